From an optimization exercise on the open Yosys and OpenROAD flow, aimed at small area; shortcuts taken in it are not production practice. Where RTL was checked, it was by simulation tests only, not by an equivalence proof against the original. The runs stand in the order in which they began. Some may have run side by side, so a run need not build on the results above it, and the first need not be the original design. Not every run is shown, and edits may drop behaviour that the tests do not exercise. Only the layout flow was run in run 7; the RTL was not checked for function there. The flow treats the clock pin as an ideal source, which a real chip does not have.

File: flow/config.mk
export PLATFORM = sky130hd
export DESIGN_NAME = TOP_FIR
export DESIGN_NICKNAME = TOP_FIR
export VERILOG_FILES = /design/flow/design.v
export SDC_FILE = /design/flow/constraint.sdc
export NUM_CORES = 4
export LEC_CHECK = 0
export CAP_MARGIN = 20
export CORE_MARGIN = 2
export CORE_UTILIZATION = 40
export SLEW_MARGIN = 20
File: flow/constraint.sdc
create_clock -name core_clock -period 5.0 [get_ports {clk}]
set_input_delay 1.0000 -clock core_clock [delete_from_list [all_inputs] [get_ports {clk}]]
set_output_delay 1.0000 -clock core_clock [all_outputs]
set_load 0.01 [all_outputs]
File: flow/design.v
`timescale 1ns / 1ps
module TOP_FIR(clk, rst, data_in, data_out);
input clk, rst;
input [15:0] data_in;
output [15:0] data_out;
reg [15:0] data_out;
parameter FIR_tap = 16;
reg [15:0] xn [(2*FIR_tap-1):0];  
wire [15:0] yn;
reg [30:0] prod [(FIR_tap-1):0];
reg [30:0] mac [(FIR_tap-1):0];
reg [15:0] b[(FIR_tap-1):0];
reg [15:0] coef_count;
reg [15:0] coefficient_addr_in;                                                                                                                                      
wire [15:0] coefficient_out;
always @ (posedge clk)
begin
	if(rst == 1)
		begin
		for(i=0; i<=(FIR_tap-1); i=i+1)
			b[i] <= 0;
		end
	else
		begin
			b[0] <= 16'd0001;
			b[1] <= 16'd0002;
			b[2] <= 16'd0003;
			b[3] <= 16'd0004;
			b[4] <= 16'd0005;
			b[5] <= 16'd0006;
			b[6] <= 16'd0007;
			b[7] <= 16'd0008;
			b[8] <= 16'd0009;
			b[9] <= 16'd0010;
			b[10] <= 16'd0011;
			b[11] <= 16'd0012;
			b[12] <= 16'd0013;
			b[13] <= 16'd0014;
			b[14] <= 16'd0015;
			b[15] <= 16'd0016;
		end
end
integer i;
always @ (posedge clk)
begin
	if(rst == 1)
		begin
			for(i=0; i<=(2*FIR_tap-1); i=i+1)
				xn[i] <= 0;
		end
	else
		begin
			xn[0] <= data_in;
			for(i=0; i<=(2*FIR_tap-2); i= i+1)
				begin
					xn[i+1] <= xn[i];
				end
		end
end
always @ (posedge clk)
begin
	if(rst == 1)
		begin
			for(i=0; i<=(FIR_tap-1); i=i+1)
				prod[i] <= 0;
		end
	else
		begin
			prod[0] <= xn[1] * b[15];
			prod[1] <= xn[3] * b[14];
			prod[2] <= xn[5] * b[13];
			prod[3] <= xn[7] * b[12];
			prod[4] <= xn[9] * b[11];
			prod[5] <= xn[11] * b[10];
			prod[6] <= xn[13] * b[9];
			prod[7] <= xn[15] * b[8];
			prod[8] <= xn[17] * b[7];
			prod[9] <= xn[19] * b[6];
			prod[10] <= xn[21] * b[5];
			prod[11] <= xn[23] * b[4];
			prod[12] <= xn[25] * b[3];
			prod[13] <= xn[27] * b[2];
			prod[14] <= xn[29] * b[1];
			prod[15] <= xn[31] * b[0];
		end
end
always @ (posedge clk)
begin
	if(rst==1)
		begin
			for(i=0; i<=(FIR_tap-1); i=i+1)
				mac[i] <= 0;
		end
	else
		begin
			mac[0] <= prod[0];
			for(i=1; i<=(FIR_tap-1); i=i+1)
				mac[i] <= mac[i-1] + prod[i];
		end
end
assign yn = mac[15];
always @ (posedge clk)
begin
	if(rst == 1)
		begin
			data_out[15:0] <= 0;
		end
	else
		begin
			data_out <= yn[15:0];
		end
end
endmodule
File: flow/run.sh
#!/bin/bash
# synth_recipe.tcl (not shown) runs the flow's synth.tcl, then flattens the netlist and writes it again
# the make line also repeats each setting of config.mk as NAME=value (left out here)
make -C /OpenROAD-flow-scripts/flow DESIGN_CONFIG=/design/flow/config.mk WORK_HOME=/design/flow/orfs CLKGATE_MAP_FILE= SYNTH_SCRIPT=/design/flow/synth_recipe.tcl finish
==> reports/qor.yml, run 1 <==
layout:
  syn_to_final_growth_pct: 12.5
  fin_area_um2: 52800
  regArea_um2: 20500
  layout-drive-gt1-share_pct: 5.51
  insertedDiodeCount: 0
  num-nets-final: 5428
  fill_cells: 11000
  multi_input_area_um2: 24900
yosys:
  yosys_warnings: 5
  syn_area_um2: 46900
  syn_nets: 5411
  yosysTopAreaCell: "dfxtp_1"
  synth-edff-count: 0
  synth.avg_cell_area_um2: 9.71
  synthCells: 4833
  synth_top_area_share_pct: 43.6
  synth_flop_cell: "dfxtp_1"
  synth_area_leaders: "dfxtp_1 44%, ha_1 13%, nor2b_1 9.2%, fa_1 3.8%, and2_1 2.9%"
  ys_types: 71
  async_reset_ff_share_pct: 0
  ys_seq_elements: 1022
  seq_area_frac_synth_pct: 43.6
detailed_routing:
  dr.pass1.iters: 7
  routed_wl_mm: 89.2
  vias: 31000
  route.detailed.drc: 0
  ant_nets: 0
  wl_per_cell_um: 13.8
  drt_iter0_markers: 1291
  vias_per_cell: 4.80
setup_path:
  critical_path_peak_fanout: 57
  start_kind: "flop"
  critical_path_buf_inv_count: 2
  worst_ep_arrival_time_ns: 4.76
  cp_slowest_cell: "dfxtp_4"
  crit_chain: "buf_4, and2_1, ha_1, inv_1, fa_1, fa_1, nor2b_1, o21ai_0, a21boi_0, o21ai_0, a31oi_1, mux2i_1"
  max_stage_delay_ns: 0.72
  critical_path_class: "reg2reg"
  cp_top_family: "compound AO/OA/AOI/OAI gates"
  cp-end-kind: "flop"
  worstPathRequired_ns: 5.61
timing:
  finClkSkew_ns: 0.0244
  drv_slew: 0
  fin_crit_sh_pct: 82.9
  setup_viol: 0
  max_freq_mhz: 241
  period_needed_ns: 4.15
  slew_headroom_pct: 33.0
  rsz0062_at_grt: "no"
  hold_viol: 0
  finalSetupTns_ns: 0
  tightest_slew_ns: 1.00
worst_hold_path:
  hold_class: "reg2reg"
global_route:
  grt_overflow: 0
  antenna_found_initial: 1
  grt_pass1_wl_mm: 150
  grt_max_degree: 184
  grt_usage_pct: 14.8
  grt_pass1_vias: 29800
placed_design:
  globalplace.congestion: 0.819
  placed_area_um2: 48900
  port_buffers: 33
  hpwl_mm: 64.1
cts:
  cts-htree-levels: 3
  cts_resized: 0
  cts_buffer_depth: 3
  cts.clk_slew.worst_paths_ns: 0.06
  clkLatencyLatePin_ns: 0.69
  cts_setup_buffers: 0
  cts.sinks: 1022
  root_buffer: "clkbuf_16"
  cts_buffers: 106
  cts_tree: "done"
  ctsHoldBuffers: 0
floorplanning:
  start_util_pct: 40.4
  boundaryPins: 34
  row_count: 125
  die_w_um: 347
  die-area_um2: 120000
  core_um2: 116000
  die_height_um: 347
status:
  outcome: "complete, no violations"
flow_run:
  maxCapViolations: 0
[placed cells by master (no fill, tap or decap), types with 22 or more instances in the layout]
cell,n
a211oi_1,63
o21ai_0,162
nand2_1,178
mux2_2,35
xnor2_1,121
and3_1,31
nor2_1,362
clkbuf_16,106
nor3_1,145
dfxtp_1,1021
xor2_1,83
bufinv_16,22
nand2b_1,34
ha_1,471
clkdlybuf4s50_1,32
o21a_1,80
a21o_1,103
inv_1,278
o21bai_1,38
a31oi_1,32
nand3_1,52
and2_1,219
fa_1,89
a21oi_1,173
nor2b_1,686
[cell families (layout without fill, tap and decap cells)]
| family | after synthesis | after routing | share of synthesized area (%) |
|---|---|---|---|
| compound gates | 799 | 799 | 11.4 |
| buf+inv | 425 | 530 | 3.40 |
| simple gates | 1777 | 1777 | 20.4 |
| fa+ha+maj | 564 | 564 | 16.4 |
| xor+xnor | 204 | 204 | 3.81 |
| flops | 1022 | 1022 | 43.6 |
| mux | 42 | 42 | 1.00 |
[metrics by stage]
step | hold slack (ns) | cells | utilization, % | setup WS [ns]
after floorplan | 0.406 | 4833 | - | 1.16
after global placement | 0.411 | 6266 | 42.1 | 1.03
after detailed placement | 0.411 | 6266 | 42.1 | 0.852
after CTS | 0.413 | 6462 | 45.4 | 0.845
after global routing | 0.432 | 6462 | 45.4 | 0.514
final | 0.419 | 6462 | 45.4 | 0.854
[final cells by class]
type	instances	share of cell area, %
clock buffers	135	5.55
clock inverters	61	1.88
inverters	279	1.98
multi-input cells	3386	47.1
flip-flops and latches	1022	38.8
well taps	1524	3.61
repair buffers	55	1.11
[registers in the layout (all words and copies together) (netlist names)]
signal / cells
b: 1
data_out: 16
prod: 241
xn: 512
mac: 252
[routing by layer]
metal	part of all wire, %	up-vias	global-route usage [%]	routed length, µm
li1	-	16300	-	-
met1	50	14300	20.3	44800
met2	45	282	24.3	40100
met3	2.6	137	2.25	2340
met4	2.2	0	3.87	1980
met5	0	-	0	0
[Yosys cell counts (all sizes together) (31+ instances only)]
| library cell | n |
|---|---|
| nand2 | 178 |
| o21a | 80 |
| a21oi | 173 |
| dfxtp | 1022 |
| and2 | 219 |
| xor2 | 83 |
| o21ai | 163 |
| inv | 278 |
| nor2 | 362 |
| nor2b | 687 |
| nor3 | 145 |
| and3 | 31 |
| mux2 | 39 |
| a21o | 103 |
| o21bai | 38 |
| nand3 | 52 |
| a31oi | 32 |
| fa | 89 |
| clkbuf | 134 |
| a211oi | 63 |
| xnor2 | 121 |
| ha | 471 |
| nand2b | 34 |
[worst reg2reg max path: stages (launching register included)]
cell and delay [ns]:
dfxtp_4 0.72, buf_4 0.44, and2_1 0.26, ha_1 0.25, inv_1 0.08, fa_1 0.45
fa_1 0.40, nor2b_1 0.18, o21ai_0 0.13, a21boi_0 0.51, o21ai_0 0.23, a31oi_1 0.24
mux2i_1 0.20
[path summary, 6_finish.rpt]
path | from | to | slack [ns] | depth (start not counted)
worst max-delay path | b[14][2]$_DFF_P_ | prod[3][13]$_SDFF_PP0_ | 0.85 | 12
worst min-delay path | xn[2][2]$_SDFF_PP0_ | xn[3][2]$_SDFF_PP0_ | 0.42 | 1
worst max register to register | b[14][2]$_DFF_P_ | prod[3][13]$_SDFF_PP0_ | 0.85 | 12
worst min register to register | xn[2][2]$_SDFF_PP0_ | xn[3][2]$_SDFF_PP0_ | 0.42 | 1
Power of run 1 is not shown: the default activity estimate is doubtful for this run.
==> run 2, diff against run 1 <==
==> flow/design.v (replaced) <==
`timescale 1ns / 1ps
module TOP_FIR(clk, rst, data_in, data_out);
input clk, rst;
input [15:0] data_in;
output [15:0] data_out;
reg [15:0] data_out;    
reg [15:0] d [0:34];
reg [5:0] cnt;          
reg [15:0] N;           
integer i;
always @(posedge clk) begin
	d[0] <= data_in;
	for (i = 1; i < 35; i = i + 1)
		d[i] <= d[i-1];
end
always @(posedge clk) begin
	if (rst)
		cnt <= 6'd0;
	else if (cnt != 6'd35)
		cnt <= cnt + 6'd1;
end
wire va = (cnt >= 6'd19);
wire vb = (cnt == 6'd35);
wire [15:0] a  = d[18] & {16{va}};       
wire [15:0] na = ~(d[18] & {16{va}});    
wire [15:0] b  = d[34] & {16{vb}};       
wire [15:0] ns_s = N ^ b ^ na;
wire [15:0] ns_c = (N & b) | (N & na) | (b & na);
wire [15:0] n_p = ns_s;
wire [15:0] n_q = {ns_c[14:0], 1'b1};
wire [16:0] n_k;
wire [15:0] n_sum;
assign n_k[0] = 1'b0;
genvar g;
generate for (g = 0; g < 16; g = g + 1) begin : n_add
	assign n_sum[g] = n_p[g] ^ n_q[g] ^ n_k[g];
	assign n_k[g+1] = (n_p[g] & n_q[g]) | (n_p[g] & n_k[g]) | (n_q[g] & n_k[g]);
end endgenerate
wire [15:0] a16 = {a[11:0], 4'b0000};
wire [15:0] ys_s = data_out ^ a16 ^ N;
wire [15:0] ys_c = (data_out & a16) | (data_out & N) | (a16 & N);
wire [15:0] y_p = ys_s;
wire [15:0] y_q = {ys_c[14:0], 1'b0};
wire [16:0] y_k;
wire [15:0] y_sum;
assign y_k[0] = 1'b0;
generate for (g = 0; g < 16; g = g + 1) begin : y_add
	assign y_sum[g] = y_p[g] ^ y_q[g] ^ y_k[g];
	assign y_k[g+1] = (y_p[g] & y_q[g]) | (y_p[g] & y_k[g]) | (y_q[g] & y_k[g]);
end endgenerate
always @(posedge clk) begin
	if (rst) begin
		N <= 16'd0;
		data_out <= 16'd0;
	end else begin
		N <= n_sum;
		data_out <= y_sum;
	end
end
endmodule
==> run 2 against run 1 <==
  * Die area decreased by 70%
  * Global-route usage down 5.9 points
  * Synthesized area fell by 70%
  * Setup slack got worse by 2.9 ns
  * Design area decreased by 68%
  * Utilization increased by 4.2 points
  * Hold slack lost 0.097 ns
  * Register-to-register slack got worse by 2.9 ns
  * Count of clock-buffer cells in the layout down 59
  * Synthesized cell count fell by 83%
  * Clock skew fell by 0.0082 ns
  * Final cell count shrank 78%
  * The layout now fails its checks (setup timing)
==> reports/qor.yml, run 2 <==
cts:
  root_buffer: "clkbuf_16"
  cts_tree: "done"
  cts-htree-levels: 2
  cts.sinks: 598
  ctsHoldBuffers: 0
  cts.clk_slew.worst_paths_ns: 0.06
  cts_buffers: 54
  clkLatencyLatePin_ns: 0.57
  cts_buffer_depth: 3
detailed_routing:
  route.detailed.drc: 0
  ant_nets: 0
  wl_per_cell_um: 10.6
  vias_per_cell: 3.74
  drt_iter0_markers: 166
  vias: 5329
  dr.pass1.iters: 4
  routed_wl_mm: 15.0
yosys:
  synth_area_leaders: "dfxtp_1 86%, fa_1 7.6%, nor2b_1 1.7%, inv_1 1.4%, ha_1 0.54%"
  synth.avg_cell_area_um2: 17.2
  synth_flop_cell: "dfxtp_1"
  async_reset_ff_share_pct: 0
  synth_most_common_cell: "dfxtp_1"
  syn_nets: 885
  syn_area_um2: 13900
  synth_top_area_share_pct: 86.0
  ys_types: 25
  ys_seq_elements: 598
  yosysTopAreaCell: "dfxtp_1"
  synthCells: 808
  seq_area_frac_synth_pct: 86.0
  synth-edff-count: 0
  synth_common_cells: "598 x dfxtp_1, 53 x fa_1, 52 x inv_1"
  yosys_warnings: 2
layout:
  reg_top3: "d x560, N x16, data_out x16"
  multi_input_area_um2: 1870
  regMostFlops: "d"
  syn_to_final_growth_pct: 22.5
  num-nets-final: 1002
  largest_reg_flops: 560
  regArea_um2: 12000
  insertedDiodeCount: 0
  final_cell_mix: "593 x dfxtp_1, 54 x clkbuf_16, 47 x inv_1, 35 x buf_4, 33 x clkdlybuf4s50_1"
  fin_cells: 1424
  layout-drive-gt1-share_pct: 18.2
  final_common_cell: "dfxtp_1"
  fill_cells: 2897
floorplanning:
  core_um2: 34400
  die_w_um: 191
  start_util_pct: 40.5
  boundaryPins: 34
  row_count: 68
  die_height_um: 191
  die-area_um2: 36300
global_route:
  grt_overflow: 0
  grt_pass1_wl_mm: 25.9
  antenna_found_initial: 0
  grt_pass1_vias: 5492
  grt_usage_pct: 8.90
  grt_max_degree: 40
placed_design:
  port_buffers: 33
  hpwl_mm: 8.97
  globalplace.congestion: 0.737
  dp.cells: 1323
worst_hold_path:
  hold_class: "reg2reg"
timing:
  finalSetupTns_ns: -8.38
  max_freq_mhz: 142
  final.setup.worst_slack_ns: -2.04
  fin_crit_sh_pct: 141
  hold_viol: 0
  period_needed_ns: 7.04
  finClkSkew_ns: 0.0162
  rsz0062_at_grt: "yes"
  slew_headroom_pct: 66.5
  drv_slew: 0
  tightest_slew_ns: 0.502
  setup_viol: 9
status:
  so_faults: "setup timing"
  outcome: "complete, but fails checks"
setup_path:
  critical_path_peak_fanout: 3
  cp-end-kind: "flop"
  worst_ep_arrival_time_ns: 7.54
  critical_path_class: "reg2reg"
  worstPathRequired_ns: 5.50
  start_kind: "flop"
flow_run:
  maxCapViolations: 0
-- run 2: what timing repair did --
action                     CTS  global route
buffers inserted             2             1
resized for setup           16            12
hold endpoints to repair     0             0
pin swaps                    5             7
setup endpoints to repair   11            11
-- run 2: critical path, cell delays in order (launching register included) --
cell	delay (ns)
dfxtp_2	0.33
ha_4	0.16
o31a_4	0.31
nor2_4	0.12
nor2b_4	0.05
fa_1	0.51
fa_2	0.21
inv_2	0.04
fa_2	0.38
fa_2	0.35
fa_2	0.34
fa_2	0.35
fa_2	0.34
fa_2	0.35
fa_2	0.35
fa_2	0.34
fa_2	0.34
fa_2	0.34
fa_2	0.36
fa_2	0.35
fa_2	0.34
xor2_1	0.16
xnor2_1	0.19
xnor2_1	0.15
mux2i_1	0.20
-- run 2: kinds of logic after synthesis --
group / synth area share [%]
and+or+nand+nor: 3.03
xor gates and xnor gates: 0.755
AOI/OAI and AO/OA: 0.225
buffers and inverters: 1.73
DFF: 86.0
adders and majority gates: 8.16
muxes: 0.144
-- run 2: per-layer routing --
metal  part of all wire, %  up-vias  track usage [%]  wire length, µm
met5                     0        -                0                0
met2                    45       89             13.8             6700
li1                      -     2679                -                -
met1                    47     2513             11.4             7090
met4                   2.9        0             4.11              432
met3                   5.4       48             2.83              810
-- run 2: final timing paths --
kind,start,endpoint,slack [ns],cells after the start
max reg2reg,cnt[0]$_SDFFE_PP0P_,N[15]$_SDFF_PP0_,-2.04,24
max,cnt[0]$_SDFFE_PP0P_,N[15]$_SDFF_PP0_,-2.04,24
min,d[32][4]$_DFF_P_,d[33][4]$_DFF_P_,0.32,0
min reg2reg,d[32][4]$_DFF_P_,d[33][4]$_DFF_P_,0.32,0
-- run 2: per-stage QoR --
stage / hold WS (ns) / cell area [µm²] / setup WS (ns) / utilization, %
floorplan: 0.310 / 14000 / -2.03 / -
finish: 0.321 / 17100 / -2.04 / 49.6
CTS: 0.325 / 17000 / -2.07 / 49.5
global placement: 0.310 / 15100 / -2.03 / 43.9
detailed placement: 0.312 / 15100 / -2.16 / 43.9
global route: 0.328 / 17100 / -2.30 / 49.6
-- run 2: final cells by class --
| class | instances | share of cell area, % |
|---|---|---|
| Tap cell | 455 | 3.34 |
| Timing Repair Buffer | 68 | 3.48 |
| Clock inverter | 24 | 1.77 |
| Sequential cell | 598 | 70.2 |
| Clock buffer | 76 | 9.11 |
| Multi-Input combinational cell | 151 | 10.9 |
| Inverter | 52 | 1.14 |
Power of run 2 is not shown: the default activity estimate is doubtful for this run.
==> run 3, diff against run 2 <==
==> flow/design.v (replaced) <==
`timescale 1ns / 1ps
module TOP_FIR(clk, rst, data_in, data_out);
input clk, rst;
input [15:0] data_in;
output [15:0] data_out;
reg [15:0] data_out;
reg [15:0] d [0:34];
reg [5:0] cnt;                 
reg f18, f19, f34, f35;        
reg [7:0] nlo;                 
reg [7:0] nhi;                 
reg [7:0] ylo;                 
reg cn7, kn8, cy7, ky8;        
integer i;
always @(posedge clk) begin
	d[0] <= data_in;
	for (i = 1; i < 35; i = i + 1)
		d[i] <= d[i-1];
end
always @(posedge clk) begin
	if (rst) begin
		cnt <= 6'd0;
		f18 <= 1'b0;
		f19 <= 1'b0;
		f34 <= 1'b0;
		f35 <= 1'b0;
	end else begin
		if (cnt != 6'd33)
			cnt <= cnt + 6'd1;
		f18 <= (cnt >= 6'd17);
		f19 <= f18;
		f34 <= (cnt == 6'd33);
		f35 <= f34;
	end
end
wire [15:0] a_h = d[18] & {16{f19}};    
wire [15:0] b_h = d[34] & {16{f35}};    
wire [15:0] a_l = d[17] & {16{f18}};    
wire [15:0] b_l = d[33] & {16{f34}};    
genvar g;
wire [7:0] nl_p = nlo ^ b_l[7:0] ^ ~a_l[7:0];
wire [7:0] nl_c = (nlo & b_l[7:0]) | (nlo & ~a_l[7:0]) | (b_l[7:0] & ~a_l[7:0]);
wire [7:0] nl_q = {nl_c[6:0], 1'b1};
wire [8:0] nl_k;
wire [7:0] nl_s;
assign nl_k[0] = 1'b0;
generate for (g = 0; g < 8; g = g + 1) begin : nl_add
	assign nl_s[g] = nl_p[g] ^ nl_q[g] ^ nl_k[g];
	assign nl_k[g+1] = (nl_p[g] & nl_q[g]) | (nl_p[g] & nl_k[g]) | (nl_q[g] & nl_k[g]);
end endgenerate
wire [7:0] nh_p = nhi ^ b_h[15:8] ^ ~a_h[15:8];
wire [7:0] nh_c = (nhi & b_h[15:8]) | (nhi & ~a_h[15:8]) | (b_h[15:8] & ~a_h[15:8]);
wire [7:0] nh_q = {nh_c[6:0], cn7};
wire [8:0] nh_k;
wire [7:0] nh_s;
assign nh_k[0] = kn8;
generate for (g = 0; g < 8; g = g + 1) begin : nh_add
	assign nh_s[g] = nh_p[g] ^ nh_q[g] ^ nh_k[g];
	assign nh_k[g+1] = (nh_p[g] & nh_q[g]) | (nh_p[g] & nh_k[g]) | (nh_q[g] & nh_k[g]);
end endgenerate
wire [7:0] al16 = {a_l[3:0], 4'b0000};
wire [7:0] yl_p = ylo ^ al16 ^ nlo;
wire [7:0] yl_c = (ylo & al16) | (ylo & nlo) | (al16 & nlo);
wire [7:0] yl_q = {yl_c[6:0], 1'b0};
wire [8:0] yl_k;
wire [7:0] yl_s;
assign yl_k[0] = 1'b0;
generate for (g = 0; g < 8; g = g + 1) begin : yl_add
	assign yl_s[g] = yl_p[g] ^ yl_q[g] ^ yl_k[g];
	assign yl_k[g+1] = (yl_p[g] & yl_q[g]) | (yl_p[g] & yl_k[g]) | (yl_q[g] & yl_k[g]);
end endgenerate
wire [7:0] ah16 = a_h[11:4];
wire [7:0] yh_p = data_out[15:8] ^ ah16 ^ nhi;
wire [7:0] yh_c = (data_out[15:8] & ah16) | (data_out[15:8] & nhi) | (ah16 & nhi);
wire [7:0] yh_q = {yh_c[6:0], cy7};
wire [8:0] yh_k;
wire [7:0] yh_s;
assign yh_k[0] = ky8;
generate for (g = 0; g < 8; g = g + 1) begin : yh_add
	assign yh_s[g] = yh_p[g] ^ yh_q[g] ^ yh_k[g];
	assign yh_k[g+1] = (yh_p[g] & yh_q[g]) | (yh_p[g] & yh_k[g]) | (yh_q[g] & yh_k[g]);
end endgenerate
always @(posedge clk) begin
	if (rst) begin
		nlo <= 8'd0;
		nhi <= 8'd0;
		ylo <= 8'd0;
		data_out <= 16'd0;
		cn7 <= 1'b0;
		kn8 <= 1'b1;
		cy7 <= 1'b0;
		ky8 <= 1'b0;
	end else begin
		nlo <= nl_s;
		nhi <= nh_s;
		ylo <= yl_s;
		data_out <= {yh_s, ylo};
		cn7 <= nl_c[7];
		kn8 <= nl_k[8];
		cy7 <= yl_c[7];
		ky8 <= yl_k[8];
	end
end
endmodule
==> run 3 against run 2 <==
  * The run now finishes clean
  * Global-route usage decreased by 0.71 points
  * Critical path depth decreased by 9
  * Synthesized cell count increased by 4.8%
  * Clock skew increased by 0.0040 ns
  * Count of clock-buffer cells in the layout decreased by 3
  * Maximum frequency increased by 56%
  * Register-to-register slack improved by 2.5 ns
  * Utilization decreased by 1.4 points
  * Via count increased by 0.69%
==> reports/qor.yml, run 3 <==
cts:
  cts.clk_slew.worst_paths_ns: 0.06
  cts.sinks: 606
  cts_tree: "done"
  cts_buffer_depth: 3
  clkLatencyLatePin_ns: 0.56
  cts_buffers: 56
  ctsHoldBuffers: 0
  cts_setup_buffers: 0
  root_buffer: "clkbuf_16"
  cts-htree-levels: 2
  cts_resized: 0
setup_path:
  endpoint: "nhi[7]$_SDFF_PP0_"
  worstPathRequired_ns: 5.44
  rrSetupSlack_ns: 0.50
  crit_top_cell: "fa_1"
  r2r_end: "nhi[7]$_SDFF_PP0_"
  worst_ep_arrival_time_ns: 4.94
  max_stage_delay_ns: 0.49
  critical_path_buf_inv_count: 3
  rr_worst_depth: 15
  critical_path_peak_fanout: 13
  start_kind: "flop"
  crit_chain: "and2_1, fa_1, inv_1, fa_1, inv_1, fa_1, inv_1, fa_1, fa_1, fa_1, fa_1, fa_1, nand3b_1, and3_1, mux2_1"
  cp_top_family: "adder cells"
  crit_start: "f19$_SDFF_PP0_"
  cp_slowest_cell: "fa_1"
  critical_path_class: "reg2reg"
  cp.depth: 15
  cp-end-kind: "flop"
  r2r-start: "f19$_SDFF_PP0_"
layout:
  regArea_um2: 12100
  insertedDiodeCount: 0
  syn_to_final_growth_pct: 19.6
  regMostFlops: "d"
  num-nets-final: 1011
  final_common_cell: "dfxtp_1"
  fill_cells: 2985
  layout-drive-gt1-share_pct: 9.79
  reg_top3: "d x552, data_out x16"
  largest_reg_flops: 552
  multi_input_area_um2: 1850
  final_cell_mix: "606 x dfxtp_1, 59 x inv_1, 56 x clkbuf_16, 53 x fa_1, 35 x nor2b_1"
yosys:
  synth_top_area_share_pct: 85.2
  synth-edff-count: 0
  synthCells: 847
  yosys_warnings: 2
  syn_nets: 926
  async_reset_ff_share_pct: 0
  ys_seq_elements: 606
  synth_flop_cell: "dfxtp_1"
  seq_area_frac_synth_pct: 85.2
  synth_area_leaders: "dfxtp_1 85%, fa_1 7.5%, inv_1 1.6%, nor2b_1 1.5%, and2_1 0.79%"
  syn_area_um2: 14200
  synth_common_cells: "606 x dfxtp_1, 59 x inv_1, 53 x fa_1"
  synth.avg_cell_area_um2: 16.8
  ys_types: 28
  synth_most_common_cell: "dfxtp_1"
  yosysTopAreaCell: "dfxtp_1"
detailed_routing:
  wl_per_cell_um: 10.0
  top_layer_used: "met4"
  routed_wl_mm: 14.3
  dr.pass1.iters: 4
  routedLengthMet1_mm: 6.90
  vias_per_cell: 3.75
  drt_iter0_markers: 123
  ant_nets: 0
  wl_met2_mm: 6.03
  vias: 5366
  wl_met3_um: 888
  route.detailed.drc: 0
flow_run:
  maxCapViolations: 0
global_route:
  grt_overflow: 0
  grt_max_degree: 55
  antenna_found_initial: 0
  grt_pass1_wl_mm: 24.1
  grt_usage_pct: 8.19
  grt_pass1_vias: 5172
placed_design:
  globalplace.congestion: 0.764
  hpwl_mm: 8.21
  dp_slack_ns: 0.506
  port_buffers: 33
timing:
  setup_viol: 0
  drv_slew: 0
  period_needed_ns: 4.50
  max_freq_mhz: 222
  finClkSkew_ns: 0.0202
  rsz0062_at_grt: "no"
  tightest_slew_ns: 0.565
  finalSetupTns_ns: 0
  final.setup.worst_slack_ns: 0.500
  hold_viol: 0
  fin_crit_sh_pct: 90.0
  slew_headroom_pct: 62.3
floorplanning:
  boundaryPins: 34
  row_count: 69
  die_w_um: 193
  die_height_um: 193
  die-area_um2: 37100
  core_um2: 35300
  start_util_pct: 40.3
worst_hold_path:
  hold_class: "reg2reg"
status:
  outcome: "complete, no violations"
==> run 3: cell count changes after synthesis, sizes merged, moves of 3 or more <==
cell	before	now
and2	1	18
dfxtp	598	606
inv	52	59
a21oi	0	5
nand2	14	19
xnor2	7	4
==> run 3: how the worst min path moves through the flow <==
| stage | from | end | slack [ns] | depth (start not counted) |
|---|---|---|---|---|
| final | d[26][5]$_DFF_P_ | d[27][5]$_DFF_P_ | 0.31 | 0 |
| after global routing | d[12][1]$_DFF_P_ | d[13][1]$_DFF_P_ | 0.32 | 0 |
| after CTS | d[12][0]$_DFF_P_ | d[13][0]$_DFF_P_ | 0.31 | 0 |
| after detailed placement | d[31][0]$_DFF_P_ | d[32][0]$_DFF_P_ | 0.31 | 0 |
| after global placement | d[12][9]$_DFF_P_ | d[13][9]$_DFF_P_ | 0.31 | 0 |
| after floorplan | d[9][0]$_DFF_P_ | d[10][0]$_DFF_P_ | 0.31 | 0 |
==> run 3: stage by stage <==
stage | hold slack [ns] | instance area (µm²) | instances | utilization [%]
3_5_place_dp | 0.312 | 15100 | 1335 | 42.8
6_report | 0.306 | 17000 | 1431 | 48.2
2_1_floorplan | 0.310 | 14200 | 847 | -
5_1_grt | 0.322 | 17000 | 1431 | 48.2
4_1_cts | 0.308 | 17000 | 1431 | 48.2
3_3_place_gp | 0.310 | 15100 | 1335 | 42.8
==> run 3: routing by layer <==
| metal | global-route usage [%] | vias up |
|---|---|---|
| met1 | 10.6 | 2498 |
| met3 | 2.86 | 48 |
| met4 | 4.46 | 0 |
| li1 | - | 2732 |
| met2 | 12.0 | 88 |
| met5 | 0 | - |
==> run 3: cell families (layout without fill, tap and decap cells) <==
group / after synthesis / count (layout) / share of synthesized area (%)
fa+ha+maj: 61 / 61 / 8.16
mux: 1 / 1 / 0.0791
simple gates: 97 / 97 / 3.85
compound gates: 8 / 8 / 0.352
flops: 606 / 606 / 85.2
buf+inv: 66 / 189 / 1.75
xor+xnor: 8 / 8 / 0.589
==> run 3: area by class of cell <==
| cell class | count | share of cell area, % |
|---|---|---|
| flip-flops and latches | 606 | 71.2 |
| multi-input cells | 175 | 10.9 |
| clock buffers | 73 | 9.19 |
| well taps | 461 | 3.39 |
| clock inverters | 23 | 2.03 |
| repair buffers | 34 | 1.95 |
| inverters | 59 | 1.30 |
==> run 3: worst reg2reg max path, delay by kind of cell, from the launching register on <==
family / cells / cell delay, ns
fa+ha+maj: 8 / 2.90
buf+inv: 3 / 0.17
flops: 1 / 0.42
mux: 1 / 0.28
simple gates: 3 / 0.62
Power of run 3 is not shown: the default activity estimate is doubtful for this run.
==> run 4, diff against run 3 <==
==> flow/flow/run.sh (new file) <==
#!/bin/bash
export CTS_ARGS="-sink_clustering_enable -repair_clock_nets -dont_use_dummy_load -buf_list sky130_fd_sc_hd__clkbuf_4 -sink_clustering_size 20"
export BUFFER_PORTS_ARGS="-buffer_cell sky130_fd_sc_hd__buf_1"
bash standard.sh > standard.log 2>&1
==> flow/standard.sh (new file) <==
#!/bin/bash
# synth_recipe.tcl (not shown) runs the flow's synth.tcl, then flattens the netlist and writes it again
# the make line also repeats each setting of config.mk as NAME=value (left out here)
make -C /OpenROAD-flow-scripts/flow DESIGN_CONFIG=/design/flow/config.mk WORK_HOME=/design/flow/orfs CLKGATE_MAP_FILE= SYNTH_SCRIPT=/design/flow/synth_recipe.tcl "${@:-finish}"
removed: flow/run.sh
==> run 4 against run 3 <==
  * Die area stayed put
  * Still clean on timing, DRC and antenna
  * Wire length is 2.3% higher
  * Sequential cell count stayed put
  * Global-route usage is 0.54 points higher
  * Sequential share of layout area is 4.5 points higher
  * Count of clock-buffer cells in the layout is 72 higher
  * Maximum frequency is 0.18% lower
  * Synthesized cell count stayed put
  * Final cell count is 3.5% higher
  * Design area is 6.0% lower
  * Synthesized area stayed put
  * Clock skew is 0.025 ns higher
==> reports/qor.yml, run 4 <==
detailed_routing:
  vias_per_cell: 3.85
  route.detailed.drc: 0
  vias: 5706
  drt_iter0_markers: 111
  dr.pass1.iters: 4
  ant_nets: 0
  wl_per_cell_um: 9.91
  routed_wl_mm: 14.7
worst_hold_path:
  hold_end: "d[8][11]$_DFF_P_"
  hold_depth: 0
  hold_start: "d[7][11]$_DFF_P_"
  hold_class: "reg2reg"
placed_design:
  hpwl_mm: 8.32
  dp_slack_ns: 0.496
  globalplace.congestion: 0.748
  dp.cells: 1335
  port_buffers: 33
yosys:
  yosys_warnings: 2
  synthXorXnorAreaFrac_pct: 0.589
  async_reset_ff_share_pct: 0
  synthSimpleGateAreaFrac_pct: 3.85
  synth_top_family_by_area: "adder cells"
  synthCells: 847
  synth-compound-area-share_pct: 0.352
  synth_top_area_share_pct: 85.2
  synth_most_common_cell: "dfxtp_1"
  syn_nets: 926
  synth.area.mux_share_pct: 0.0791
  synth_common_cells: "606 x dfxtp_1, 59 x inv_1, 53 x fa_1"
  synthAdderAreaFrac_pct: 8.16
  ys_types: 28
  synth.avg_cell_area_um2: 16.8
  syn_area_um2: 14200
  synth-edff-count: 0
  synth_area_leaders: "dfxtp_1 85%, fa_1 7.5%, inv_1 1.6%, nor2b_1 1.5%, and2_1 0.79%"
  yosysTopAreaCell: "dfxtp_1"
  synth_flop_cell: "dfxtp_1"
  seq_area_frac_synth_pct: 85.2
  ys_seq_elements: 606
global_route:
  grt_overflow: 0
  grt_use_met3_pct: 5.02
  grtUsageMet1_pct: 9.59
  antenna_found_initial: 2
  grt_max_degree: 55
  grt_pass1_vias: 5872
  grt_usage_pct: 8.73
  grt_pass1_wl_mm: 25.0
  grtUsageMet2_pct: 12.3
  top_usage_layer: "met2"
setup_path:
  critical_path_buf_inv_count: 3
  crit_top_cell: "fa_1"
  worst_ep_arrival_time_ns: 5.09
  cp.depth: 15
  cp_top_family: "adder cells"
  critical_path_peak_fanout: 13
  r2r-start: "f19$_SDFF_PP0_"
  critical_path_class: "reg2reg"
  cp-end-kind: "flop"
  rr_worst_depth: 15
  rrSetupSlack_ns: 0.49
  crit_chain: "and2_1, fa_1, inv_1, fa_1, inv_1, fa_1, inv_1, fa_1, fa_1, fa_1, fa_1, fa_1, nand3b_1, and3_1, mux2_1"
  r2r_end: "nhi[7]$_SDFF_PP0_"
  max_stage_delay_ns: 0.48
  start_kind: "flop"
  worstPathRequired_ns: 5.58
  cp_slowest_cell: "fa_1"
layout:
  syn_to_final_growth_pct: 12.5
  num-nets-final: 1100
  multi_input_area_um2: 1850
  largest_reg_flops: 552
  final_cell_mix: "606 x dfxtp_1, 145 x clkbuf_4, 59 x inv_1, 53 x fa_1, 35 x nor2b_1"
  layout-drive-gt1-share_pct: 14.8
  reg_top3: "d x552, data_out x16"
  final_common_cell: "dfxtp_1"
  fin_cells: 1481
  regMostFlops: "d"
  regArea_um2: 12100
  fill_cells: 3127
cts:
  clkLatencyLatePin_ns: 0.74
  cts_resized: 0
  root_buffer: "clkbuf_4"
  ctsHoldBuffers: 0
  cts_buffers: 145
  cts.clk_slew.worst_paths_ns: 0.06
  cts_buffer_depth: 3
  cts_setup_buffers: 0
  cts-htree-levels: 4
  cts.sinks: 606
  cts_tree: "done"
timing:
  finalSetupTns_ns: 0
  fin_crit_sh_pct: 90.2
  tightest_slew_ns: 0.566
  drv_slew: 0
  finClkSkew_ns: 0.0456
  hold_viol: 0
  slew_headroom_pct: 62.3
  setup_viol: 0
  final.setup.worst_slack_ns: 0.492
  period_needed_ns: 4.51
  max_freq_mhz: 222
  rsz0062_at_grt: "no"
floorplanning:
  die-area_um2: 37100
  die_w_um: 193
  row_count: 69
  start_util_pct: 40.3
  die_height_um: 193
  boundaryPins: 34
  core_um2: 35300
status:
  outcome: "complete, no violations"
flow_run:
  maxCapViolations: 0
==> run 4: changes by cell type in the layout (fill, tap and decap cells not counted), sizes merged <==
cell           before  now
clkbuf             73  146
clkdlybuf4s50      32    0
buf                 2   33
bufinv              8    0
clkinv              8    0
clkinvlp            6    0
diode               0    1
inv                60   59
==> run 4: metrics by stage <==
stage / instance area (µm²) / util (%) / hold WS [ns]
2_1_floorplan: 14200 / - / 0.310
3_3_place_gp: 14900 / 42.2 / 0.310
3_5_place_dp: 14900 / 42.2 / 0.312
4_1_cts: 16000 / 45.3 / 0.243
5_1_grt: 16000 / 45.3 / 0.241
6_report: 16000 / 45.3 / 0.283
==> run 4: worst register-to-register path, cell delays in order (launching register included) <==
cell and delay (ns):
dfxtp_1 0.41, and2_1 0.22, fa_1 0.48, inv_1 0.05, fa_1 0.35, inv_1 0.08, fa_1 0.16, inv_1 0.05
fa_1 0.37, fa_1 0.38, fa_1 0.39, fa_1 0.39, fa_1 0.38, nand3b_1 0.18, and3_1 0.20, mux2_1 0.28
==> run 4: worst max-delay path by stage <==
stage                         from                end
floorplan           f19$_SDFF_PP0_  nhi[7]$_SDFF_PP0_
global placement    f19$_SDFF_PP0_  nhi[7]$_SDFF_PP0_
detailed placement  f19$_SDFF_PP0_  nhi[7]$_SDFF_PP0_
CTS                 f19$_SDFF_PP0_  nhi[7]$_SDFF_PP0_
global route        f19$_SDFF_PP0_  nhi[7]$_SDFF_PP0_
finish              f19$_SDFF_PP0_  nhi[7]$_SDFF_PP0_
==> run 4: cell type report <==
cell class	instances	share of cell area, %
Timing Repair Buffer	34	0.829
Tap cell	461	3.60
Sequential cell	606	75.8
Multi-Input combinational cell	175	11.6
Inverter	59	1.38
Antenna cell	1	0.0156
Clock buffer	145	6.80
==> run 4: kinds of logic after synthesis <==
logic type | Yosys count
AOI/OAI and AO/OA | 8
xor gates and xnor gates | 8
adders and majority gates | 61
buffers and inverters | 66
DFF | 606
muxes | 1
and+or+nand+nor | 97
==> run 4: routing by layer <==
metal | vias to the layer above | part of all wire, %
met5 | - | 0
met4 | 0 | 3.2
met3 | 43 | 7.4
met2 | 143 | 44
met1 | 2601 | 46
li1 | 2919 | -
Power of run 4 is not shown: the default activity estimate is doubtful for this run.
==> run 5, diff against run 4 <==
==> flow/flow/run.sh (replaced) <==
#!/bin/bash
export CTS_ARGS="-sink_clustering_enable -repair_clock_nets -dont_use_dummy_load -buf_list sky130_fd_sc_hd__clkbuf_16 -sink_clustering_size 35 -sink_clustering_max_diameter 100"
export BUFFER_PORTS_ARGS="-buffer_cell sky130_fd_sc_hd__buf_1"
bash standard.sh > standard.log 2>&1
==> run 5 against run 4 <==
  * Still clean
  * Critical path depth unchanged
  * First-iteration DRC count up 5.4%
  * Register-to-register slack better by 0.03 ns
  * Synthesized cell count unchanged
  * Design area down 3.5%
  * Final cell count shrank 8.4%
  * Clock skew shrank 0.020 ns
==> reports/qor.yml, run 5 <==
floorplanning:
  die_w_um: 193
  start_util_pct: 40.3
  core_um2: 35300
  boundaryPins: 34
  die-area_um2: 37100
  die_height_um: 193
  row_count: 69
detailed_routing:
  ant_nets: 0
  vias_per_cell: 3.72
  vias: 5048
  routed_wl_mm: 13.6
  dr.pass1.iters: 4
  wl_per_cell_um: 10.0
  route.detailed.drc: 0
  drt_iter0_markers: 117
timing:
  final.setup.worst_slack_ns: 0.520
  finalSetupTns_ns: 0
  setup_viol: 0
  period_needed_ns: 4.48
  hold_viol: 0
  tightest_slew_ns: 0.566
  finClkSkew_ns: 0.0257
  rsz0062_at_grt: "no"
  drv_slew: 0
  max_freq_mhz: 223
  fin_crit_sh_pct: 89.6
  slew_headroom_pct: 62.3
yosys:
  ys_types: 28
  synth-edff-count: 0
  synth_most_common_cell: "dfxtp_1"
  synth_flop_cell: "dfxtp_1"
  ys_seq_elements: 606
  syn_nets: 926
  synth.avg_cell_area_um2: 16.8
  yosys_warnings: 2
  synthCells: 847
  synth_top_area_share_pct: 85.2
  syn_area_um2: 14200
  seq_area_frac_synth_pct: 85.2
  async_reset_ff_share_pct: 0
  yosysTopAreaCell: "dfxtp_1"
  synth_area_leaders: "dfxtp_1 85%, fa_1 7.5%, inv_1 1.6%, nor2b_1 1.5%, and2_1 0.79%"
  synth_common_cells: "606 x dfxtp_1, 59 x inv_1, 53 x fa_1"
cts:
  cts_setup_buffers: 0
  cts_tree: "done"
  cts-htree-levels: 1
  cts.sinks: 606
  cts_buffers: 21
  ctsHoldBuffers: 0
  cts_resized: 0
  root_buffer: "clkbuf_16"
  cts.clk_slew.worst_paths_ns: 0.12
  cts_buffer_depth: 3
  clkLatencyLatePin_ns: 0.53
flow_run:
  maxCapViolations: 0
layout:
  num-nets-final: 976
  regMostFlops: "d"
  postLayoutCoreUtil_pct: 43.7
  syn_to_final_growth_pct: 8.48
  final_common_cell: "dfxtp_1"
  reg_top3: "d x552, data_out x16"
  largest_reg_flops: 552
  insertedDiodeCount: 0
  layout-drive-gt1-share_pct: 3.02
  final_cell_mix: "606 x dfxtp_1, 59 x inv_1, 53 x fa_1, 35 x nor2b_1, 32 x buf_1"
global_route:
  grt_overflow: 0
  grt_pass1_wl_mm: 22.3
  grt_pass1_vias: 4698
  grt_max_degree: 55
  antenna_found_initial: 1
  grt_usage_pct: 7.45
setup_path:
  critical_path_peak_fanout: 13
  cp_slowest_cell: "fa_1"
  crit_chain: "and2_1, fa_1, inv_1, fa_1, inv_1, fa_1, inv_1, fa_1, fa_1, fa_1, fa_1, fa_1, nand3b_1, and3_1, mux2_1"
  cp-end-kind: "flop"
  max_stage_delay_ns: 0.48
  start_kind: "flop"
  critical_path_class: "reg2reg"
  rrSetupSlack_ns: 0.52
  r2r_end: "nhi[7]$_SDFF_PP0_"
  worstPathRequired_ns: 5.44
  crit_top_cell: "fa_1"
  r2r-start: "f19$_SDFF_PP0_"
  rr_worst_depth: 15
  worst_ep_arrival_time_ns: 4.92
placed_design:
  globalplace.congestion: 0.748
  port_buffers: 33
  hpwl_mm: 8.32
  dp_slack_ns: 0.496
status:
  outcome: "complete, no violations"
worst_hold_path:
  hold_end: "d[1][5]$_DFF_P_"
  hold_depth: 0
  hold_start: "d[0][5]$_DFF_P_"
  hold_class: "reg2reg"
run 5: worst max-delay path by stage:
| stage | startpoint | endpoint | cells after the start |
|---|---|---|---|
| final | f19$_SDFF_PP0_ | nhi[7]$_SDFF_PP0_ | 15 |
| after global routing | f19$_SDFF_PP0_ | nhi[7]$_SDFF_PP0_ | 15 |
| after CTS | f19$_SDFF_PP0_ | nhi[7]$_SDFF_PP0_ | 15 |
| after detailed placement | f19$_SDFF_PP0_ | nhi[7]$_SDFF_PP0_ | 15 |
| after global placement | f19$_SDFF_PP0_ | nhi[7]$_SDFF_PP0_ | 15 |
| after floorplan | f19$_SDFF_PP0_ | nhi[7]$_SDFF_PP0_ | 16 |
run 5: critical path, delay by kind of cell, from the launching register on:
kind                       cells  cell delay, ns
and+or+nand+nor                3            0.60
muxes                          1            0.28
DFF                            1            0.43
buffers and inverters          3            0.18
adders and majority gates      8            2.91
run 5: cell type report:
type	count	area, µm²
inverters	59	221
well taps	461	577
multi-input cells	175	1850
fillers	3109	19900
clock buffers	21	526
flip-flops and latches	606	12100
repair buffers	34	133
run 5: kinds of logic after synthesis:
| logic type | Yosys count | synth area share, % |
|---|---|---|
| AND/OR/NAND/NOR | 97 | 3.85 |
| flip-flops | 606 | 85.2 |
| adder cells (fa/ha/maj) | 61 | 8.16 |
| AO/OA/AOI/OAI | 8 | 0.352 |
| XOR/XNOR | 8 | 0.589 |
| buffers and inverters | 66 | 1.75 |
| multiplexers | 1 | 0.0791 |
run 5: through the flow:
step / cells / instance area, µm² / hold WS (ns)
floorplan: 847 / 14200 / 0.310
CTS: 1356 / 15400 / 0.304
global placement: 1335 / 14900 / 0.310
detailed placement: 1335 / 14900 / 0.312
finish: 1356 / 15400 / 0.303
global route: 1356 / 15400 / 0.308
run 5: layer usage:
metal | vias to the layer above | routed length (µm) | track usage (%)
li1 | 2626 | - | -
met1 | 2336 | 6910 | 10.2
met2 | 59 | 5620 | 11.5
met3 | 27 | 532 | 1.75
met4 | 0 | 497 | 2.85
met5 | - | 0 | 0
Power of run 5 is not shown: the default activity estimate is doubtful for this run.
==> run 6, diff against run 5 <==
==> flow/flow/run.sh (replaced) <==
#!/bin/bash
export CTS_ARGS="-sink_clustering_enable -repair_clock_nets -dont_use_dummy_load -buf_list sky130_fd_sc_hd__clkbuf_16 -sink_clustering_size 40 -sink_clustering_max_diameter 60"
export BUFFER_PORTS_ARGS="-buffer_cell sky130_fd_sc_hd__buf_1"
bash standard.sh > standard.log 2>&1
==> run 6 against run 5 <==
  * Synthesized area did not move
  * Die area did not move
  * Hold slack got worse by 0.027 ns
  * Sequential share of layout area fell by 1.7 points
  * Sequential cell count did not move
  * Global-route usage rose by 0.27 points
  * Still clean on timing, DRC and antenna
==> reports/qor.yml, run 6 <==
status:
  outcome: "complete, no violations"
yosys:
  synth_flop_cell: "dfxtp_1"
  synth-compound-area-share_pct: 0.352
  syn_area_um2: 14200
  yosys_warnings: 2
  synthAdderAreaFrac_pct: 8.16
  ys_seq_elements: 606
  async_reset_ff_share_pct: 0
  seq_area_frac_synth_pct: 85.2
  synthXorXnorAreaFrac_pct: 0.589
  synth_top_area_share_pct: 85.2
  synth.area.mux_share_pct: 0.0791
  synthSimpleGateAreaFrac_pct: 3.85
  synth-edff-count: 0
  synth_area_leaders: "dfxtp_1 85%, fa_1 7.5%, inv_1 1.6%, nor2b_1 1.5%, and2_1 0.79%"
  synth.avg_cell_area_um2: 16.8
  synth_most_common_cell: "dfxtp_1"
  synth_common_cells: "606 x dfxtp_1, 59 x inv_1, 53 x fa_1"
  ys_types: 28
  synthCells: 847
  yosysTopAreaCell: "dfxtp_1"
  syn_nets: 926
  synth_top_family_by_area: "adder cells"
floorplanning:
  die-area_um2: 37100
  boundaryPins: 34
  die_w_um: 193
  start_util_pct: 40.3
  row_count: 69
  core_um2: 35300
  die_height_um: 193
layout:
  largest_reg_flops: 552
  insertedDiodeCount: 0
  multi_input_area_um2: 1850
  final_common_cell: "dfxtp_1"
  layout-drive-gt1-share_pct: 4.51
  fill_cells: 3087
  regMostFlops: "d"
  syn_to_final_growth_pct: 10.9
  reg_top3: "d x552, data_out x16"
  fin_area_um2: 15800
  final_cell_mix: "606 x dfxtp_1, 59 x inv_1, 53 x fa_1, 35 x nor2b_1, 35 x clkbuf_16"
  regArea_um2: 12100
  num-nets-final: 990
cts:
  cts.clk_slew.worst_paths_ns: 0.11
  cts_buffer_depth: 3
  cts_tree: "done"
  cts_setup_buffers: 0
  ctsHoldBuffers: 0
  clkLatencyLatePin_ns: 0.53
  cts.sinks: 606
  cts_resized: 0
  root_buffer: "clkbuf_16"
  cts_buffers: 35
  cts-htree-levels: 2
placed_design:
  hpwl_mm: 8.32
  globalplace.congestion: 0.748
  port_buffers: 33
  placed_area_um2: 14900
detailed_routing:
  dr.pass1.iters: 4
  ant_nets: 0
  route.detailed.drc: 0
  vias_per_cell: 3.75
  drt_iter0_markers: 130
  vias: 5144
  routed_wl_mm: 13.8
  wl_per_cell_um: 10.1
flow_run:
  maxCapViolations: 0
timing:
  rsz0062_at_grt: "no"
  tightest_slew_ns: 0.561
  drv_slew: 0
  slew_headroom_pct: 62.6
  setup_viol: 0
  fin_crit_sh_pct: 90.1
  finClkSkew_ns: 0.0558
  finalSetupTns_ns: 0
  period_needed_ns: 4.50
  max_freq_mhz: 222
  hold_viol: 0
setup_path:
  crit_chain: "and2_1, fa_1, inv_1, fa_1, inv_1, fa_1, inv_1, fa_1, fa_1, fa_1, fa_1, fa_1, nand3b_1, and3_1, mux2_1"
  critical_path_class: "reg2reg"
  start_kind: "flop"
  cp_top_family: "adder cells"
  cp_slowest_cell: "fa_1"
  max_stage_delay_ns: 0.48
  critical_path_peak_fanout: 13
  worst_ep_arrival_time_ns: 4.91
  critical_path_buf_inv_count: 3
  worstPathRequired_ns: 5.41
  cp-end-kind: "flop"
  rrSetupSlack_ns: 0.50
  crit_top_cell: "fa_1"
global_route:
  grt_usage_pct: 7.72
  grt_max_degree: 55
  grt_pass1_wl_mm: 22.7
  grt_pass1_vias: 4870
  antenna_found_initial: 1
  grt_overflow: 0
worst_hold_path:
  hold_class: "reg2reg"
[run 6: cell counts after synthesis]
No cell type changed its count.
[run 6: per-layer routing]
metal | GRT usage (%) | vias to the layer above | part of all wire, %
met2 | 11.6 | 81 | 41
met3 | 2.33 | 41 | 5.2
li1 | - | 2656 | -
met4 | 3.76 | 0 | 3.8
met1 | 10.1 | 2366 | 50
met5 | 0 | - | 0
[run 6: logic make-up (layout without fill, tap and decap cells)]
| group | count (synthesis) | in the layout |
|---|---|---|
| multiplexers | 1 | 1 |
| XOR/XNOR | 8 | 8 |
| buffers and inverters | 66 | 128 |
| adder cells (fa/ha/maj) | 61 | 61 |
| AO/OA/AOI/OAI | 8 | 8 |
| flip-flops | 606 | 606 |
| AND/OR/NAND/NOR | 97 | 97 |
[run 6: worst register-to-register path: stages, from the launching register on]
cell and delay [ns]:
dfxtp_1 0.43, and2_1 0.22, fa_1 0.48, inv_1 0.05
fa_1 0.35, inv_1 0.08, fa_1 0.16, inv_1 0.05
fa_1 0.37, fa_1 0.38, fa_1 0.39, fa_1 0.40
fa_1 0.38, nand3b_1 0.18, and3_1 0.20, mux2_1 0.28
[run 6: final timing paths]
| check | from | end | cells past startpoint |
|---|---|---|---|
| hold / removal | d[23][2]$_DFF_P_ | d[24][2]$_DFF_P_ | 0 |
| setup / recovery | f19$_SDFF_PP0_ | nhi[7]$_SDFF_PP0_ | 15 |
| setup reg to reg | f19$_SDFF_PP0_ | nhi[7]$_SDFF_PP0_ | 15 |
| hold reg to reg | d[23][2]$_DFF_P_ | d[24][2]$_DFF_P_ | 0 |
[run 6: final cells by class]
| type | instances | area share [%] |
|---|---|---|
| repair buffers | 34 | 0.840 |
| clock buffers | 35 | 5.55 |
| multi-input cells | 175 | 11.7 |
| inverters | 59 | 1.40 |
| well taps | 461 | 3.65 |
| flip-flops and latches | 606 | 76.8 |
[run 6: stage by stage]
stage / setup slack (ns) / instances / hold WS [ns] / util, %
floorplan: 0.646 / 847 / 0.310 / -
global placement: 0.550 / 1335 / 0.310 / 42.2
detailed placement: 0.496 / 1335 / 0.312 / 42.2
CTS: 0.444 / 1370 / 0.277 / 44.7
global route: 0.240 / 1370 / 0.281 / 44.7
finish: 0.496 / 1370 / 0.276 / 44.7
Power of run 6 is not shown: the default activity estimate is doubtful for this run.
==> run 7, diff against run 6 <==
--- a/flow/design.v
+++ b/flow/design.v
@@ -8,3 +8,2 @@
 reg [5:0] cnt;                 
-reg f18, f19, f34, f35;        
 reg [7:0] nlo;                 
@@ -20,17 +19,11 @@
 always @(posedge clk) begin
-	if (rst) begin
+	if (rst)
 		cnt <= 6'd0;
-		f18 <= 1'b0;
-		f19 <= 1'b0;
-		f34 <= 1'b0;
-		f35 <= 1'b0;
-	end else begin
-		if (cnt != 6'd33)
-			cnt <= cnt + 6'd1;
-		f18 <= (cnt >= 6'd17);
-		f19 <= f18;
-		f34 <= (cnt == 6'd33);
-		f35 <= f34;
-	end
+	else if (cnt != 6'd35)
+		cnt <= cnt + 6'd1;
 end
+wire f18 = (cnt >= 6'd18);
+wire f19 = (cnt >= 6'd19);
+wire f34 = (cnt >= 6'd34);
+wire f35 = (cnt == 6'd35);
 wire [15:0] a_h = d[18] & {16{f19}};    
==> flow/flow/run.sh (replaced) <==
#!/bin/bash
export CTS_ARGS="-sink_clustering_enable -repair_clock_nets -dont_use_dummy_load -buf_list sky130_fd_sc_hd__clkbuf_16 -sink_clustering_size 35 -sink_clustering_max_diameter 100"
export BUFFER_PORTS_ARGS="-buffer_cell sky130_fd_sc_hd__buf_1"
bash standard.sh > standard.log 2>&1
==> run 7 against run 6 <==
  * Clock skew is 0.0074 ns higher
  * Global-route usage hardly changed
  * Die area is 0.55% lower
  * Via count is 1.5% lower
  * Count of clock-buffer cells in the layout is 14 lower
  * Design area is 1.8% lower
  * Synthesized cell count is 0.71% lower
  * Utilization is 0.067 points lower
  * Register-to-register slack worse by 0.33 ns
  * Final cell count is 1.2% lower
  * Critical path depth is 3 higher
  * Wire length is 1.1% lower
  * Critical path type unchanged
  * Largest cell class unchanged
==> reports/qor.yml, run 7 <==
worst_hold_path:
  hold_end: "d[3][1]$_DFF_P_"
  hold_start: "d[2][1]$_DFF_P_"
  hold_class: "reg2reg"
  hold_depth: 0
cts:
  clkLatencyLatePin_ns: 0.54
  cts.sinks: 602
  cts-htree-levels: 1
  cts.clk_slew.worst_paths_ns: 0.11
  cts_buffers: 21
  cts_buffer_depth: 3
  root_buffer: "clkbuf_16"
  cts_tree: "done"
yosys:
  synth_top_area_share_pct: 85.1
  ys_seq_elements: 602
  synth_flop_cell: "dfxtp_1"
  ys_types: 30
  synth-edff-count: 0
  synth_most_common_cell: "dfxtp_1"
  synth_common_cells: "602 x dfxtp_1, 54 x inv_1, 53 x fa_1"
  synth_area_leaders: "dfxtp_1 85%, fa_1 7.5%, nor2b_1 1.7%, inv_1 1.4%, ha_1 0.62%"
  seq_area_frac_synth_pct: 85.1
  yosysTopAreaCell: "dfxtp_1"
  async_reset_ff_share_pct: 0
  syn_area_um2: 14200
  syn_nets: 919
  synthCells: 841
  yosys_warnings: 2
  synth.avg_cell_area_um2: 16.8
detailed_routing:
  vias_per_cell: 3.74
  dr.pass1.iters: 4
  drt_iter0_markers: 189
  ant_nets: 0
  vias: 5068
  route.detailed.drc: 0
  routed_wl_mm: 13.7
  wl_per_cell_um: 10.1
timing:
  fin_hold_ws_ns: 0.250
  rsz0062_at_grt: "yes"
  hold_viol: 0
  slew_headroom_pct: 61.6
  tightest_slew_ns: 0.576
  setup_viol: 0
  max_freq_mhz: 207
  drv_slew: 0
  period_needed_ns: 4.83
  final.setup.worst_slack_ns: 0.169
  finClkSkew_ns: 0.0632
  fin_crit_sh_pct: 96.6
setup_path:
  r2r-start: "cnt[3]$_SDFFE_PP0P_"
  worstPathRequired_ns: 5.45
  critical_path_peak_fanout: 4
  critical_path_class: "reg2reg"
  rrSetupSlack_ns: 0.17
  rr_worst_depth: 18
  worst_ep_arrival_time_ns: 5.28
  r2r_end: "nhi[7]$_SDFF_PP0_"
  start_kind: "flop"
  cp-end-kind: "flop"
layout:
  fin_area_um2: 15500
  final_cell_mix: "597 x dfxtp_1, 54 x inv_1, 47 x fa_1, 38 x nor2b_1, 32 x buf_1"
  regMostFlops: "d"
  fill_cells: 3043
  num-nets-final: 979
  fin_cells: 1354
  final_common_cell: "dfxtp_1"
  largest_reg_flops: 552
  insertedDiodeCount: 0
  layout-drive-gt1-share_pct: 6.67
  reg_top3: "d x552, data_out x16"
  multi_input_area_um2: 1900
  syn_to_final_growth_pct: 9.52
  regArea_um2: 12100
placed_design:
  dp_slack_ns: -0.0451
  globalplace.congestion: 0.766
  port_buffers: 33
  hpwl_mm: 8.26
  dp.cells: 1329
  placed_area_um2: 14900
global_route:
  grt_overflow: 0
  grt_pass1_wl_mm: 23.0
  grt_pass1_vias: 4885
  antenna_found_initial: 0
  grt_max_degree: 36
  grt_usage_pct: 7.72
flow_run:
  maxCapViolations: 0
floorplanning:
  start_util_pct: 40.8
  core_um2: 34700
  row_count: 68
  die-area_um2: 36900
  die_w_um: 192
  die_height_um: 192
  boundaryPins: 34
status:
  outcome: "complete, no violations"
## run 7: worst max-delay path by stage
stage / from / to / slack [ns] / cells after the start
finish: cnt[3]$_SDFFE_PP0P_ / nhi[7]$_SDFF_PP0_ / 0.17 / 18
global route: cnt[3]$_SDFFE_PP0P_ / nhi[7]$_SDFF_PP0_ / -0.04 / 18
CTS: cnt[3]$_SDFFE_PP0P_ / nhi[7]$_SDFF_PP0_ / 0.004 / 18
detailed placement: cnt[2]$_SDFFE_PP0P_ / nhi[7]$_SDFF_PP0_ / -0.05 / 18
global placement: cnt[0]$_SDFFE_PP0P_ / nhi[7]$_SDFF_PP0_ / 0.11 / 19
floorplan: cnt[1]$_SDFFE_PP0P_ / nhi[7]$_SDFF_PP0_ / 0.002 / 20
## run 7: kinds of logic after synthesis
family | after synthesis | share of synthesized area (%)
AO/OA/AOI/OAI | 7 | 0.389
flip-flops | 602 | 85.1
AND/OR/NAND/NOR | 94 | 3.76
multiplexers | 1 | 0.0795
adder cells (fa/ha/maj) | 60 | 8.11
XOR/XNOR | 11 | 0.681
buffers and inverters | 66 | 1.84
## run 7: repair_timing
action,CTS,global route
gates cloned,0,0
gates resized for setup,8,8
pin swaps,3,3
hold buffers,0,0
setup buffers,1,3
endpoints found under the setup margin,1,4
endpoints found under the hold margin,0,0
## run 7: metal layers
| metal | vias to the layer above | wire [µm] | track usage, % |
|---|---|---|---|
| li1 | 2624 | - | - |
| met1 | 2353 | 7000 | 10.6 |
| met2 | 61 | 5640 | 11.7 |
| met3 | 30 | 616 | 2.17 |
| met4 | 0 | 434 | 2.67 |
| met5 | - | 0 | 0 |
## run 7: layout make-up
cell class | instances | area share, %
clock buffers | 21 | 3.39
inverters | 57 | 1.38
flip-flops and latches | 602 | 77.8
repair buffers | 46 | 1.46
well taps | 455 | 3.67
multi-input cells | 173 | 12.3
## run 7: through the flow
step	setup TNS [ns]	utilization, %
final	0	44.7
after global routing	-0.0386	44.7
after CTS	0	44.5
after detailed placement	-0.0451	42.9
after global placement	0	42.9
after floorplan	0	-
## run 7: critical path, cell delays in order, from the launching register on
cell     delay (ns)
dfxtp_4        0.38
nor4b_4        0.32
and2_4         0.20
nand2_1        0.08
fa_1           0.52
inv_1          0.05
fa_1           0.35
inv_1          0.08
fa_1           0.17
inv_1          0.05
fa_2           0.34
fa_2           0.34
fa_2           0.34
fa_2           0.34
fa_2           0.35
xor2_2         0.17
xnor2_2        0.14
xnor2_1        0.16
mux2_2         0.34
Power of run 7 is not shown: the default activity estimate is doubtful for this run.
==> run 8, diff against run 7 <==
--- a/flow/design.v
+++ b/flow/design.v
@@ -8,2 +8,3 @@
 reg [5:0] cnt;                 
+reg f18, f19, f34, f35;        
 reg [7:0] nlo;                 
@@ -19,11 +20,17 @@
 always @(posedge clk) begin
-	if (rst)
+	if (rst) begin
 		cnt <= 6'd0;
-	else if (cnt != 6'd35)
-		cnt <= cnt + 6'd1;
+		f18 <= 1'b0;
+		f19 <= 1'b0;
+		f34 <= 1'b0;
+		f35 <= 1'b0;
+	end else begin
+		if (cnt != 6'd33)
+			cnt <= cnt + 6'd1;
+		f18 <= (cnt >= 6'd17);
+		f19 <= f18;
+		f34 <= (cnt == 6'd33);
+		f35 <= f34;
+	end
 end
-wire f18 = (cnt >= 6'd18);
-wire f19 = (cnt >= 6'd19);
-wire f34 = (cnt >= 6'd34);
-wire f35 = (cnt == 6'd35);
 wire [15:0] a_h = d[18] & {16{f19}};    
==> flow/flow/run.sh (replaced) <==
#!/bin/bash
# The standard layout with three changes:
#  - after synthesis, flow/polopt.py re-chooses the polarity of the full-adder
#    cells to drop inverters (the netlist stays logically the same, registers untouched);
#  - clock tree synthesis adds no dummy loads and clusters up to 35 sinks per buffer;
#  - port buffers are buf_1.
set -e
W=$PWD
R=$W/orfs/results/sky130hd/TOP_FIR/base
export CTS_ARGS="-sink_clustering_enable -repair_clock_nets -dont_use_dummy_load -buf_list sky130_fd_sc_hd__clkbuf_16 -sink_clustering_size 35 -sink_clustering_max_diameter 100"
export BUFFER_PORTS_ARGS="-buffer_cell sky130_fd_sc_hd__buf_1"
bash standard.sh $R/1_2_yosys.v > standard_synth.log 2>&1
cp $R/1_2_yosys.v $W/1_2_yosys_orig.v
python3 $W/flow/polopt.py $W/1_2_yosys_orig.v $R/1_2_yosys.v > polopt.log 2>&1
bash standard.sh > standard.log 2>&1
==> flow/flow/polopt.py (new file) <==
#!/usr/bin/env python3
"""Re-choose the polarity of full-adder cells in a mapped sky130hd netlist.

A full adder is self-dual: FA(~a, ~b, ~c) = (~sum, ~cout). For every fa cell this
script chooses whether it computes on true or complemented signals so that as few
inverters as possible are needed between cells. nor2b cells whose B_N input is
available complemented become nor2 cells. All inverters (inv_*) of the input
netlist are removed and the inverters still needed are re-inserted. Registers and
ports are untouched.

usage: polopt.py in.v out.v
"""
import re
import random
import sys

INV_RE = re.compile(r'^sky130_fd_sc_hd__(inv|clkinv)_\d+$')
INST_RE = re.compile(r'^(\s*)(sky130_fd_sc_hd__\w+)\s+(\S+)\s*\((.*?)\);', re.S | re.M)
PIN_RE = re.compile(r'\.(\w+)\(\s*([^()]*?)\s*\)')
OUT_PINS = {'X', 'Y', 'Q', 'Q_N', 'SUM', 'COUT', 'HI', 'LO'}

A_INV = 3.7536
A_NOR2B = 6.256
A_NOR2 = 3.7536


def main(src, dst):
    text = open(src).read()
    insts = []
    for m in INST_RE.finditer(text):
        pins = PIN_RE.findall(m.group(4))
        insts.append(dict(span=m.span(), indent=m.group(1), typ=m.group(2), name=m.group(3),
                          pins=[(p, n) for p, n in pins]))
    driver = {}
    for i, c in enumerate(insts):
        for p, n in c['pins']:
            if p in OUT_PINS:
                driver[n] = (i, p)

    rm_inv_set = set()
    invs = {i for i, c in enumerate(insts) if INV_RE.match(c['typ'])}

    def base(n):
        pol = 0
        while n in driver and driver[n][0] in rm_inv_set:
            c = insts[driver[n][0]]
            n = dict(c['pins'])['A']
            pol ^= 1
        return n, pol

    # ports: nets named like the module ports; inverters driving a port are kept
    hdr = re.search(r'module\s+\w+\s*\((.*?)\);', text, re.S).group(1)
    ports = {p.strip() for p in hdr.split(',')}

    def is_port(n):
        return n.split('[')[0].strip() in ports

    keep_inv = set()
    for i in invs:
        y = dict(insts[i]['pins'])['Y']
        if is_port(y):
            keep_inv.add(i)
    rm_inv = invs - keep_inv
    rm_inv_set.update(rm_inv)

    fas = [i for i, c in enumerate(insts) if c['typ'].startswith('sky130_fd_sc_hd__fa_')]
    fa_index = {i: k for k, i in enumerate(fas)}

    # sinks: (cell, pin, base net, pol)
    sinks = []
    for i, c in enumerate(insts):
        if i in rm_inv:
            continue
        for p, n in c['pins']:
            if p in OUT_PINS:
                continue
            b, pol = base(n)
            sinks.append((i, p, b, pol))
    # loads of removed inverters that are kept inverters' inputs are covered above

    by_base = {}
    for s in sinks:
        by_base.setdefault(s[2], []).append(s)

    def src_pol(b, f):
        if b in driver and driver[b][0] in fa_index:
            return f[fa_index[driver[b][0]]]
        return 0

    nor2b = {i for i, c in enumerate(insts) if c['typ'] == 'sky130_fd_sc_hd__nor2b_1'}

    def cost_base(b, f):
        sp = src_pol(b, f)
        need_inv = False
        extra = 0.0
        for (i, p, _, pol) in by_base[b]:
            req = pol ^ (f[fa_index[i]] if i in fa_index else 0)
            if i in nor2b and p == 'B_N':
                # nor2b(A, v) == nor2(A, ~v)
                extra += A_NOR2B if req == sp else A_NOR2
                continue
            if req != sp:
                need_inv = True
        return (A_INV if need_inv else 0.0) + extra

    # bases touched by each fa (its outputs and its inputs)
    touch = {}
    for i in fas:
        bs = set()
        for p, n in insts[i]['pins']:
            if p in OUT_PINS:
                if n in by_base:
                    bs.add(n)
            else:
                bs.add(base(n)[0])
        touch[i] = bs

    def total(f):
        return sum(cost_base(b, f) for b in by_base)

    def delta(f, k):
        bs = touch[fas[k]]
        before = sum(cost_base(b, f) for b in bs)
        f[k] ^= 1
        after = sum(cost_base(b, f) for b in bs)
        f[k] ^= 1
        return after - before

    rng = random.Random(1)
    best_f = [0] * len(fas)
    best = total(best_f)
    start = best
    for restart in range(60):
        f = [0] * len(fas) if restart == 0 else [rng.randint(0, 1) for _ in fas]
        improved = True
        while improved:
            improved = False
            order = list(range(len(fas)))
            rng.shuffle(order)
            for k in order:
                if delta(f, k) < -1e-9:
                    f[k] ^= 1
                    improved = True
            if not improved:
                # try pair flips of connected adders
                for k in order:
                    for k2 in range(len(fas)):
                        if k2 == k or not (touch[fas[k]] & touch[fas[k2]]):
                            continue
                        c0 = total_local(f, k, k2, touch, fas, cost_base)
                        f[k] ^= 1
                        f[k2] ^= 1
                        c1 = total_local(f, k, k2, touch, fas, cost_base)
                        if c1 < c0 - 1e-9:
                            improved = True
                            break
                        f[k] ^= 1
                        f[k2] ^= 1
                    if improved:
                        break
        t = total(f)
        if t < best - 1e-9:
            best, best_f = t, f[:]
    f = best_f
    sys.stderr.write('polopt: %d fa, %d inverters removed, cost %.1f -> %.1f\n'
                     % (len(fas), len(rm_inv), start, best))

    # ---- rebuild ----
    new_conn = {}      # (inst, pin) -> net
    new_type = {}      # inst -> type
    new_invs = []      # (name, in, out)
    inv_net = {}
    wires = []

    def inverted(b):
        if b not in inv_net:
            k = len(inv_net)
            nn = '_polopt_n%d_' % k
            inv_net[b] = nn
            new_invs.append(('_polopt_inv%d_' % k, b, nn))
            wires.append(nn)
        return inv_net[b]

    for b, ss in by_base.items():
        sp = src_pol(b, f)
        for (i, p, _, pol) in ss:
            req = pol ^ (f[fa_index[i]] if i in fa_index else 0)
            if i in nor2b and p == 'B_N':
                if req == sp:
                    new_conn[(i, p)] = b
                else:
                    new_type[i] = 'sky130_fd_sc_hd__nor2_1'
                    new_conn[(i, 'B')] = b
                    new_conn[(i, p)] = None
                continue
            new_conn[(i, p)] = b if req == sp else inverted(b)

    out = []
    pos = 0
    for i, c in enumerate(insts):
        s, e = c['span']
        out.append(text[pos:s])
        pos = e
        if i in rm_inv:
            continue
        typ = new_type.get(i, c['typ'])
        pins = []
        for p, n in c['pins']:
            if p in OUT_PINS:
                pins.append((p, n))
            elif (i, p) in new_conn:
                if new_conn[(i, p)] is None:
                    pins.append(('B', new_conn[(i, 'B')]))
                else:
                    pins.append((p, new_conn[(i, p)]))
            else:
                pins.append((p, n))
        body = ',\n'.join('    .%s(%s)' % (p, n if not n.startswith('\\') else n + ' ')
                          for p, n in pins)
        out.append('%s%s %s (\n%s\n  );' % (c['indent'], typ, c['name'], body))
    out.append(text[pos:])
    res = ''.join(out)
    add = ''.join('  wire %s;\n' % w for w in wires)
    add += ''.join('  sky130_fd_sc_hd__inv_1 %s (\n    .A(%s),\n    .Y(%s)\n  );\n'
                   % (nm, a if not a.startswith('\\') else a + ' ', y) for nm, a, y in new_invs)
    k = res.rindex('endmodule')
    res = res[:k] + add + res[k:]
    open(dst, 'w').write(res)


def total_local(f, k, k2, touch, fas, cost_base):
    bs = touch[fas[k]] | touch[fas[k2]]
    return sum(cost_base(b, f) for b in bs)


if __name__ == '__main__':
    main(sys.argv[1], sys.argv[2])
==> run 8 against run 7 <==
  * Critical path depth is 5 lower
  * First-iteration DRC count up 14%
  * Design area down 1.2%
  * Non-clock buffer count shrank 11
  * Synthesized area is 0.34% lower
  * Largest cell class unchanged
==> reports/qor.yml, run 8 <==
timing:
  fin_crit_sh_pct: 91.3
  finClkSkew_ns: 0.0527
  drv_slew: 0
  fin_hold_ws_ns: 0.262
  max_freq_mhz: 219
  finalSetupTns_ns: 0
  period_needed_ns: 4.57
  rsz0062_at_grt: "no"
  tightest_slew_ns: 0.579
  slew_headroom_pct: 61.3
  setup_viol: 0
  hold_viol: 0
yosys:
  synth.avg_cell_area_um2: 17.1
  syn_area_um2: 14100
  yosys_warnings: 2
  synthCells: 823
  syn_nets: 902
global_route:
  grt_overflow: 0
  antenna_found_initial: 0
  grt_pass1_vias: 4841
  grt_pass1_wl_mm: 23.2
  grt_usage_pct: 7.85
  grt_max_degree: 55
setup_path:
  worst_ep_arrival_time_ns: 5.00
  worstPathRequired_ns: 5.44
  r2r-start: "f35$_SDFF_PP0_"
  endpoint: "nhi[7]$_SDFF_PP0_"
  cp-end-kind: "flop"
  r2r_end: "nhi[7]$_SDFF_PP0_"
  start_kind: "flop"
  critical_path_peak_fanout: 8
  critical_path_class: "reg2reg"
  crit_start: "f35$_SDFF_PP0_"
  rr_worst_depth: 13
  rrSetupSlack_ns: 0.43
floorplanning:
  start_util_pct: 40.7
  die_w_um: 192
  die-area_um2: 36800
  die_height_um: 192
  row_count: 68
  boundaryPins: 34
  core_um2: 34600
placed_design:
  globalplace.congestion: 0.732
  hpwl_mm: 8.38
  port_buffers: 33
cts:
  root_buffer: "clkbuf_16"
  cts_buffers: 21
  cts-htree-levels: 1
  ctsHoldBuffers: 0
  cts.clk_slew.worst_paths_ns: 0.11
  cts.sinks: 606
  cts_buffer_depth: 3
  clkLatencyLatePin_ns: 0.53
  cts_resized: 0
  cts_tree: "done"
  cts_setup_buffers: 0
layout:
  multi_input_area_um2: 1820
  syn_to_final_growth_pct: 8.56
  largest_reg_flops: 552
  regMostFlops: "d"
  postLayoutCoreUtil_pct: 44.2
  reg_top3: "d x552, data_out x16"
  final_common_cell: "dfxtp_1"
  final_cell_mix: "606 x dfxtp_1, 53 x fa_1, 35 x inv_1, 32 x buf_1, 26 x nor2_1"
  fill_cells: 3018
  regArea_um2: 12100
  layout-drive-gt1-share_pct: 3.21
  num-nets-final: 953
  insertedDiodeCount: 0
status:
  outcome: "complete, no violations"
flow_run:
  maxCapViolations: 0
detailed_routing:
  ant_nets: 0
  vias: 5082
  route.detailed.drc: 0
  wl_per_cell_um: 10.2
  dr.pass1.iters: 4
  drt_iter0_markers: 216
  vias_per_cell: 3.83
  routed_wl_mm: 13.5
worst_hold_path:
  hold_class: "reg2reg"
==> run 8: through the flow <==
stage | area, µm² | instances | setup slack [ns]
after floorplan | 14100 | 823 | 0.383
after global placement | 14800 | 1306 | 0.490
after detailed placement | 14800 | 1306 | 0.414
after CTS | 15300 | 1327 | 0.397
after global routing | 15300 | 1327 | 0.286
final | 15300 | 1327 | 0.434
==> run 8: how the worst min path moves through the flow <==
| stage | start | to | cells after the start |
|---|---|---|---|
| after floorplan | d[9][0]$_DFF_P_ | d[10][0]$_DFF_P_ | 0 |
| after global placement | d[12][12]$_DFF_P_ | d[13][12]$_DFF_P_ | 0 |
| after detailed placement | d[32][4]$_DFF_P_ | d[33][4]$_DFF_P_ | 0 |
| after CTS | d[7][3]$_DFF_P_ | d[8][3]$_DFF_P_ | 0 |
| after global routing | d[6][2]$_DFF_P_ | d[7][2]$_DFF_P_ | 0 |
| final | d[7][3]$_DFF_P_ | d[8][3]$_DFF_P_ | 0 |
==> run 8: layer usage <==
metal | global-route usage, % | vias to the layer above | routed length (µm)
met1 | 11.0 | 2406 | 6990
met5 | 0 | - | 0
met4 | 2.87 | 0 | 452
li1 | - | 2583 | -
met2 | 11.8 | 60 | 5520
met3 | 1.83 | 33 | 544
==> run 8: critical path, stage by stage (launching register included) <==
cell and delay [ns]:
dfxtp_1 0.45, nand2_1 0.12, fa_1 0.49, fa_1 0.39, fa_1 0.39, fa_1 0.39, fa_1 0.38, fa_1 0.38
fa_1 0.38, fa_1 0.37, inv_1 0.06, a21bo_2 0.22, and3_1 0.15, mux2_1 0.28
==> run 8: layout make-up <==
class | count | area share [%]
Tap cell | 455 | 3.72
Timing Repair Buffer | 35 | 0.915
Sequential cell | 606 | 79.2
Inverter | 35 | 0.858
Clock buffer | 21 | 3.43
Multi-Input combinational cell | 175 | 11.9
Power of run 8 is not shown: the default activity estimate is doubtful for this run.
==> run 9, diff against run 8 <==
--- a/flow/flow/run.sh
+++ b/flow/flow/run.sh
@@ -9,3 +9,3 @@
 R=$W/orfs/results/sky130hd/TOP_FIR/base
-export CTS_ARGS="-sink_clustering_enable -repair_clock_nets -dont_use_dummy_load -buf_list sky130_fd_sc_hd__clkbuf_16 -sink_clustering_size 35 -sink_clustering_max_diameter 100"
+export CTS_ARGS="-sink_clustering_enable -repair_clock_nets -dont_use_dummy_load -buf_list sky130_fd_sc_hd__clkbuf_8 -sink_clustering_size 20 -sink_clustering_max_diameter 60"
 export BUFFER_PORTS_ARGS="-buffer_cell sky130_fd_sc_hd__buf_1"
==> run 9 against run 8 <==
  * Critical endpoint unchanged
  * Sequential cell count stayed put
  * Sequential share of layout area is 0.058 points lower
  * Utilization hardly changed
  * Count of clock-buffer cells in the layout is 18 higher
  * Clock skew is 0.0094 ns lower
  * Wire length is 1.8% higher
  * Global-route usage is 0.34 points higher
  * Hold slack better by 0.022 ns
  * First-iteration DRC count is 6.0% lower
  * Synthesized area stayed put
  * Synthesized cell count stayed put
==> reports/qor.yml, run 9 <==
setup_path:
  cp-end-kind: "flop"
  worst_ep_arrival_time_ns: 4.98
  critical_path_peak_fanout: 8
  critical_path_class: "reg2reg"
  rr_worst_depth: 13
  start_kind: "flop"
  worstPathRequired_ns: 5.46
cts:
  cts_resized: 0
  cts_buffers: 39
  cts-htree-levels: 2
  cts_buffer_depth: 3
  cts.sinks: 606
  cts_setup_buffers: 0
  cts.clk_slew.worst_paths_ns: 0.10
  ctsHoldBuffers: 0
  cts_tree: "done"
  clkLatencyLatePin_ns: 0.57
  root_buffer: "clkbuf_8"
yosys:
  yosys_warnings: 2
  syn_area_um2: 14100
  synthCells: 823
  synth.avg_cell_area_um2: 17.1
  syn_nets: 902
timing:
  finClkSkew_ns: 0.0433
  rsz0062_at_grt: "no"
  drv_slew: 0
  finalSetupTns_ns: 0
  tightest_slew_ns: 0.577
  fin_crit_sh_pct: 90.3
  hold_viol: 0
  slew_headroom_pct: 61.4
  period_needed_ns: 4.51
  setup_viol: 0
  fin_hold_ws_ns: 0.284
  max_freq_mhz: 222
floorplanning:
  start_util_pct: 40.7
  die_w_um: 192
  core_um2: 34600
  row_count: 68
  die-area_um2: 36800
  boundaryPins: 34
  die_height_um: 192
global_route:
  antenna_found_initial: 0
  grt_pass1_wl_mm: 23.9
  grt_usage_pct: 8.19
  grt_overflow: 0
  grt_max_degree: 55
  grt_pass1_vias: 5057
placed_design:
  port_buffers: 33
  hpwl_mm: 8.38
  globalplace.congestion: 0.732
layout:
  regArea_um2: 12100
  layout-drive-gt1-share_pct: 5.17
  largest_reg_flops: 552
  num-nets-final: 971
  multi_input_area_um2: 1820
  fill_cells: 3021
  final_common_cell: "dfxtp_1"
  regMostFlops: "d"
  syn_to_final_growth_pct: 8.64
  insertedDiodeCount: 0
  final_cell_mix: "606 x dfxtp_1, 53 x fa_1, 39 x clkbuf_8, 35 x inv_1, 32 x buf_1"
  reg_top3: "d x552, data_out x16"
worst_hold_path:
  hold_depth: 0
  hold_class: "reg2reg"
detailed_routing:
  wl_per_cell_um: 10.2
  dr.pass1.iters: 4
  routed_wl_mm: 13.8
  route.detailed.drc: 0
  drt_iter0_markers: 203
  vias: 5148
  vias_per_cell: 3.83
  ant_nets: 0
status:
  outcome: "complete, no violations"
flow_run:
  maxCapViolations: 0
## run 9: area by class of cell
| cell class | instances | area share (%) |
|---|---|---|
| Tap cell | 455 | 3.71 |
| Clock buffer | 39 | 3.50 |
| Timing Repair Buffer | 35 | 0.914 |
| Sequential cell | 606 | 79.2 |
| Inverter | 35 | 0.857 |
| Multi-Input combinational cell | 175 | 11.9 |
## run 9: critical path: stages, from the launching register on
cell and delay, ns:
dfxtp_1 0.43, nand2_1 0.12, fa_1 0.49, fa_1 0.39, fa_1 0.39, fa_1 0.39, fa_1 0.38, fa_1 0.38
fa_1 0.38, fa_1 0.36, inv_1 0.06, a21bo_2 0.22, and3_1 0.15, mux2_1 0.28
## run 9: metal layers
layer	share of wire, %	GRT usage [%]	up-vias	wire length, µm
met2	40	11.9	89	5560
met5	0	0	-	0
met1	50	11.0	2406	6870
met3	5.8	2.56	41	797
met4	3.8	4.11	0	529
li1	-	-	2612	-
## run 9: metrics by stage
stage                     instance area, µm²  utilization [%]  setup WS (ns)  cells
after floorplan                        14100                -          0.383    823
after global routing                   15300             44.3          0.287   1345
after global placement                 14800             42.7          0.490   1306
after detailed placement               14800             42.7          0.414   1306
final                                  15300             44.3          0.486   1345
after CTS                              15300             44.3          0.454   1345
## run 9: final timing paths
check | to | slack, ns | startpoint
max | nhi[7]$_SDFF_PP0_ | 0.49 | f35$_SDFF_PP0_
min | d[28][12]$_DFF_P_ | 0.28 | d[27][12]$_DFF_P_
max reg2reg | nhi[7]$_SDFF_PP0_ | 0.49 | f35$_SDFF_PP0_
min reg2reg | d[28][12]$_DFF_P_ | 0.28 | d[27][12]$_DFF_P_
Power of run 9 is not shown: the default activity estimate is doubtful for this run.
==> run 10, diff against run 9 <==
--- a/flow/flow/run.sh
+++ b/flow/flow/run.sh
@@ -9,3 +9,3 @@
 R=$W/orfs/results/sky130hd/TOP_FIR/base
-export CTS_ARGS="-sink_clustering_enable -repair_clock_nets -dont_use_dummy_load -buf_list sky130_fd_sc_hd__clkbuf_8 -sink_clustering_size 20 -sink_clustering_max_diameter 60"
+export CTS_ARGS="-sink_clustering_enable -repair_clock_nets -dont_use_dummy_load -buf_list sky130_fd_sc_hd__clkbuf_16 -sink_clustering_size 40 -sink_clustering_max_diameter 60"
 export BUFFER_PORTS_ARGS="-buffer_cell sky130_fd_sc_hd__buf_1"
==> run 10 against run 9 <==
  * Hold slack worse by 0.018 ns
  * Wire length grew 0.81%
  * Design area up 2.4%
  * Die area did not move
==> reports/qor.yml, run 10 <==
global_route:
  grt_pass1_vias: 5077
  grt_overflow: 0
  grt_usage_pct: 8.18
  antenna_found_initial: 0
  grt_pass1_wl_mm: 24.0
  grt_max_degree: 55
timing:
  rsz0062_at_grt: "no"
  hold_viol: 0
  max_freq_mhz: 219
  drv_slew: 0
  finClkSkew_ns: 0.0610
  period_needed_ns: 4.56
  final.setup.worst_slack_ns: 0.441
  tightest_slew_ns: 0.580
  finalSetupTns_ns: 0
  slew_headroom_pct: 61.2
  setup_viol: 0
  fin_crit_sh_pct: 91.2
yosys:
  synthCells: 823
  synth.avg_cell_area_um2: 17.1
  yosys_warnings: 2
  syn_nets: 902
  syn_area_um2: 14100
layout:
  layout-drive-gt1-share_pct: 4.85
  reg_top3: "d x552, data_out x16"
  syn_to_final_growth_pct: 11.2
  regMostFlops: "d"
  final_cell_mix: "606 x dfxtp_1, 53 x fa_1, 36 x clkbuf_16, 35 x inv_1, 32 x buf_1"
  largest_reg_flops: 552
  final_common_cell: "dfxtp_1"
  num-nets-final: 968
  insertedDiodeCount: 0
setup_path:
  critical_path_peak_fanout: 8
  rr_worst_depth: 13
  worstPathRequired_ns: 5.38
  critical_path_class: "reg2reg"
  start_kind: "flop"
  cp-end-kind: "flop"
  worst_ep_arrival_time_ns: 4.93
cts:
  clkLatencyLatePin_ns: 0.53
  cts.clk_slew.worst_paths_ns: 0.11
  cts_setup_buffers: 0
  cts-htree-levels: 2
  cts_buffers: 36
  cts_buffer_depth: 3
  cts.sinks: 606
  ctsHoldBuffers: 0
  cts_tree: "done"
  root_buffer: "clkbuf_16"
  cts_resized: 0
worst_hold_path:
  hold_depth: 0
  hold_class: "reg2reg"
detailed_routing:
  dr.pass1.iters: 4
  ant_nets: 0
  wl_per_cell_um: 10.3
  vias: 5148
  routed_wl_mm: 13.9
  vias_per_cell: 3.84
  route.detailed.drc: 0
  drt_iter0_markers: 153
floorplanning:
  die-area_um2: 36800
  row_count: 68
  core_um2: 34600
  start_util_pct: 40.7
  die_w_um: 192
  die_height_um: 192
  boundaryPins: 34
placed_design:
  hpwl_mm: 8.38
  globalplace.congestion: 0.732
  dp_slack_ns: 0.414
  port_buffers: 33
flow_run:
  maxCapViolations: 0
status:
  outcome: "complete, no violations"
[run 10: layer usage]
layer  vias up  part of all wire, %  track usage (%)
met5         -                    0                0
met4         0                  3.7             3.82
met3        39                  4.9             2.38
met2        75                   41             12.2
met1      2423                   51             11.0
li1       2611                    -                -
[run 10: worst paths after layout]
kind	from	to	slack [ns]
setup / recovery	f35$_SDFF_PP0_	nhi[7]$_SDFF_PP0_	0.44
hold / removal	d[6][14]$_DFF_P_	d[7][14]$_DFF_P_	0.27
setup reg to reg	f35$_SDFF_PP0_	nhi[7]$_SDFF_PP0_	0.44
hold reg to reg	d[6][14]$_DFF_P_	d[7][14]$_DFF_P_	0.27
[run 10: area by class of cell]
cell class / count / area [µm²]
Clock buffer: 36 / 901
Fill cell: 2986 / 18900
Inverter: 35 / 131
Multi-Input combinational cell: 175 / 1820
Sequential cell: 606 / 12100
Tap cell: 455 / 569
Timing Repair Buffer: 35 / 140
[run 10: through the flow]
stage / cells / util, % / cell area [µm²] / hold WS, ns
floorplan: 823 / - / 14100 / 0.310
global placement: 1306 / 42.7 / 14800 / 0.310
detailed placement: 1306 / 42.7 / 14800 / 0.312
CTS: 1342 / 45.3 / 15700 / 0.264
global route: 1342 / 45.3 / 15700 / 0.257
finish: 1342 / 45.3 / 15700 / 0.266
[run 10: worst max-delay path, cell delays in order (launching register included)]
cell and delay, ns:
dfxtp_1 0.43, nand2_1 0.12, fa_1 0.49, fa_1 0.39, fa_1 0.39, fa_1 0.39
fa_1 0.38, fa_1 0.38, fa_1 0.38, fa_1 0.36, inv_1 0.06, a21bo_2 0.22
and3_1 0.15, mux2_1 0.28
Power of run 10 is not shown: the default activity estimate is doubtful for this run.
==> run 11, diff against run 10 <==
--- a/flow/flow/run.sh
+++ b/flow/flow/run.sh
@@ -9,3 +9,3 @@
 R=$W/orfs/results/sky130hd/TOP_FIR/base
-export CTS_ARGS="-sink_clustering_enable -repair_clock_nets -dont_use_dummy_load -buf_list sky130_fd_sc_hd__clkbuf_16 -sink_clustering_size 40 -sink_clustering_max_diameter 60"
+export CTS_ARGS="-sink_clustering_enable -repair_clock_nets -dont_use_dummy_load -buf_list sky130_fd_sc_hd__clkbuf_16 -sink_clustering_size 35 -sink_clustering_max_diameter 200"
 export BUFFER_PORTS_ARGS="-buffer_cell sky130_fd_sc_hd__buf_1"
==> run 11 against run 10 <==
  * Global-route usage is 0.33 points lower
  * Register-to-register slack hardly changed
  * First-iteration DRC count increased by 41%
  * Count of clock-buffer cells in the layout shrank 15
  * Critical path depth unchanged
==> reports/qor.yml, run 11 <==
global_route:
  grt_overflow: 0
  antenna_found_initial: 0
  grt_pass1_vias: 4841
  grt_usage_pct: 7.85
  grt_pass1_wl_mm: 23.2
  grt_max_degree: 55
cts:
  cts.sinks: 606
  cts_tree: "done"
  root_buffer: "clkbuf_16"
  clkLatencyLatePin_ns: 0.53
  cts_buffer_depth: 3
  cts_buffers: 21
  cts_setup_buffers: 0
  cts.clk_slew.worst_paths_ns: 0.11
  ctsHoldBuffers: 0
  cts-htree-levels: 1
  cts_resized: 0
layout:
  final_cell_mix: "606 x dfxtp_1, 53 x fa_1, 35 x inv_1, 32 x buf_1, 26 x nor2_1"
  largest_reg_flops: 552
  fin_area_um2: 15300
  regMostFlops: "d"
  insertedDiodeCount: 0
  reg_top3: "d x552, data_out x16"
  final_common_cell: "dfxtp_1"
  layout-drive-gt1-share_pct: 3.21
  fill_cells: 3018
  syn_to_final_growth_pct: 8.56
  num-nets-final: 953
  postLayoutCoreUtil_pct: 44.2
detailed_routing:
  vias_per_cell: 3.83
  vias: 5082
  dr.pass1.iters: 4
  routed_wl_mm: 13.5
  wl_per_cell_um: 10.2
  ant_nets: 0
  drt_iter0_markers: 216
  route.detailed.drc: 0
timing:
  max_freq_mhz: 219
  period_needed_ns: 4.57
  drv_slew: 0
  rsz0062_at_grt: "no"
  finalSetupTns_ns: 0
  finClkSkew_ns: 0.0527
  slew_headroom_pct: 61.3
  fin_crit_sh_pct: 91.3
  final.setup.worst_slack_ns: 0.434
  tightest_slew_ns: 0.579
  hold_viol: 0
  setup_viol: 0
setup_path:
  cp-end-kind: "flop"
  critical_path_peak_fanout: 8
  worstPathRequired_ns: 5.44
  critical_path_class: "reg2reg"
  worst_ep_arrival_time_ns: 5.00
  start_kind: "flop"
yosys:
  synthCells: 823
  syn_nets: 902
  syn_area_um2: 14100
  synth.avg_cell_area_um2: 17.1
  yosys_warnings: 2
placed_design:
  dp_slack_ns: 0.414
  globalplace.congestion: 0.732
  placed_area_um2: 14800
  port_buffers: 33
  hpwl_mm: 8.38
floorplanning:
  start_util_pct: 40.7
  core_um2: 34600
  boundaryPins: 34
  die_height_um: 192
  die_w_um: 192
  die-area_um2: 36800
  row_count: 68
worst_hold_path:
  hold_class: "reg2reg"
flow_run:
  maxCapViolations: 0
status:
  outcome: "complete, no violations"
-- run 11: through the flow --
step | hold WS, ns | cells
3_3_place_gp | 0.310 | 1306
2_1_floorplan | 0.310 | 823
4_1_cts | 0.258 | 1327
6_report | 0.262 | 1327
5_1_grt | 0.262 | 1327
3_5_place_dp | 0.312 | 1306
-- run 11: worst max-delay path, cell delays in order, from the launching register on --
cell and delay (ns):
dfxtp_1 0.45, nand2_1 0.12, fa_1 0.49, fa_1 0.39, fa_1 0.39, fa_1 0.39
fa_1 0.38, fa_1 0.38, fa_1 0.38, fa_1 0.37, inv_1 0.06, a21bo_2 0.22
and3_1 0.15, mux2_1 0.28
-- run 11: path summary, 6_finish.rpt --
kind	startpoint	endpoint	slack, ns	cells after the start
worst max-delay path	f35$_SDFF_PP0_	nhi[7]$_SDFF_PP0_	0.43	13
worst max register to register	f35$_SDFF_PP0_	nhi[7]$_SDFF_PP0_	0.43	13
worst min-delay path	d[7][3]$_DFF_P_	d[8][3]$_DFF_P_	0.26	0
worst min register to register	d[7][3]$_DFF_P_	d[8][3]$_DFF_P_	0.26	0
-- run 11: layer usage --
metal	wire, µm	vias up	GRT usage, %
met5	0	-	0
met4	452	0	2.87
met3	544	33	1.83
met2	5520	60	11.8
met1	6990	2406	11.0
li1	-	2583	-
-- run 11: area by class of cell --
cell class | instances | area, µm² | share of cell area, %
inverters | 35 | 131 | 0.858
repair buffers | 35 | 140 | 0.915
multi-input cells | 175 | 1820 | 11.9
flip-flops and latches | 606 | 12100 | 79.2
clock buffers | 21 | 526 | 3.43
well taps | 455 | 569 | 3.72
Power of run 11 is not shown: the default activity estimate is doubtful for this run.
==> run 12, diff against run 11 <==
--- a/flow/design.v
+++ b/flow/design.v
@@ -60,11 +60,18 @@
 end endgenerate
-wire [7:0] al16 = {a_l[3:0], 4'b0000};
-wire [7:0] yl_p = ylo ^ al16 ^ nlo;
-wire [7:0] yl_c = (ylo & al16) | (ylo & nlo) | (al16 & nlo);
-wire [7:0] yl_q = {yl_c[6:0], 1'b0};
-wire [8:0] yl_k;
+wire [3:0] yl0_s;
+wire [4:0] yl0_k;
+assign yl0_k[0] = 1'b0;
+generate for (g = 0; g < 4; g = g + 1) begin : yl0_add
+	assign yl0_s[g] = ylo[g] ^ nlo[g] ^ yl0_k[g];
+	assign yl0_k[g+1] = (ylo[g] & nlo[g]) | (ylo[g] & yl0_k[g]) | (nlo[g] & yl0_k[g]);
+end endgenerate
+wire [3:0] yl_p = ylo[7:4] ^ a_l[3:0] ^ nlo[7:4];
+wire [3:0] yl_c = (ylo[7:4] & a_l[3:0]) | (ylo[7:4] & nlo[7:4]) | (a_l[3:0] & nlo[7:4]);
+wire [3:0] yl_q = {yl_c[2:0], 1'b0};
+wire [4:0] yl_k;
 wire [7:0] yl_s;
-assign yl_k[0] = 1'b0;
-generate for (g = 0; g < 8; g = g + 1) begin : yl_add
-	assign yl_s[g] = yl_p[g] ^ yl_q[g] ^ yl_k[g];
+assign yl_k[0] = yl0_k[4];
+assign yl_s[3:0] = yl0_s;
+generate for (g = 0; g < 4; g = g + 1) begin : yl_add
+	assign yl_s[g+4] = yl_p[g] ^ yl_q[g] ^ yl_k[g];
 	assign yl_k[g+1] = (yl_p[g] & yl_q[g]) | (yl_p[g] & yl_k[g]) | (yl_q[g] & yl_k[g]);
@@ -99,4 +106,4 @@
 		kn8 <= nl_k[8];
-		cy7 <= yl_c[7];
-		ky8 <= yl_k[8];
+		cy7 <= yl_c[3];
+		ky8 <= yl_k[4];
 	end
==> flow/flow/run.sh (replaced) <==
#!/bin/bash
# The standard layout with three changes:
#  - after synthesis, flow/polopt2.py re-chooses the polarity of the full-adder
#    cells (and the cell type of two-input gates) to drop inverters (the netlist stays logically the same, registers untouched);
#  - clock tree synthesis adds no dummy loads and clusters up to 35 sinks per buffer;
#  - port buffers are buf_1.
set -e
W=$PWD
R=$W/orfs/results/sky130hd/TOP_FIR/base
export CTS_ARGS="-sink_clustering_enable -repair_clock_nets -dont_use_dummy_load -buf_list sky130_fd_sc_hd__clkbuf_16 -sink_clustering_size 35 -sink_clustering_max_diameter 100"
export BUFFER_PORTS_ARGS="-buffer_cell sky130_fd_sc_hd__buf_1"
bash standard.sh $R/1_2_yosys.v > standard_synth.log 2>&1
cp $R/1_2_yosys.v $W/1_2_yosys_orig.v
python3 $W/flow/polopt2.py $W/1_2_yosys_orig.v $R/1_2_yosys.v > polopt.log 2>&1
bash standard.sh > standard.log 2>&1
==> flow/flow/polopt2.py (new file) <==
#!/usr/bin/env python3
"""Re-choose signal polarities in a mapped sky130hd netlist to save inverters.

 - A full adder is self-dual: FA(~a, ~b, ~c) = (~sum, ~cout), so every fa cell may
   compute on complemented signals instead.
 - A two-input gate (and2, nand2, nor2, or2 and their inverted-input forms, xor2,
   xnor2) may be replaced by the cheapest such cell that computes the same output
   from whatever polarity of its inputs is available.
All inverters of the input netlist are removed, a polarity is chosen for every
full adder, and the inverters still needed are re-inserted. Registers, their names
and ports are untouched; the netlist computes the same function.

usage: polopt2.py in.v out.v
"""
import re
import random
import sys

INV_RE = re.compile(r'^sky130_fd_sc_hd__(inv|clkinv)_\d+$')
INST_RE = re.compile(r'^(\s*)(sky130_fd_sc_hd__\w+)\s+(\S+)\s*\((.*?)\);', re.S | re.M)
PIN_RE = re.compile(r'\.(\w+)\(\s*([^()]*?)\s*\)')
OUT_PINS = {'X', 'Y', 'Q', 'Q_N', 'SUM', 'COUT', 'HI', 'LO'}
P = 'sky130_fd_sc_hd__'
A_INV = 3.7536

# two-input cells: name -> (area, input pins, output pin, function of the two pins)
G2 = {
    'and2_1': (6.256, ('A', 'B'), 'X', lambda a, b: a & b),
    'and2b_1': (7.5072, ('A_N', 'B'), 'X', lambda a, b: (1 - a) & b),
    'nand2_1': (3.7536, ('A', 'B'), 'Y', lambda a, b: 1 - (a & b)),
    'nand2b_1': (6.256, ('A_N', 'B'), 'Y', lambda a, b: 1 - ((1 - a) & b)),
    'nor2_1': (3.7536, ('A', 'B'), 'Y', lambda a, b: 1 - (a | b)),
    'nor2b_1': (6.256, ('A', 'B_N'), 'Y', lambda a, b: (1 - a) & b),
    'or2_1': (6.256, ('A', 'B'), 'X', lambda a, b: a | b),
    'or2b_1': (7.5072, ('A', 'B_N'), 'X', lambda a, b: a | (1 - b)),
    'xor2_1': (8.7584, ('A', 'B'), 'X', lambda a, b: a ^ b),
    'xnor2_1': (8.7584, ('A', 'B'), 'Y', lambda a, b: 1 - (a ^ b)),
}


def tt(fn):
    return tuple(fn(a, b) for a in (0, 1) for b in (0, 1))


BEST = {}
for cell, (area, pins, outp, fn) in G2.items():
    for swap in (0, 1):
        t = tuple(fn(b, a) if swap else fn(a, b) for a in (0, 1) for b in (0, 1))
        if t not in BEST or area < BEST[t][0]:
            BEST[t] = (area, cell, swap)


def main(src, dst, seed=1, restarts=200):
    text = open(src).read()
    insts = []
    for m in INST_RE.finditer(text):
        insts.append(dict(span=m.span(), indent=m.group(1), typ=m.group(2), name=m.group(3),
                          pins=PIN_RE.findall(m.group(4))))
    driver = {}
    for i, c in enumerate(insts):
        for p, n in c['pins']:
            if p in OUT_PINS:
                driver[n] = (i, p)

    hdr = re.search(r'module\s+\w+\s*\((.*?)\);', text, re.S).group(1)
    ports = {p.strip() for p in hdr.split(',')}

    def is_port(n):
        return n.split('[')[0].strip() in ports

    invs = {i for i, c in enumerate(insts) if INV_RE.match(c['typ'])}
    rm_inv = {i for i in invs if not is_port(dict(insts[i]['pins'])['Y'])}

    def base(n):
        pol = 0
        while n in driver and driver[n][0] in rm_inv:
            n = dict(insts[driver[n][0]]['pins'])['A']
            pol ^= 1
        return n, pol

    fas = [i for i, c in enumerate(insts) if c['typ'] == P + 'fa_1']
    fa_index = {i: k for k, i in enumerate(fas)}
    gates = {}
    for i, c in enumerate(insts):
        short = c['typ'][len(P):]
        if short in G2:
            area, pins, outp, fn = G2[short]
            pm = dict(c['pins'])
            # logical function over (pin0 net, pin1 net) as given
            gates[i] = (tt(fn), [pm[pins[0]], pm[pins[1]]], outp, pm[outp])

    # rigid sinks: (inst, pin, base, pol)
    rigid = {}
    gate_in = {}   # gate inst -> [(base, pol), (base, pol)]
    for i, c in enumerate(insts):
        if i in rm_inv:
            continue
        if i in gates:
            gate_in[i] = [base(n) for n in gates[i][1]]
            continue
        for p, n in c['pins']:
            if p in OUT_PINS:
                continue
            b, pol = base(n)
            rigid.setdefault(b, []).append((i, p, pol))
    bases = set(rigid)
    for i, ins in gate_in.items():
        for b, _ in ins:
            bases.add(b)
    bases = sorted(bases)

    def src_pol(b, f):
        if b in driver and driver[b][0] in fa_index:
            return f[fa_index[driver[b][0]]]
        return 0

    def evaluate(f, detail=False):
        sp = {b: src_pol(b, f) for b in bases}
        has_inv = {}
        for b in bases:
            need = False
            for (i, p, pol) in rigid.get(b, ()):
                req = pol ^ (f[fa_index[i]] if i in fa_index else 0)
                if req != sp[b]:
                    need = True
                    break
            has_inv[b] = need
        cost = A_INV * sum(has_inv.values())
        choice = {}
        for i, (t, _, _, _) in gates.items():
            (b0, p0), (b1, p1) = gate_in[i]
            best = None
            opts0 = [sp[b0]] + ([1 - sp[b0]] if has_inv[b0] else [])
            opts1 = [sp[b1]] + ([1 - sp[b1]] if has_inv[b1] else [])
            for q0 in opts0:
                for q1 in opts1:
                    # physical value x0 = logical_base0 ^ q0; gate wants logical input
                    # v0 = base0 ^ p0 = x0 ^ q0 ^ p0
                    d0, d1 = q0 ^ p0, q1 ^ p1
                    tt2 = tuple(t[(a ^ d0) * 2 + (b ^ d1)] for a in (0, 1) for b in (0, 1))
                    area, cell, swap = BEST[tt2]
                    if best is None or area < best[0]:
                        best = (area, cell, swap, q0, q1)
            cost += best[0]
            choice[i] = best
        if detail:
            return cost, sp, has_inv, choice
        return cost

    rng = random.Random(seed)
    nfa = len(fas)
    best_f = [0] * nfa
    best = evaluate(best_f)
    start = best
    for restart in range(restarts):
        f = [0] * nfa if restart == 0 else [rng.randint(0, 1) for _ in fas]
        cur = evaluate(f)
        improved = True
        while improved:
            improved = False
            order = list(range(nfa))
            rng.shuffle(order)
            for k in order:
                f[k] ^= 1
                c = evaluate(f)
                if c < cur - 1e-9:
                    cur = c
                    improved = True
                else:
                    f[k] ^= 1
        if cur < best - 1e-9:
            best, best_f = cur, f[:]
    f = best_f
    cost, sp, has_inv, choice = evaluate(f, True)
    sys.stderr.write('polopt2: %d fa, %d gates, %d inverters removed, cost %.1f -> %.1f\n'
                     % (nfa, len(gates), len(rm_inv), start, cost))

    # ---- rebuild ----
    inv_net = {}
    new_invs = []

    def net(b, q):
        """physical net carrying base b complemented q times relative to its source"""
        if q == sp[b]:
            return b
        if b not in inv_net:
            k = len(inv_net)
            inv_net[b] = '_polopt_n%d_' % k
            new_invs.append(('_polopt_inv%d_' % k, b, inv_net[b]))
        return inv_net[b]

    new_pins = {}
    for b, ss in rigid.items():
        for (i, p, pol) in ss:
            req = pol ^ (f[fa_index[i]] if i in fa_index else 0)
            new_pins[(i, p)] = net(b, req)
    for i, (area, cell, swap, q0, q1) in choice.items():
        (b0, _), (b1, _) = gate_in[i]
        n0, n1 = net(b0, q0), net(b1, q1)
        cpins = G2[cell][1]
        outp = G2[cell][2]
        ins = (n1, n0) if swap else (n0, n1)
        new_pins[i] = (P + cell, [(cpins[0], ins[0]), (cpins[1], ins[1]), (outp, gates[i][3])])

    def fmt(n):
        return n + ' ' if n.startswith('\\') else n

    out = []
    pos = 0
    for i, c in enumerate(insts):
        s, e = c['span']
        out.append(text[pos:s])
        pos = e
        if i in rm_inv:
            continue
        if i in gates:
            typ, pins = new_pins[i]
        else:
            typ = c['typ']
            pins = [(p, new_pins.get((i, p), n)) if p not in OUT_PINS else (p, n)
                    for p, n in c['pins']]
        body = ',\n'.join('    .%s(%s)' % (p, fmt(n)) for p, n in pins)
        out.append('%s%s %s (\n%s\n  );' % (c['indent'], typ, c['name'], body))
    out.append(text[pos:])
    res = ''.join(out)
    add = ''.join('  wire %s;\n' % nn for _, _, nn in new_invs)
    add += ''.join('  %sinv_1 %s (\n    .A(%s),\n    .Y(%s)\n  );\n' % (P, nm, fmt(a), y)
                   for nm, a, y in new_invs)
    k = res.rindex('endmodule')
    open(dst, 'w').write(res[:k] + add + res[k:])


if __name__ == '__main__':
    main(sys.argv[1], sys.argv[2])
removed: flow/flow/polopt.py
==> run 12 against run 11 <==
  * Non-clock buffer count stayed put
  * Final cell count is 0.53% lower
  * Largest cell class unchanged
  * Synthesized cell count decreased by 0.85%
  * Sequential cell count is the same
  * First-iteration DRC count is 13% lower
  * Via count fell by 0.77%
  * Utilization about the same
  * Maximum frequency fell by 0.62%
  * Synthesized area is 0.37% lower
  * Die area fell by 0.36%
==> reports/qor.yml, run 12 <==
global_route:
  grt_pass1_wl_mm: 23.8
  grt_max_degree: 54
  grt_usage_pct: 8.06
  grt_overflow: 0
  antenna_found_initial: 0
  grt_pass1_vias: 4915
layout:
  num-nets-final: 943
  insertedDiodeCount: 0
  regArea_um2: 12100
  fill_cells: 3085
  regMostFlops: "d"
  fin_area_um2: 15300
  multi_input_area_um2: 1780
  largest_reg_flops: 552
  layout-drive-gt1-share_pct: 3.24
  final_cell_mix: "606 x dfxtp_1, 53 x fa_1, 32 x buf_1, 31 x inv_1, 26 x nor2_1"
  final_common_cell: "dfxtp_1"
  reg_top3: "d x552, data_out x16"
  syn_to_final_growth_pct: 8.59
setup_path:
  rrSetupSlack_ns: 0.41
  crit_top_cell: "fa_1"
  max_stage_delay_ns: 0.48
  critical_path_class: "reg2reg"
  cp_slowest_cell: "fa_1"
  cp-end-kind: "flop"
  start_kind: "flop"
  cp_top_family: "adder cells"
  critical_path_peak_fanout: 8
  worst_ep_arrival_time_ns: 5.02
  critical_path_buf_inv_count: 1
  worstPathRequired_ns: 5.43
  crit_chain: "nand2_1, fa_1, fa_1, fa_1, fa_1, fa_1, fa_1, fa_1, fa_1, inv_1, a21bo_2, and3_1, mux2_1"
yosys:
  synth.avg_cell_area_um2: 17.2
  syn_area_um2: 14100
  synthCells: 816
  yosys_warnings: 2
  syn_nets: 892
cts:
  cts.clk_slew.worst_paths_ns: 0.12
  cts_setup_buffers: 0
  root_buffer: "clkbuf_16"
  cts_resized: 0
  cts-htree-levels: 1
  cts_tree: "done"
  cts.sinks: 606
  ctsHoldBuffers: 0
  cts_buffers: 21
  cts_buffer_depth: 3
  clkLatencyLatePin_ns: 0.54
timing:
  hold_viol: 0
  max_freq_mhz: 218
  tightest_slew_ns: 0.557
  fin_crit_sh_pct: 91.9
  rsz0062_at_grt: "no"
  period_needed_ns: 4.59
  slew_headroom_pct: 62.9
  finClkSkew_ns: 0.0523
  finalSetupTns_ns: 0
  setup_viol: 0
  drv_slew: 0
floorplanning:
  core_um2: 34500
  row_count: 68
  start_util_pct: 40.7
  die_w_um: 191
  die_height_um: 191
  boundaryPins: 34
  die-area_um2: 36700
placed_design:
  hpwl_mm: 8.49
  port_buffers: 33
  placed_area_um2: 14700
  globalplace.congestion: 0.743
detailed_routing:
  vias: 5043
  vias_per_cell: 3.82
  route.detailed.drc: 0
  drt_iter0_markers: 187
  ant_nets: 0
  dr.pass1.iters: 4
  wl_per_cell_um: 10.5
  routed_wl_mm: 13.8
flow_run:
  maxCapViolations: 0
status:
  outcome: "complete, no violations"
worst_hold_path:
  hold_class: "reg2reg"
## run 12: metal layers
| layer | global-route usage [%] | vias to the layer above | wire length, µm |
|---|---|---|---|
| li1 | - | 2557 | - |
| met1 | 11.3 | 2405 | 7150 |
| met2 | 12.2 | 56 | 5700 |
| met3 | 2.11 | 25 | 625 |
| met4 | 2.51 | 0 | 362 |
| met5 | 0 | - | 0 |
## run 12: path summary, 6_finish.rpt
check / startpoint / end / cells past startpoint
setup / recovery: f35$_SDFF_PP0_ / nhi[7]$_SDFF_PP0_ / 13
hold / removal: d[11][2]$_DFF_P_ / d[12][2]$_DFF_P_ / 0
setup reg to reg: f35$_SDFF_PP0_ / nhi[7]$_SDFF_PP0_ / 13
hold reg to reg: d[11][2]$_DFF_P_ / d[12][2]$_DFF_P_ / 0
## run 12: worst register-to-register path, cell delays in order, from the launching register on
cell     delay, ns
dfxtp_1       0.45
nand2_1       0.12
fa_1          0.48
fa_1          0.41
fa_1          0.40
fa_1          0.39
fa_1          0.38
fa_1          0.38
fa_1          0.38
fa_1          0.37
inv_1         0.07
a21bo_2       0.22
and3_1        0.16
mux2_1        0.29
## run 12: per-stage QoR
stage	hold WS [ns]	instances	utilization [%]	setup WS (ns)
3_3_place_gp	0.310	1299	42.7	0.469
5_1_grt	0.260	1320	44.2	0.172
4_1_cts	0.263	1320	44.2	0.360
2_1_floorplan	0.310	816	-	0.383
3_5_place_dp	0.312	1299	42.7	0.383
6_report	0.267	1320	44.2	0.406
## run 12: final cells by class
| class | count | area share (%) |
|---|---|---|
| flip-flops and latches | 606 | 79.5 |
| multi-input cells | 172 | 11.7 |
| well taps | 455 | 3.73 |
| clock buffers | 21 | 3.44 |
| repair buffers | 35 | 0.918 |
| inverters | 31 | 0.762 |
Power of run 12 is not shown: the default activity estimate is doubtful for this run.
==> run 13, diff against run 12 <==
--- a/flow/design.v
+++ b/flow/design.v
@@ -7,3 +7,3 @@
 reg [15:0] d [0:34];
-reg [5:0] cnt;                 
+reg [4:0] lf;                  
 reg f18, f19, f34, f35;        
@@ -21,3 +21,3 @@
 	if (rst) begin
-		cnt <= 6'd0;
+		lf <= 5'd0;
 		f18 <= 1'b0;
@@ -27,7 +27,6 @@
 	end else begin
-		if (cnt != 6'd33)
-			cnt <= cnt + 6'd1;
-		f18 <= (cnt >= 6'd17);
+		lf <= {lf[3:0], ~(lf[4] ^ lf[0])};
+		f18 <= f18 | (lf[4] & lf[3] & ~lf[0]);
 		f19 <= f18;
-		f34 <= (cnt == 6'd33);
+		f34 <= f34 | (f18 & lf[3] & lf[2] & lf[1]);
 		f35 <= f34;
==> flow/flow/run.sh (replaced) <==
#!/bin/bash
# The standard layout (standard.sh) with these changes:
#  - after the standard synthesis, flow/handmap.py rebuilds the logic in front of
#    the accumulator registers as the carry-save / ripple-carry adders the RTL
#    describes, and flow/polopt2.py re-chooses the polarity of the full-adder cells
#    and the type of two-input gates to drop inverters. Both keep the netlist
#    logically the same and leave every register, its name and cell type alone;
#  - clock tree synthesis adds no dummy loads and clusters up to 35 sinks per buffer;
#  - port buffers are buf_1.
set -e
W=$PWD
R=$W/orfs/results/sky130hd/TOP_FIR/base
export CTS_ARGS="-sink_clustering_enable -repair_clock_nets -dont_use_dummy_load -buf_list sky130_fd_sc_hd__clkbuf_16 -sink_clustering_size 35 -sink_clustering_max_diameter 100"
export BUFFER_PORTS_ARGS="-buffer_cell sky130_fd_sc_hd__buf_1"
bash standard.sh $R/1_2_yosys.v > standard_synth.log 2>&1
cp $R/1_2_yosys.v $W/1_2_yosys_std.v
python3 $W/flow/handmap.py $W/1_2_yosys_std.v $W/1_2_yosys_hm.v > handmap.log 2>&1
python3 $W/flow/polopt2.py $W/1_2_yosys_hm.v $R/1_2_yosys.v > polopt.log 2>&1
bash standard.sh > standard.log 2>&1
==> flow/flow/handmap.py (new file) <==
#!/usr/bin/env python3
"""Map the filter's arithmetic by hand.

Reads bench's standard synthesis of rtl/TOP_FIR.v and replaces the logic in front
of the accumulator registers (nlo, nhi, ylo, data_out and the four carry
registers) with the carry-save / ripple-carry structure that rtl/TOP_FIR.v
describes, built from sky130hd fa_1, ha_1 and two-input gates. Logic that no
longer drives anything is removed. All registers, their names and cell types, and
the rest of the logic (sample delay line, reset counter and flags) stay as
synthesized. The result computes the same function as the RTL.

usage: handmap.py in.v out.v
"""
import re
import sys

INST_RE = re.compile(r'^(\s*)(sky130_fd_sc_hd__\w+)\s+(\S+)\s*\((.*?)\);', re.S | re.M)
PIN_RE = re.compile(r'\.(\w+)\(\s*([^()]*?)\s*\)')
OUT_PINS = {'X', 'Y', 'Q', 'Q_N', 'SUM', 'COUT', 'HI', 'LO'}
P = 'sky130_fd_sc_hd__'


def main(src, dst):
    text = open(src).read()
    insts = []
    for m in INST_RE.finditer(text):
        insts.append(dict(span=m.span(), typ=m.group(2), name=m.group(3),
                          pins=[list(x) for x in PIN_RE.findall(m.group(4))]))
    hdr = re.search(r'module\s+\w+\s*\((.*?)\);', text, re.S).group(1)
    ports = {p.strip() for p in hdr.split(',')}

    # register name (before the $) -> instance
    flops = {}
    for i, c in enumerate(insts):
        if c['typ'].startswith(P + 'df'):
            flops[c['name'].lstrip('\\').split('$')[0]] = i

    def q(reg):
        return dict(insts[flops[reg]]['pins'])['Q']

    new = []
    cnt = [0]

    def net():
        cnt[0] += 1
        return '_hm_n%d_' % cnt[0]

    def cell(typ, **pins):
        cnt[0] += 1
        new.append((P + typ, '_hm_c%d_' % cnt[0], list(pins.items())))

    def g2(typ, a, b, apin='A', bpin='B', opin=None):
        o = net()
        if opin is None:
            opin = 'X' if typ.startswith(('and', 'or', 'xor')) else 'Y'
        cell(typ, **{apin: a, bpin: b, opin: o})
        return o

    def fa(a, b, c, need_cout=True):
        s, co = net(), net()
        pins = dict(A=a, B=b, CIN=c, SUM=s)
        if need_cout:
            pins['COUT'] = co
        cell('fa_1', **pins)
        return s, (co if need_cout else None)

    def ha(a, b):
        s, co = net(), net()
        cell('ha_1', A=a, B=b, SUM=s, COUT=co)
        return s, co

    def xor5(a, b, c_, d_, e):
        return g2('xor2_1', g2('xor2_1', g2('xor2_1', a, b), c_), g2('xor2_1', d_, e))

    rst = 'rst'
    d = lambda k, i: q('d[%d][%d]' % (k, i))
    f18, f19, f34, f35 = q('f18'), q('f19'), q('f34'), q('f35')
    nlo = [q('nlo[%d]' % i) for i in range(8)]
    nhi = [q('nhi[%d]' % i) for i in range(8)]
    ylo = [q('ylo[%d]' % i) for i in range(8)]
    dout = [q('data_out[%d]' % i) for i in range(16)]

    D = {}   # register -> net for its D pin

    def keep0(reg, s):
        D[reg] = g2('nor2b_1', rst, s, 'A', 'B_N', 'Y')      # ~rst & s

    # masked samples
    na_l = {i: g2('nand2_1', d(17, i), f18) for i in range(8)}
    al = {i: g2('and2_1', d(17, i), f18) for i in range(4)}
    na_h = {i: g2('nand2_1', d(18, i), f19) for i in range(8, 16)}
    ah = {i: g2('and2_1', d(18, i), f19) for i in range(4, 12)}
    bl = {i: g2('and2_1', d(33, i), f34) for i in range(8)}
    bh = {i: g2('and2_1', d(34, i), f35) for i in range(8, 16)}

    # N low byte: nlo + b + ~a + 1
    p, c = {}, {}
    for i in range(8):
        p[i], c[i] = fa(nlo[i], bl[i], na_l[i])
    D['nlo[0]'] = g2('nor2_1', rst, p[0])                  # ~rst & ~p0
    k = p[0]
    for i in range(1, 8):
        s, k = fa(p[i], c[i - 1], k)
        keep0('nlo[%d]' % i, s)
    keep0('cn7', c[7])
    D['kn8'] = g2('or2_1', rst, k)                         # reset value 1

    # N high byte: nhi + b + ~a + carries
    p, c = {}, {}
    for j in range(7):
        p[j], c[j] = fa(nhi[j], bh[8 + j], na_h[8 + j])
    k = q('kn8')
    cin = q('cn7')
    for j in range(7):
        s, k = fa(p[j], cin if j == 0 else c[j - 1], k)
        keep0('nhi[%d]' % j, s)
    # top bit: sum only
    keep0('nhi[7]', xor5(nhi[7], bh[15], na_h[15], c[6], k))

    # y low byte: ylo + 16*a + N
    s, k = ha(ylo[0], nlo[0])
    keep0('ylo[0]', s)
    for i in range(1, 4):
        s, k = fa(ylo[i], nlo[i], k)
        keep0('ylo[%d]' % i, s)
    p, c = {}, {}
    for i in range(4, 8):
        p[i], c[i] = fa(ylo[i], al[i - 4], nlo[i])
    s, k = ha(p[4], k)
    keep0('ylo[4]', s)
    for i in range(5, 8):
        s, k = fa(p[i], c[i - 1], k)
        keep0('ylo[%d]' % i, s)
    keep0('cy7', c[7])
    keep0('ky8', k)
    for i in range(8):
        keep0('data_out[%d]' % i, ylo[i])

    # y high byte: y + 16*a + N + carries
    p, c = {}, {}
    for j in range(7):
        p[j], c[j] = fa(dout[8 + j], ah[4 + j], nhi[j])
    k = q('ky8')
    for j in range(7):
        s, k = fa(p[j], q('cy7') if j == 0 else c[j - 1], k)
        keep0('data_out[%d]' % (8 + j), s)
    keep0('data_out[15]', xor5(dout[15], ah[11], nhi[7], c[6], k))

    # rewire the D pins
    for reg, n in D.items():
        for pin in insts[flops[reg]]['pins']:
            if pin[0] == 'D':
                pin[1] = n

    # remove logic that drives nothing
    def is_port(n):
        return n.split('[')[0].strip() in ports
    alive = [True] * len(insts)
    while True:
        used = set()
        for i, c in enumerate(insts):
            if alive[i]:
                for p_, n in c['pins']:
                    if p_ not in OUT_PINS:
                        used.add(n)
        for _, _, pins in new:
            for p_, n in pins:
                if p_ not in OUT_PINS:
                    used.add(n)
        changed = False
        for i, c in enumerate(insts):
            if not alive[i] or c['typ'].startswith(P + 'df'):
                continue
            outs = [n for p_, n in c['pins'] if p_ in OUT_PINS]
            if not any(n in used or is_port(n) for n in outs):
                alive[i] = False
                changed = True
        if not changed:
            break

    def fmt(n):
        return n + ' ' if n.startswith('\\') else n

    out = []
    pos = 0
    for i, c in enumerate(insts):
        s_, e_ = c['span']
        out.append(text[pos:s_])
        pos = e_
        if not alive[i]:
            continue
        body = ',\n'.join('    .%s(%s)' % (p_, fmt(n)) for p_, n in c['pins'])
        out.append('  %s %s (\n%s\n  );' % (c['typ'], c['name'], body))
    out.append(text[pos:])
    res = ''.join(out)
    nets = sorted({n for _, _, pins in new for _, n in pins if n.startswith('_hm_n')})
    add = ''.join('  wire %s;\n' % n for n in nets)
    for typ, name, pins in new:
        body = ',\n'.join('    .%s(%s)' % (p_, fmt(n)) for p_, n in pins)
        add += '  %s %s (\n%s\n  );\n' % (typ, name, body)
    kk = res.rindex('endmodule')
    open(dst, 'w').write(res[:kk] + add + res[kk:])
    sys.stderr.write('handmap: %d cells added, %d removed\n'
                     % (len(new), alive.count(False)))


if __name__ == '__main__':
    main(sys.argv[1], sys.argv[2])
==> run 13 against run 12 <==
  * Setup slack improved by 0.19 ns
  * Design area decreased by 1.1%
  * Non-clock buffer count up 1
  * Register-to-register slack better by 0.19 ns
  * Synthesized cell count fell by 5.6%
  * Sequential share of layout area is 0.78 points higher
  * Wire length down 4.2%
==> reports/qor.yml, run 13 <==
setup_path:
  cp-end-kind: "flop"
  critical_path_peak_fanout: 15
  critical_path_class: "reg2reg"
  r2r-start: "f19$_SDFF_PP0_"
  max_stage_delay_ns: 0.46
  worstPathRequired_ns: 5.42
  crit_chain: "buf_4, nand2_1, fa_1, fa_1, fa_1, fa_1, fa_1, fa_1, fa_1, fa_1, xor2_1, xor2_1, nor2b_1"
  crit_top_cell: "fa_1"
  cp_slowest_cell: "fa_1"
  crit_start: "f19$_SDFF_PP0_"
  worst_ep_arrival_time_ns: 4.83
  start_kind: "flop"
floorplanning:
  core_um2: 34400
  start_util_pct: 40.3
  row_count: 68
  boundaryPins: 34
  die-area_um2: 36200
  die_height_um: 190
  die_w_um: 190
detailed_routing:
  route.detailed.drc: 0
  vias: 4782
  routed_wl_mm: 13.3
  dr.pass1.iters: 3
  drt_iter0_markers: 140
  ant_nets: 0
  wl_per_cell_um: 10.4
  vias_per_cell: 3.74
yosys:
  synth.avg_cell_area_um2: 18.0
  synthCells: 770
  syn_nets: 843
  yosys_warnings: 2
  syn_area_um2: 13900
global_route:
  grt_max_degree: 36
  grt_overflow: 0
  grt_usage_pct: 7.92
  grt_pass1_wl_mm: 23.1
  grt_pass1_vias: 4812
  antenna_found_initial: 0
placed_design:
  hpwl_mm: 8.06
  port_buffers: 33
  dp.cells: 1258
  dp_slack_ns: 0.570
  globalplace.congestion: 0.733
cts:
  cts_tree: "done"
  ctsHoldBuffers: 0
  cts_setup_buffers: 0
  clkLatencyLatePin_ns: 0.54
  root_buffer: "clkbuf_16"
  cts.sinks: 605
  cts_buffers: 21
  cts_buffer_depth: 3
  cts_resized: 0
  cts.clk_slew.worst_paths_ns: 0.12
  cts-htree-levels: 1
timing:
  finClkSkew_ns: 0.0387
  setup_viol: 0
  period_needed_ns: 4.41
  finalSetupTns_ns: 0
  hold_viol: 0
  final.setup.worst_slack_ns: 0.595
  rsz0062_at_grt: "no"
  max_freq_mhz: 227
  fin_crit_sh_pct: 88.1
  tightest_slew_ns: 0.654
  slew_headroom_pct: 56.4
  drv_slew: 0
layout:
  final_cell_mix: "605 x dfxtp_1, 53 x fa_1, 47 x nor2b_1, 32 x buf_1, 28 x and2_1"
  largest_reg_flops: 552
  reg_top3: "d x552, data_out x16"
  fin_cells: 1279
  postLayoutCoreUtil_pct: 43.9
  regMostFlops: "d"
  syn_to_final_growth_pct: 8.83
  layout-drive-gt1-share_pct: 3.16
  insertedDiodeCount: 0
  final_common_cell: "dfxtp_1"
  num-nets-final: 899
status:
  outcome: "complete, no violations"
worst_hold_path:
  hold_class: "reg2reg"
  hold_start: "d[4][15]$_DFF_P_"
flow_run:
  maxCapViolations: 0
-- run 13: cell type report --
| type | count | area (µm²) |
|---|---|---|
| repair buffers | 36 | 148 |
| flip-flops and latches | 605 | 12100 |
| clock buffers | 21 | 526 |
| inverters | 1 | 3.75 |
| fillers | 3055 | 19300 |
| well taps | 455 | 569 |
| multi-input cells | 161 | 1730 |
-- run 13: metal layers --
layer,routed length (µm),GRT usage [%],vias to the layer above,part of all wire (%)
met4,563,3.55,0,4.2
met2,5460,12.2,52,41
met5,0,0,-,0
li1,-,-,2446,-
met1,6820,10.9,2256,51
met3,408,1.55,28,3.1
-- run 13: per-stage QoR --
step	area [µm²]	hold slack, ns
3_5_place_dp	14600	0.312
2_1_floorplan	13900	0.310
3_3_place_gp	14600	0.310
4_1_cts	15100	0.288
6_report	15100	0.286
5_1_grt	15100	0.290
-- run 13: path summary, 6_finish.rpt --
path                                          end  slack [ns]  cells after the start
worst min register to register   d[5][15]$_DFF_P_        0.29                      0
worst max register to register  nhi[7]$_SDFF_PP0_        0.59                     13
worst min-delay path             d[5][15]$_DFF_P_        0.29                      0
worst max-delay path            nhi[7]$_SDFF_PP0_        0.59                     13
-- run 13: worst max-delay path: cells and delay by family, from the launching register on --
kind | cells | cell delay [ns]
xor gates and xnor gates | 2 | 0.30
DFF | 1 | 0.34
and+or+nand+nor | 2 | 0.20
buffers and inverters | 1 | 0.19
adders and majority gates | 8 | 3.23
Power of run 13 is not shown: the default activity estimate is doubtful for this run.
==> run 14, diff against run 13 <==
--- a/flow/flow/run.sh
+++ b/flow/flow/run.sh
@@ -12,3 +12,3 @@
 R=$W/orfs/results/sky130hd/TOP_FIR/base
-export CTS_ARGS="-sink_clustering_enable -repair_clock_nets -dont_use_dummy_load -buf_list sky130_fd_sc_hd__clkbuf_16 -sink_clustering_size 35 -sink_clustering_max_diameter 100"
+export CTS_ARGS="-sink_clustering_enable -repair_clock_nets -dont_use_dummy_load -buf_list sky130_fd_sc_hd__clkbuf_16 -sink_clustering_size 37 -sink_clustering_max_diameter 100"
 export BUFFER_PORTS_ARGS="-buffer_cell sky130_fd_sc_hd__buf_1"
--- a/flow/config.mk
+++ b/flow/config.mk
@@ -9,3 +9,4 @@
 export CORE_MARGIN = 2
-export CORE_UTILIZATION = 40
+export CORE_UTILIZATION = 70
+export PLACE_DENSITY = 0.85
 export SLEW_MARGIN = 20
==> run 14 against run 13 <==
  * Wire length is 10% higher
  * Count of clock-buffer cells in the layout is 1 lower
  * Sequential cell count stayed put
  * Critical endpoint unchanged
==> reports/qor.yml, run 14 <==
status:
  outcome: "complete, no violations"
layout:
  insertedDiodeCount: 0
  regMostFlops: "d"
  syn_to_final_growth_pct: 6.82
  reg_top3: "d x552, data_out x16"
  final_common_cell: "dfxtp_1"
  fin_area_um2: 14800
  layout-drive-gt1-share_pct: 2.80
  largest_reg_flops: 552
  fin_cells: 1086
  num-nets-final: 896
  final_cell_mix: "605 x dfxtp_1, 53 x fa_1, 47 x nor2b_1, 32 x buf_1, 28 x and2_1"
detailed_routing:
  route.detailed.drc: 0
  routed_wl_mm: 14.6
  dr.pass1.iters: 4
  wl_per_cell_um: 13.5
  ant_nets: 0
  drt_iter0_markers: 152
  vias_per_cell: 4.44
  vias: 4822
cts:
  cts_buffers: 20
  cts_resized: 0
  cts_buffer_depth: 3
  cts.clk_slew.worst_paths_ns: 0.12
  clkLatencyLatePin_ns: 0.54
  cts_tree: "done"
  root_buffer: "clkbuf_16"
  cts.sinks: 605
  ctsHoldBuffers: 0
  cts_setup_buffers: 0
  cts-htree-levels: 1
setup_path:
  critical_path_peak_fanout: 8
  cp-end-kind: "flop"
  crit_start: "f35$_SDFF_PP0_"
  r2r_end: "nhi[7]$_SDFF_PP0_"
  worst_ep_arrival_time_ns: 4.88
  critical_path_class: "reg2reg"
  r2r-start: "f35$_SDFF_PP0_"
  rrSetupSlack_ns: 0.50
  rr_worst_depth: 12
  endpoint: "nhi[7]$_SDFF_PP0_"
  start_kind: "flop"
  worstPathRequired_ns: 5.38
global_route:
  grt_pass1_wl_mm: 24.0
  grt_pass1_vias: 5017
  grt_usage_pct: 14.9
  grt_max_degree: 52
  grt_overflow: 0
  antenna_found_initial: 0
timing:
  tightest_slew_ns: 1.00
  period_needed_ns: 4.50
  fin_crit_sh_pct: 89.9
  drv_slew: 0
  finClkSkew_ns: 0.0518
  slew_headroom_pct: 33.1
  rsz0062_at_grt: "no"
  max_freq_mhz: 222
  setup_viol: 0
  finalSetupTns_ns: 0
  hold_viol: 0
floorplanning:
  boundaryPins: 34
  die-area_um2: 20900
  die_w_um: 145
  core_um2: 19500
  die_height_um: 145
  row_count: 51
  start_util_pct: 71.2
worst_hold_path:
  hold_class: "reg2reg"
  hold_depth: 0
yosys:
  synthCells: 770
  yosys_warnings: 2
  syn_area_um2: 13900
  syn_nets: 843
  synth.avg_cell_area_um2: 18.0
placed_design:
  port_buffers: 33
  globalplace.congestion: 0.850
  dp.cells: 1066
  placed_area_um2: 14300
  hpwl_mm: 9.13
flow_run:
  maxCapViolations: 0
==> run 14: layer usage <==
layer | up-vias | GRT usage [%] | wire length (µm)
met3 | 28 | 3.32 | 560
met1 | 2291 | 18.9 | 6760
met5 | - | 0 | 0
met2 | 72 | 26.0 | 6950
li1 | 2431 | - | -
met4 | 0 | 4.55 | 360
==> run 14: cell type report <==
cell class | instances | area, µm²
Fill cell | 1101 | 4650
Sequential cell | 605 | 12100
Tap cell | 265 | 332
Timing Repair Buffer | 34 | 133
Clock buffer | 20 | 500
Multi-Input combinational cell | 161 | 1730
Inverter | 1 | 3.75
==> run 14: critical path: stages (launching register included) <==
cell     delay [ns]
dfxtp_1        0.48
and2_1         0.21
fa_1           0.46
fa_1           0.45
fa_1           0.39
fa_1           0.39
fa_1           0.38
fa_1           0.39
fa_1           0.40
fa_1           0.38
xor2_1         0.16
xor2_1         0.13
nor2b_1        0.12
==> run 14: how the worst min path moves through the flow <==
stage	endpoint	slack (ns)	from
floorplan	d[10][0]$_DFF_P_	0.31	d[9][0]$_DFF_P_
global placement	d[15][3]$_DFF_P_	0.31	d[14][3]$_DFF_P_
detailed placement	d[28][12]$_DFF_P_	0.31	d[27][12]$_DFF_P_
CTS	d[7][10]$_DFF_P_	0.27	d[6][10]$_DFF_P_
global route	d[7][10]$_DFF_P_	0.27	d[6][10]$_DFF_P_
finish	d[1][9]$_DFF_P_	0.27	d[0][9]$_DFF_P_
==> run 14: stage by stage <==
step                hold WS, ns  setup slack [ns]  util (%)
floorplan                 0.310             0.657         -
global placement          0.310             0.637      73.5
detailed placement        0.312             0.525      73.5
CTS                       0.275             0.488      76.1
global route              0.266             0.346      76.1
finish                    0.272             0.504      76.1
Power of run 14 is not shown: the default activity estimate is doubtful for this run.
==> run 15, diff against run 14 <==
--- a/flow/flow/run.sh
+++ b/flow/flow/run.sh
@@ -12,3 +12,3 @@
 R=$W/orfs/results/sky130hd/TOP_FIR/base
-export CTS_ARGS="-sink_clustering_enable -repair_clock_nets -dont_use_dummy_load -buf_list sky130_fd_sc_hd__clkbuf_16 -sink_clustering_size 37 -sink_clustering_max_diameter 100"
+export CTS_ARGS="-sink_clustering_enable -repair_clock_nets -dont_use_dummy_load -buf_list sky130_fd_sc_hd__clkbuf_16 -sink_clustering_size 38 -sink_clustering_max_diameter 100"
 export BUFFER_PORTS_ARGS="-buffer_cell sky130_fd_sc_hd__buf_1"
--- a/flow/config.mk
+++ b/flow/config.mk
@@ -9,4 +9,4 @@
 export CORE_MARGIN = 2
-export CORE_UTILIZATION = 70
-export PLACE_DENSITY = 0.85
+export CORE_UTILIZATION = 75
+export PLACE_DENSITY = 0.92
 export SLEW_MARGIN = 20
==> run 15 against run 14 <==
  * Synthesized area did not move
  * Synthesized cell count stayed put
  * Maximum frequency is 4.9% lower
  * Critical endpoint unchanged
  * Largest cell class unchanged
==> reports/qor.yml, run 15 <==
status:
  outcome: "complete, no violations"
floorplanning:
  die_w_um: 140
  die-area_um2: 19600
  die_height_um: 140
  row_count: 49
  boundaryPins: 34
  core_um2: 18000
  start_util_pct: 76.9
global_route:
  grt_pass1_vias: 5514
  grt_overflow: 0
  grt_pass1_wl_mm: 28.9
  grt_usage_pct: 19.3
  antenna_found_initial: 1
  grt_max_degree: 52
timing:
  setup_viol: 0
  max_freq_mhz: 212
  slew_headroom_pct: 34.8
  hold_viol: 0
  finClkSkew_ns: 0.0203
  fin_crit_sh_pct: 94.5
  rsz0062_at_grt: "no"
  finalSetupTns_ns: 0
  tightest_slew_ns: 0.978
  drv_slew: 0
  period_needed_ns: 4.73
layout:
  final_cell_mix: "605 x dfxtp_1, 53 x fa_1, 47 x nor2b_1, 32 x buf_1, 28 x and2_1"
  layout-drive-gt1-share_pct: 2.68
  syn_to_final_growth_pct: 6.32
  postLayoutCoreUtil_pct: 81.8
  regMostFlops: "d"
  fill_cells: 865
  insertedDiodeCount: 0
  num-nets-final: 895
  final_common_cell: "dfxtp_1"
  largest_reg_flops: 552
  reg_top3: "d x552, data_out x16"
cts:
  cts_buffer_depth: 3
  root_buffer: "clkbuf_16"
  cts-htree-levels: 1
  cts_setup_buffers: 0
  clkLatencyLatePin_ns: 0.54
  cts_resized: 0
  ctsHoldBuffers: 0
  cts_tree: "done"
  cts.sinks: 605
  cts.clk_slew.worst_paths_ns: 0.12
  cts_buffers: 19
setup_path:
  critical_path_peak_fanout: 8
  worstPathRequired_ns: 5.45
  endpoint: "nhi[7]$_SDFF_PP0_"
  worst_ep_arrival_time_ns: 5.18
  start_kind: "flop"
  r2r-start: "f35$_SDFF_PP0_"
  rr_worst_depth: 12
  cp-end-kind: "flop"
  critical_path_class: "reg2reg"
  rrSetupSlack_ns: 0.27
  crit_start: "f35$_SDFF_PP0_"
  r2r_end: "nhi[7]$_SDFF_PP0_"
detailed_routing:
  wl_per_cell_um: 17.2
  ant_nets: 0
  dr.pass1.iters: 4
  routed_wl_mm: 18.0
  route.detailed.drc: 0
  vias: 4956
  drt_iter0_markers: 219
  vias_per_cell: 4.72
yosys:
  synthCells: 770
  synth.avg_cell_area_um2: 18.0
  syn_nets: 843
  yosys_warnings: 2
  syn_area_um2: 13900
placed_design:
  globalplace.congestion: 0.781
  port_buffers: 33
  hpwl_mm: 10.3
worst_hold_path:
  hold_class: "reg2reg"
flow_run:
  maxCapViolations: 0
[run 15: critical path, cell delays in order, from the launching register on]
cell	delay, ns
dfxtp_1	0.49
and2_1	0.26
fa_1	0.49
fa_1	0.45
fa_1	0.42
fa_1	0.40
fa_1	0.39
fa_1	0.40
fa_1	0.39
fa_1	0.39
xor2_1	0.18
xor2_1	0.20
nor2b_1	0.18
[run 15: final cells by class]
cell class | instances | area, µm² | area share, %
flip-flops and latches | 605 | 12100 | 82.2
multi-input cells | 161 | 1730 | 11.7
clock buffers | 19 | 475 | 3.23
well taps | 229 | 287 | 1.94
repair buffers | 34 | 133 | 0.900
inverters | 1 | 3.75 | 0.0255
[run 15: per-layer routing]
metal / global-route usage (%) / vias up / wire length, µm
li1: - / 2425 / -
met1: 24.0 / 2409 / 7570
met2: 35.4 / 88 / 9410
met3: 2.87 / 34 / 501
met4: 5.84 / 0 / 541
met5: 0 / - / 0
[run 15: worst min path at each step]
stage                      startpoint           endpoint  slack, ns  cells after the start
floorplan             d[9][0]$_DFF_P_   d[10][0]$_DFF_P_       0.31                      0
global placement      d[3][0]$_DFF_P_    d[4][0]$_DFF_P_       0.31                      0
CTS                 d[31][14]$_DFF_P_  d[32][14]$_DFF_P_       0.32                      0
detailed placement   d[31][0]$_DFF_P_   d[32][0]$_DFF_P_       0.31                      0
global route         d[13][7]$_DFF_P_   d[14][7]$_DFF_P_       0.32                      0
finish               d[20][1]$_DFF_P_   d[21][1]$_DFF_P_       0.33                      0
[run 15: metrics by stage]
step	hold WS (ns)	instances	worst slack, ns	area, µm²
after CTS	0.321	1049	0.322	14700
final	0.329	1049	0.275	14700
after floorplan	0.310	770	0.657	13900
after global routing	0.323	1049	0.160	14700
after detailed placement	0.312	1030	0.391	14300
after global placement	0.310	1030	0.640	14300
Power of run 15 is not shown: the default activity estimate is doubtful for this run.
==> run 16, diff against run 15 <==
--- a/flow/flow/handmap.py
+++ b/flow/flow/handmap.py
@@ -55,3 +55,6 @@
             opin = 'X' if typ.startswith(('and', 'or', 'xor')) else 'Y'
-        cell(typ, **{apin: a, bpin: b, opin: o})
+        pins = {apin: a, opin: o}
+        if bpin is not None:
+            pins[bpin] = b
+        cell(typ, **pins)
         return o
@@ -89,5 +92,9 @@
     na_l = {i: g2('nand2_1', d(17, i), f18) for i in range(8)}
-    al = {i: g2('and2_1', d(17, i), f18) for i in range(4)}
     na_h = {i: g2('nand2_1', d(18, i), f19) for i in range(8, 16)}
-    ah = {i: g2('and2_1', d(18, i), f19) for i in range(4, 12)}
+    # where the N and y adders take the same masked sample bit, y's is the
+    # complement of N's
+    inv = lambda a: g2('inv_1', a, None, 'A', None, 'Y')
+    al = {i: inv(na_l[i]) for i in range(4)}
+    ah = {i: g2('and2_1', d(18, i), f19) for i in range(4, 8)}
+    ah.update({i: inv(na_h[i]) for i in range(8, 12)})
     bl = {i: g2('and2_1', d(33, i), f34) for i in range(8)}
--- a/flow/config.mk
+++ b/flow/config.mk
@@ -9,4 +9,4 @@
 export CORE_MARGIN = 2
-export CORE_UTILIZATION = 75
-export PLACE_DENSITY = 0.92
+export CORE_UTILIZATION = 82
+export PLACE_DENSITY = 0.95
 export SLEW_MARGIN = 20
==> run 16 against run 15 <==
  * The run now fails in 3_5_place_dp
  * Synthesized cell count is 0.52% higher
  * Synthesized area is 0.18% lower
==> reports/qor.yml, run 16 <==
yosys:
  syn_nets: 847
  yosys_warnings: 2
  synth.avg_cell_area_um2: 17.9
  syn_area_um2: 13800
  synthCells: 774
floorplanning:
  row_count: 47
  die_height_um: 134
  boundaryPins: 34
  start_util_pct: 83.8
  die_w_um: 134
status:
  outcome: "did not finish"
  lastStage: "3_5_place_dp"
  first-error: "Error: detail_place.tcl, 38 bad optional access"
placed_design:
  port_buffers: 33
  globalplace.congestion: 0.818
[run 16: how the worst max path moves through the flow]
stage | slack, ns | cells past startpoint | endpoint | from
floorplan | 0.71 | 12 | data_out[15]$_SDFF_PP0_ | f19$_SDFF_PP0_
global placement | 0.57 | 13 | data_out[15]$_SDFF_PP0_ | f19$_SDFF_PP0_
[run 16: per-stage QoR]
stage / cell area [µm²] / setup WS [ns] / hold slack [ns]
floorplan: 13800 / 0.707 / 0.310
global placement: 14200 / 0.574 / 0.310
==> run 17, diff against run 16 <==
--- a/flow/flow/run.sh
+++ b/flow/flow/run.sh
@@ -12,3 +12,3 @@
 R=$W/orfs/results/sky130hd/TOP_FIR/base
-export CTS_ARGS="-sink_clustering_enable -repair_clock_nets -dont_use_dummy_load -buf_list sky130_fd_sc_hd__clkbuf_16 -sink_clustering_size 38 -sink_clustering_max_diameter 100"
+export CTS_ARGS="-sink_clustering_enable -repair_clock_nets -dont_use_dummy_load -buf_list sky130_fd_sc_hd__clkbuf_16 -sink_clustering_size 41 -sink_clustering_max_diameter 100"
 export BUFFER_PORTS_ARGS="-buffer_cell sky130_fd_sc_hd__buf_1"
--- a/flow/config.mk
+++ b/flow/config.mk
@@ -9,4 +9,4 @@
 export CORE_MARGIN = 2
-export CORE_UTILIZATION = 82
-export PLACE_DENSITY = 0.95
+export CORE_UTILIZATION = 80
+export PLACE_DENSITY = 0.92
 export SLEW_MARGIN = 20
==> run 17 against run 16 <==
  * Synthesized area unchanged
  * Synthesized cell count unchanged
  * The flow again stops in 3_5_place_dp
==> reports/qor.yml, run 17 <==
yosys:
  syn_area_um2: 13800
  synth.avg_cell_area_um2: 17.9
  yosys_warnings: 2
  synthCells: 774
  syn_nets: 847
placed_design:
  globalplace.congestion: 0.775
  port_buffers: 33
floorplanning:
  row_count: 48
  boundaryPins: 34
  die_w_um: 136
  die_height_um: 136
  start_util_pct: 80.9
status:
  lastStage: "3_5_place_dp"
  outcome: "did not finish"
  first-error: "Error: detail_place.tcl, 38 bad optional access"
run 17: worst max-delay path by stage:
stage                       from                 endpoint  slack (ns)  depth (start not counted)
floorplan         f19$_SDFF_PP0_  data_out[15]$_SDFF_PP0_        0.71                         12
global placement  f19$_SDFF_PP0_  data_out[15]$_SDFF_PP0_        0.54                         13
run 17: metrics by stage:
step	worst slack, ns	std cells	hold slack (ns)	cell area (µm²)
3_3_place_gp	0.543	1030	0.310	14200
2_1_floorplan	0.707	774	0.310	13800
==> run 18, diff against run 17 <==
--- a/flow/flow/run.sh
+++ b/flow/flow/run.sh
@@ -7,3 +7,3 @@
 #    logically the same and leave every register, its name and cell type alone;
-#  - clock tree synthesis adds no dummy loads and clusters up to 35 sinks per buffer;
+#  - clock tree synthesis adds no dummy loads and clusters up to 37 sinks per buffer;
 #  - port buffers are buf_1.
@@ -12,3 +12,3 @@
 R=$W/orfs/results/sky130hd/TOP_FIR/base
-export CTS_ARGS="-sink_clustering_enable -repair_clock_nets -dont_use_dummy_load -buf_list sky130_fd_sc_hd__clkbuf_16 -sink_clustering_size 41 -sink_clustering_max_diameter 100"
+export CTS_ARGS="-sink_clustering_enable -repair_clock_nets -dont_use_dummy_load -buf_list sky130_fd_sc_hd__clkbuf_16 -sink_clustering_size 37 -sink_clustering_max_diameter 100"
 export BUFFER_PORTS_ARGS="-buffer_cell sky130_fd_sc_hd__buf_1"
--- a/flow/config.mk
+++ b/flow/config.mk
@@ -9,4 +9,4 @@
 export CORE_MARGIN = 2
-export CORE_UTILIZATION = 80
-export PLACE_DENSITY = 0.92
+export CORE_UTILIZATION = 70
+export PLACE_DENSITY = 0.85
 export SLEW_MARGIN = 20
==> run 18 against run 17 <==
  * Now clean on timing, DRC and antenna
  * Synthesized cell count stayed put
  * Synthesized area unchanged
==> reports/qor.yml, run 18 <==
setup_path:
  r2r-start: "f19$_SDFF_PP0_"
  critical_path_peak_fanout: 12
  critical_path_class: "reg2reg"
  crit_top_cell: "fa_1"
  crit_chain: "buf_4, and2_1, fa_1, fa_1, fa_1, fa_1, fa_1, fa_1, fa_1, fa_1, xor2_1, xor2_1, nor2b_1"
  max_stage_delay_ns: 0.49
  worstPathRequired_ns: 5.37
  rrSetupSlack_ns: 0.42
  cp_slowest_cell: "fa_1"
  worst_ep_arrival_time_ns: 4.95
  start_kind: "flop"
  r2r_end: "data_out[15]$_SDFF_PP0_"
  rr_worst_depth: 13
  cp-end-kind: "flop"
  critical_path_buf_inv_count: 1
  cp_top_family: "adder cells"
global_route:
  grt_pass1_vias: 5229
  grt_pass1_wl_mm: 25.0
  antenna_found_initial: 0
  grt_max_degree: 52
  grt_usage_pct: 15.6
  grt_overflow: 0
status:
  outcome: "complete, no violations"
timing:
  finalSetupTns_ns: 0
  period_needed_ns: 4.58
  fin_crit_sh_pct: 91.6
  rsz0062_at_grt: "no"
  setup_viol: 0
  max_freq_mhz: 218
  tightest_slew_ns: 1.03
  fin_hold_ws_ns: 0.269
  hold_viol: 0
  finClkSkew_ns: 0.0496
  drv_slew: 0
  slew_headroom_pct: 31.5
yosys:
  synthCells: 774
  syn_nets: 847
  yosys_warnings: 2
  syn_area_um2: 13800
  synth.avg_cell_area_um2: 17.9
layout:
  final_common_cell: "dfxtp_1"
  final_cell_mix: "605 x dfxtp_1, 53 x fa_1, 39 x nor2b_1, 32 x buf_1"
  largest_reg_flops: 552
  reg_top3: "d x552, data_out x16"
  insertedDiodeCount: 0
  regMostFlops: "d"
  fill_cells: 1088
  syn_to_final_growth_pct: 6.83
  layout-drive-gt1-share_pct: 2.79
  num-nets-final: 900
detailed_routing:
  ant_nets: 0
  vias_per_cell: 4.44
  wl_per_cell_um: 14.1
  route.detailed.drc: 0
  drt_iter0_markers: 188
  vias: 4845
  dr.pass1.iters: 4
  routed_wl_mm: 15.4
cts:
  cts.clk_slew.worst_paths_ns: 0.12
  cts_buffers: 20
  cts_tree: "done"
  clkLatencyLatePin_ns: 0.54
  cts_buffer_depth: 3
  cts-htree-levels: 1
  ctsHoldBuffers: 0
  root_buffer: "clkbuf_16"
  cts_setup_buffers: 0
  cts_resized: 0
  cts.sinks: 605
floorplanning:
  die_w_um: 145
  boundaryPins: 34
  die-area_um2: 20900
  start_util_pct: 71.1
  die_height_um: 145
  row_count: 51
  core_um2: 19500
placed_design:
  globalplace.congestion: 0.807
  port_buffers: 33
  hpwl_mm: 9.34
worst_hold_path:
  hold_end: "d[1][15]$_DFF_P_"
  hold_depth: 0
  hold_start: "d[0][15]$_DFF_P_"
  hold_class: "reg2reg"
flow_run:
  maxCapViolations: 0
[run 18: worst max-delay path by stage]
stage	from	to	cells after the start
global placement	f19$_SDFF_PP0_	data_out[15]$_SDFF_PP0_	13
finish	f19$_SDFF_PP0_	data_out[15]$_SDFF_PP0_	13
global route	f19$_SDFF_PP0_	data_out[15]$_SDFF_PP0_	13
CTS	f19$_SDFF_PP0_	data_out[15]$_SDFF_PP0_	13
floorplan	f19$_SDFF_PP0_	data_out[15]$_SDFF_PP0_	12
detailed placement	f19$_SDFF_PP0_	data_out[15]$_SDFF_PP0_	13
[run 18: final cells by class]
cell class	count	area (µm²)	share of cell area (%)
Tap cell	265	332	2.24
Inverter	13	48.8	0.330
Timing Repair Buffer	34	133	0.897
Sequential cell	605	12100	81.9
Clock buffer	20	500	3.38
Multi-Input combinational cell	153	1660	11.2
[run 18: worst register-to-register path, cell delays in order (launching register included)]
cell	delay (ns)
dfxtp_1	0.33
buf_4	0.17
and2_1	0.18
fa_1	0.49
fa_1	0.45
fa_1	0.40
fa_1	0.40
fa_1	0.39
fa_1	0.39
fa_1	0.39
fa_1	0.39
xor2_1	0.16
xor2_1	0.14
nor2b_1	0.14
[run 18: per-layer routing]
metal | wire, µm | share of wire [%] | vias up | GRT usage [%]
li1 | - | - | 2426 | -
met1 | 6860 | 44 | 2316 | 18.9
met2 | 7620 | 49 | 70 | 28.5
met3 | 500 | 3.2 | 33 | 2.91
met4 | 439 | 2.8 | 0 | 4.80
met5 | 0 | 0 | - | 0
[run 18: stage by stage]
step	util [%]	std cells	worst slack, ns	instance area [µm²]
floorplan	-	774	0.707	13800
global placement	73.4	1070	0.546	14300
detailed placement	73.4	1070	0.447	14300
CTS	76.0	1090	0.415	14800
global route	76.0	1090	0.238	14800
finish	76.0	1090	0.419	14800
Power of run 18 is not shown: the default activity estimate is doubtful for this run.
==> run 19, diff against run 18 <==
--- a/flow/config.mk
+++ b/flow/config.mk
@@ -9,4 +9,4 @@
 export CORE_MARGIN = 2
-export CORE_UTILIZATION = 70
-export PLACE_DENSITY = 0.85
+export CORE_UTILIZATION = 75
+export PLACE_DENSITY = 0.92
 export SLEW_MARGIN = 20
==> run 19 against run 18 <==
  * Clock skew rose by 0.0044 ns
  * Utilization rose by 5.8 points
  * Sequential cell count did not move
  * Count of clock-buffer cells in the layout did not move
  * Global-route usage rose by 5.4 points
  * Maximum frequency fell by 3.2%
  * Register-to-register slack got worse by 0.15 ns
  * Largest cell class unchanged
==> reports/qor.yml, run 19 <==
global_route:
  grt_max_degree: 52
  antenna_found_initial: 0
  grt_overflow: 0
  grt_usage_pct: 21.0
  grt_pass1_vias: 5803
  grt_pass1_wl_mm: 31.0
detailed_routing:
  ant_nets: 0
  drt_iter0_markers: 259
  routed_wl_mm: 19.6
  route.detailed.drc: 0
  wl_per_cell_um: 18.6
  vias_per_cell: 4.80
  dr.pass1.iters: 4
  vias: 5059
floorplanning:
  row_count: 49
  die-area_um2: 19600
  boundaryPins: 34
  die_w_um: 140
  core_um2: 18000
  die_height_um: 140
  start_util_pct: 76.8
status:
  outcome: "complete, no violations"
setup_path:
  start_kind: "flop"
  rr_worst_depth: 12
  rrSetupSlack_ns: 0.27
  r2r-start: "f35$_SDFF_PP0_"
  critical_path_class: "reg2reg"
  cp-end-kind: "flop"
  worst_ep_arrival_time_ns: 5.19
  r2r_end: "nhi[7]$_SDFF_PP0_"
  critical_path_peak_fanout: 8
  worstPathRequired_ns: 5.46
cts:
  cts_buffer_depth: 3
  cts_resized: 0
  cts_buffers: 20
  cts_setup_buffers: 0
  root_buffer: "clkbuf_16"
  cts_tree: "done"
  cts.sinks: 605
  ctsHoldBuffers: 0
  cts-htree-levels: 1
  clkLatencyLatePin_ns: 0.54
  cts.clk_slew.worst_paths_ns: 0.12
timing:
  setup_viol: 0
  slew_headroom_pct: 32.6
  tightest_slew_ns: 1.01
  drv_slew: 0
  rsz0062_at_grt: "no"
  hold_viol: 0
  fin_hold_ws_ns: 0.271
  fin_crit_sh_pct: 94.6
  max_freq_mhz: 211
  finalSetupTns_ns: 0
  period_needed_ns: 4.73
  finClkSkew_ns: 0.0540
layout:
  num-nets-final: 900
  syn_to_final_growth_pct: 6.51
  regMostFlops: "d"
  largest_reg_flops: 552
  layout-drive-gt1-share_pct: 2.79
  final_cell_mix: "605 x dfxtp_1, 53 x fa_1, 39 x nor2b_1, 32 x buf_1"
  final_common_cell: "dfxtp_1"
  reg_top3: "d x552, data_out x16"
  insertedDiodeCount: 0
worst_hold_path:
  hold_start: "d[6][13]$_DFF_P_"
  hold_depth: 0
  hold_end: "d[7][13]$_DFF_P_"
  hold_class: "reg2reg"
placed_design:
  hpwl_mm: 11.0
  port_buffers: 33
  globalplace.congestion: 0.853
yosys:
  synthCells: 774
  synth.avg_cell_area_um2: 17.9
  yosys_warnings: 2
  syn_nets: 847
  syn_area_um2: 13800
flow_run:
  maxCapViolations: 0
run 19: cell counts in the layout (fill, tap and decap cells not counted):
No cell type changed its count.
run 19: metal layers:
metal | routed length [µm] | track usage, %
met1 | 7810 | 24.8
met2 | 10200 | 38.1
met4 | 799 | 8.37
met5 | 0 | 0
met3 | 776 | 3.82
run 19: through the flow:
step           cell area, µm²  worst slack [ns]  utilization, %  std cells
2_1_floorplan           13800             0.707               -        774
3_3_place_gp            14200             0.546            79.0       1034
3_5_place_dp            14200             0.453            79.0       1034
4_1_cts                 14700             0.226            81.8       1054
5_1_grt                 14700            0.0830            81.8       1054
6_report                14700             0.268            81.8       1054
run 19: worst max path at each step:
stage	from	endpoint	slack, ns
floorplan	f19$_SDFF_PP0_	data_out[15]$_SDFF_PP0_	0.71
global placement	f19$_SDFF_PP0_	data_out[15]$_SDFF_PP0_	0.55
detailed placement	f19$_SDFF_PP0_	data_out[15]$_SDFF_PP0_	0.45
CTS	f19$_SDFF_PP0_	data_out[15]$_SDFF_PP0_	0.23
global route	f35$_SDFF_PP0_	nhi[7]$_SDFF_PP0_	0.08
finish	f35$_SDFF_PP0_	nhi[7]$_SDFF_PP0_	0.27
run 19: critical path, cell delays in order (launching register included):
cell and delay, ns:
dfxtp_1 0.50, and2_1 0.21, fa_1 0.46, fa_1 0.46, fa_1 0.40, fa_1 0.39
fa_1 0.38, fa_1 0.39, fa_1 0.40, fa_1 0.39, xor2_1 0.24, xor2_1 0.24
nor2b_1 0.19
run 19: final cells by class:
class                   count  area (µm²)
clock buffers              20         500
fillers                   815        3280
inverters                  13        48.8
multi-input cells         153        1660
flip-flops and latches    605       12100
well taps                 229         287
repair buffers             34         133
Power of run 19 is not shown: the default activity estimate is doubtful for this run.
==> run 20, diff against run 19 <==
--- a/flow/design.v
+++ b/flow/design.v
@@ -8,3 +8,4 @@
 reg [4:0] lf;                  
-reg f18, f19, f34, f35;        
+reg f18, f19;                  
+reg n34, n35;                  
 reg [7:0] nlo;                 
@@ -14,2 +15,8 @@
 integer i;
+wire [7:0] na_l = ~(d[17][7:0] & {8{f18}});       
+wire [15:8] na_h = ~(d[18][15:8] & {8{f19}});     
+wire [3:0] a_l = ~na_l[3:0];                       
+wire [11:4] a_h = {~na_h[11:8], ~d[18][7:4] & {4{f19}}};    
+wire [7:0] b_l = ~d[33][7:0] & {8{~n34}};          
+wire [15:8] b_h = ~d[34][15:8] & {8{~n35}};        
 always @(posedge clk) begin
@@ -18,2 +25,4 @@
 		d[i] <= d[i-1];
+	d[18][7:0] <= na_l;
+	d[19][15:8] <= na_h;
 end
@@ -24,4 +33,4 @@
 		f19 <= 1'b0;
-		f34 <= 1'b0;
-		f35 <= 1'b0;
+		n34 <= 1'b1;
+		n35 <= 1'b1;
 	end else begin
@@ -30,13 +39,9 @@
 		f19 <= f18;
-		f34 <= f34 | (f18 & lf[3] & lf[2] & lf[1]);
-		f35 <= f34;
+		n34 <= n34 & ~(f18 & lf[3] & lf[2] & lf[1]);
+		n35 <= n34;
 	end
 end
-wire [15:0] a_h = d[18] & {16{f19}};    
-wire [15:0] b_h = d[34] & {16{f35}};    
-wire [15:0] a_l = d[17] & {16{f18}};    
-wire [15:0] b_l = d[33] & {16{f34}};    
 genvar g;
-wire [7:0] nl_p = nlo ^ b_l[7:0] ^ ~a_l[7:0];
-wire [7:0] nl_c = (nlo & b_l[7:0]) | (nlo & ~a_l[7:0]) | (b_l[7:0] & ~a_l[7:0]);
+wire [7:0] nl_p = nlo ^ b_l ^ na_l;
+wire [7:0] nl_c = (nlo & b_l) | (nlo & na_l) | (b_l & na_l);
 wire [7:0] nl_q = {nl_c[6:0], 1'b1};
@@ -49,4 +54,4 @@
 end endgenerate
-wire [7:0] nh_p = nhi ^ b_h[15:8] ^ ~a_h[15:8];
-wire [7:0] nh_c = (nhi & b_h[15:8]) | (nhi & ~a_h[15:8]) | (b_h[15:8] & ~a_h[15:8]);
+wire [7:0] nh_p = nhi ^ b_h ^ na_h;
+wire [7:0] nh_c = (nhi & b_h) | (nhi & na_h) | (b_h & na_h);
 wire [7:0] nh_q = {nh_c[6:0], cn7};
--- a/flow/flow/handmap.py
+++ b/flow/flow/handmap.py
@@ -5,3 +5,3 @@
 of the accumulator registers (nlo, nhi, ylo, data_out and the four carry
-registers) with the carry-save / ripple-carry structure that rtl/TOP_FIR.v
+registers) and of the delay-line registers that take masked samples with the carry-save / ripple-carry structure that rtl/TOP_FIR.v
 describes, built from sky130hd fa_1, ha_1 and two-input gates. Logic that no
@@ -78,4 +78,5 @@
     rst = 'rst'
+    D = {}   # register -> net for its D pin
     d = lambda k, i: q('d[%d][%d]' % (k, i))
-    f18, f19, f34, f35 = q('f18'), q('f19'), q('f34'), q('f35')
+    f18, f19, n34, n35 = q('f18'), q('f19'), q('n34'), q('n35')
     nlo = [q('nlo[%d]' % i) for i in range(8)]
@@ -85,3 +86,2 @@
 
-    D = {}   # register -> net for its D pin
 
@@ -90,13 +90,16 @@
 
-    # masked samples
+    # masked samples; past the taps the delay line holds them inverted
     na_l = {i: g2('nand2_1', d(17, i), f18) for i in range(8)}
     na_h = {i: g2('nand2_1', d(18, i), f19) for i in range(8, 16)}
-    # where the N and y adders take the same masked sample bit, y's is the
-    # complement of N's
+    for i in range(8):
+        D['d[18][%d]' % i] = na_l[i]
+    for i in range(8, 16):
+        D['d[19][%d]' % i] = na_h[i]
     inv = lambda a: g2('inv_1', a, None, 'A', None, 'Y')
+    g19 = inv(f19)
     al = {i: inv(na_l[i]) for i in range(4)}
-    ah = {i: g2('and2_1', d(18, i), f19) for i in range(4, 8)}
+    ah = {i: g2('nor2_1', d(18, i), g19) for i in range(4, 8)}
     ah.update({i: inv(na_h[i]) for i in range(8, 12)})
-    bl = {i: g2('and2_1', d(33, i), f34) for i in range(8)}
-    bh = {i: g2('and2_1', d(34, i), f35) for i in range(8, 16)}
+    bl = {i: g2('nor2_1', d(33, i), n34) for i in range(8)}
+    bh = {i: g2('nor2_1', d(34, i), n35) for i in range(8, 16)}
 
--- a/flow/config.mk
+++ b/flow/config.mk
@@ -9,4 +9,4 @@
 export CORE_MARGIN = 2
-export CORE_UTILIZATION = 75
-export PLACE_DENSITY = 0.92
+export CORE_UTILIZATION = 70
+export PLACE_DENSITY = 0.85
 export SLEW_MARGIN = 20
==> run 20 against run 19 <==
  * Still clean
  * Critical path depth unchanged
  * Wire length decreased by 24%
  * Utilization decreased by 5.8 points
  * Critical endpoint is now data_out[15]$_SDFF_PP0_
  * Clock skew decreased by 0.0016 ns
  * Synthesized cell count increased by 0.13%
  * Via count decreased by 3.6%
  * Maximum frequency increased by 6.3%
  * Non-clock buffer count unchanged
==> reports/qor.yml, run 20 <==
status:
  outcome: "complete, no violations"
cts:
  cts_buffers: 20
  clkLatencyLatePin_ns: 0.54
  root_buffer: "clkbuf_16"
  cts_buffer_depth: 3
  cts_tree: "done"
  cts_setup_buffers: 0
  cts_resized: 0
  ctsHoldBuffers: 0
  cts.sinks: 605
  cts.clk_slew.worst_paths_ns: 0.12
  cts-htree-levels: 1
yosys:
  syn_nets: 848
  synth.avg_cell_area_um2: 17.8
  yosys_warnings: 2
  synthCells: 775
  syn_area_um2: 13800
timing:
  setup_viol: 0
  fin_crit_sh_pct: 89.0
  drv_slew: 0
  max_freq_mhz: 225
  finalSetupTns_ns: 0
  final.setup.worst_slack_ns: 0.548
  tightest_slew_ns: 1.04
  slew_headroom_pct: 30.5
  rsz0062_at_grt: "no"
  period_needed_ns: 4.45
  finClkSkew_ns: 0.0523
  hold_viol: 0
floorplanning:
  die_w_um: 144
  core_um2: 19400
  die_height_um: 144
  boundaryPins: 34
  start_util_pct: 71.1
  row_count: 51
  die-area_um2: 20800
detailed_routing:
  vias_per_cell: 4.47
  wl_per_cell_um: 13.6
  drt_iter0_markers: 180
  dr.pass1.iters: 4
  route.detailed.drc: 0
  ant_nets: 0
  routed_wl_mm: 14.8
  vias: 4878
layout:
  fin_area_um2: 14700
  final_cell_mix: "605 x dfxtp_1, 53 x fa_1, 42 x nor2b_1, 32 x buf_1, 28 x nor2_1"
  fin_cells: 1091
  fill_cells: 1120
  num-nets-final: 901
  reg_top3: "d x552, data_out x16"
  insertedDiodeCount: 0
  largest_reg_flops: 552
  final_common_cell: "dfxtp_1"
  layout-drive-gt1-share_pct: 2.66
  syn_to_final_growth_pct: 6.88
  regMostFlops: "d"
placed_design:
  dp_slack_ns: 0.553
  placed_area_um2: 14200
  dp.cells: 1071
  port_buffers: 33
  hpwl_mm: 9.06
  globalplace.congestion: 0.823
flow_run:
  maxCapViolations: 0
global_route:
  antenna_found_initial: 0
  grt_usage_pct: 14.9
  grt_pass1_vias: 4957
  grt_overflow: 0
  grt_pass1_wl_mm: 23.8
  grt_max_degree: 52
setup_path:
  worst_ep_arrival_time_ns: 4.82
  cp_slowest_cell: "fa_1"
  crit_top_cell: "fa_1"
  critical_path_buf_inv_count: 0
  worstPathRequired_ns: 5.37
  critical_path_peak_fanout: 5
  cp-end-kind: "flop"
  start_kind: "flop"
  crit_chain: "nor2b_1, fa_1, fa_1, fa_1, fa_1, fa_1, fa_1, fa_1, fa_1, xor2_1, xor2_1, nor2b_1"
  cp_top_family: "adder cells"
  max_stage_delay_ns: 0.47
  critical_path_class: "reg2reg"
worst_hold_path:
  hold_class: "reg2reg"
[run 20: cell type report]
type / count / area (µm²) / share of cell area, %
Multi-Input combinational cell: 153 / 1620 / 11.0
Sequential cell: 605 / 12100 / 82.1
Timing Repair Buffer: 34 / 133 / 0.899
Clock buffer: 20 / 500 / 3.39
Inverter: 14 / 52.6 / 0.356
Tap cell: 265 / 332 / 2.25
[run 20: layer usage]
metal	vias up	wire, µm	track usage [%]
li1	2439	-	-
met1	2317	6740	19.4
met2	87	7000	25.1
met3	35	552	2.88
met4	0	553	5.72
met5	-	0	0
[run 20: worst register-to-register path, stage by stage (launching register included)]
cell,delay [ns]
dfxtp_1,0.41
nor2b_1,0.21
fa_1,0.47
fa_1,0.44
fa_1,0.39
fa_1,0.38
fa_1,0.39
fa_1,0.39
fa_1,0.40
fa_1,0.39
xor2_1,0.17
xor2_1,0.14
nor2b_1,0.13
[run 20: path summary, 6_finish.rpt]
path,end,start,slack [ns],cells after the start
worst max-delay path,data_out[15]$_SDFF_PP0_,f19$_SDFF_PP0_,0.55,12
worst min-delay path,d[8][4]$_DFF_P_,d[7][4]$_DFF_P_,0.27,0
worst max register to register,data_out[15]$_SDFF_PP0_,f19$_SDFF_PP0_,0.55,12
worst min register to register,d[8][4]$_DFF_P_,d[7][4]$_DFF_P_,0.27,0
[run 20: through the flow]
stage | hold slack [ns] | util, %
2_1_floorplan | 0.310 | -
3_3_place_gp | 0.310 | 73.4
3_5_place_dp | 0.312 | 73.4
4_1_cts | 0.269 | 76.0
5_1_grt | 0.262 | 76.0
6_report | 0.266 | 76.0
Power of run 20 is not shown: the default activity estimate is doubtful for this run.
==> run 21, diff against run 20 <==
--- a/flow/flow/run.sh
+++ b/flow/flow/run.sh
@@ -12,3 +12,3 @@
 R=$W/orfs/results/sky130hd/TOP_FIR/base
-export CTS_ARGS="-sink_clustering_enable -repair_clock_nets -dont_use_dummy_load -buf_list sky130_fd_sc_hd__clkbuf_16 -sink_clustering_size 37 -sink_clustering_max_diameter 100"
+export CTS_ARGS="-sink_clustering_enable -repair_clock_nets -dont_use_dummy_load -buf_list sky130_fd_sc_hd__clkbuf_16 -sink_clustering_size 38 -sink_clustering_max_diameter 100 -balance_levels"
 export BUFFER_PORTS_ARGS="-buffer_cell sky130_fd_sc_hd__buf_1"
--- a/flow/config.mk
+++ b/flow/config.mk
@@ -9,4 +9,4 @@
 export CORE_MARGIN = 2
-export CORE_UTILIZATION = 70
-export PLACE_DENSITY = 0.85
+export CORE_UTILIZATION = 75
+export PLACE_DENSITY = 0.92
 export SLEW_MARGIN = 20
==> run 21 against run 20 <==
  * Non-clock buffer count unchanged
  * Register-to-register slack got worse by 0.18 ns
  * Hold slack improved by 0.051 ns
  * Design area decreased by 0.48%
  * Via count increased by 2.8%
  * Wire length increased by 19%
  * Global-route usage increased by 4.0 points
  * Maximum frequency decreased by 3.8%
  * Final cell count decreased by 3.4%
  * Utilization increased by 5.4 points
  * Critical path depth unchanged
  * Count of clock-buffer cells in the layout decreased by 1
==> reports/qor.yml, run 21 <==
global_route:
  grt_pass1_vias: 5500
  grt_overflow: 0
  grt_pass1_wl_mm: 28.4
  grt_usage_pct: 18.9
  grt_max_degree: 52
  antenna_found_initial: 0
yosys:
  syn_nets: 848
  synthCells: 775
  syn_area_um2: 13800
  yosys_warnings: 2
  synth.avg_cell_area_um2: 17.8
layout:
  reg_top3: "d x552, data_out x16"
  num-nets-final: 900
  regMostFlops: "d"
  syn_to_final_growth_pct: 6.38
  final_common_cell: "dfxtp_1"
  layout-drive-gt1-share_pct: 2.55
  largest_reg_flops: 552
  fin_cells: 1054
  insertedDiodeCount: 0
  final_cell_mix: "605 x dfxtp_1, 53 x fa_1, 42 x nor2b_1, 32 x buf_1, 28 x nor2_1"
floorplanning:
  row_count: 49
  core_um2: 18000
  die_w_um: 140
  die-area_um2: 19500
  die_height_um: 140
  start_util_pct: 76.5
  boundaryPins: 34
cts:
  cts_resized: 0
  clkLatencyLatePin_ns: 0.53
  cts_setup_buffers: 0
  cts_tree: "done"
  ctsHoldBuffers: 0
  cts.clk_slew.worst_paths_ns: 0.13
  cts-htree-levels: 1
  cts_buffer_depth: 3
  cts.sinks: 605
  root_buffer: "clkbuf_16"
  cts_buffers: 19
setup_path:
  cp-end-kind: "flop"
  start_kind: "flop"
  cp_slowest_cell: "fa_1"
  max_stage_delay_ns: 0.51
  endpoint: "nhi[7]$_SDFF_PP0_"
  worstPathRequired_ns: 5.45
  crit_chain: "nor2_1, fa_1, fa_1, fa_1, fa_1, fa_1, fa_1, fa_1, fa_1, xor2_1, xor2_1, nor2b_1"
  crit_start: "n35$_SDFF_PP1_"
  critical_path_peak_fanout: 8
  r2r-start: "n35$_SDFF_PP1_"
  critical_path_class: "reg2reg"
  crit_top_cell: "fa_1"
  worst_ep_arrival_time_ns: 5.08
  rr_worst_depth: 12
  r2r_end: "nhi[7]$_SDFF_PP0_"
  rrSetupSlack_ns: 0.37
placed_design:
  globalplace.congestion: 0.831
  dp.cells: 1035
  port_buffers: 33
  hpwl_mm: 10.7
detailed_routing:
  vias_per_cell: 4.76
  route.detailed.drc: 0
  wl_per_cell_um: 16.8
  routed_wl_mm: 17.7
  drt_iter0_markers: 202
  dr.pass1.iters: 4
  ant_nets: 0
  vias: 5016
timing:
  hold_viol: 0
  period_needed_ns: 4.63
  fin_crit_sh_pct: 92.6
  setup_viol: 0
  max_freq_mhz: 216
  finClkSkew_ns: 0.0216
  drv_slew: 0
  tightest_slew_ns: 1.06
  slew_headroom_pct: 29.1
  finalSetupTns_ns: 0
  rsz0062_at_grt: "no"
worst_hold_path:
  hold_class: "reg2reg"
  hold_start: "d[13][11]$_DFF_P_"
  hold_depth: 0
flow_run:
  maxCapViolations: 0
status:
  outcome: "complete, no violations"
-- run 21: changes by cell type in the layout (fill, tap and decap cells not counted) --
cell       before  now
clkbuf_16      20   19
-- run 21: routing by layer --
metal | wire length, µm | share of wire, % | GRT usage (%)
met1 | 7320 | 41 | 23.3
met2 | 9250 | 52 | 34.8
met3 | 634 | 3.6 | 3.41
met4 | 494 | 2.8 | 5.00
met5 | 0 | 0 | 0
-- run 21: how the worst min path moves through the flow --
stage / end / slack, ns
2_1_floorplan: d[10][0]$_DFF_P_ / 0.31
3_3_place_gp: d[16][6]$_DFF_P_ / 0.31
3_5_place_dp: d[33][4]$_DFF_P_ / 0.31
4_1_cts: d[14][11]$_DFF_P_ / 0.33
5_1_grt: d[21][2]$_DFF_P_ / 0.34
6_report: d[14][11]$_DFF_P_ / 0.32
-- run 21: through the flow --
step	hold WS, ns	util, %	worst slack, ns	cell area, µm²
final	0.317	81.4	0.371	14700
after global routing	0.338	81.4	0.201	14700
after CTS	0.327	81.4	0.356	14700
after detailed placement	0.312	78.8	0.367	14200
after global placement	0.310	78.8	0.668	14200
after floorplan	0.310	-	0.670	13800
-- run 21: worst max-delay path, delay by kind of cell (launching register included) --
family	cells	cell delay, ns
XOR/XNOR	2	0.39
AND/OR/NAND/NOR	2	0.31
adder cells (fa/ha/maj)	8	3.34
flip-flops	1	0.49
-- run 21: area by class of cell --
cell class                 count  area [µm²]
fill                         851        3350
clock buffer                  19         475
inverter                      14        52.6
sequential                   605       12100
timing repair buffer          34         133
multi-input combinational    153        1620
tap                          229         287
Power of run 21 is not shown: the default activity estimate is doubtful for this run.
==> run 22, diff against run 21 <==
--- a/flow/flow/run.sh
+++ b/flow/flow/run.sh
@@ -12,3 +12,3 @@
 R=$W/orfs/results/sky130hd/TOP_FIR/base
-export CTS_ARGS="-sink_clustering_enable -repair_clock_nets -dont_use_dummy_load -buf_list sky130_fd_sc_hd__clkbuf_16 -sink_clustering_size 38 -sink_clustering_max_diameter 100 -balance_levels"
+export CTS_ARGS="-sink_clustering_enable -repair_clock_nets -dont_use_dummy_load -buf_list {sky130_fd_sc_hd__clkbuf_8 sky130_fd_sc_hd__clkbuf_16} -sink_clustering_size 37 -sink_clustering_max_diameter 100"
 export BUFFER_PORTS_ARGS="-buffer_cell sky130_fd_sc_hd__buf_1"
--- a/flow/config.mk
+++ b/flow/config.mk
@@ -9,4 +9,4 @@
 export CORE_MARGIN = 2
-export CORE_UTILIZATION = 75
-export PLACE_DENSITY = 0.92
+export CORE_UTILIZATION = 70
+export PLACE_DENSITY = 0.85
 export SLEW_MARGIN = 20
==> run 22 against run 21 <==
  * Count of clock-buffer cells in the layout up 1
  * Wire length fell by 16%
  * Maximum frequency up 4.0%
  * Via count down 2.8%
  * Sequential share of layout area down 0.39 points
  * First-iteration DRC count down 11%
  * Non-clock buffer count is the same
  * Sequential cell count unchanged
  * Synthesized area unchanged
  * Final cell count rose by 3.5%
  * Critical path depth unchanged
==> reports/qor.yml, run 22 <==
status:
  outcome: "complete, no violations"
layout:
  final_cell_mix: "605 x dfxtp_1, 53 x fa_1, 42 x nor2b_1, 32 x buf_1, 28 x nor2_1"
  final_common_cell: "dfxtp_1"
  num-nets-final: 901
  insertedDiodeCount: 0
  layout-drive-gt1-share_pct: 2.66
  regMostFlops: "d"
  largest_reg_flops: 552
  syn_to_final_growth_pct: 6.88
  fin_cells: 1091
  reg_top3: "d x552, data_out x16"
worst_hold_path:
  hold_class: "reg2reg"
  hold_start: "d[7][4]$_DFF_P_"
  hold_depth: 0
  hold_end: "d[8][4]$_DFF_P_"
floorplanning:
  die_height_um: 144
  die-area_um2: 20800
  row_count: 51
  core_um2: 19400
  die_w_um: 144
  start_util_pct: 71.1
  boundaryPins: 34
setup_path:
  r2r_end: "data_out[15]$_SDFF_PP0_"
  cp-end-kind: "flop"
  critical_path_class: "reg2reg"
  worst_ep_arrival_time_ns: 4.82
  rrSetupSlack_ns: 0.55
  start_kind: "flop"
  critical_path_peak_fanout: 5
  worstPathRequired_ns: 5.37
  rr_worst_depth: 12
  r2r-start: "f19$_SDFF_PP0_"
timing:
  rsz0062_at_grt: "no"
  setup_viol: 0
  period_needed_ns: 4.45
  max_freq_mhz: 225
  slew_headroom_pct: 30.5
  fin_crit_sh_pct: 89.0
  finClkSkew_ns: 0.0523
  tightest_slew_ns: 1.04
  finalSetupTns_ns: 0
  drv_slew: 0
  hold_viol: 0
placed_design:
  hpwl_mm: 9.06
  port_buffers: 33
  globalplace.congestion: 0.823
  dp.cells: 1071
detailed_routing:
  vias_per_cell: 4.47
  route.detailed.drc: 0
  ant_nets: 0
  dr.pass1.iters: 4
  wl_per_cell_um: 13.6
  vias: 4878
  routed_wl_mm: 14.8
  drt_iter0_markers: 180
cts:
  cts_resized: 0
  cts_buffer_depth: 3
  root_buffer: "clkbuf_16"
  cts_setup_buffers: 0
  cts.sinks: 605
  cts_buffers: 20
  cts-htree-levels: 1
  cts_tree: "done"
  ctsHoldBuffers: 0
  cts.clk_slew.worst_paths_ns: 0.12
  clkLatencyLatePin_ns: 0.54
yosys:
  yosys_warnings: 2
  synth.avg_cell_area_um2: 17.8
  syn_area_um2: 13800
  synthCells: 775
  syn_nets: 848
global_route:
  antenna_found_initial: 0
  grt_usage_pct: 14.9
  grt_pass1_wl_mm: 23.8
  grt_overflow: 0
  grt_max_degree: 52
  grt_pass1_vias: 4957
flow_run:
  maxCapViolations: 0
## run 22: cell types whose count changed in the layout (fill, tap and decap cells not counted), sizes merged
| cell | previous run | this run |
|---|---|---|
| clkbuf | 20 | 21 |
## run 22: stage by stage
stage,worst slack [ns],hold slack (ns),util (%),instance area [µm²]
after global placement,0.645,0.310,73.4,14200
after floorplan,0.670,0.310,-,13800
after detailed placement,0.553,0.312,73.4,14200
after global routing,0.341,0.262,76.0,14700
final,0.548,0.266,76.0,14700
after CTS,0.536,0.269,76.0,14700
## run 22: critical path, cell delays in order (launching register included)
cell and delay (ns):
dfxtp_1 0.41, nor2b_1 0.21, fa_1 0.47, fa_1 0.44
fa_1 0.38, fa_1 0.38, fa_1 0.39, fa_1 0.39
fa_1 0.40, fa_1 0.39, xor2_1 0.17, xor2_1 0.14
nor2b_1 0.13
## run 22: area by class of cell
class / instances / area (µm²)
Sequential cell: 605 / 12100
Clock buffer: 20 / 500
Tap cell: 265 / 332
Fill cell: 1120 / 4650
Multi-Input combinational cell: 153 / 1620
Inverter: 14 / 52.6
Timing Repair Buffer: 34 / 133
## run 22: per-layer routing
| metal | share of wire (%) | global-route usage, % |
|---|---|---|
| met5 | 0 | 0 |
| met4 | 3.7 | 5.72 |
| met3 | 3.7 | 2.88 |
| met2 | 47 | 25.1 |
| met1 | 45 | 19.4 |
## run 22: how the worst max path moves through the flow
stage	startpoint	to	cells after the start
after floorplan	f19$_SDFF_PP0_	data_out[15]$_SDFF_PP0_	12
after global placement	f19$_SDFF_PP0_	data_out[15]$_SDFF_PP0_	12
after detailed placement	n35$_SDFF_PP1_	nhi[7]$_SDFF_PP0_	12
after CTS	f19$_SDFF_PP0_	data_out[15]$_SDFF_PP0_	12
after global routing	f19$_SDFF_PP0_	data_out[15]$_SDFF_PP0_	12
final	f19$_SDFF_PP0_	data_out[15]$_SDFF_PP0_	12
Power of run 22 is not shown: the default activity estimate is doubtful for this run.
==> run 23, diff against run 22 <==
--- a/flow/flow/run.sh
+++ b/flow/flow/run.sh
@@ -12,3 +12,3 @@
 R=$W/orfs/results/sky130hd/TOP_FIR/base
-export CTS_ARGS="-sink_clustering_enable -repair_clock_nets -dont_use_dummy_load -buf_list {sky130_fd_sc_hd__clkbuf_8 sky130_fd_sc_hd__clkbuf_16} -sink_clustering_size 37 -sink_clustering_max_diameter 100"
+export CTS_ARGS="-sink_clustering_enable -repair_clock_nets -dont_use_dummy_load -buf_list sky130_fd_sc_hd__clkbuf_16 -root_buf sky130_fd_sc_hd__clkbuf_4 -sink_clustering_size 37 -sink_clustering_max_diameter 100"
 export BUFFER_PORTS_ARGS="-buffer_cell sky130_fd_sc_hd__buf_1"
==> run 23 against run 22 <==
  * Sequential cell count stayed put
  * Wire length is 0.70% lower
  * Global-route usage shrank 0.087 points
  * Maximum frequency down 0.13%
  * Die area unchanged
  * Count of clock-buffer cells in the layout unchanged
  * Setup slack lost 0.0059 ns
  * Design area down 0.34%
  * Critical path type unchanged
  * Critical endpoint unchanged
==> reports/qor.yml, run 23 <==
detailed_routing:
  drt_iter0_markers: 188
  route.detailed.drc: 0
  vias_per_cell: 4.43
  vias: 4841
  wl_per_cell_um: 13.5
  ant_nets: 0
  dr.pass1.iters: 4
  routed_wl_mm: 14.7
cts:
  cts_buffer_depth: 3
  cts.clk_slew.worst_paths_ns: 0.12
  ctsHoldBuffers: 0
  cts_tree: "done"
  cts.sinks: 605
  cts-htree-levels: 1
  cts_buffers: 20
  cts_setup_buffers: 0
  root_buffer: "clkbuf_4"
  clkLatencyLatePin_ns: 0.77
  cts_resized: 0
floorplanning:
  die-area_um2: 20800
  core_um2: 19400
  row_count: 51
  boundaryPins: 34
  die_w_um: 144
  start_util_pct: 71.1
  die_height_um: 144
timing:
  max_freq_mhz: 224
  period_needed_ns: 4.46
  hold_viol: 0
  tightest_slew_ns: 1.06
  final.setup.worst_slack_ns: 0.542
  rsz0062_at_grt: "no"
  drv_slew: 0
  finalSetupTns_ns: 0
  finClkSkew_ns: 0.0748
  setup_viol: 0
  slew_headroom_pct: 29.4
  fin_crit_sh_pct: 89.2
flow_run:
  maxCapViolations: 0
worst_hold_path:
  hold_class: "reg2reg"
setup_path:
  critical_path_class: "reg2reg"
  start_kind: "flop"
  cp-end-kind: "flop"
  worst_ep_arrival_time_ns: 5.01
  worstPathRequired_ns: 5.56
  critical_path_peak_fanout: 5
layout:
  fin_area_um2: 14700
  largest_reg_flops: 552
  final_cell_mix: "605 x dfxtp_1, 53 x fa_1, 42 x nor2b_1, 32 x buf_1, 28 x nor2_1"
  layout-drive-gt1-share_pct: 2.66
  postLayoutCoreUtil_pct: 75.8
  final_common_cell: "dfxtp_1"
  num-nets-final: 901
  regMostFlops: "d"
  reg_top3: "d x552, data_out x16"
  syn_to_final_growth_pct: 6.52
global_route:
  grt_usage_pct: 14.8
  antenna_found_initial: 1
  grt_overflow: 0
  grt_max_degree: 52
  grt_pass1_vias: 4957
  grt_pass1_wl_mm: 23.8
placed_design:
  hpwl_mm: 9.06
  dp_slack_ns: 0.553
  placed_area_um2: 14200
  globalplace.congestion: 0.823
  port_buffers: 33
status:
  outcome: "complete, no violations"
yosys:
  synthCells: 775
  syn_area_um2: 13800
  yosys_warnings: 2
  syn_nets: 848
  synth.avg_cell_area_um2: 17.8
[run 23: cell count changes in the layout (fill, tap and decap cells not counted), sizes merged]
cell	before	now
diode	0	1
[run 23: final timing paths]
kind | startpoint | to | slack (ns) | cells past startpoint
worst max register to register | f19$_SDFF_PP0_ | data_out[15]$_SDFF_PP0_ | 0.54 | 12
worst max-delay path | f19$_SDFF_PP0_ | data_out[15]$_SDFF_PP0_ | 0.54 | 12
worst min-delay path | d[7][4]$_DFF_P_ | d[8][4]$_DFF_P_ | 0.26 | 0
worst min register to register | d[7][4]$_DFF_P_ | d[8][4]$_DFF_P_ | 0.26 | 0
[run 23: worst max-delay path, cell delays in order (launching register included)]
cell     delay, ns
dfxtp_1       0.42
nor2b_1       0.21
fa_1          0.46
fa_1          0.44
fa_1          0.38
fa_1          0.38
fa_1          0.39
fa_1          0.39
fa_1          0.40
fa_1          0.39
xor2_1        0.17
xor2_1        0.14
nor2b_1       0.13
[run 23: per-layer routing]
metal	up-vias	global-route usage, %	part of all wire, %
li1	2441	-	-
met1	2292	19.5	46
met2	75	25.0	47
met3	33	2.85	3.5
met4	0	5.21	3.5
met5	-	0	0
[run 23: final cells by class]
type                    count  area [µm²]
fillers                  1134        4700
repair buffers             34         133
inverters                  14        52.6
diodes                      1        2.50
well taps                 265         332
multi-input cells         153        1620
clock buffers              20         448
flip-flops and latches    605       12100
[run 23: metrics by stage]
step / hold WS (ns) / instances
2_1_floorplan: 0.310 / 775
3_3_place_gp: 0.310 / 1071
3_5_place_dp: 0.312 / 1071
4_1_cts: 0.244 / 1091
5_1_grt: 0.240 / 1092
6_report: 0.264 / 1092
Power of run 23 is not shown: the default activity estimate is doubtful for this run.
==> run 24, diff against run 23 <==
--- a/flow/flow/run.sh
+++ b/flow/flow/run.sh
@@ -12,3 +12,3 @@
 R=$W/orfs/results/sky130hd/TOP_FIR/base
-export CTS_ARGS="-sink_clustering_enable -repair_clock_nets -dont_use_dummy_load -buf_list sky130_fd_sc_hd__clkbuf_16 -root_buf sky130_fd_sc_hd__clkbuf_4 -sink_clustering_size 37 -sink_clustering_max_diameter 100"
+export CTS_ARGS="-sink_clustering_enable -repair_clock_nets -dont_use_dummy_load -buf_list sky130_fd_sc_hd__clkbuf_16 -root_buf sky130_fd_sc_hd__clkbuf_2 -sink_clustering_size 37 -sink_clustering_max_diameter 100"
 export BUFFER_PORTS_ARGS="-buffer_cell sky130_fd_sc_hd__buf_1"
==> run 24 against run 23 <==
  * Design area rose by 1.0%
  * Non-clock buffer count rose by 16
  * Global-route usage increased by 0.050 points
  * Final cell count rose by 1.5%
  * Sequential cell count unchanged
  * Synthesized area is the same
  * Clock skew grew 0.063 ns
  * Maximum frequency decreased by 0.85%
  * Hold slack worse by 0.057 ns
  * Setup slack worse by 0.038 ns
  * Via count rose by 1.3%
  * Wire length rose by 0.44%
==> reports/qor.yml, run 24 <==
detailed_routing:
  vias_per_cell: 4.43
  ant_nets: 0
  dr.pass1.iters: 4
  route.detailed.drc: 0
  wl_per_cell_um: 13.4
  vias: 4905
  drt_iter0_markers: 178
  routed_wl_mm: 14.8
floorplanning:
  start_util_pct: 71.1
  row_count: 51
  boundaryPins: 34
  die-area_um2: 20800
  die_w_um: 144
  core_um2: 19400
  die_height_um: 144
flow_run:
  maxCapViolations: 0
global_route:
  grt_pass1_vias: 4984
  grt_max_degree: 52
  antenna_found_initial: 1
  grt_overflow: 0
  grt_pass1_wl_mm: 23.8
  grt_usage_pct: 14.9
setup_path:
  start_kind: "flop"
  worst_ep_arrival_time_ns: 5.22
  worstPathRequired_ns: 5.72
  cp-end-kind: "flop"
  rrSetupSlack_ns: 0.50
  rr_worst_depth: 10
  critical_path_peak_fanout: 10
  r2r_end: "nlo[7]$_SDFF_PP0_"
  r2r-start: "f18$_SDFF_PP0_"
  critical_path_class: "reg2reg"
layout:
  syn_to_final_growth_pct: 7.63
  final_cell_mix: "605 x dfxtp_1, 53 x fa_1, 42 x nor2b_1, 32 x buf_1, 28 x nor2_1"
  layout-drive-gt1-share_pct: 2.61
  largest_reg_flops: 552
  num-nets-final: 917
  reg_top3: "d x552, data_out x16"
  final_common_cell: "dfxtp_1"
  fill_cells: 1117
  regMostFlops: "d"
yosys:
  syn_area_um2: 13800
  synthCells: 775
  yosys_warnings: 2
  synth.avg_cell_area_um2: 17.8
  syn_nets: 848
timing:
  tightest_slew_ns: 1.06
  slew_headroom_pct: 29.6
  fin_crit_sh_pct: 89.9
  rsz0062_at_grt: "no"
  setup_viol: 0
  max_freq_mhz: 222
  finalSetupTns_ns: 0
  finClkSkew_ns: 0.138
  period_needed_ns: 4.50
  hold_viol: 0
  drv_slew: 0
cts:
  cts_buffers: 20
  cts_buffer_depth: 3
  root_buffer: "clkbuf_2"
  clkLatencyLatePin_ns: 0.98
  cts-htree-levels: 1
  cts_setup_buffers: 0
  cts.clk_slew.worst_paths_ns: 0.13
  cts.sinks: 605
  cts_resized: 0
  ctsHoldBuffers: 16
  cts_tree: "done"
placed_design:
  hpwl_mm: 9.06
  globalplace.congestion: 0.823
  port_buffers: 33
worst_hold_path:
  hold_depth: 0
  hold_class: "reg2reg"
  hold_end: "d[17][3]$_DFF_P_"
  hold_start: "d[16][3]$_DFF_P_"
status:
  outcome: "complete, no violations"
==> run 24: final cells by class <==
type,count,area (µm²),area share (%)
flip-flops and latches,605,12100,81.6
multi-input cells,153,1620,10.9
clock buffers,20,440,2.97
well taps,265,332,2.23
repair buffers,50,293,1.97
inverters,14,52.6,0.354
diodes,1,2.50,0.0169
==> run 24: worst max-delay path, stage by stage (launching register included) <==
cell and delay [ns]:
dfxtp_1 0.52, nand2_1 0.20, fa_1 0.50, fa_1 0.46
fa_1 0.40, fa_1 0.39, fa_1 0.40, fa_1 0.40
fa_1 0.41, fa_1 0.42, nor2b_1 0.13
==> run 24: worst max path at each step <==
stage	slack [ns]	from	cells past startpoint	to
global placement	0.64	f19$_SDFF_PP0_	12	data_out[15]$_SDFF_PP0_
floorplan	0.67	f19$_SDFF_PP0_	12	data_out[15]$_SDFF_PP0_
detailed placement	0.55	n35$_SDFF_PP1_	12	nhi[7]$_SDFF_PP0_
CTS	0.49	f18$_SDFF_PP0_	10	nlo[7]$_SDFF_PP0_
global route	0.34	f18$_SDFF_PP0_	10	nlo[7]$_SDFF_PP0_
finish	0.50	f18$_SDFF_PP0_	10	nlo[7]$_SDFF_PP0_
==> run 24: metal layers <==
metal  wire (µm)  GRT usage (%)  vias up  share of wire, %
met5           0              0        -                 0
met4         516           5.21        0               3.5
met3         483           2.95       32               3.3
met2        6940           25.1       75                47
met1        6870           19.4     2326                46
li1            -              -     2472                 -
==> run 24: metrics by stage <==
step	util (%)	hold slack [ns]	setup slack [ns]	area, µm²	instances
finish	76.5	0.207	0.504	14800	1108
global route	76.5	0.212	0.341	14800	1108
detailed placement	73.4	0.312	0.553	14200	1071
floorplan	-	0.310	0.670	13800	775
CTS	76.5	0.197	0.490	14800	1107
global placement	73.4	0.310	0.645	14200	1071
Power of run 24 is not shown: the default activity estimate is doubtful for this run.
==> run 25, diff against run 24 <==
--- a/flow/flow/run.sh
+++ b/flow/flow/run.sh
@@ -7,3 +7,4 @@
 #    logically the same and leave every register, its name and cell type alone;
-#  - clock tree synthesis adds no dummy loads and clusters up to 37 sinks per buffer;
+#  - clock tree synthesis adds no dummy loads, clusters up to 37 sinks per
+#    buffer and uses clkbuf_4 above the leaf buffers;
 #  - port buffers are buf_1.
@@ -12,3 +13,3 @@
 R=$W/orfs/results/sky130hd/TOP_FIR/base
-export CTS_ARGS="-sink_clustering_enable -repair_clock_nets -dont_use_dummy_load -buf_list sky130_fd_sc_hd__clkbuf_16 -root_buf sky130_fd_sc_hd__clkbuf_2 -sink_clustering_size 37 -sink_clustering_max_diameter 100"
+export CTS_ARGS="-sink_clustering_enable -repair_clock_nets -dont_use_dummy_load -buf_list sky130_fd_sc_hd__clkbuf_16 -root_buf sky130_fd_sc_hd__clkbuf_4 -sink_clustering_size 37 -sink_clustering_max_diameter 100"
 export BUFFER_PORTS_ARGS="-buffer_cell sky130_fd_sc_hd__buf_1"
==> run 25 against run 24 <==
  * First-iteration DRC count up 5.6%
  * Critical path type unchanged
  * Clock skew down 0.063 ns
  * Count of clock-buffer cells in the layout unchanged
  * Die area unchanged
  * Utilization down 0.79 points
  * Via count down 1.3%
  * Critical path depth up 2
  * Design area down 1.0%
  * Final cell count down 1.4%
==> reports/qor.yml, run 25 <==
layout:
  largest_reg_flops: 552
  final_cell_mix: "605 x dfxtp_1, 53 x fa_1, 42 x nor2b_1, 32 x buf_1, 28 x nor2_1"
  num-nets-final: 901
  final_common_cell: "dfxtp_1"
  syn_to_final_growth_pct: 6.52
  fill_cells: 1134
  reg_top3: "d x552, data_out x16"
  regMostFlops: "d"
  layout-drive-gt1-share_pct: 2.66
detailed_routing:
  vias_per_cell: 4.43
  drt_iter0_markers: 188
  ant_nets: 0
  dr.pass1.iters: 4
  wl_per_cell_um: 13.5
  routed_wl_mm: 14.7
  route.detailed.drc: 0
  vias: 4841
cts:
  cts_buffers: 20
  root_buffer: "clkbuf_4"
  cts_buffer_depth: 3
  cts.clk_slew.worst_paths_ns: 0.12
  cts_setup_buffers: 0
  cts-htree-levels: 1
  cts_tree: "done"
  cts.sinks: 605
  ctsHoldBuffers: 0
  cts_resized: 0
  clkLatencyLatePin_ns: 0.77
flow_run:
  maxCapViolations: 0
floorplanning:
  boundaryPins: 34
  core_um2: 19400
  die-area_um2: 20800
  row_count: 51
  die_w_um: 144
  start_util_pct: 71.1
  die_height_um: 144
setup_path:
  cp.depth: 12
  crit_chain: "nor2b_1, fa_1, fa_1, fa_1, fa_1, fa_1, fa_1, fa_1, fa_1, xor2_1, xor2_1, nor2b_1"
  worst_ep_arrival_time_ns: 5.01
  rr_worst_depth: 12
  cp_top_family: "adder cells"
  rrSetupSlack_ns: 0.54
  start_kind: "flop"
  critical_path_class: "reg2reg"
  cp-end-kind: "flop"
  max_stage_delay_ns: 0.46
  worstPathRequired_ns: 5.56
  crit_start: "f19$_SDFF_PP0_"
  critical_path_buf_inv_count: 0
  critical_path_peak_fanout: 5
  cp_slowest_cell: "fa_1"
  crit_top_cell: "fa_1"
  r2r-start: "f19$_SDFF_PP0_"
  r2r_end: "data_out[15]$_SDFF_PP0_"
  endpoint: "data_out[15]$_SDFF_PP0_"
yosys:
  synth.avg_cell_area_um2: 17.8
  synthCells: 775
  syn_area_um2: 13800
  syn_nets: 848
  yosys_warnings: 2
global_route:
  grt_pass1_wl_mm: 23.8
  grt_usage_pct: 14.8
  grt_overflow: 0
  grt_pass1_vias: 4957
  grt_max_degree: 52
  antenna_found_initial: 1
timing:
  finClkSkew_ns: 0.0748
  slew_headroom_pct: 29.4
  fin_crit_sh_pct: 89.2
  period_needed_ns: 4.46
  tightest_slew_ns: 1.06
  drv_slew: 0
  max_freq_mhz: 224
  setup_viol: 0
  hold_viol: 0
  finalSetupTns_ns: 0
  rsz0062_at_grt: "no"
worst_hold_path:
  hold_class: "reg2reg"
placed_design:
  globalplace.congestion: 0.823
  port_buffers: 33
  hpwl_mm: 9.06
status:
  outcome: "complete, no violations"
-- run 25: how the worst min path moves through the flow --
stage,startpoint,end,slack (ns),depth (start not counted)
floorplan,d[9][0]$_DFF_P_,d[10][0]$_DFF_P_,0.31,0
global placement,d[15][3]$_DFF_P_,d[16][3]$_DFF_P_,0.31,0
detailed placement,d[13][2]$_DFF_P_,d[14][2]$_DFF_P_,0.31,0
CTS,data_in[5],d[0][5]$_DFF_P_,0.24,1
global route,data_in[15],d[0][15]$_DFF_P_,0.24,1
finish,d[7][4]$_DFF_P_,d[8][4]$_DFF_P_,0.26,0
-- run 25: layout make-up --
class / count / area [µm²] / share of cell area, %
sequential: 605 / 12100 / 82.4
timing repair buffer: 34 / 133 / 0.903
clock buffer: 20 / 448 / 3.05
multi-input combinational: 153 / 1620 / 11.0
tap: 265 / 332 / 2.26
antenna: 1 / 2.50 / 0.0170
inverter: 14 / 52.6 / 0.358
-- run 25: metrics by stage --
stage	instance area, µm²	utilization [%]	hold slack (ns)	setup WS (ns)	std cells
2_1_floorplan	13800	-	0.310	0.670	775
3_3_place_gp	14200	73.4	0.310	0.645	1071
3_5_place_dp	14200	73.4	0.312	0.553	1071
4_1_cts	14700	75.7	0.244	0.533	1091
5_1_grt	14700	75.8	0.240	0.375	1092
6_report	14700	75.8	0.264	0.542	1092
-- run 25: routing by layer --
metal | global-route usage (%) | part of all wire (%)
met1 | 19.5 | 46
met2 | 25.0 | 47
met3 | 2.85 | 3.5
met4 | 5.21 | 3.5
met5 | 0 | 0
Power of run 25 is not shown: the default activity estimate is doubtful for this run.
==> run 26, diff against run 25 <==
--- a/flow/flow/run.sh
+++ b/flow/flow/run.sh
@@ -4,3 +4,3 @@
 #    the accumulator registers as the carry-save / ripple-carry adders the RTL
-#    describes, and flow/polopt2.py re-chooses the polarity of the full-adder cells
+#    describes, and flow/polopt.py re-chooses the polarity of the full-adder and xor cells
 #    and the type of two-input gates to drop inverters. Both keep the netlist
@@ -18,3 +18,3 @@
 python3 $W/flow/handmap.py $W/1_2_yosys_std.v $W/1_2_yosys_hm.v > handmap.log 2>&1
-python3 $W/flow/polopt2.py $W/1_2_yosys_hm.v $R/1_2_yosys.v > polopt.log 2>&1
+python3 $W/flow/polopt.py $W/1_2_yosys_hm.v $R/1_2_yosys.v > polopt.log 2>&1
 bash standard.sh > standard.log 2>&1
==> flow/flow/polopt.py (new file) <==
#!/usr/bin/env python3
"""Re-choose signal polarities in a mapped sky130hd netlist to save inverters.

 - A full adder is self-dual: FA(~a, ~b, ~c) = (~sum, ~cout), so every fa cell may
   compute on complemented signals instead.
 - An xor2 or xnor2 cell may compute the complement of its output instead.
 - A two-input gate (and2, nand2, nor2, or2 and their inverted-input forms, xor2,
   xnor2) may be replaced by the cheapest such cell that computes the same output
   from whatever polarity of its inputs is available.
All inverters of the input netlist are removed, a polarity is chosen for every
full adder, and the inverters still needed are re-inserted. Registers, their names
and ports are untouched; the netlist computes the same function.

usage: polopt.py in.v out.v
"""
import re
import random
import sys

INV_RE = re.compile(r'^sky130_fd_sc_hd__(inv|clkinv)_\d+$')
INST_RE = re.compile(r'^(\s*)(sky130_fd_sc_hd__\w+)\s+(\S+)\s*\((.*?)\);', re.S | re.M)
PIN_RE = re.compile(r'\.(\w+)\(\s*([^()]*?)\s*\)')
OUT_PINS = {'X', 'Y', 'Q', 'Q_N', 'SUM', 'COUT', 'HI', 'LO'}
P = 'sky130_fd_sc_hd__'
A_INV = 3.7536

# two-input cells: name -> (area, input pins, output pin, function of the two pins)
G2 = {
    'and2_1': (6.256, ('A', 'B'), 'X', lambda a, b: a & b),
    'and2b_1': (7.5072, ('A_N', 'B'), 'X', lambda a, b: (1 - a) & b),
    'nand2_1': (3.7536, ('A', 'B'), 'Y', lambda a, b: 1 - (a & b)),
    'nand2b_1': (6.256, ('A_N', 'B'), 'Y', lambda a, b: 1 - ((1 - a) & b)),
    'nor2_1': (3.7536, ('A', 'B'), 'Y', lambda a, b: 1 - (a | b)),
    'nor2b_1': (6.256, ('A', 'B_N'), 'Y', lambda a, b: (1 - a) & b),
    'or2_1': (6.256, ('A', 'B'), 'X', lambda a, b: a | b),
    'or2b_1': (7.5072, ('A', 'B_N'), 'X', lambda a, b: a | (1 - b)),
    'xor2_1': (8.7584, ('A', 'B'), 'X', lambda a, b: a ^ b),
    'xnor2_1': (8.7584, ('A', 'B'), 'Y', lambda a, b: 1 - (a ^ b)),
}


def tt(fn):
    return tuple(fn(a, b) for a in (0, 1) for b in (0, 1))


BEST = {}
for cell, (area, pins, outp, fn) in G2.items():
    for swap in (0, 1):
        t = tuple(fn(b, a) if swap else fn(a, b) for a in (0, 1) for b in (0, 1))
        if t not in BEST or area < BEST[t][0]:
            BEST[t] = (area, cell, swap)


def main(src, dst, seed=1, restarts=200):
    text = open(src).read()
    insts = []
    for m in INST_RE.finditer(text):
        insts.append(dict(span=m.span(), indent=m.group(1), typ=m.group(2), name=m.group(3),
                          pins=PIN_RE.findall(m.group(4))))
    driver = {}
    for i, c in enumerate(insts):
        for p, n in c['pins']:
            if p in OUT_PINS:
                driver[n] = (i, p)

    hdr = re.search(r'module\s+\w+\s*\((.*?)\);', text, re.S).group(1)
    ports = {p.strip() for p in hdr.split(',')}

    def is_port(n):
        return n.split('[')[0].strip() in ports

    invs = {i for i, c in enumerate(insts) if INV_RE.match(c['typ'])}
    rm_inv = {i for i in invs if not is_port(dict(insts[i]['pins'])['Y'])}

    def base(n):
        pol = 0
        while n in driver and driver[n][0] in rm_inv:
            n = dict(insts[driver[n][0]]['pins'])['A']
            pol ^= 1
        return n, pol

    fas = [i for i, c in enumerate(insts) if c['typ'] == P + 'fa_1']
    xors = [i for i, c in enumerate(insts) if c['typ'] in (P + 'xor2_1', P + 'xnor2_1')]
    fa_index = {i: k for k, i in enumerate(fas)}
    xor_index = {i: len(fas) + k for k, i in enumerate(xors)}
    gates = {}
    for i, c in enumerate(insts):
        short = c['typ'][len(P):]
        if short in G2:
            area, pins, outp, fn = G2[short]
            pm = dict(c['pins'])
            # logical function over (pin0 net, pin1 net) as given
            gates[i] = (tt(fn), [pm[pins[0]], pm[pins[1]]], outp, pm[outp])

    # rigid sinks: (inst, pin, base, pol)
    rigid = {}
    gate_in = {}   # gate inst -> [(base, pol), (base, pol)]
    for i, c in enumerate(insts):
        if i in rm_inv:
            continue
        if i in gates:
            gate_in[i] = [base(n) for n in gates[i][1]]
            continue
        for p, n in c['pins']:
            if p in OUT_PINS:
                continue
            b, pol = base(n)
            rigid.setdefault(b, []).append((i, p, pol))
    bases = set(rigid)
    for i, ins in gate_in.items():
        for b, _ in ins:
            bases.add(b)
    bases = sorted(bases)

    def src_pol(b, f):
        if b in driver and driver[b][0] in fa_index:
            return f[fa_index[driver[b][0]]]
        if b in driver and driver[b][0] in xor_index:
            return f[xor_index[driver[b][0]]]
        return 0

    def evaluate(f, detail=False):
        sp = {b: src_pol(b, f) for b in bases}
        has_inv = {}
        for b in bases:
            need = False
            for (i, p, pol) in rigid.get(b, ()):
                req = pol ^ (f[fa_index[i]] if i in fa_index else 0)
                if req != sp[b]:
                    need = True
                    break
            has_inv[b] = need
        cost = A_INV * sum(has_inv.values())
        choice = {}
        for i, (t, _, _, _) in gates.items():
            (b0, p0), (b1, p1) = gate_in[i]
            best = None
            opts0 = [sp[b0]] + ([1 - sp[b0]] if has_inv[b0] else [])
            opts1 = [sp[b1]] + ([1 - sp[b1]] if has_inv[b1] else [])
            for q0 in opts0:
                for q1 in opts1:
                    # physical value x0 = logical_base0 ^ q0; gate wants logical input
                    # v0 = base0 ^ p0 = x0 ^ q0 ^ p0
                    d0, d1 = q0 ^ p0, q1 ^ p1
                    fo = f[xor_index[i]] if i in xor_index else 0
                    tt2 = tuple(t[(a ^ d0) * 2 + (b ^ d1)] ^ fo for a in (0, 1) for b in (0, 1))
                    area, cell, swap = BEST[tt2]
                    if best is None or area < best[0]:
                        best = (area, cell, swap, q0, q1)
            cost += best[0]
            choice[i] = best
        if detail:
            return cost, sp, has_inv, choice
        return cost

    rng = random.Random(seed)
    nfa = len(fas) + len(xors)
    best_f = [0] * nfa
    best = evaluate(best_f)
    start = best
    for restart in range(restarts):
        f = [0] * nfa if restart == 0 else [rng.randint(0, 1) for _ in range(nfa)]
        cur = evaluate(f)
        improved = True
        while improved:
            improved = False
            order = list(range(nfa))
            rng.shuffle(order)
            for k in order:
                f[k] ^= 1
                c = evaluate(f)
                if c < cur - 1e-9:
                    cur = c
                    improved = True
                else:
                    f[k] ^= 1
        if cur < best - 1e-9:
            best, best_f = cur, f[:]
    f = best_f
    cost, sp, has_inv, choice = evaluate(f, True)
    sys.stderr.write('polopt: %d fa, %d gates, %d inverters removed, cost %.1f -> %.1f\n'
                     % (nfa, len(gates), len(rm_inv), start, cost))

    # ---- rebuild ----
    inv_net = {}
    new_invs = []

    def net(b, q):
        """physical net carrying base b complemented q times relative to its source"""
        if q == sp[b]:
            return b
        if b not in inv_net:
            k = len(inv_net)
            inv_net[b] = '_polopt_n%d_' % k
            new_invs.append(('_polopt_inv%d_' % k, b, inv_net[b]))
        return inv_net[b]

    new_pins = {}
    for b, ss in rigid.items():
        for (i, p, pol) in ss:
            req = pol ^ (f[fa_index[i]] if i in fa_index else 0)
            new_pins[(i, p)] = net(b, req)
    for i, (area, cell, swap, q0, q1) in choice.items():
        (b0, _), (b1, _) = gate_in[i]
        n0, n1 = net(b0, q0), net(b1, q1)
        cpins = G2[cell][1]
        outp = G2[cell][2]
        ins = (n1, n0) if swap else (n0, n1)
        new_pins[i] = (P + cell, [(cpins[0], ins[0]), (cpins[1], ins[1]), (outp, gates[i][3])])

    def fmt(n):
        return n + ' ' if n.startswith('\\') else n

    out = []
    pos = 0
    for i, c in enumerate(insts):
        s, e = c['span']
        out.append(text[pos:s])
        pos = e
        if i in rm_inv:
            continue
        if i in gates:
            typ, pins = new_pins[i]
        else:
            typ = c['typ']
            pins = [(p, new_pins.get((i, p), n)) if p not in OUT_PINS else (p, n)
                    for p, n in c['pins']]
        body = ',\n'.join('    .%s(%s)' % (p, fmt(n)) for p, n in pins)
        out.append('%s%s %s (\n%s\n  );' % (c['indent'], typ, c['name'], body))
    out.append(text[pos:])
    res = ''.join(out)
    add = ''.join('  wire %s;\n' % nn for _, _, nn in new_invs)
    add += ''.join('  %sinv_1 %s (\n    .A(%s),\n    .Y(%s)\n  );\n' % (P, nm, fmt(a), y)
                   for nm, a, y in new_invs)
    k = res.rindex('endmodule')
    open(dst, 'w').write(res[:k] + add + res[k:])


if __name__ == '__main__':
    main(sys.argv[1], sys.argv[2])
removed: flow/flow/polopt2.py
==> run 26 against run 25 <==
  * Final cell count hardly changed
  * Clock skew about the same
  * Non-clock buffer count unchanged
==> reports/qor.yml, run 26 <==
setup_path:
  critical_path_class: "reg2reg"
  crit_chain: "buf_4, nand2_1, fa_1, fa_1, fa_1, fa_1, fa_1, fa_1, fa_1, fa_1, xor2_1, xnor2_1, nor2_1"
  crit_top_cell: "fa_1"
  start_kind: "flop"
  worstPathRequired_ns: 5.56
  cp-end-kind: "flop"
  r2r-start: "f19$_SDFF_PP0_"
  crit_start: "f19$_SDFF_PP0_"
  max_stage_delay_ns: 0.49
  worst_ep_arrival_time_ns: 5.04
  critical_path_peak_fanout: 10
  cp_slowest_cell: "fa_1"
cts:
  ctsHoldBuffers: 0
  cts_tree: "done"
  cts.sinks: 605
  cts_resized: 0
  clkLatencyLatePin_ns: 0.77
  root_buffer: "clkbuf_4"
  cts_buffers: 20
  cts-htree-levels: 1
  cts_buffer_depth: 3
  cts.clk_slew.worst_paths_ns: 0.12
  cts_setup_buffers: 0
placed_design:
  port_buffers: 33
  hpwl_mm: 9.75
  globalplace.congestion: 0.848
  dp.cells: 1071
layout:
  reg_top3: "d x552, data_out x16"
  multi_input_area_um2: 1610
  final_cell_mix: "605 x dfxtp_1, 53 x fa_1, 40 x nor2b_1, 32 x buf_1, 30 x nor2_1"
  final_common_cell: "dfxtp_1"
  num-nets-final: 901
  fill_cells: 1131
  syn_to_final_growth_pct: 6.54
  fin_cells: 1093
  regMostFlops: "d"
  layout-drive-gt1-share_pct: 2.66
  largest_reg_flops: 552
  regArea_um2: 12100
  postLayoutCoreUtil_pct: 75.7
detailed_routing:
  vias: 4854
  ant_nets: 0
  wl_per_cell_um: 14.0
  drt_iter0_markers: 198
  routed_wl_mm: 15.3
  dr.pass1.iters: 4
  route.detailed.drc: 0
  vias_per_cell: 4.44
timing:
  finClkSkew_ns: 0.0746
  finalSetupTns_ns: 0
  period_needed_ns: 4.48
  slew_headroom_pct: 29.2
  fin_hold_ws_ns: 0.268
  hold_viol: 0
  rsz0062_at_grt: "no"
  fin_crit_sh_pct: 89.5
  setup_viol: 0
  max_freq_mhz: 223
  drv_slew: 0
  tightest_slew_ns: 1.06
global_route:
  grt_max_degree: 52
  grt_overflow: 0
  grt_pass1_wl_mm: 24.3
  grt_usage_pct: 15.2
  grt_pass1_vias: 5115
  antenna_found_initial: 1
worst_hold_path:
  hold_class: "reg2reg"
  hold_start: "d[5][4]$_DFF_P_"
yosys:
  synth.avg_cell_area_um2: 17.8
  yosys_warnings: 2
  syn_nets: 848
  synthCells: 775
  syn_area_um2: 13800
status:
  outcome: "complete, no violations"
floorplanning:
  core_um2: 19400
  start_util_pct: 71.1
  die_w_um: 144
  boundaryPins: 34
  die-area_um2: 20800
  die_height_um: 144
  row_count: 51
flow_run:
  maxCapViolations: 0
[run 26: cell types whose count changed in the layout (fill, tap and decap cells not counted), sizes merged]
cell | before | now
xnor2 | 1 | 5
nor2b | 42 | 40
diode | 1 | 2
xor2 | 8 | 4
nor2 | 28 | 30
[run 26: critical path, delay by kind of cell, from the launching register on]
kind	cells	cell delay [ns]
xor+xnor	2	0.31
fa+ha+maj	8	3.27
buf+inv	1	0.18
flops	1	0.38
simple gates	2	0.20
[run 26: layout make-up]
class	count	area share, %
multi-input combinational	153	11.0
timing repair buffer	34	0.903
sequential	605	82.4
inverter	14	0.358
clock buffer	20	3.05
antenna	2	0.0341
tap	265	2.26
[run 26: worst paths after layout]
| check | end | slack (ns) | depth (start not counted) |
|---|---|---|---|
| worst max-delay path | nhi[7]$_SDFF_PP0_ | 0.52 | 13 |
| worst min-delay path | d[6][4]$_DFF_P_ | 0.27 | 0 |
| worst max register to register | nhi[7]$_SDFF_PP0_ | 0.52 | 13 |
| worst min register to register | d[6][4]$_DFF_P_ | 0.27 | 0 |
[run 26: metal layers]
metal	up-vias	part of all wire (%)	track usage (%)
met5	-	0	0
met4	0	3.2	4.80
met3	30	3.0	2.75
met2	68	49	27.2
met1	2321	45	19.0
li1	2435	-	-
[run 26: per-stage QoR]
stage          setup WS, ns  area [µm²]
6_report              0.524       14700
5_1_grt               0.371       14700
4_1_cts               0.511       14700
3_5_place_dp          0.540       14200
3_3_place_gp          0.679       14200
2_1_floorplan         0.740       13800
Power of run 26 is not shown: the default activity estimate is doubtful for this run.
==> run 27, diff against run 26 <==
--- a/flow/flow/run.sh
+++ b/flow/flow/run.sh
@@ -7,3 +7,3 @@
 #    logically the same and leave every register, its name and cell type alone;
-#  - clock tree synthesis adds no dummy loads, clusters up to 37 sinks per
+#  - clock tree synthesis adds no dummy loads, clusters up to 36 sinks per
 #    buffer and uses clkbuf_4 above the leaf buffers;
@@ -13,3 +13,3 @@
 R=$W/orfs/results/sky130hd/TOP_FIR/base
-export CTS_ARGS="-sink_clustering_enable -repair_clock_nets -dont_use_dummy_load -buf_list sky130_fd_sc_hd__clkbuf_16 -root_buf sky130_fd_sc_hd__clkbuf_4 -sink_clustering_size 37 -sink_clustering_max_diameter 100"
+export CTS_ARGS="-sink_clustering_enable -repair_clock_nets -dont_use_dummy_load -buf_list sky130_fd_sc_hd__clkbuf_16 -root_buf sky130_fd_sc_hd__clkbuf_4 -sink_clustering_size 36 -sink_clustering_max_diameter 100"
 export BUFFER_PORTS_ARGS="-buffer_cell sky130_fd_sc_hd__buf_1"
==> run 27 against run 26 <==
  * Still clean
  * Count of clock-buffer cells in the layout stayed put
  * Via count is 0.12% higher
  * Setup slack better by 0.034 ns
  * Design area stayed put
  * Critical path depth stayed put
  * Die area stayed put
  * Non-clock buffer count stayed put
  * Sequential share of layout area stayed put
  * Critical path type unchanged
  * Largest cell class unchanged
==> reports/qor.yml, run 27 <==
setup_path:
  r2r_end: "nhi[7]$_SDFF_PP0_"
  r2r-start: "f19$_SDFF_PP0_"
  critical_path_peak_fanout: 10
  crit_start: "f19$_SDFF_PP0_"
  worst_ep_arrival_time_ns: 5.00
  rr_worst_depth: 13
  cp-end-kind: "flop"
  critical_path_class: "reg2reg"
  crit_top_cell: "fa_1"
  max_stage_delay_ns: 0.48
  crit_chain: "buf_4, nand2_1, fa_1, fa_1, fa_1, fa_1, fa_1, fa_1, fa_1, fa_1, xor2_1, xnor2_1, nor2_1"
  rrSetupSlack_ns: 0.56
  worstPathRequired_ns: 5.56
  cp_slowest_cell: "fa_1"
  start_kind: "flop"
cts:
  cts-htree-levels: 1
  cts_buffer_depth: 3
  cts_tree: "done"
  cts_setup_buffers: 0
  clkLatencyLatePin_ns: 0.77
  cts.clk_slew.worst_paths_ns: 0.12
  root_buffer: "clkbuf_4"
  ctsHoldBuffers: 0
  cts_resized: 0
  cts_buffers: 20
  cts.sinks: 605
timing:
  setup_viol: 0
  finClkSkew_ns: 0.0763
  hold_viol: 0
  final.setup.worst_slack_ns: 0.558
  fin_crit_sh_pct: 88.8
  max_freq_mhz: 225
  rsz0062_at_grt: "no"
  tightest_slew_ns: 1.05
  slew_headroom_pct: 29.9
  drv_slew: 0
  fin_hold_ws_ns: 0.274
  period_needed_ns: 4.44
  finalSetupTns_ns: 0
layout:
  regArea_um2: 12100
  multi_input_area_um2: 1610
  layout-drive-gt1-share_pct: 2.66
  regMostFlops: "d"
  fill_cells: 1134
  syn_to_final_growth_pct: 6.54
  num-nets-final: 901
  fin_cells: 1093
  final_cell_mix: "605 x dfxtp_1, 53 x fa_1, 40 x nor2b_1, 32 x buf_1, 30 x nor2_1"
  final_common_cell: "dfxtp_1"
  largest_reg_flops: 552
  reg_top3: "d x552, data_out x16"
yosys:
  syn_nets: 848
  synth.avg_cell_area_um2: 17.8
  syn_area_um2: 13800
  yosys_warnings: 2
  synthCells: 775
detailed_routing:
  ant_nets: 0
  vias: 4860
  wl_per_cell_um: 14.0
  drt_iter0_markers: 190
  routed_wl_mm: 15.3
  dr.pass1.iters: 4
  vias_per_cell: 4.45
  route.detailed.drc: 0
floorplanning:
  die-area_um2: 20800
  die_height_um: 144
  die_w_um: 144
  start_util_pct: 71.1
  row_count: 51
  core_um2: 19400
  boundaryPins: 34
placed_design:
  dp_slack_ns: 0.540
  port_buffers: 33
  hpwl_mm: 9.75
  dp.cells: 1071
  globalplace.congestion: 0.848
global_route:
  grt_usage_pct: 15.1
  grt_pass1_vias: 5092
  antenna_found_initial: 2
  grt_max_degree: 52
  grt_overflow: 0
  grt_pass1_wl_mm: 24.2
worst_hold_path:
  hold_end: "d[17][0]$_DFF_P_"
  hold_start: "d[16][0]$_DFF_P_"
  hold_depth: 0
  hold_class: "reg2reg"
status:
  outcome: "complete, no violations"
flow_run:
  maxCapViolations: 0
## run 27: cell counts in the layout (fill, tap and decap cells not counted)
Identical to the previous run, type by type.
## run 27: final cells by class
type                    instances  share of cell area, %
flip-flops and latches        605                   82.4
multi-input cells             153                   11.0
clock buffers                  20                   3.05
well taps                     265                   2.26
repair buffers                 34                  0.903
inverters                      14                  0.358
diodes                          2                 0.0341
## run 27: how the worst max path moves through the flow
stage,end,slack [ns]
after floorplan,data_out[15]$_SDFF_PP0_,0.74
after global placement,nhi[7]$_SDFF_PP0_,0.68
after detailed placement,nhi[7]$_SDFF_PP0_,0.54
after CTS,nhi[7]$_SDFF_PP0_,0.53
after global routing,nhi[7]$_SDFF_PP0_,0.38
final,nhi[7]$_SDFF_PP0_,0.56
## run 27: stage by stage
| step | instance area [µm²] | util, % |
|---|---|---|
| detailed placement | 14200 | 73.4 |
| floorplan | 13800 | - |
| CTS | 14700 | 75.7 |
| global route | 14700 | 75.7 |
| finish | 14700 | 75.7 |
| global placement | 14200 | 73.4 |
## run 27: layer usage
layer | up-vias | wire (µm) | GRT usage (%)
met5 | - | 12 | 0
met4 | 2 | 417 | 4.14
met3 | 34 | 564 | 3.05
met2 | 64 | 7580 | 26.9
met1 | 2319 | 6750 | 19.1
li1 | 2441 | - | -
## run 27: worst max-delay path: cells and delay by family (launching register included)
| family | cells | cell delay (ns) |
|---|---|---|
| fa+ha+maj | 8 | 3.26 |
| flops | 1 | 0.37 |
| simple gates | 2 | 0.19 |
| xor+xnor | 2 | 0.31 |
| buf+inv | 1 | 0.17 |
Power of run 27 is not shown: the default activity estimate is doubtful for this run.

==> separate check: timing with driven ports <==
The flow's constraints put no driver on any port. The routed layouts listed below were extracted and timed again, unchanged, in two steps.
Step 1 (the two cells are an assumption about what drives the block):
set clk [get_ports {clk}]
set_driving_cell -lib_cell sky130_fd_sc_hd__clkbuf_16 $clk
set_driving_cell -lib_cell sky130_fd_sc_hd__buf_2 [delete_from_list [all_inputs] $clk]
Step 2 times the ports against the registers' clock, not the clock port: input delays grow and output delays shrink by t, the midpoint of the rising clock arrivals with the driver on.
Slacks: ideal / step 1 / step 2; pairs: ideal / step 1.
run	shift t [ns]	slack for setup (ns)	hold slack, ns	clock arrival spread, ns	cell pins on the clock port's net
run 1	0.741	0.854 / 0.854 / 0.854	0.419 / 0.419 / 0.419	0.028 / 0.028	1
run 2	0.610	-2.042 / -2.042 / -2.042	0.321 / 0.321 / 0.321	0.016 / 0.016	1
run 3	0.599	0.500 / 0.500 / 0.500	0.306 / 0.306 / 0.306	0.023 / 0.022	1
run 4	0.748	0.492 / 0.492 / 0.492	0.283 / 0.283 / 0.283	0.064 / 0.063	1
run 5	0.573	0.520 / 0.520 / 0.520	0.303 / 0.303 / 0.303	0.037 / 0.038	1
run 6	0.551	0.496 / 0.496 / 0.496	0.276 / 0.276 / 0.276	0.062 / 0.062	1
run 7	0.559	0.169 / 0.169 / 0.169	0.250 / 0.250 / 0.250	0.070 / 0.070	1
run 8	0.561	0.434 / 0.434 / 0.434	0.262 / 0.262 / 0.262	0.068 / 0.068	1
run 9	0.585	0.486 / 0.486 / 0.486	0.284 / 0.284 / 0.284	0.055 / 0.054	1
run 10	0.553	0.441 / 0.441 / 0.441	0.266 / 0.266 / 0.266	0.064 / 0.064	1
run 11	0.561	0.434 / 0.434 / 0.434	0.262 / 0.262 / 0.262	0.068 / 0.068	1
run 12	0.561	0.406 / 0.406 / 0.406	0.267 / 0.267 / 0.267	0.054 / 0.053	1
run 13	0.568	0.595 / 0.595 / 0.595	0.286 / 0.286 / 0.286	0.048 / 0.048	1
run 14	0.558	0.504 / 0.504 / 0.504	0.272 / 0.272 / 0.272	0.054 / 0.053	1
run 15	0.572	0.275 / 0.275 / 0.275	0.329 / 0.329 / 0.329	0.032 / 0.032	1
run 18	0.561	0.419 / 0.420 / 0.420	0.269 / 0.269 / 0.269	0.054 / 0.054	1
run 19	0.559	0.268 / 0.268 / 0.268	0.271 / 0.271 / 0.271	0.055 / 0.055	1
run 20	0.557	0.548 / 0.549 / 0.549	0.266 / 0.266 / 0.266	0.052 / 0.052	1
run 21	0.564	0.371 / 0.371 / 0.371	0.317 / 0.317 / 0.317	0.027 / 0.027	1
run 22	0.557	0.548 / 0.549 / 0.549	0.266 / 0.266 / 0.266	0.052 / 0.052	1
run 23	0.766	0.542 / 0.543 / 0.543	0.264 / 0.264 / 0.264	0.080 / 0.081	1
run 24	0.948	0.504 / 0.505 / 0.505	0.207 / 0.207 / 0.207	0.141 / 0.141	1
run 25	0.766	0.542 / 0.543 / 0.543	0.264 / 0.264 / 0.264	0.080 / 0.081	1
run 26	0.768	0.524 / 0.524 / 0.524	0.268 / 0.268 / 0.268	0.079 / 0.079	1
run 27	0.769	0.558 / 0.558 / 0.558	0.274 / 0.274 / 0.274	0.083 / 0.084	1
